This is an optimization exercise on Yosys and OpenROAD, whose aim is small area, not a production implementation. In this exercise RTL edits were held to simulation tests only and were not proved equivalent to the original. Order is by start time. A run may have started before the one above it ended, and the first run may already hold edits. Not every run is shown, and edits may drop behaviour that the tests do not exercise. The flow treats the clock pin as an ideal source, which a real chip does not have.

==> flow/design.v <==
`timescale 1ns / 1ps
module UART(
    input clk,
    input rst,
    input start,
    output reg tx,
    input rx,
    output reg [7:0] rxdata,
    output reg Rxflag
    );
    parameter clk_value=100_000_000;
    parameter baud=9600;
    parameter wait_count=clk_value/baud;
    reg bitdone;
    integer count;
    parameter idle=0,send=1,check=2;
    reg[1:0] state;
    always@(posedge clk)
    begin
    if(rst)
    begin
        count <=0;
        bitdone <=1'b0;
    end
    else if(state == idle)
    begin
        count <=0;
    end
    else begin
        if(count == wait_count)
        begin
            bitdone <=1'b1;
            count <=0;
        end
        else
        begin
            count<=count+1;
            bitdone <=1'b0;
        end
    end
    end
    reg[9:0] txData;
    integer Bitidx;
    always@(posedge clk)
    begin
    if(rst)
    begin
        tx     <=1'b1;
        txData <=10'h000;
        Bitidx <=0;
        state  <=idle;
    end
    else
    case(state)
        idle: begin
            tx     <=1'b1;
            txData <=8'h00;
            Bitidx=0;
            if(start==1'b1)
            begin
                txData <={1'b1,8'h41,1'b0};
                state <=send;
            end
            else
            begin
                state <=idle;
            end
            end
         send: begin
            tx     <= txData[Bitidx];
            Bitidx <=Bitidx+1;
            state  <=check;
         end
         check: begin
         if(bitdone == 1'b1)
            begin
            if(Bitidx==10)
                begin
                state <=idle;
                end
             else
                begin
                state <=send;
                end   
            end
         end
    default : state <=idle;   
    endcase
    end
    integer rcount;
    integer rindex;
    parameter ridle=0,rwait=1,recv=2,rcheck=3;
    reg [1:0] rstate;
    always@(posedge clk)
    begin
    if(rst)
    begin
        Rxflag <=1'b0;
        rxdata <=8'h00;
        rindex <=0;
        rcount <=0;
        rstate <=ridle;
    end
    else
    case(rstate)
    ridle:
        begin
            Rxflag <=0;
            rxdata <=8'h00;
            rindex <=0;
            if(rx == 1'b0)
            begin
                rstate <= recv;
            end
            else
            begin
                rstate <=ridle;
            end
        end
    rwait:
        begin
            if(rcount < wait_count/2 )
            begin
                rcount <= rcount+1;
                rstate <= rwait;
            end
            else
            begin
                rcount <=0;
                rstate <=recv;
                rxdata <={rx,rxdata[7:1]};
            end
        end    
    recv:
        begin
            if(bitdone == 1'b1)
            begin
                rstate <= rcheck;
            end
            else
            begin
                rstate <=recv;
           end
        end
     rcheck:
        begin
        if(rindex <8)
            begin
                rindex <= rindex+1;
                rstate <= rwait;
            end
        else
            begin
                rstate <=ridle;
                rindex <=0;
                Rxflag <= 1'b1;
            end    
        end 
    default : rstate <=ridle;      
    endcase
    end
endmodule
==> flow/run.sh <==
#!/bin/bash
# synth_recipe.tcl (not shown) runs the flow's synth.tcl, then flattens the netlist and writes it again
# the make line also repeats each setting of config.mk as NAME=value (left out here)
make -C /OpenROAD-flow-scripts/flow DESIGN_CONFIG=/design/flow/config.mk WORK_HOME=/design/flow/orfs CLKGATE_MAP_FILE= SYNTH_SCRIPT=/design/flow/synth_recipe.tcl finish
==> flow/config.mk <==
export PLATFORM = sky130hd
export DESIGN_NAME = UART
export DESIGN_NICKNAME = UART
export VERILOG_FILES = /design/flow/design.v
export SDC_FILE = /design/flow/constraint.sdc
export NUM_CORES = 4
export LEC_CHECK = 0
export CAP_MARGIN = 20
export CORE_MARGIN = 2
export CORE_UTILIZATION = 40
export PLACE_DENSITY = 0.6
export SLEW_MARGIN = 20
==> flow/constraint.sdc <==
create_clock -name core_clock -period 10.0 [get_ports {clk}]
set_input_delay 2.0000 -clock core_clock [delete_from_list [all_inputs] [get_ports {clk}]]
set_output_delay 2.0000 -clock core_clock [all_outputs]
set_load 0.01 [all_outputs]
==> PnR_summary.wiki, run 1 <==
{| class="wikitable"
! Metric !! Value
|-
| Total routed wirelength || 13.2 mm
|-
| Antenna violations before repair || 1
|-
| IO Count || 14
|-
| Final worst path period need || 4290 ps
|-
| Slowest CP cell || clkdlybuf4s50_1
|-
| Final period util || 42.9%
|-
| Number of buffers inserted by hold repair at cts || 0
|-
| Syn_nets || 788
|-
| Post-synthesis share of cell area spent on xor and xnor gates || 14.1%
|-
| Filler cells || 1584
|-
| Rel. slew slack || 28.6%
|-
| Overall die width || 133 um
|-
| Largest net degree at the start of global routing || 34
|-
| Total Neg Setup Slack || 0 ps
|-
| Vias in the first global route || 4798
|-
| Multiplexer fraction of the synthesized cell area || 0.338%
|-
| Setup crit start kind || input pin
|-
| Most frequent standard cell in the layout excluding fill and tap cells || dfxtp_1
|-
| Remaining antenna violation count after routing || 0
|-
| Number of setup buffers added after CTS || 0
|-
| Netlist Area Pre-Place || 0.00666 mm^2
|-
| Number of input and output port buffers inserted || 13
|-
| Number of synthesized flops with an enable pin || 0
|-
| Count of synthesis-stage warnings from yosys || 1
|-
| Worst hold margin || 477 ps
|-
| Syn Area/Cell || 8.60 um^2
|-
| Length of the first detailed-routing pass in iterations || 4
|-
| Die Y-Extent || 133 um
|-
| FF+latch count, synth || 144
|-
| Routed wl met2 || 5.89 mm
|-
| Total vias in the final route || 5225
|-
| Final #Nets || 797
|-
| Area share of fa/ha/maj cells after synthesis || 1.88%
|-
| Initial core utilization || 40.6%
|-
| Dominant combinational cell family by area after synthesis || simple AND/OR/NAND/NOR gates
|-
| Synthesized-area fraction occupied by ao, oa, aoi and oai cells || 5.68%
|-
| Area of the core || 0.0164 mm^2
|-
| Post-detailed-route via-to-cell ratio || 5.14
|-
| Clock latency of the later-clocked register in the worst-skew pair || 420 ps
|-
| Number of rows in the core area || 47
|-
| Number of failing hold endpoints at the final stage || 0
|-
| Wire length of the first global-routing pass || 22.7 mm
|-
| Layout overhead on the synthesized area || 14.2%
|-
| Final setup skew || 9.15 ps
|-
| Most common cell type on the critical path || buf_4
|-
| Maximum fanout along the worst path || 33
|-
| Tot GR Track Use || 15.7%
|-
| Share of synthesized cell area in and, or, nand and nor gates || 31.7%
|-
| DRC viols || 0
|-
| Number of standard cells in the final layout excluding fillers || 1016
|-
| Proportion of layout cells with a drive suffix above 1 || 6.29%
|-
| Metal1 wirelength || 6.87 mm
|-
| Unrepaired setup endpoints after global routing || false
|-
| Most used flip-flop cell after synthesis || dfxtp_1
|-
| Setup violation total in the final timing report || 0
|-
| Instance count after placement with tap cells included || 984
|-
| Reg clk slew, reported paths || 60 ps
|-
| Max-slew violations || 0
|-
| Critical-path cell list || clkdlybuf4s50_1, inv_1, o21ai_2, buf_4, o21bai_2, buf_4, nor2_1, mux2_2
|-
| Data required time at the worst endpoint || 10310 ps
|-
| Number of CTS-inserted buffers || 17
|-
| Share of synthesized registers carrying an async set or reset || 0%
|-
| Weighted congestion reported at the end of routability-driven placement || 0.745
|-
| H-tree Lvls || 4
|-
| Wire length per cell after detailed routing || 13.0 um
|-
| Initial drt markers || 311
|-
| Number of gates resized after cts || 0
|-
| Distinct cell type count after synthesis || 49
|-
| Result of the run || complete, no violations
|-
| Stage delay of the slowest cell on the critical path || 830 ps
|-
| Area enclosed by the die boundary || 0.0177 mm^2
|-
| TritonCTS clock tree || built
|-
| Start-to-end type of the worst setup path || input pin to register
|-
| Number of violations of the max-capacitance limit || 0
|-
| Number of instances in the synthesized netlist || 774
|-
| Min-Delay Path Class || register to register
|-
| Highest signal layer in the routed design || met4
|-
| Critical Path End Type || register
|-
| Highest Clock Rate || 0.233 GHz
|-
| Transition time of the tightest slew-check pin || 1060 ps
|-
| Wire length on met3 || 346 um
|-
| Clk sink count || 144
|-
| Most frequent cells in the layout || dfxtp_1, nor2_1, xor2_1
|-
| Arrival @ worst endpoint || 4600 ps
|-
| Max clock buf depth || 2
|-
| Overflow after GRT || 0
|-
| Root Buffer Master || clkbuf_16
|-
| DP HPWL || 8.68 mm
|-
| Share of synthesized area occupied by flip-flops and latches || 43.3%
|}
==> registers in the layout, summed over array words and instances (netlist names) <==
| register | cells |
|---|---|
| Bitidx | 32 |
| Rxflag | 1 |
| bitdone | 1 |
| count | 32 |
| rcount | 32 |
| rindex | 32 |
| rstate | 2 |
| rxdata | 8 |
| state | 2 |
| tx | 1 |
| txData | 1 |
==> worst paths after layout <==
check | cells after the start | from | slack (ps) | endpoint
max | 8 | rst | 5710 | count[31]
max reg2reg | 7 | rstate[0] | 7280 | rindex[14]
min reg2reg | 2 | txData[7] | 480 | txData[7]
min | 2 | txData[7] | 480 | txData[7]
==> cell usage after synthesis, types with 7 or more instances <==
cell type  count  area, um^2
a41o_1         7        70.1
xnor2_1       34         298
nor4_1        29         181
inv_1         25        93.8
nand2_1       47         176
nor2b_1        8        50.1
nand3_1       43         215
dfxtp_1      144        2880
and4_1        21         184
nor3_1        11        55.1
nor2_1       133         499
and3_1        20         125
or3_1         13        81.3
ha_1          10         125
clkbuf_1      21        78.8
xor2_1        73         639
o21ai_0       18        90.1
nand4_1       44         275
a21oi_1       23         115
==> metrics by stage <==
stage,cell area [um^2],util [%],setup slack (ps)
detailed placement,7000,42.7,5250
global route,7600,46.3,5490
global placement,7000,42.6,5290
finish,7600,46.3,5710
floorplan,6660,-,7060
CTS,7600,46.3,5700
==> worst max-delay path: cells and delay by family <==
family          cells  cell delay [ps]
simple gates        1               70
compound gates      2              320
mux                 1              260
buf+inv             4             1920
==> kinds of logic after synthesis <==
| family | after synthesis |
|---|---|
| fa+ha+maj | 10 |
| flops | 144 |
| buf+inv | 52 |
| mux | 2 |
| xor+xnor | 107 |
| simple gates | 398 |
| compound gates | 61 |
==> layout make-up <==
class | count | area, um^2 | share of cell area, %
diodes | 1 | 2.50 | 0.0329
clock buffers | 21 | 460 | 6.06
clock inverters | 10 | 136 | 1.79
inverters | 25 | 93.8 | 1.23
multi-input cells | 578 | 3590 | 47.2
flip-flops and latches | 144 | 2880 | 37.9
well taps | 220 | 275 | 3.62
repair buffers | 17 | 160 | 2.11
==> metal layers <==
layer | track usage (%) | vias to the layer above
met3 | 4.52 | 4
met1 | 21.3 | 2435
met2 | 23.8 | 43
li1 | - | 2743
met4 | 5.20 | 0
met5 | 0 | -
Power of run 1 is not shown: the default activity estimate is doubtful for this run.
==> run 2: changes to the inputs <==
==> flow/design.v (replaced) <==
`timescale 1ns / 1ps
module UART(
    input clk,
    input rst,
    input start,
    output reg tx,
    input rx,
    output reg [7:0] rxdata,
    output reg Rxflag
    );
    parameter clk_value=100_000_000;
    parameter baud=9600;
    parameter wait_count=clk_value/baud;
    reg bitdone;
    reg [13:0] count;
    parameter idle=0,send=1,check=2;
    reg [1:0] state;
    always@(posedge clk)
    begin
    if(rst) begin
        count <=0;
        bitdone <=1'b0;
    end
    else if(state == idle)
        count <=0;
    else if(count == wait_count) begin
        bitdone <=1'b1;
        count <=0;
    end
    else begin
        count<=count+1'b1;
        bitdone <=1'b0;
    end
    end
    localparam [9:0] txData = {1'b1,8'h41,1'b0};
    reg [3:0] Bitidx;
    always@(posedge clk)
    begin
    if(rst) begin
        tx     <=1'b1;
        Bitidx <=0;
        state  <=idle;
    end
    else
    case(state)
        idle: begin
            tx     <=1'b1;
            Bitidx <=0;
            if(start) state <=send;
        end
        send: begin
            tx     <= txData[Bitidx];
            Bitidx <=Bitidx+1'b1;
            state  <=check;
        end
        default: begin
            if(bitdone)
                state <= (Bitidx==10) ? idle : send;
        end
    endcase
    end
    reg [12:0] rcount;
    reg [3:0] rindex;
    parameter ridle=0,rwait=1,recv=2,rcheck=3;
    reg [1:0] rstate;
    always@(posedge clk)
    begin
    if(rst) begin
        Rxflag <=1'b0;
        rxdata <=8'h00;
        rindex <=0;
        rcount <=0;
        rstate <=ridle;
    end
    else
    case(rstate)
    ridle: begin
        Rxflag <=0;
        rxdata <=8'h00;
        rindex <=0;
        if(rx == 1'b0) rstate <= recv;
    end
    rwait: begin
        if(rcount < wait_count/2) rcount <= rcount+1'b1;
        else begin
            rcount <=0;
            rstate <=recv;
            rxdata <={rx,rxdata[7:1]};
        end
    end
    recv: if(bitdone) rstate <= rcheck;
    rcheck: begin
        if(rindex[3]==1'b0) begin
            rindex <= rindex+1'b1;
            rstate <= rwait;
        end else begin
            rstate <=ridle;
            rindex <=0;
            Rxflag <= 1'b1;
        end
    end
    endcase
    end
endmodule
==> PnR_summary.wiki, run 2 <==
{| class="wikitable"
! Metric !! Value
|-
| Multi-input logic area || 0.00148 mm^2 (-59%)
|-
| Critical-path cell list || clkdlybuf4s50_1, buf_4, inv_1, o21ai_0, or2_1, nor2_1
|-
| Fin util || 45.3% (-1.1 points)
|-
| Wire length per cell after detailed routing || 12.6 um (-2.7%)
|-
| FF+latch count, synth || 50 (-65%)
|-
| Setup crit start kind || input pin
|-
| Overall die width || 85.9 um (-35%)
|-
| Unrepaired setup endpoints after global routing || false
|-
| Crit path setup slack, layout || 6420 ps (+707 ps)
|-
| Number of rows in the core area || 29 (-38%)
|-
| Stage delay of the slowest cell on the critical path || 470 ps (-360 ps)
|-
| Final setup skew || 13.7 ps (+4.57 ps)
|-
| Number of input and output port buffers inserted || 13 (unchanged)
|-
| Clock latency of the later-clocked register in the worst-skew pair || 300 ps (-120 ps)
|-
| Most frequent standard cell in the layout excluding fill and tap cells || dfxtp_1
|-
| Root Buffer Master || clkbuf_8
|-
| Max-slew violations || 0 (unchanged)
|-
| Die Y-Extent || 85.9 um (-35%)
|-
| Final period util || 35.8% (-7.1 points)
|-
| Placement-stage worst setup slack || 6080 ps (+829 ps)
|-
| Final worst path period need || 3580 ps (-707 ps)
|-
| Number of gates resized after cts || 0 (unchanged)
|-
| Result of the run || complete, no violations
|-
| Total routed wirelength || 5.11 mm (-61%)
|-
| Most frequent cells in the layout || dfxtp_1, nand2_1, nor2_1
|-
| Number of instances in the synthesized netlist || 325 (-58%)
|-
| Registers with the most flip-flops || count x14, rcount x13, rxdata x8
|-
| Setup violation total in the final timing report || 0 (unchanged)
|-
| Total vias in the final route || 2214 (-58%)
|-
| Start point of the critical path || rst
|-
| DP HPWL || 3.32 mm (-62%)
|-
| Antenna Cells || 0 (-1)
|-
| Transition time of the tightest slew-check pin || 886 ps (-175 ps)
|-
| Reg clk slew, reported paths || 90 ps (+30 ps)
|-
| Count of synthesis-stage warnings from yosys || 1 (unchanged)
|-
| Netlist Area Pre-Place || 0.00268 mm^2 (-60%)
|-
| Number of buffers inserted by hold repair at cts || 0 (unchanged)
|-
| Number of cells on the worst reg-to-reg path || 6 (-1)
|-
| Clk sink count || 50 (-65%)
|-
| Top post-synthesis cells by count || dfxtp_1, nand2_1, nor2_1
|-
| Share of synthesized area occupied by flip-flops and latches || 37.3% (-6.0 points)
|-
| Number of failing hold endpoints at the final stage || 0 (unchanged)
|-
| Min-Delay Path Class || register to register
|-
| Maximum fanout along the worst path || 36 (+9.1%)
|-
| Critical Path End Type || register
|-
| Share of synthesized registers carrying an async set or reset || 0% (unchanged)
|-
| Startpoint of the worst register-to-register path || rstate[1]
|-
| Most area-hungry cell type in the Yosys netlist || dfxtp_1
|-
| Remaining antenna violation count after routing || 0 (unchanged)
|-
| Start-to-end type of the worst setup path || input pin to register
|-
| Number of setup buffers added after CTS || 0 (unchanged)
|-
| Length of the first detailed-routing pass in iterations || 6 (+2)
|-
| Weighted congestion reported at the end of routability-driven placement || 0.729 (-2.2%)
|-
| Destination of the critical timing path || count[11]
|-
| Post-detailed-route via-to-cell ratio || 5.47 (+6.3%)
|-
| Number of CTS-inserted buffers || 5 (-12)
|-
| DRC viols || 0 (unchanged)
|-
| Most used flip-flop cell after synthesis || dfxtp_1
|-
| Tot GR Track Use || 14.5% (-1.2 points)
|-
| Worst hold margin || 470 ps (-7.14 ps)
|-
| Max FFs per register || 14
|-
| Syn_nets || 341 (-57%)
|-
| Total Neg Setup Slack || 0 ps (unchanged)
|-
| TritonCTS clock tree || built
|-
| Register-to-Register Setup Slack || 7310 ps (+30 ps)
|-
| Synth top area share || 37.3% (-6.0 points)
|-
| Syn Area/Cell || 8.25 um^2 (-4.1%)
|-
| Count leader, synth || dfxtp_1
|-
| Data required time at the worst endpoint || 10170 ps (-140 ps)
|-
| Layout overhead on the synthesized area || 8.40%
|-
| Filler cells || 612 (-61%)
|-
| Highest Clock Rate || 0.279 GHz (+20%)
|-
| Register with the most flip-flops || count
|-
| Area enclosed by the die boundary || 0.00737 mm^2 (-58%)
|-
| Arrival @ worst endpoint || 3750 ps (-850 ps)
|-
| Antenna violations before repair || 0 (-1)
|-
| Number of synthesized flops with an enable pin || 0 (unchanged)
|-
| Number of violations of the max-capacitance limit || 0 (unchanged)
|-
| Storage cell area || 0.00100 mm^2 (-65%)
|-
| Distinct cell type count after synthesis || 48 (-2.0%)
|-
| Proportion of layout cells with a drive suffix above 1 || 5.18% (-1.1 points)
|-
| Vias in the first global route || 1881 (-61%)
|-
| Largest net degree at the start of global routing || 37 (+8.8%)
|-
| Area of the core || 0.00642 mm^2 (-61%)
|-
| Initial core utilization || 41.7% (+1.2 points)
|-
| H-tree Lvls || 2 (-2)
|-
| IO Count || 14 (unchanged)
|-
| Final #Nets || 344 (-57%)
|-
| Wire length of the first global-routing pass || 8.85 mm (-61%)
|-
| Initial drt markers || 178 (-43%)
|-
| Capture point of the worst reg-to-reg path || rstate[0]
|-
| Overflow after GRT || 0 (unchanged)
|-
| Max clock buf depth || 2 (unchanged)
|-
| Slowest CP cell || or2_1
|-
| Top post-synthesis cells by area || dfxtp_1, ha_1, nand2_1, nor2_1, xnor2_1
|-
| Rel. slew slack || 40.8% (+12 points)
|}
run 2: metal layers:
| metal | share of wire (%) | GRT usage, % |
|---|---|---|
| met1 | 53 | 21.6 |
| met3 | 3.3 | 2.31 |
| met5 | 0 | 0 |
| met4 | 1.4 | 4.76 |
| met2 | 42 | 21.2 |
run 2: critical path, delay by kind of cell:
kind / cells / cell delay (ps)
buffers and inverters: 3 / 980
AND/OR/NAND/NOR: 2 / 560
AO/OA/AOI/OAI: 1 / 200
run 2: layout make-up:
cell class                      count  area share [%]
Timing Repair Buffer               15            4.99
Clock inverter                      1            1.03
Inverter                           19            2.45
Sequential cell                    50            34.4
Tap cell                           77            3.31
Clock buffer                        6            2.84
Multi-Input combinational cell    237            50.9
run 2: logic make-up (layout without fill, tap and decap cells):
| logic type | Yosys count | in the layout | share of synthesized area, % |
|---|---|---|---|
| adders and majority gates | 12 | 12 | 5.60 |
| and+or+nand+nor | 139 | 139 | 26.2 |
| AOI/OAI and AO/OA | 69 | 69 | 17.6 |
| buffers and inverters | 38 | 41 | 7.47 |
| muxes | 3 | 3 | 1.21 |
| xor gates and xnor gates | 14 | 14 | 4.57 |
| DFF | 50 | 50 | 37.3 |
run 2: worst min-delay path by stage:
stage | start | endpoint | slack (ps) | cells past startpoint
2_1_floorplan | count[0] | count[0] | 440 | 1
6_report | rindex[3] | Rxflag | 470 | 2
5_1_grt | rindex[3] | Rxflag | 500 | 2
3_5_place_dp | rindex[3] | Rxflag | 460 | 2
3_3_place_gp | rindex[3] | Rxflag | 460 | 2
4_1_cts | rindex[3] | Rxflag | 480 | 2
run 2: metrics by stage:
| stage | instances | cell area (um^2) |
|---|---|---|
| floorplan | 325 | 2680 |
| global placement | 398 | 2790 |
| detailed placement | 398 | 2790 |
| CTS | 405 | 2910 |
| global route | 405 | 2910 |
| finish | 405 | 2910 |
Power of run 2 is not shown: the default activity estimate is doubtful for this run.
==> run 3: changes to the inputs <==
==> flow/design.v (replaced) <==
`timescale 1ns / 1ps
module UART(
    input clk,
    input rst,
    input start,
    output tx,
    input rx,
    output reg [7:0] rxdata,
    output Rxflag
    );
    localparam [13:0] C_START = 14'd5147, C_TERM = 14'd4416, C_MASK = 14'd10943, C_POL = 14'd10922;
    localparam [12:0] R_START = 13'd7005, R_TERM = 13'd392, R_MASK = 13'd1663, R_POL = 13'd2730;
    reg p0;
    reg [3:0] m;
    wire idle = ~p0 & (m == 4'd0);
    wire m10 = m[3] & m[1];                  
    assign tx = ~(m[0] | m[2]);             
    reg [13:0] cq;
    wire [13:0] c = cq ^ C_POL;
    wire cterm = (c & C_MASK) == (C_TERM & C_MASK);
    wire cclr = rst | idle | cterm;
    wire [13:0] c_nx = cclr ? C_START : {c[12:0], c[12] ^ c[13]};
    reg bitdone;
    always @(posedge clk) begin
        cq <= c_nx ^ C_POL;
        bitdone <= ~rst & ~idle & cterm;
    end
    always @(posedge clk) begin
        p0 <= ~rst & ((idle & start) | (bitdone & ~m10));
        if (rst | (bitdone & m10)) m <= 4'd0;
        else if (p0) m <= m + 4'd1;
    end
    localparam RI = 2'd0, RW = 2'd1, RR = 2'd2, RC = 2'd3;
    reg [1:0] rstate;
    reg [3:0] rindex;
    reg [12:0] rq;
    wire [12:0] r = rq ^ R_POL;
    wire rterm = (r & R_MASK) == (R_TERM & R_MASK);
    wire rw = rstate == RW;
    wire [12:0] r_nx = (rst | ~rw | rterm) ? R_START : {r[11:0], r[3] ^ r[12]};
    always @(posedge clk) rq <= r_nx ^ R_POL;
    assign Rxflag = (rstate == RI) & rindex[3];
    always @(posedge clk)
    if (rst) begin
        rxdata <= 8'h00;
        rindex <= 4'd0;
        rstate <= RI;
    end else case (rstate)
        RI: begin
            rxdata <= 8'h00;
            rindex <= 4'd0;
            if (!rx) rstate <= RR;
        end
        RW: if (rterm) begin
            rstate <= RR;
            rxdata <= {rx, rxdata[7:1]};
        end
        RR: if (bitdone) rstate <= RC;
        default: if (!rindex[3]) begin
            rindex <= rindex + 4'd1;
            rstate <= RW;
        end else
            rstate <= RI;
    endcase
endmodule
==> PnR_summary.wiki, run 3 <==
{| class="wikitable"
! Metric !! Value
|-
| Count of synthesis-stage warnings from yosys || 1 (unchanged)
|-
| Result of the run || complete, no violations
|-
| Stages on the worst setup path || 4 (-2)
|-
| Register with the most flip-flops || cq
|-
| Weighted congestion reported at the end of routability-driven placement || 0.764 (+4.9%)
|-
| Hold wc startpoint || rq[11]
|-
| Initial core utilization || 42.0% (+0.30 points)
|-
| Top post-synthesis cells by area || dfxtp_1, nand2_1, ha_1, nor2_1, a21oi_1
|-
| Wire length per cell after detailed routing || 11.6 um (-8.2%)
|-
| Most frequent cells in the layout || dfxtp_1, nand2_1, nor2_1
|-
| Antenna violations before repair || 0 (unchanged)
|-
| Sum of buffers and inverters on the critical path || 2 (-1)
|-
| Total routed wirelength || 2.78 mm (-46%)
|-
| Post-detailed-route via-to-cell ratio || 4.89 (-11%)
|-
| Final setup skew || 10.8 ps (-2.97 ps)
|-
| Most used flip-flop cell after synthesis || dfxtp_1
|-
| Largest net degree at the start of global routing || 22 (-41%)
|-
| FF+latch count, synth || 47 (-6.0%)
|-
| Final #Nets || 200 (-42%)
|-
| Startpoint of the worst register-to-register path || m[0]
|-
| Filler cells || 410 (-33%)
|-
| Vias in the first global route || 1156 (-39%)
|-
| Initial drt markers || 49 (-72%)
|-
| Synth top area share || 55.5% (+18 points)
|-
| Top post-synthesis cells by count || dfxtp_1, nand2_1, nor2_1
|-
| Setup crit start kind || register
|-
| Critical-path cell list || inv_1, ha_1, and2_1, clkdlybuf4s50_1
|-
| Number of setup buffers added after CTS || 0 (unchanged)
|-
| Stage delay of the slowest cell on the critical path || 530 ps (+60 ps)
|-
| Reg clk slew, reported paths || 90 ps (about the same)
|-
| Family with the most delay on the worst path || buffers and inverters
|-
| Clk sink count || 47 (-6.0%)
|-
| Most area-hungry cell type in the Yosys netlist || dfxtp_1
|-
| Remaining antenna violation count after routing || 0 (unchanged)
|-
| Number of buffers inserted by hold repair at cts || 0 (unchanged)
|-
| Layout overhead on the synthesized area || 15.4%
|-
| Critical Path End Type || output port
|-
| Area of the core || 0.00403 mm^2 (-37%)
|-
| DRC viols || 0 (unchanged)
|-
| Number of rows in the core area || 23 (-21%)
|-
| Rel. slew slack || 54.4% (+14 points)
|-
| Overall die width || 69.1 um (-20%)
|-
| DP HPWL || 2.06 mm (-38%)
|-
| Number of violations of the max-capacitance limit || 0 (unchanged)
|-
| Proportion of layout cells with a drive suffix above 1 || 7.37% (+2.2 points)
|-
| Max-slew violations || 0 (unchanged)
|-
| Number of failing hold endpoints at the final stage || 0 (unchanged)
|-
| Slowest CP cell || clkdlybuf4s50_1
|-
| Data required time at the worst endpoint || 8000 ps (-2170 ps)
|-
| Count leader, synth || dfxtp_1
|-
| Root Buffer Master || clkbuf_8
|-
| Arrival @ worst endpoint || 1750 ps (-2000 ps)
|-
| Area enclosed by the die boundary || 0.00477 mm^2 (-35%)
|-
| Number of synthesized flops with an enable pin || 0 (unchanged)
|-
| Overflow after GRT || 0 (unchanged)
|-
| Storage cell area || 941 um^2 (-6.0%)
|-
| Start-to-end type of the worst setup path || register to output port
|-
| Clock latency of the later-clocked register in the worst-skew pair || 300 ps (about the same)
|-
| Most frequent standard cell in the layout excluding fill and tap cells || dfxtp_1
|-
| Transition time of the tightest slew-check pin || 681 ps (-204 ps)
|-
| Met1 track demand over resource in global routing || 14.6% (-7.0 points)
|-
| Length of the first detailed-routing pass in iterations || 4 (-2)
|-
| Min-Delay Path Class || register to register
|-
| Multi-input logic area || 703 um^2 (-52%)
|-
| Number of CTS-inserted buffers || 5 (unchanged)
|-
| GR peak layer || met2
|-
| Setup violation total in the final timing report || 0 (unchanged)
|-
| Die Y-Extent || 69.1 um (-20%)
|-
| TritonCTS clock tree || built
|-
| Final period util || 37.5% (+1.7 points)
|-
| H-tree Lvls || 2 (unchanged)
|-
| Wire length of the first global-routing pass || 4.99 mm (-44%)
|-
| Syn Area/Cell || 9.79 um^2 (+19%)
|-
| Number of gates resized after cts || 0 (unchanged)
|-
| Share of synthesized area occupied by flip-flops and latches || 55.5% (+18 points)
|-
| Met3 Track Usage GR || 5.41% (+3.1 points)
|-
| Register-to-Register Setup Slack || 8310 ps (+1000 ps)
|-
| Max FFs per register || 14 (unchanged)
|-
| Number of instances in the synthesized netlist || 173 (-47%)
|-
| Final worst path period need || 3750 ps (+165 ps)
|-
| Netlist Area Pre-Place || 0.00169 mm^2 (-37%)
|-
| Hold Crit Depth || 1 (-1)
|-
| Number of cells on the worst reg-to-reg path || 6 (unchanged)
|-
| Syn_nets || 184 (-46%)
|-
| Total vias in the final route || 1174 (-47%)
|-
| Share of synthesized registers carrying an async set or reset || 0% (unchanged)
|-
| Highest Clock Rate || 0.267 GHz (-4.4%)
|-
| Total Neg Setup Slack || 0 ps (unchanged)
|-
| Worst Hold Endpoint || rq[12]
|-
| Grt met2 use || 21.3% (+0.049 points)
|-
| Tot GR Track Use || 12.9% (-1.5 points)
|-
| Capture point of the worst reg-to-reg path || cq[3]
|-
| IO Count || 14 (unchanged)
|-
| Maximum fanout along the worst path || 8 (-78%)
|-
| Antenna Cells || 0 (unchanged)
|-
| Max clock buf depth || 2 (unchanged)
|-
| Instance count after placement with tap cells included || 232 (-42%)
|-
| Number of input and output port buffers inserted || 13 (unchanged)
|-
| Number of standard cells in the final layout excluding fillers || 240 (-41%)
|-
| Unrepaired setup endpoints after global routing || false
|-
| Distinct cell type count after synthesis || 35 (-27%)
|-
| Registers with the most flip-flops || cq x14, rq x13, rxdata x8
|}
[run 3: cell count changes after synthesis, sizes merged, moves of 8 or more]
cell / previous run / this run
a31oi: 14 / 0
nor2: 32 / 18
inv: 19 / 8
xnor2: 12 / 1
or3: 10 / 0
clkbuf: 11 / 2
nand2: 37 / 28
o21ai: 12 / 3
nor4: 8 / 0
[run 3: metrics by stage]
| step | util, % | hold slack (ps) | cell area (um^2) | worst slack (ps) |
|---|---|---|---|---|
| global route | 48.5 | 380 | 1960 | 6140 |
| CTS | 48.5 | 371 | 1960 | 6230 |
| floorplan | - | 343 | 1690 | 7140 |
| finish | 48.5 | 369 | 1960 | 6250 |
| global placement | 46.3 | 348 | 1870 | 6220 |
| detailed placement | 46.3 | 349 | 1870 | 6140 |
[run 3: how the worst max path moves through the flow]
stage	from	end	slack [ps]
floorplan	rstate[0]	Rxflag	7140
global placement	rst	cq[8]	6220
detailed placement	rst	cq[9]	6140
CTS	rstate[1]	Rxflag	6230
global route	rstate[0]	Rxflag	6140
finish	rstate[1]	Rxflag	6250
[run 3: per-layer routing]
| metal | part of all wire, % | vias to the layer above |
|---|---|---|
| li1 | - | 609 |
| met1 | 46 | 546 |
| met2 | 49 | 15 |
| met3 | 3.9 | 4 |
| met4 | 1.2 | 0 |
| met5 | 0 | - |
[run 3: final cells by class]
| cell class | count | area share [%] |
|---|---|---|
| flip-flops and latches | 47 | 48.1 |
| multi-input cells | 114 | 36.0 |
| repair buffers | 13 | 6.65 |
| clock buffers | 5 | 3.52 |
| well taps | 50 | 3.20 |
| inverters | 8 | 1.54 |
| clock inverters | 3 | 1.02 |
[run 3: kinds of logic (layout without fill, tap and decap cells)]
logic type | Yosys count | in the layout | share of synthesized area [%]
XOR/XNOR | 5 | 5 | 2.58
multiplexers | 5 | 5 | 3.10
buffers and inverters | 12 | 29 | 2.95
adder cells (fa/ha/maj) | 7 | 7 | 5.17
AO/OA/AOI/OAI | 19 | 19 | 6.80
AND/OR/NAND/NOR | 78 | 78 | 23.9
flip-flops | 47 | 47 | 55.5
Power of run 3 is not shown: the default activity estimate is doubtful for this run.
==> run 4: changes to the inputs <==
==> flow/flow/run.sh (new file) <==
#!/bin/bash
# Own layout flow: the standard ORFS flow (standard.sh) with
#  - synthesis: the standard synthesis script, but abc maps with an
#    area-oriented script (flow/area.abc) and no adder extraction;
#    registers, names and flattening are unchanged;
#  - port buffers: buf_1 instead of the default choice;
#  - CTS: clkbuf_8 buffers only, no dummy loads.
set -euo pipefail
HERE=$(pwd)
# synthesis wrapper: synth_recipe.tcl with abc's script swapped
{
  head -n 1 synth_recipe.tcl
  cat <<EOF
proc abc {args} {
  set i [lsearch -exact \$args -script]
  if {\$i >= 0} { lset args [expr {\$i+1}] $HERE/flow/area.abc }
  yosys abc {*}\$args
}
EOF
  tail -n +2 synth_recipe.tcl
} > area_synth.tcl
export ADDER_MAP_FILE=
bash standard.sh SYNTH_SCRIPT=$HERE/area_synth.tcl \
  "BUFFER_PORTS_ARGS=-buffer_cell sky130_fd_sc_hd__buf_1" \
  "CTS_ARGS=-sink_clustering_enable -repair_clock_nets -dont_use_dummy_load -buf_list sky130_fd_sc_hd__clkbuf_8" \
  finish > flow.log 2>&1
==> flow/flow/area.abc (new file) <==
strash
ifraig
dch -f
map -a
mfs2 -a
strash
dch -f
map -a
mfs2 -a
strash
dch -f
map -a
topo
dnsize
==> flow/standard.sh (new file) <==
#!/bin/bash
# synth_recipe.tcl (not shown) runs the flow's synth.tcl, then flattens the netlist and writes it again
# the make line also repeats each setting of config.mk as NAME=value (left out here)
make -C /OpenROAD-flow-scripts/flow DESIGN_CONFIG=/design/flow/config.mk WORK_HOME=/design/flow/orfs CLKGATE_MAP_FILE= SYNTH_SCRIPT=/design/flow/synth_recipe.tcl "${@:-finish}"
removed: flow/run.sh
==> PnR_summary.wiki, run 4 <==
{| class="wikitable"
! Metric !! Value
|-
| Antenna violations before repair || 0 (unchanged)
|-
| Most frequent standard cell in the layout excluding fill and tap cells || dfxtp_1
|-
| Register with the most flip-flops || cq
|-
| Final period util || 32.8% (-4.7 points)
|-
| Overall die width || 64.5 um (-6.6%)
|-
| Total Neg Setup Slack || 0 ps (unchanged)
|-
| Synth top area share || 64.2% (+8.7 points)
|-
| Filler cells || 338 (-18%)
|-
| Vias in the first global route || 1011 (-13%)
|-
| Distinct cell type count after synthesis || 16 (-54%)
|-
| Remaining antenna violation count after routing || 0 (unchanged)
|-
| Top post-synthesis cells by area || dfxtp_1, nor2_1, nand2_1, a22oi_1, clkinv_1
|-
| TritonCTS clock tree || built
|-
| Top post-synthesis cells by count || dfxtp_1, nor2_1, nand2_1
|-
| Number of rows in the core area || 21 (-8.7%)
|-
| Start-to-end type of the worst setup path || register to output port
|-
| Most common cell type on the critical path || nor2_1
|-
| H-tree Lvls || 2 (unchanged)
|-
| Max FFs per register || 14 (unchanged)
|-
| Root Buffer Master || clkbuf_8
|-
| Wire length of the first global-routing pass || 4.10 mm (-18%)
|-
| Number of input and output port buffers inserted || 13 (unchanged)
|-
| Weighted congestion reported at the end of routability-driven placement || 0.822 (+7.5%)
|-
| Initial core utilization || 42.9% (+0.84 points)
|-
| Number of gates resized after cts || 0 (unchanged)
|-
| Antenna Cells || 0 (unchanged)
|-
| Family with the most delay on the worst path || flip-flops
|-
| Initial drt markers || 75 (+53%)
|-
| Rel. slew slack || 40.1% (-14 points)
|-
| FF+latch count, synth || 47 (unchanged)
|-
| Area enclosed by the die boundary || 0.00416 mm^2 (-13%)
|-
| DP HPWL || 1.74 mm (-16%)
|-
| Syn_nets || 165 (-10%)
|-
| Result of the run || complete, no violations
|-
| Total vias in the final route || 1084 (-7.7%)
|-
| Number of buffers inserted by hold repair at cts || 0 (unchanged)
|-
| Syn Area/Cell || 9.10 um^2 (-7.1%)
|-
| Registers with the most flip-flops || cq x14, rq x13, rxdata x8
|-
| Max clock buf depth || 2 (unchanged)
|-
| Clk sink count || 47 (unchanged)
|-
| Proportion of layout cells with a drive suffix above 1 || 2.79% (-4.6 points)
|-
| IO Count || 14 (unchanged)
|-
| Critical Path End Type || output port
|-
| Number of instances in the synthesized netlist || 161 (-6.9%)
|-
| Critical-path cell list || nor2_1, clkinv_1, nor2_1, buf_1
|-
| Most area-hungry cell type in the Yosys netlist || dfxtp_1
|-
| Final worst path period need || 3280 ps (-469 ps)
|-
| Number of setup buffers added after CTS || 0 (unchanged)
|-
| Slowest CP cell || dfxtp_1
|-
| Final #Nets || 185 (-7.5%)
|-
| Unrepaired setup endpoints after global routing || false
|-
| Stage delay of the slowest cell on the critical path || 340 ps (-190 ps)
|-
| Most used flip-flop cell after synthesis || dfxtp_1
|-
| Share of synthesized registers carrying an async set or reset || 0% (unchanged)
|-
| Number of failing hold endpoints at the final stage || 0 (unchanged)
|-
| Length of the first detailed-routing pass in iterations || 4 (unchanged)
|-
| Total routed wirelength || 2.38 mm (-14%)
|-
| Post-detailed-route via-to-cell ratio || 4.82 (-1.5%)
|-
| Count leader, synth || dfxtp_1
|-
| Die Y-Extent || 64.5 um (-6.6%)
|-
| Arrival @ worst endpoint || 1280 ps (-470 ps)
|-
| Area of the core || 0.00342 mm^2 (-15%)
|-
| Number of violations of the max-capacitance limit || 0 (unchanged)
|-
| Sum of buffers and inverters on the critical path || 2 (unchanged)
|-
| Number of CTS-inserted buffers || 5 (unchanged)
|-
| Wire length per cell after detailed routing || 10.6 um (-8.7%)
|-
| Min-Delay Path Class || register to register
|-
| Maximum fanout along the worst path || 4 (-4)
|-
| Largest net degree at the start of global routing || 19 (-14%)
|-
| Overflow after GRT || 0 (unchanged)
|-
| Most frequent cells in the layout || dfxtp_1, nor2_1, nand2_1
|-
| Setup crit start kind || register
|-
| Register-to-Register Setup Slack || 7800 ps (-510 ps)
|-
| Data required time at the worst endpoint || 8000 ps (about the same)
|-
| Tot GR Track Use || 12.8% (-0.17 points)
|-
| Layout overhead on the synthesized area || 12.0%
|-
| Final setup skew || 25.0 ps (+14.2 ps)
|-
| Netlist Area Pre-Place || 0.00147 mm^2 (-14%)
|-
| Transition time of the tightest slew-check pin || 891 ps (+210 ps)
|-
| Setup violation total in the final timing report || 0 (unchanged)
|-
| Reg clk slew, reported paths || 90 ps (about the same)
|-
| Count of synthesis-stage warnings from yosys || 1 (unchanged)
|-
| Max-slew violations || 0 (unchanged)
|-
| DRC viols || 0 (unchanged)
|-
| Highest Clock Rate || 0.305 GHz (+14%)
|-
| Share of synthesized area occupied by flip-flops and latches || 64.2% (+8.7 points)
|-
| Number of synthesized flops with an enable pin || 0 (unchanged)
|-
| Clock latency of the later-clocked register in the worst-skew pair || 300 ps (about the same)
|}
## run 4: worst paths after layout
path,from,end,cells after the start
min,rq[11],rq[12],1
min reg2reg,rq[11],rq[12],1
max reg2reg,rq[10],rxdata[6],6
max,rstate[0],Rxflag,4
## run 4: worst reg2reg max path, cell delays in order (launching register included)
cell	delay (ps)
dfxtp_1	310
nor4_1	280
nand4_1	170
nor3_1	710
nor2_1	310
a22oi_1	230
nor2_1	60
## run 4: logic make-up after synthesis
| kind of cell | after synthesis | synth area share [%] |
|---|---|---|
| buffers and inverters | 14 | 3.59 |
| AND/OR/NAND/NOR | 75 | 21.0 |
| AO/OA/AOI/OAI | 22 | 9.39 |
| flip-flops | 47 | 64.2 |
| XOR/XNOR | 3 | 1.79 |
## run 4: per-layer routing
layer / up-vias / track usage, % / part of all wire, %
met2: 26 / 21.9 / 45
met4: 0 / 4.79 / 1.9
met5: - / 0 / 0
li1: 564 / - / -
met3: 5 / 5.21 / 5.5
met1: 489 / 14.2 / 47
## run 4: stage by stage
| step | utilization, % | cell area [um^2] | hold slack [ps] | cells | setup WS [ps] |
|---|---|---|---|---|---|
| CTS | 48.0 | 1640 | 379 | 225 | 6700 |
| finish | 48.0 | 1640 | 375 | 225 | 6720 |
| global placement | 46.0 | 1570 | 354 | 220 | 6660 |
| detailed placement | 46.0 | 1570 | 357 | 220 | 6620 |
| floorplan | - | 1470 | 352 | 161 | 7190 |
| global route | 48.0 | 1640 | 386 | 225 | 6570 |
## run 4: cell type report
class | instances | area (um^2) | share of cell area, %
Clock buffer | 5 | 68.8 | 4.20
Sequential cell | 47 | 941 | 57.4
Inverter | 14 | 52.6 | 3.20
Multi-Input combinational cell | 100 | 472 | 28.8
Timing Repair Buffer | 13 | 48.8 | 2.97
Tap cell | 46 | 57.6 | 3.51
Power of run 4 is not shown: the default activity estimate is doubtful for this run.
==> run 5: changes to the inputs <==
==> flow/design.v (replaced) <==
`timescale 1ns / 1ps
module UART(
    input clk,
    input rst,
    input start,
    output tx,
    input rx,
    output reg [7:0] rxdata,
    output Rxflag
    );
    localparam [13:0] C_START = 14'd5147, C_TERM = 14'd4416, C_MASK = 14'd10943, C_POL = 14'd5461;
    localparam [12:0] R_START = 13'd3667, R_TERM = 13'd2304, R_MASK = 13'd3703, R_POL = 13'd2730;
    reg p0;
    reg [3:0] m;
    wire idle = ~p0 & (m == 4'd0);
    wire m10 = m[3] & m[1];                  
    assign tx = ~(m[0] | m[2]);             
    reg [13:0] cq;
    wire [13:0] c = cq ^ C_POL;
    wire cterm = (c & C_MASK) == (C_TERM & C_MASK);
    wire cclr = rst | idle | cterm;
    wire [13:0] c_nx = cclr ? C_START : {c[12:0], c[12] ^ c[13]};
    reg bitdone;
    always @(posedge clk) begin
        cq <= c_nx ^ C_POL;
        bitdone <= ~rst & ~idle & cterm;
    end
    always @(posedge clk) begin
        p0 <= ~rst & ((idle & start) | (bitdone & ~m10));
        if (rst | (bitdone & m10)) m <= 4'd0;
        else if (p0) m <= m + 4'd1;
    end
    localparam [3:0] RFLAG = 4'd9, RIDLE = 4'd11;
    reg rcnt;
    reg [3:0] rindex;
    wire ridle = rindex[3] & rindex[0];      
    wire r8 = rindex[3] & ~rindex[0];
    assign Rxflag = ridle & ~rindex[1];
    wire counting = ~ridle & rcnt;
    reg [12:0] rq;
    wire [12:0] r = rq ^ R_POL;
    wire rterm = (r & R_MASK) == (R_TERM & R_MASK);
    wire [12:0] r_nx = (rst | ~counting | rterm) ? R_START : {r[11:0], r[0] ^ r[12]};
    always @(posedge clk) rq <= r_nx ^ R_POL;
    wire rsh = ~rst & counting & ~r8 & rterm;
    wire rhd = ~rst & ~ridle & ~rsh;
    always @(posedge clk)
        rxdata <= ({8{rsh}} & {rx, rxdata[7:1]}) | ({8{rhd}} & rxdata);
    always @(posedge clk)
    if (rst) begin
        rindex <= RIDLE;
        rcnt <= 1'b0;
    end else if (ridle) begin
        rcnt <= 1'b0;
        rindex <= rx ? RIDLE : 4'd0;
    end else if (!rcnt) begin
        if (bitdone) rcnt <= 1'b1;
    end else if (r8) begin
        rindex <= RFLAG;
    end else if (rterm) begin
        rindex <= rindex + 4'd1;
        rcnt <= 1'b0;
    end
endmodule
==> PnR_summary.wiki, run 5 <==
{| class="wikitable"
! Metric !! Value
|-
| Number of rows in the core area || 21 (unchanged)
|-
| Capture point of the worst reg-to-reg path || rxdata[5]
|-
| Root Buffer Master || clkbuf_8
|-
| Most area-hungry cell type in the Yosys netlist || dfxtp_1
|-
| Netlist Area Pre-Place || 0.00144 mm^2 (-2.0%)
|-
| Critical Path End Type || output port
|-
| Count of synthesis-stage warnings from yosys || 1 (unchanged)
|-
| Clock latency of the later-clocked register in the worst-skew pair || 290 ps (about the same)
|-
| Startpoint of the worst register-to-register path || rq[2]
|-
| Cell area reported after detailed placement || 0.00154 mm^2 (-1.8%)
|-
| Met1 track demand over resource in global routing || 16.2% (+2.0 points)
|-
| Transition time of the tightest slew-check pin || 609 ps (-282 ps)
|-
| Number of buffers inserted by hold repair at cts || 0 (unchanged)
|-
| Most frequent standard cell in the layout excluding fill and tap cells || dfxtp_1
|-
| Area of the core || 0.00339 mm^2 (-0.77%)
|-
| Final #Nets || 187 (+1.1%)
|-
| Overflow after GRT || 0 (unchanged)
|-
| Total vias in the final route || 1067 (-1.6%)
|-
| Top post-synthesis cells by area || dfxtp_1, nor2_1, clkinv_1, nand2_1, o22ai_1
|-
| Most frequent cells in the layout || dfxtp_1, nor2_1, clkinv_1
|-
| Start-to-end type of the worst setup path || register to output port
|-
| Setup crit start kind || register
|-
| Data required time at the worst endpoint || 8000 ps (about the same)
|-
| Hold Crit Depth || 1 (unchanged)
|-
| Antenna violations before repair || 0 (unchanged)
|-
| Die Y-Extent || 63.9 um (-0.92%)
|-
| Number of synthesized flops with an enable pin || 0 (unchanged)
|-
| Number of standard cells in the final layout excluding fillers || 227 (+0.89%)
|-
| Clk sink count || 46 (-2.1%)
|-
| DP HPWL || 1.78 mm (+2.6%)
|-
| Layout overhead on the synthesized area || 12.5%
|-
| Total Neg Setup Slack || 0 ps (unchanged)
|-
| Final setup skew || 14.0 ps (-11.0 ps)
|-
| FF+latch count, synth || 46 (-2.1%)
|-
| Registers with the most flip-flops || cq x14, rq x13, rxdata x8
|-
| Remaining antenna violation count after routing || 0 (unchanged)
|-
| Number of CTS-inserted buffers || 5 (unchanged)
|-
| Worst Hold Endpoint || cq[9]
|-
| Hold wc startpoint || cq[8]
|-
| TritonCTS clock tree || built
|-
| Placement-stage worst setup slack || 6750 ps (+128 ps)
|-
| Maximum fanout along the worst path || 4 (unchanged)
|-
| Min-Delay Path Class || register to register
|-
| Antenna Cells || 0 (unchanged)
|-
| Number of instances in the synthesized netlist || 162 (+0.62%)
|-
| Number of setup buffers added after CTS || 0 (unchanged)
|-
| Unrepaired setup endpoints after global routing || false
|-
| IO Count || 14 (unchanged)
|-
| Number of input and output port buffers inserted || 13 (unchanged)
|-
| Number of cells on the worst reg-to-reg path || 8 (+2)
|-
| Filler cells || 333 (-1.5%)
|-
| Grt met2 use || 21.2% (-0.65 points)
|-
| Area enclosed by the die boundary || 0.00409 mm^2 (-1.8%)
|-
| Initial core utilization || 42.4% (-0.52 points)
|-
| Reg clk slew, reported paths || 80 ps (about the same)
|-
| Register with the most flip-flops || cq
|-
| Max-slew violations || 0 (unchanged)
|-
| Distinct cell type count after synthesis || 15 (-1)
|-
| Tot GR Track Use || 13.7% (+0.90 points)
|-
| Share of synthesized registers carrying an async set or reset || 0% (unchanged)
|-
| Multi-input logic area || 429 um^2 (-9.0%)
|-
| Post-layout instance area || 0.00162 mm^2 (-1.4%)
|-
| Final period util || 34.4% (+1.6 points)
|-
| Initial drt markers || 40 (-47%)
|-
| Post-detailed-route via-to-cell ratio || 4.70 (-2.4%)
|-
| Number of failing hold endpoints at the final stage || 0 (unchanged)
|-
| Weighted congestion reported at the end of routability-driven placement || 0.789 (-4.0%)
|-
| Setup violation total in the final timing report || 0 (unchanged)
|-
| Proportion of layout cells with a drive suffix above 1 || 3.87% (+1.1 points)
|-
| Syn Area/Cell || 8.87 um^2 (-2.6%)
|-
| Synth top area share || 64.1% (-0.11 points)
|-
| Top post-synthesis cells by count || dfxtp_1, nor2_1, clkinv_1
|-
| Vias in the first global route || 1039 (+2.8%)
|-
| Overall die width || 63.9 um (-0.92%)
|-
| Storage cell area || 921 um^2 (-2.1%)
|-
| Result of the run || complete, no violations
|-
| Max FFs per register || 14 (unchanged)
|-
| Syn_nets || 166 (+0.61%)
|-
| Final worst path period need || 3440 ps (+160 ps)
|-
| H-tree Lvls || 2 (unchanged)
|-
| Highest Clock Rate || 0.291 GHz (-4.7%)
|-
| Max clock buf depth || 2 (unchanged)
|-
| GR peak layer || met2
|-
| Number of violations of the max-capacitance limit || 0 (unchanged)
|-
| DRC viols || 0 (unchanged)
|-
| Arrival @ worst endpoint || 1440 ps (+160 ps)
|-
| Register-to-Register Setup Slack || 8230 ps (+430 ps)
|-
| Total routed wirelength || 2.40 mm (+1.0%)
|-
| Instance count after placement with tap cells included || 221 (+0.45%)
|-
| Rel. slew slack || 59.0% (+19 points)
|-
| Count leader, synth || dfxtp_1
|-
| Wire length of the first global-routing pass || 4.28 mm (+4.5%)
|-
| Largest net degree at the start of global routing || 14 (-5)
|-
| Number of gates resized after cts || 0 (unchanged)
|-
| Most used flip-flop cell after synthesis || dfxtp_1
|-
| Wire length per cell after detailed routing || 10.6 um (+0.12%)
|-
| Length of the first detailed-routing pass in iterations || 4 (unchanged)
|-
| Crit path setup slack, layout || 6560 ps (-160 ps)
|-
| Share of synthesized area occupied by flip-flops and latches || 64.1% (-0.11 points)
|-
| Met3 Track Usage GR || 5.28% (+0.073 points)
|}
[run 5: critical path, stage by stage (launching register included)]
cell      delay [ps]
dfxtp_1          370
clkinv_1         140
nor2_1           230
clkinv_1         140
nor2_1           110
buf_1            150
[run 5: kinds of logic (layout without fill, tap and decap cells)]
logic type,count (synthesis),count (layout),synth area share [%]
AND/OR/NAND/NOR,70,70,19.9
flip-flops,46,46,64.1
buffers and inverters,23,42,6.01
AO/OA/AOI/OAI,21,21,8.71
XOR/XNOR,2,2,1.22
[run 5: final cells by class]
type | count | area share [%]
multi-input combinational | 93 | 26.5
timing repair buffer | 14 | 3.33
sequential | 46 | 57.0
tap | 46 | 3.56
clock buffer | 5 | 4.26
inverter | 23 | 5.34
[run 5: metrics by stage]
stage,util (%),hold slack [ps]
global route,47.7,385
detailed placement,45.5,364
global placement,45.5,355
floorplan,-,352
finish,47.7,371
CTS,47.5,370
[run 5: how the worst max path moves through the flow]
stage / endpoint / slack [ps] / cells after the start / from
5_1_grt: Rxflag / 6410 / 5 / rindex[3]
3_3_place_gp: rxdata[3] / 6800 / 5 / rst
4_1_cts: Rxflag / 6560 / 5 / rindex[3]
2_1_floorplan: Rxflag / 7110 / 4 / rindex[3]
6_report: Rxflag / 6560 / 5 / rindex[3]
3_5_place_dp: rxdata[5] / 6750 / 5 / rst
[run 5: metal layers]
metal,wire [um],up-vias
li1,-,562
met1,1160,480
met2,1050,19
met3,131,6
met4,55,0
met5,0,-
Power of run 5 is not shown: the default activity estimate is doubtful for this run.
==> run 6: changes to the inputs <==
==> flow/flow/run.sh (replaced) <==
#!/bin/bash
# Own layout flow: the standard ORFS flow (standard.sh) with
#  - synthesis: the standard synthesis script, but abc maps with an
#    area-oriented script (flow/area.abc) and no adder extraction;
#    registers, their names and the flattening are unchanged;
#  - port buffers: buf_1 instead of the default choice;
#  - CTS: clkbuf_4 buffers, no dummy loads; then flow/post_cts.tcl gives
#    each clock buffer the smallest size that keeps the flip-flop clock
#    slews under target.
# Tool output goes to flow.log here and to ORFS's own logs under orfs/logs.
set -euo pipefail
HERE=$(pwd)
{
  head -n 1 synth_recipe.tcl
  cat <<EOF
proc abc {args} {
  set i [lsearch -exact \$args -script]
  if {\$i >= 0} { lset args [expr {\$i+1}] $HERE/flow/area.abc }
  yosys abc {*}\$args
}
EOF
  tail -n +2 synth_recipe.tcl
} > area_synth.tcl
export ADDER_MAP_FILE=
bash standard.sh SYNTH_SCRIPT=$HERE/area_synth.tcl \
  "BUFFER_PORTS_ARGS=-buffer_cell sky130_fd_sc_hd__buf_1" \
  "CTS_ARGS=-sink_clustering_enable -repair_clock_nets -dont_use_dummy_load -buf_list sky130_fd_sc_hd__clkbuf_4" \
  POST_CTS_TCL=$HERE/flow/post_cts.tcl \
  finish > flow.log 2>&1
==> flow/flow/area.abc (replaced) <==
strash
&get -n
&dch -f
&nf -R 1000
&put
mfs2 -a -W 20 -F 4 -D 20
strash
&get -n
&dch -f
&nf -R 1000
&put
mfs2 -a -W 20 -F 4 -D 20
strash
&get -n
&dch -f
&nf -R 1000
&put
==> flow/flow/post_cts.tcl (new file) <==
# Resize the clock buffers CTS built: each takes the smallest clkbuf size
# that keeps every flip-flop clock pin's slew under the target (estimated
# from placement parasitics): starting from all clkbuf_16, each buffer in
# turn, root first, takes the smallest size that still meets the target. Then re-legalize placement.
set clk_slew_target 0.112
proc max_clk_slew {} {
  estimate_parasitics -placement
  set mx 0
  foreach p [get_pins -hierarchical */CLK] {
    set s [get_property $p slew_max]
    if {$s > $mx} {set mx $s}
  }
  return $mx
}
set bufs {}
foreach c [get_cells clkbuf_*] { lappend bufs [get_full_name $c] }
set bufs [lsort $bufs]
puts "clock buffers: $bufs, max clock slew [max_clk_slew]"
foreach b $bufs { replace_cell $b sky130_fd_sc_hd__clkbuf_16 }
puts "all clkbuf_16: max clock slew [max_clk_slew]"
foreach pass {1 2} {
  foreach b $bufs {
    set orig [get_property [get_cells $b] ref_name]
    set done 0
    foreach sz {1 2 4 8 16} {
      replace_cell $b sky130_fd_sc_hd__clkbuf_$sz
      if {[max_clk_slew] < $clk_slew_target} { set done 1; break }
    }
    if {!$done} { replace_cell $b $orig }
    puts "pass $pass: $b $orig -> [get_property [get_cells $b] ref_name], max clock slew [max_clk_slew]"
  }
}
detailed_placement
puts "after legalization: max clock slew [max_clk_slew]"
==> PnR_summary.wiki, run 6 <==
{| class="wikitable"
! Metric !! Value
|-
| Result of the run || complete, no violations
|-
| Filler cells || 358 (+7.5%)
|-
| Total vias in the final route || 984 (-7.8%)
|-
| Number of instances in the synthesized netlist || 136 (-16%)
|-
| IO Count || 14 (unchanged)
|-
| Netlist Area Pre-Place || 0.00140 mm^2 (-2.3%)
|-
| Overall die width || 63.2 um (-1.1%)
|-
| Antenna Cells || 0 (unchanged)
|-
| Rel. slew slack || 38.2% (-21 points)
|-
| Length of the first detailed-routing pass in iterations || 4 (unchanged)
|-
| Critical Path End Type || output port
|-
| Area of the core || 0.00336 mm^2 (-0.78%)
|-
| Transition time of the tightest slew-check pin || 920 ps (+311 ps)
|-
| DP HPWL || 1.67 mm (-6.0%)
|-
| Wire length of the first global-routing pass || 4.08 mm (-4.7%)
|-
| Synth top area share || 65.6% (+1.5 points)
|-
| Syn_nets || 140 (-16%)
|-
| DRC viols || 0 (unchanged)
|-
| Clk sink count || 46 (unchanged)
|-
| Most frequent cells in the layout || dfxtp_1, nor2_1, nand2_1
|-
| Maximum fanout along the worst path || 7 (+3)
|-
| Number of synthesized flops with an enable pin || 0 (unchanged)
|-
| Distinct cell type count after synthesis || 22 (+7)
|-
| Initial core utilization || 41.7% (-0.64 points)
|-
| Top post-synthesis cells by area || dfxtp_1, nor2_1, a22o_1, nand2_1, nor3_1
|-
| Final setup skew || 33.0 ps (+19.0 ps)
|-
| Final #Nets || 160 (-14%)
|-
| Post-detailed-route via-to-cell ratio || 4.92 (+4.7%)
|-
| Min-Delay Path Class || register to register
|-
| Wire length per cell after detailed routing || 11.4 um (+7.5%)
|-
| Register with the most flip-flops || cq
|-
| Stage delay of the slowest cell on the critical path || 460 ps (+90 ps)
|-
| Most frequent standard cell in the layout excluding fill and tap cells || dfxtp_1
|-
| Number of violations of the max-capacitance limit || 0 (unchanged)
|-
| Weighted congestion reported at the end of routability-driven placement || 0.685 (-13%)
|-
| Reg clk slew, reported paths || 100 ps (+20 ps)
|-
| Final period util || 32.9% (-1.5 points)
|-
| TritonCTS clock tree || built
|-
| Clock latency of the later-clocked register in the worst-skew pair || 490 ps (+200 ps)
|-
| Initial drt markers || 26 (-35%)
|-
| Count of synthesis-stage warnings from yosys || 1 (unchanged)
|-
| Remaining antenna violation count after routing || 0 (unchanged)
|-
| Setup violation total in the final timing report || 0 (unchanged)
|-
| Largest net degree at the start of global routing || 14 (unchanged)
|-
| Setup crit start kind || register
|-
| Number of failing hold endpoints at the final stage || 0 (unchanged)
|-
| Number of rows in the core area || 21 (unchanged)
|-
| Die Y-Extent || 63.2 um (-1.1%)
|-
| Antenna violations before repair || 0 (unchanged)
|-
| Registers with the most flip-flops || cq x14, rq x13, rxdata x8
|-
| Layout overhead on the synthesized area || 11.8%
|-
| Overflow after GRT || 0 (unchanged)
|-
| Total routed wirelength || 2.28 mm (-5.3%)
|-
| Total Neg Setup Slack || 0 ps (unchanged)
|-
| Unrepaired setup endpoints after global routing || false
|-
| Share of synthesized registers carrying an async set or reset || 0% (unchanged)
|-
| Highest Clock Rate || 0.304 GHz (+4.5%)
|-
| Top post-synthesis cells by count || dfxtp_1, nor2_1, nand2_1
|-
| Syn Area/Cell || 10.3 um^2 (+16%)
|-
| Data required time at the worst endpoint || 8000 ps (about the same)
|-
| Tot GR Track Use || 12.7% (-0.91 points)
|-
| Arrival @ worst endpoint || 1290 ps (-150 ps)
|-
| Most area-hungry cell type in the Yosys netlist || dfxtp_1
|-
| Slowest CP cell || dfxtp_1
|-
| Vias in the first global route || 965 (-7.1%)
|-
| Share of synthesized area occupied by flip-flops and latches || 65.6% (+1.5 points)
|-
| Max-slew violations || 0 (unchanged)
|-
| Most used flip-flop cell after synthesis || dfxtp_1
|-
| Start-to-end type of the worst setup path || register to output port
|-
| Area enclosed by the die boundary || 0.00400 mm^2 (-2.1%)
|-
| Count leader, synth || dfxtp_1
|-
| Sum of buffers and inverters on the critical path || 1 (-2)
|-
| Family with the most delay on the worst path || flip-flops
|-
| Number of input and output port buffers inserted || 13 (unchanged)
|-
| FF+latch count, synth || 46 (unchanged)
|-
| Proportion of layout cells with a drive suffix above 1 || 3.25% (-0.62 points)
|-
| Critical-path cell list || nand2_1, nor2_1, buf_1
|-
| Final worst path period need || 3290 ps (-149 ps)
|-
| Max FFs per register || 14 (unchanged)
|}
[run 6: changes by cell type after synthesis, moves of 3 or more]
cell	delta
a22o_1	+8
and3_1	+3
o22ai_1	-7
o21ai_0	-4
clkinv_1	-20
o211ai_1	-3
a21oi_1	+3
nor2_1	-13
[run 6: per-stage QoR]
step / utilization (%) / cells / hold slack, ps / cell area, um^2 / worst slack, ps
6_report: 46.7 / 200 / 355 / 1570 / 6710
5_1_grt: 46.7 / 200 / 365 / 1570 / 6570
3_3_place_gp: 44.9 / 195 / 350 / 1510 / 6060
3_5_place_dp: 45.1 / 195 / 350 / 1520 / 6360
2_1_floorplan: - / 136 / 343 / 1400 / 6510
[run 6: final timing paths]
path,startpoint,to,slack [ps],depth (start not counted)
setup / recovery,rindex[3],Rxflag,6710,3
hold / removal,rq[5],rq[6],350,1
setup reg to reg,rq[2],rxdata[7],7790,5
hold reg to reg,rq[5],rq[6],350,1
[run 6: area by class of cell]
class	count	area (um^2)	area share, %
Clock buffer	5	52.6	3.35
Inverter	3	11.3	0.718
Multi-Input combinational cell	87	478	30.5
Sequential cell	46	921	58.7
Tap cell	46	57.6	3.67
Timing Repair Buffer	13	48.8	3.11
[run 6: cells by family after synthesis]
logic type | count (synthesis) | synth area share [%]
AND/OR/NAND/NOR | 60 | 19.4
buffers and inverters | 3 | 0.802
AO/OA/AOI/OAI | 23 | 11.7
XOR/XNOR | 4 | 2.50
flip-flops | 46 | 65.6
[run 6: per-layer routing]
metal  vias to the layer above  track usage, %  routed length, um
li1                        507               -                  -
met1                       464            15.3               1110
met2                        11            21.1               1080
met3                         2            4.29                 71
met4                         0            4.89                  8
met5                         -               0                  0
Power of run 6 is not shown: the default activity estimate is doubtful for this run.
==> run 7: changes to the inputs <==
--- a/flow/design.v
+++ b/flow/design.v
@@ -9,7 +9,7 @@
     output Rxflag
     );
     localparam [13:0] C_START = 14'd5147, C_TERM = 14'd4416, C_MASK = 14'd10943, C_POL = 14'd5461;
-    localparam [12:0] R_START = 13'd3667, R_TERM = 13'd2304, R_MASK = 13'd3703, R_POL = 13'd2730;
+    localparam [12:0] R_START = 13'd1089, R_TERM = 13'd281, R_MASK = 13'd3815, R_POL = 13'd2730;
     reg p0;
     reg [3:0] m;
     wire idle = ~p0 & (m == 4'd0);
@@ -40,7 +40,7 @@
     reg [12:0] rq;
     wire [12:0] r = rq ^ R_POL;
     wire rterm = (r & R_MASK) == (R_TERM & R_MASK);
-    wire [12:0] r_nx = (rst | ~counting | rterm) ? R_START : {r[11:0], r[0] ^ r[12]};
+    wire [12:0] r_nx = (rst | ~counting | rterm) ? R_START : {r[11:0], r[11] ^ r[12]};
     always @(posedge clk) rq <= r_nx ^ R_POL;
     wire rsh = ~rst & counting & ~r8 & rterm;
     wire rhd = ~rst & ~ridle & ~rsh;
--- a/flow/flow/run.sh
+++ b/flow/flow/run.sh
@@ -4,10 +4,6 @@
 #    area-oriented script (flow/area.abc) and no adder extraction;
 #    registers, their names and the flattening are unchanged;
 #  - port buffers: buf_1 instead of the default choice;
-#  - CTS: clkbuf_4 buffers, no dummy loads; then flow/post_cts.tcl gives
-#    each clock buffer the smallest size that keeps the flip-flop clock
-#    slews under target.
-# Tool output goes to flow.log here and to ORFS's own logs under orfs/logs.
 set -euo pipefail
 HERE=$(pwd)
 {
==> flow/flow/post_cts.tcl (replaced) <==
set clk_slew_target 0.112
proc max_clk_slew {} {
  estimate_parasitics -placement
  set mx 0
  foreach p [get_pins -hierarchical */CLK] {
    set s [get_property $p slew_max]
    if {$s > $mx} {set mx $s}
  }
  return $mx
}
proc buf_area {b} { return [get_property [get_lib_cells [get_property [get_cells $b] ref_name]] area] }
set root ""
set leaves {}
foreach c [get_cells clkbuf_*] {
  set n [get_full_name $c]
  if {[string match clkbuf_0_* $n]} { set root $n } else { lappend leaves $n }
}
set leaves [lsort $leaves]
set orig {}
foreach b [concat [list $root] $leaves] { lappend orig $b [get_property [get_cells $b] ref_name] }
puts "clock tree: root $root, leaves $leaves, max clock slew [max_clk_slew]"
set best_area 1e9
set best {}
foreach rs {1 2 4 8 16} {
  replace_cell $root sky130_fd_sc_hd__clkbuf_$rs
  foreach b $leaves { replace_cell $b sky130_fd_sc_hd__clkbuf_16 }
  if {[max_clk_slew] >= $clk_slew_target} { continue }
  foreach b $leaves {
    foreach sz {1 2 4 8 16} {
      replace_cell $b sky130_fd_sc_hd__clkbuf_$sz
      if {[max_clk_slew] < $clk_slew_target} { break }
    }
  }
  set a 0
  set cfg {}
  foreach b [concat [list $root] $leaves] { set a [expr {$a + [buf_area $b]}]; lappend cfg $b [get_property [get_cells $b] ref_name] }
  puts "root clkbuf_$rs: area $a, max clock slew [max_clk_slew], $cfg"
  if {$a < $best_area} { set best_area $a; set best $cfg }
}
if {$best == {}} { set best $orig }
foreach {b m} $best { replace_cell $b $m }
detailed_placement
puts "chosen: $best, area $best_area, max clock slew after legalization [max_clk_slew]"
--- a/flow/config.mk
+++ b/flow/config.mk
@@ -7,6 +7,6 @@
 export LEC_CHECK = 0
 export CAP_MARGIN = 20
 export CORE_MARGIN = 2
-export CORE_UTILIZATION = 40
-export PLACE_DENSITY = 0.6
+export CORE_UTILIZATION = 60
+export PLACE_DENSITY = 0.8
 export SLEW_MARGIN = 20
==> PnR_summary.wiki, run 7 <==
{| class="wikitable"
! Metric !! Value
|-
| Critical Path End Type || output port
|-
| Setup crit start kind || register
|-
| Wire length per cell after detailed routing || 13.6 um (+19%)
|-
| Clock latency of the later-clocked register in the worst-skew pair || 510 ps (+20 ps)
|-
| FF+latch count, synth || 46 (unchanged)
|-
| Number of instances in the synthesized netlist || 134 (-1.5%)
|-
| Most area-hungry cell type in the Yosys netlist || dfxtp_1
|-
| Tot GR Track Use || 21.7% (+8.9 points)
|-
| Setup violation total in the final timing report || 0 (unchanged)
|-
| DP HPWL || 1.79 mm (+7.2%)
|-
| TritonCTS clock tree || built
|-
| Number of violations of the max-capacitance limit || 0 (unchanged)
|-
| Share of synthesized area occupied by flip-flops and latches || 65.9% (+0.29 points)
|-
| Layout overhead on the synthesized area || 8.86%
|-
| Initial core utilization || 63.2% (+21 points)
|-
| Count of synthesis-stage warnings from yosys || 1 (unchanged)
|-
| Maximum fanout along the worst path || 7 (unchanged)
|-
| Syn Area/Cell || 10.4 um^2 (+1.0%)
|-
| Top post-synthesis cells by count || dfxtp_1, nand2_1, nor2_1
|-
| Most used flip-flop cell after synthesis || dfxtp_1
|-
| Total routed wirelength || 2.44 mm (+7.4%)
|-
| Start point of the critical path || rindex[0]
|-
| Most frequent standard cell in the layout excluding fill and tap cells || dfxtp_1
|-
| Syn_nets || 138 (-1.4%)
|-
| Post-detailed-route via-to-cell ratio || 5.52 (+12%)
|-
| Registers with the most flip-flops || cq x14, rq x13, rxdata x8
|-
| Top post-synthesis cells by area || dfxtp_1, nand2_1, nor2_1, a22o_1, nor3_1
|-
| Final worst path period need || 3350 ps (+65.3 ps)
|-
| Die Y-Extent || 52.3 um (-17%)
|-
| Share of synthesized registers carrying an async set or reset || 0% (unchanged)
|-
| Area enclosed by the die boundary || 0.00273 mm^2 (-32%)
|-
| Data required time at the worst endpoint || 8000 ps (about the same)
|-
| Length of the first detailed-routing pass in iterations || 4 (unchanged)
|-
| Register-to-Register Setup Slack || 7330 ps (-460 ps)
|-
| Clk sink count || 46 (unchanged)
|-
| Register with the most flip-flops || cq
|-
| Netlist Area Pre-Place || 0.00140 mm^2 (-0.45%)
|-
| Transition time of the tightest slew-check pin || 909 ps (-11.1 ps)
|-
| DRC viols || 0 (unchanged)
|-
| Filler cells || 176 (-51%)
|-
| Crit path setup slack, layout || 6650 ps (-65.3 ps)
|-
| Reg clk slew, reported paths || 110 ps (about the same)
|-
| Number of cells on the worst reg-to-reg path || 6 (+1)
|-
| Antenna Cells || 0 (unchanged)
|-
| Initial drt markers || 14 (-46%)
|-
| Unrepaired setup endpoints after global routing || false
|-
| Area of the core || 0.00221 mm^2 (-34%)
|-
| Result of the run || complete, no violations
|-
| Synth top area share || 65.9% (+0.29 points)
|-
| Destination of the critical timing path || Rxflag
|-
| Most frequent cells in the layout || dfxtp_1, nand2_1, nor2_1
|-
| Number of input and output port buffers inserted || 13 (unchanged)
|-
| Max FFs per register || 14 (unchanged)
|-
| Arrival @ worst endpoint || 1350 ps (+60 ps)
|-
| Rel. slew slack || 38.9% (+0.75 points)
|-
| Number of rows in the core area || 17 (-19%)
|-
| Antenna violations before repair || 0 (unchanged)
|-
| Count leader, synth || dfxtp_1
|-
| IO Count || 14 (unchanged)
|-
| Max-slew violations || 0 (unchanged)
|-
| Start-to-end type of the worst setup path || register to output port
|-
| Largest net degree at the start of global routing || 16 (+2)
|-
| Placement-stage worst setup slack || 6300 ps (-61.3 ps)
|-
| Proportion of layout cells with a drive suffix above 1 || 2.63% (-0.62 points)
|-
| Overall die width || 52.3 um (-17%)
|-
| Highest Clock Rate || 0.298 GHz (-1.9%)
|-
| Wire length of the first global-routing pass || 4.08 mm (-0.17%)
|-
| Multi-input logic area || 469 um^2 (-1.8%)
|-
| Vias in the first global route || 980 (+1.6%)
|-
| Total Neg Setup Slack || 0 ps (unchanged)
|-
| Capture point of the worst reg-to-reg path || rxdata[3]
|-
| Startpoint of the worst register-to-register path || rq[11]
|-
| Total vias in the final route || 994 (+1.0%)
|-
| Number of synthesized flops with an enable pin || 0 (unchanged)
|-
| Final setup skew || 22.7 ps (-10.3 ps)
|-
| Min-Delay Path Class || register to register
|-
| Remaining antenna violation count after routing || 0 (unchanged)
|-
| Storage cell area || 921 um^2 (unchanged)
|-
| Number of failing hold endpoints at the final stage || 0 (unchanged)
|-
| Final #Nets || 158 (-1.3%)
|-
| Distinct cell type count after synthesis || 24 (+9.1%)
|-
| Final period util || 33.5% (+0.65 points)
|-
| Weighted congestion reported at the end of routability-driven placement || 0.764 (+11%)
|-
| Overflow after GRT || 0 (unchanged)
|}
-- run 7: layout make-up --
type,count,area share (%)
clock buffer,5,2.63
timing repair buffer,13,3.21
inverter,2,0.493
multi-input combinational,86,30.8
tap,28,2.30
sequential,46,60.5
-- run 7: worst max-delay path: stages, from the launching register on --
cell and delay, ps:
dfxtp_1 460, nand2_1 140, nor2_1 100, buf_1 150
-- run 7: per-stage QoR --
stage / cell area (um^2) / std cells / util, % / hold WS (ps)
5_1_grt: 1520 / 180 / 68.8 / 361
6_report: 1520 / 180 / 68.8 / 353
2_1_floorplan: 1400 / 134 / - / 343
3_3_place_gp: 1480 / 175 / 67.0 / 351
3_5_place_dp: 1480 / 175 / 67.0 / 355
-- run 7: cells by family after synthesis --
kind of cell,count (synthesis),synth area share [%]
simple gates,59,19.3
xor+xnor,4,2.51
compound gates,23,11.7
buf+inv,2,0.537
flops,46,65.9
-- run 7: routing by layer --
layer	vias up	track usage [%]	share of wire [%]
li1	502	-	-
met1	469	22.6	43
met2	17	37.1	51
met3	6	7.71	3.8
met4	0	12.8	2.5
met5	-	0	0
-- run 7: worst min-delay path by stage --
stage                     depth (start not counted)   from  slack, ps     to
after floorplan                                   1  rq[4]        340  rq[5]
after global placement                            1  rq[8]        350  rq[9]
after detailed placement                          1  rq[4]        350  rq[5]
after global routing                              1  rq[8]        360  rq[9]
final                                             1  rq[8]        350  rq[9]
Power of run 7 is not shown: the default activity estimate is doubtful for this run.
==> run 8: changes to the inputs <==
--- a/flow/design.v
+++ b/flow/design.v
@@ -9,7 +9,7 @@
     output Rxflag
     );
     localparam [13:0] C_START = 14'd5147, C_TERM = 14'd4416, C_MASK = 14'd10943, C_POL = 14'd5461;
-    localparam [12:0] R_START = 13'd1089, R_TERM = 13'd281, R_MASK = 13'd3815, R_POL = 13'd2730;
+    localparam [12:0] R_START = 13'd3667, R_TERM = 13'd2304, R_MASK = 13'd3703, R_POL = 13'd2730;
     reg p0;
     reg [3:0] m;
     wire idle = ~p0 & (m == 4'd0);
@@ -40,7 +40,7 @@
     reg [12:0] rq;
     wire [12:0] r = rq ^ R_POL;
     wire rterm = (r & R_MASK) == (R_TERM & R_MASK);
-    wire [12:0] r_nx = (rst | ~counting | rterm) ? R_START : {r[11:0], r[11] ^ r[12]};
+    wire [12:0] r_nx = (rst | ~counting | rterm) ? R_START : {r[11:0], r[0] ^ r[12]};
     always @(posedge clk) rq <= r_nx ^ R_POL;
     wire rsh = ~rst & counting & ~r8 & rterm;
     wire rhd = ~rst & ~ridle & ~rsh;
--- a/flow/config.mk
+++ b/flow/config.mk
@@ -5,8 +5,9 @@
 export SDC_FILE = /design/flow/constraint.sdc
 export NUM_CORES = 4
 export LEC_CHECK = 0
-export CAP_MARGIN = 20
+export CAP_MARGIN = 0
 export CORE_MARGIN = 2
 export CORE_UTILIZATION = 60
+export GPL_TIMING_DRIVEN = 0
 export PLACE_DENSITY = 0.8
-export SLEW_MARGIN = 20
+export SLEW_MARGIN = 0
==> PnR_summary.wiki, run 8 <==
{| class="wikitable"
! Metric !! Value
|-
| Result of the run || complete, no violations
|-
| Number of instances in the synthesized netlist || 136 (+1.5%)
|-
| IO Count || 14 (unchanged)
|-
| Number of input and output port buffers inserted || 13 (unchanged)
|-
| Multiplexer fraction of the synthesized cell area || 0% (unchanged)
|-
| Share of synthesized cell area in and, or, nand and nor gates || 19.4% (+0.092 points)
|-
| Tot GR Track Use || 18.6% (-3.1 points)
|-
| Layout overhead on the synthesized area || 9.36%
|-
| Post-layout instance area || 0.00154 mm^2 (+0.90%)
|-
| Total vias in the final route || 993 (-0.10%)
|-
| Share of synthesized area occupied by flip-flops and latches || 65.6% (-0.29 points)
|-
| Number of synthesized flops with an enable pin || 0 (unchanged)
|-
| Data required time at the worst endpoint || 10280 ps (+2280 ps)
|-
| Arrival @ worst endpoint || 3620 ps (+2270 ps)
|-
| Highest Clock Rate || 0.300 GHz (+0.51%)
|-
| Clk sink count || 46 (unchanged)
|-
| Final period util || 33.4% (-0.17 points)
|-
| Maximum fanout along the worst path || 11 (+4)
|-
| Final worst path period need || 3340 ps (-17.1 ps)
|-
| Count leader, synth || dfxtp_1
|-
| Reg clk slew, reported paths || 100 ps (about the same)
|-
| Critical-path cell list || buf_1, nor4b_2, nor3_1, a22o_1
|-
| Slowest CP cell || nor3_1
|-
| Wire length of the first global-routing pass || 3.55 mm (-13%)
|-
| Start-to-end type of the worst setup path || input pin to register
|-
| Unrepaired setup endpoints after global routing || false
|-
| Share of synthesized registers carrying an async set or reset || 0% (unchanged)
|-
| Final #Nets || 160 (+1.3%)
|-
| DRC viols || 0 (unchanged)
|-
| Registers with the most flip-flops || cq x14, rq x13, rxdata x8
|-
| Overall die width || 52.4 um (+0.20%)
|-
| Number of violations of the max-capacitance limit || 0 (unchanged)
|-
| Most area-hungry cell type in the Yosys netlist || dfxtp_1
|-
| Critical Path End Type || register
|-
| Top post-synthesis cells by area || dfxtp_1, nor2_1, a22o_1, nand2_1, nor3_1
|-
| Proportion of layout cells with a drive suffix above 1 || 3.90% (+1.3 points)
|-
| Initial core utilization || 63.5% (+0.28 points)
|-
| Weighted congestion reported at the end of routability-driven placement || 0.691 (-9.5%)
|-
| Overflow after GRT || 0 (unchanged)
|-
| Min-Delay Path Class || register to register
|-
| Syn Area/Cell || 10.3 um^2 (-1.0%)
|-
| Setup violation total in the final timing report || 0 (unchanged)
|-
| Most frequent cells in the layout || dfxtp_1, nor2_1, nand2_1
|-
| Max FFs per register || 14 (unchanged)
|-
| Largest net degree at the start of global routing || 15 (-1)
|-
| Post-detailed-route via-to-cell ratio || 5.46 (-1.2%)
|-
| Most used flip-flop cell after synthesis || dfxtp_1
|-
| Area of the core || 0.00221 mm^2 (unchanged)
|-
| Wire length per cell after detailed routing || 12.0 um (-11%)
|-
| Post-synthesis share of cell area spent on xor and xnor gates || 2.50% (-0.011 points)
|-
| Total routed wirelength || 2.19 mm (-10%)
|-
| Stage delay of the slowest cell on the critical path || 820 ps (+360 ps)
|-
| Register with the most flip-flops || cq
|-
| Remaining antenna violation count after routing || 0 (unchanged)
|-
| Number of failing hold endpoints at the final stage || 0 (unchanged)
|-
| Vias in the first global route || 846 (-14%)
|-
| Rel. slew slack || 34.4% (-4.5 points)
|-
| Syn_nets || 140 (+1.4%)
|-
| Most frequent standard cell in the layout excluding fill and tap cells || dfxtp_1
|-
| Initial drt markers || 14 (unchanged)
|-
| DP HPWL || 1.55 mm (-14%)
|-
| Setup crit start kind || input pin
|-
| Count of synthesis-stage warnings from yosys || 1 (unchanged)
|-
| Antenna Cells || 0 (unchanged)
|-
| TritonCTS clock tree || built
|-
| Total Neg Setup Slack || 0 ps (unchanged)
|-
| Dominant combinational cell family by area after synthesis || simple AND/OR/NAND/NOR gates
|-
| Transition time of the tightest slew-check pin || 976 ps (+67.1 ps)
|-
| Final setup skew || 25.1 ps (+2.41 ps)
|-
| Synthesized-area fraction occupied by ao, oa, aoi and oai cells || 11.7% (-0.052 points)
|-
| Synth top area share || 65.6% (-0.29 points)
|-
| Length of the first detailed-routing pass in iterations || 4 (unchanged)
|-
| FF+latch count, synth || 46 (unchanged)
|-
| Clock latency of the later-clocked register in the worst-skew pair || 360 ps (-150 ps)
|-
| Number of rows in the core area || 17 (unchanged)
|-
| Die Y-Extent || 52.4 um (+0.20%)
|-
| Area share of fa/ha/maj cells after synthesis || 0% (unchanged)
|-
| Max-slew violations || 0 (unchanged)
|-
| Distinct cell type count after synthesis || 22 (-8.3%)
|-
| Area enclosed by the die boundary || 0.00274 mm^2 (+0.40%)
|-
| Filler cells || 180 (+2.3%)
|-
| Cell area reported after detailed placement || 0.00149 mm^2 (+0.42%)
|-
| Netlist Area Pre-Place || 0.00140 mm^2 (+0.45%)
|-
| Top post-synthesis cells by count || dfxtp_1, nor2_1, nand2_1
|-
| Antenna violations before repair || 0 (unchanged)
|}
==> run 8: metrics by stage <==
stage,util [%],setup slack (ps),hold WS [ps],instances
after floorplan,-,6510,343,136
final,69.4,6660,372,182
after global placement,67.3,5910,349,177
after detailed placement,67.3,5820,365,177
after global routing,69.4,6510,397,182
==> run 8: kinds of logic (layout without fill, tap and decap cells) <==
kind of cell | count (synthesis) | count (layout)
AND/OR/NAND/NOR | 60 | 60
flip-flops | 46 | 46
AO/OA/AOI/OAI | 23 | 23
buffers and inverters | 3 | 21
XOR/XNOR | 4 | 4
==> run 8: routing by layer <==
metal / global-route usage, % / up-vias / part of all wire [%]
met1: 23.7 / 465 / 48
met4: 12.8 / 0 / 1.6
met5: 0 / - / 0
met3: 6.00 / 5 / 4.3
met2: 26.5 / 17 / 46
li1: - / 506 / -
==> run 8: worst paths after layout <==
| path | endpoint | startpoint | depth (start not counted) | slack [ps] |
|---|---|---|---|---|
| setup / recovery | rxdata[1] | rst | 4 | 6660 |
| hold reg to reg | rq[8] | rq[7] | 1 | 370 |
| setup reg to reg | rxdata[1] | rq[2] | 5 | 7800 |
| hold / removal | rq[8] | rq[7] | 1 | 370 |
==> run 8: layout make-up <==
cell class              instances  area [um^2]  area share [%]
well taps                      28         35.0            2.28
repair buffers                 13         48.8            3.18
multi-input cells              87          478            31.1
flip-flops and latches         46          921            60.0
inverters                       3         11.3           0.733
clock buffers                   5         41.3            2.69
==> run 8: critical path, delay by kind of cell <==
kind / cells / cell delay, ps
AO/OA/AOI/OAI: 1 / 240
buffers and inverters: 1 / 360
AND/OR/NAND/NOR: 2 / 1010
Power of run 8 is not shown: the default activity estimate is doubtful for this run.
==> run 9: changes to the inputs <==
--- a/flow/design.v
+++ b/flow/design.v
@@ -9,7 +9,7 @@
     output Rxflag
     );
     localparam [13:0] C_START = 14'd5147, C_TERM = 14'd4416, C_MASK = 14'd10943, C_POL = 14'd5461;
-    localparam [12:0] R_START = 13'd3667, R_TERM = 13'd2304, R_MASK = 13'd3703, R_POL = 13'd2730;
+    localparam [12:0] R_START = 13'd1089, R_TERM = 13'd281, R_MASK = 13'd3815, R_POL = 13'd2730;
     reg p0;
     reg [3:0] m;
     wire idle = ~p0 & (m == 4'd0);
@@ -40,7 +40,7 @@
     reg [12:0] rq;
     wire [12:0] r = rq ^ R_POL;
     wire rterm = (r & R_MASK) == (R_TERM & R_MASK);
-    wire [12:0] r_nx = (rst | ~counting | rterm) ? R_START : {r[11:0], r[0] ^ r[12]};
+    wire [12:0] r_nx = (rst | ~counting | rterm) ? R_START : {r[11:0], r[11] ^ r[12]};
     always @(posedge clk) rq <= r_nx ^ R_POL;
     wire rsh = ~rst & counting & ~r8 & rterm;
     wire rhd = ~rst & ~ridle & ~rsh;
==> flow/config.mk (replaced) <==
export PLATFORM = sky130hd
export DESIGN_NAME = UART
export DESIGN_NICKNAME = UART
export VERILOG_FILES = /design/flow/design.v
export SDC_FILE = /design/flow/constraint.sdc
export NUM_CORES = 4
export LEC_CHECK = 0
export CAP_MARGIN = 20
export CORE_MARGIN = 2
export CORE_UTILIZATION = 40
export PLACE_DENSITY = 0.6
export SLEW_MARGIN = 20
==> PnR_summary.wiki, run 9 <==
{| class="wikitable"
! Metric !! Value
|-
| Register with the most flip-flops || cq
|-
| Unrepaired setup endpoints after global routing || false
|-
| Synth top area share || 65.9% (+0.29 points)
|-
| Clk sink count || 46 (unchanged)
|-
| Most used flip-flop cell after synthesis || dfxtp_1
|-
| Filler cells || 339 (+88%)
|-
| Registers with the most flip-flops || cq x14, rq x13, rxdata x8
|-
| Area enclosed by the die boundary || 0.00398 mm^2 (+45%)
|-
| Start point of the critical path || rindex[3]
|-
| Transition time of the tightest slew-check pin || 881 ps (-94.8 ps)
|-
| Total routed wirelength || 2.28 mm (+4.0%)
|-
| Startpoint of the worst register-to-register path || rq[10]
|-
| Distinct cell type count after synthesis || 24 (+9.1%)
|-
| Final setup skew || 29.5 ps (+4.36 ps)
|-
| Share of synthesized area occupied by flip-flops and latches || 65.9% (+0.29 points)
|-
| DRC viols || 0 (unchanged)
|-
| Result of the run || complete, no violations
|-
| TritonCTS clock tree || built
|-
| Hold wc startpoint || cq[8]
|-
| Total vias in the final route || 968 (-2.5%)
|-
| Count of synthesis-stage warnings from yosys || 1 (unchanged)
|-
| Remaining antenna violation count after routing || 0 (unchanged)
|-
| Overflow after GRT || 0 (unchanged)
|-
| Reg clk slew, reported paths || 110 ps (about the same)
|-
| Rel. slew slack || 40.8% (+6.4 points)
|-
| Number of instances in the synthesized netlist || 134 (-1.5%)
|-
| Number of rows in the core area || 21 (+4)
|-
| Data required time at the worst endpoint || 8000 ps (-2280 ps)
|-
| FF+latch count, synth || 46 (unchanged)
|-
| Number of failing hold endpoints at the final stage || 0 (unchanged)
|-
| Most area-hungry cell type in the Yosys netlist || dfxtp_1
|-
| Number of input and output port buffers inserted || 13 (unchanged)
|-
| Final #Nets || 158 (-1.3%)
|-
| Family with the most delay on the worst path || flip-flops
|-
| Proportion of layout cells with a drive suffix above 1 || 2.63% (-1.3 points)
|-
| Max FFs per register || 14 (unchanged)
|-
| Overall die width || 63.1 um (+21%)
|-
| Count leader, synth || dfxtp_1
|-
| Top post-synthesis cells by area || dfxtp_1, nand2_1, nor2_1, a22o_1, nor3_1
|-
| Netlist Area Pre-Place || 0.00140 mm^2 (-0.45%)
|-
| DP HPWL || 1.59 mm (+2.4%)
|-
| Wire length of the first global-routing pass || 4.03 mm (+14%)
|-
| Share of synthesized registers carrying an async set or reset || 0% (unchanged)
|-
| Layout overhead on the synthesized area || 10.9%
|-
| Initial core utilization || 41.9% (-22 points)
|-
| Syn_nets || 138 (-1.4%)
|-
| Length of the first detailed-routing pass in iterations || 4 (unchanged)
|-
| Most frequent cells in the layout || dfxtp_1, nand2_1, nor2_1
|-
| Arrival @ worst endpoint || 1410 ps (-2210 ps)
|-
| Die Y-Extent || 63.1 um (+21%)
|-
| Initial drt markers || 31 (+17)
|-
| Top post-synthesis cells by count || dfxtp_1, nand2_1, nor2_1
|-
| Critical-path cell list || nand2_1, nor2_1, buf_1
|-
| Highest Clock Rate || 0.294 GHz (-2.1%)
|-
| Final worst path period need || 3410 ps (+71.1 ps)
|-
| Weighted congestion reported at the end of routability-driven placement || 0.709 (+2.6%)
|-
| Number of violations of the max-capacitance limit || 0 (unchanged)
|-
| Sum of buffers and inverters on the critical path || 1 (unchanged)
|-
| Largest net degree at the start of global routing || 15 (unchanged)
|-
| Area of the core || 0.00334 mm^2 (+51%)
|-
| Setup crit start kind || register
|-
| Final period util || 34.1% (+0.71 points)
|-
| IO Count || 14 (unchanged)
|-
| Min-Delay Path Class || register to register
|-
| Antenna violations before repair || 0 (unchanged)
|-
| Start-to-end type of the worst setup path || register to output port
|-
| Setup violation total in the final timing report || 0 (unchanged)
|-
| Total Neg Setup Slack || 0 ps (unchanged)
|-
| Stage delay of the slowest cell on the critical path || 470 ps (-350 ps)
|-
| Max-slew violations || 0 (unchanged)
|-
| Number of synthesized flops with an enable pin || 0 (unchanged)
|-
| Antenna Cells || 0 (unchanged)
|-
| Tot GR Track Use || 13.2% (-5.4 points)
|-
| Clock latency of the later-clocked register in the worst-skew pair || 500 ps (+140 ps)
|-
| Slowest CP cell || dfxtp_1
|-
| Vias in the first global route || 901 (+6.5%)
|-
| Most frequent standard cell in the layout excluding fill and tap cells || dfxtp_1
|-
| Wire length per cell after detailed routing || 11.5 um (-4.4%)
|-
| Maximum fanout along the worst path || 7 (-4)
|-
| Post-detailed-route via-to-cell ratio || 4.89 (-10%)
|-
| Syn Area/Cell || 10.4 um^2 (+1.0%)
|-
| Critical Path End Type || output port
|}
## run 9: final cells by class
class,count,area (um^2),share of cell area (%)
clock buffers,5,46.3,2.99
repair buffers,13,48.8,3.15
multi-input cells,86,469,30.3
well taps,46,57.6,3.71
inverters,2,7.51,0.484
flip-flops and latches,46,921,59.4
## run 9: per-layer routing
metal	track usage, %	wire, um
met4	5.83	19
met2	19.8	1100
met5	0	0
met3	5.89	84
met1	16.3	1080
## run 9: worst register-to-register path, stage by stage (launching register included)
cell and delay (ps):
dfxtp_1 320, nand3b_1 150, nor4_1 550, nand2_1 110
nor3_1 690, nor3_1 330, a22o_1 270
## run 9: worst paths after layout
kind                            depth (start not counted)  slack, ps   endpoint
worst max-delay path                                    3       6590     Rxflag
worst min-delay path                                    1        360      cq[9]
worst max register to register                          6       7520  rxdata[7]
worst min register to register                          1        360      cq[9]
## run 9: cells by family after synthesis
family                 count (synthesis)  share of synthesized area, %
buffers and inverters                  2                         0.537
AND/OR/NAND/NOR                       59                          19.3
flip-flops                            46                          65.9
AO/OA/AOI/OAI                         23                          11.7
XOR/XNOR                               4                          2.51
## run 9: metrics by stage
stage	util, %	cell area, um^2	hold WS [ps]	cells	worst slack [ps]
floorplan	-	1400	343	134	6850
global placement	45.1	1500	352	193	6380
detailed placement	45.1	1500	357	193	6300
global route	46.5	1550	387	198	6420
finish	46.5	1550	359	198	6590
Power of run 9 is not shown: the default activity estimate is doubtful for this run.
==> run 10: changes to the inputs <==
--- a/flow/config.mk
+++ b/flow/config.mk
@@ -8,5 +8,5 @@
 export CAP_MARGIN = 20
 export CORE_MARGIN = 2
 export CORE_UTILIZATION = 40
-export PLACE_DENSITY = 0.6
+export PLACE_DENSITY = 0.8
 export SLEW_MARGIN = 20
==> PnR_summary.wiki, run 10 <==
{| class="wikitable"
! Metric !! Value
|-
| Post-detailed-route via-to-cell ratio || 4.99 (+2.1%)
|-
| DRC viols || 0 (unchanged)
|-
| Total vias in the final route || 988 (+2.1%)
|-
| Tot GR Track Use || 13.2% (+0.045 points)
|-
| Destination of the critical timing path || Rxflag
|-
| Overall die width || 63.1 um (unchanged)
|-
| Number of instances in the synthesized netlist || 134 (unchanged)
|-
| DP HPWL || 1.78 mm (+12%)
|-
| Number of rows in the core area || 21 (unchanged)
|-
| Startpoint of the worst register-to-register path || rq[11]
|-
| Min-Delay Path Class || register to register
|-
| Most area-hungry cell type in the Yosys netlist || dfxtp_1
|-
| Syn Area/Cell || 10.4 um^2 (unchanged)
|-
| Share of synthesized registers carrying an async set or reset || 0% (unchanged)
|-
| TritonCTS clock tree || built
|-
| Total routed wirelength || 2.35 mm (+3.0%)
|-
| Number of failing hold endpoints at the final stage || 0 (unchanged)
|-
| Register with the most flip-flops || cq
|-
| Clock latency of the later-clocked register in the worst-skew pair || 470 ps (-30 ps)
|-
| Multi-input logic area || 469 um^2 (unchanged)
|-
| Arrival @ worst endpoint || 1310 ps (-100 ps)
|-
| Final setup skew || 28.3 ps (-1.18 ps)
|-
| Weighted congestion reported at the end of routability-driven placement || 0.725 (+2.1%)
|-
| Setup violation total in the final timing report || 0 (unchanged)
|-
| Area of the core || 0.00334 mm^2 (unchanged)
|-
| Area enclosed by the die boundary || 0.00398 mm^2 (unchanged)
|-
| Largest net degree at the start of global routing || 15 (unchanged)
|-
| Netlist Area Pre-Place || 0.00140 mm^2 (unchanged)
|-
| Storage cell area || 921 um^2 (unchanged)
|-
| Number of synthesized flops with an enable pin || 0 (unchanged)
|-
| Length of the first detailed-routing pass in iterations || 4 (unchanged)
|-
| Stage delay of the slowest cell on the critical path || 450 ps (-20 ps)
|-
| Final #Nets || 158 (unchanged)
|-
| Registers with the most flip-flops || cq x14, rq x13, rxdata x8
|-
| Highest Clock Rate || 0.302 GHz (+2.9%)
|-
| Unrepaired setup endpoints after global routing || false
|-
| Distinct cell type count after synthesis || 24 (unchanged)
|-
| FF+latch count, synth || 46 (unchanged)
|-
| Vias in the first global route || 982 (+9.0%)
|-
| Start point of the critical path || rindex[3]
|-
| Data required time at the worst endpoint || 8000 ps (about the same)
|-
| Share of synthesized area occupied by flip-flops and latches || 65.9% (unchanged)
|-
| Register-to-Register Setup Slack || 7450 ps (-70 ps)
|-
| Count of synthesis-stage warnings from yosys || 1 (unchanged)
|-
| Syn_nets || 138 (unchanged)
|-
| Clk sink count || 46 (unchanged)
|-
| Layout overhead on the synthesized area || 10.5%
|-
| Transition time of the tightest slew-check pin || 865 ps (-16.4 ps)
|-
| Final period util || 33.1% (-0.97 points)
|-
| Most frequent cells in the layout || dfxtp_1, nand2_1, nor2_1
|-
| Setup crit start kind || register
|-
| Sum of buffers and inverters on the critical path || 1 (unchanged)
|-
| Wire length of the first global-routing pass || 4.13 mm (+2.4%)
|-
| Critical-path cell list || nand2_1, nor2_1, buf_1
|-
| Max FFs per register || 14 (unchanged)
|-
| Number of violations of the max-capacitance limit || 0 (unchanged)
|-
| Start-to-end type of the worst setup path || register to output port
|-
| Filler cells || 342 (+0.88%)
|-
| Critical Path End Type || output port
|-
| Capture point of the worst reg-to-reg path || rxdata[5]
|-
| IO Count || 14 (unchanged)
|-
| Slowest CP cell || dfxtp_1
|-
| Die Y-Extent || 63.1 um (unchanged)
|-
| Initial core utilization || 41.9% (unchanged)
|-
| Total Neg Setup Slack || 0 ps (unchanged)
|-
| Wire length per cell after detailed routing || 11.9 um (+3.0%)
|-
| Final worst path period need || 3310 ps (-97.3 ps)
|-
| Proportion of layout cells with a drive suffix above 1 || 2.63% (unchanged)
|-
| Rel. slew slack || 41.9% (+1.1 points)
|-
| Maximum fanout along the worst path || 7 (unchanged)
|-
| Synth top area share || 65.9% (unchanged)
|-
| Number of input and output port buffers inserted || 13 (unchanged)
|-
| Antenna violations before repair || 0 (unchanged)
|-
| Reg clk slew, reported paths || 100 ps (about the same)
|-
| Most used flip-flop cell after synthesis || dfxtp_1
|-
| Family with the most delay on the worst path || flip-flops
|-
| Remaining antenna violation count after routing || 0 (unchanged)
|-
| Number of cells on the worst reg-to-reg path || 6 (unchanged)
|-
| Initial drt markers || 74 (+140%)
|-
| Top post-synthesis cells by count || dfxtp_1, nand2_1, nor2_1
|-
| Count leader, synth || dfxtp_1
|-
| Stages on the worst setup path || 3 (unchanged)
|-
| Max-slew violations || 0 (unchanged)
|-
| Overflow after GRT || 0 (unchanged)
|-
| Top post-synthesis cells by area || dfxtp_1, nand2_1, nor2_1, a22o_1, nor3_1
|-
| Antenna Cells || 0 (unchanged)
|-
| Result of the run || complete, no violations
|-
| Most frequent standard cell in the layout excluding fill and tap cells || dfxtp_1
|}
## run 10: routing by layer
layer  up-vias  global-route usage [%]  wire [um]
met5         -                       0          0
met2        13                    24.6       1260
met3         4                    4.29         86
li1        504                       -          -
met1       467                    13.7        974
met4         0                    5.00         24
## run 10: cells by family after synthesis
family,after synthesis,share of synthesized area [%]
buf+inv,2,0.537
compound gates,23,11.7
simple gates,59,19.3
flops,46,65.9
xor+xnor,4,2.51
## run 10: worst reg2reg max path, cell delays in order (launching register included)
cell and delay, ps:
dfxtp_1 380, nand3b_1 100, nor4_1 590, nand2_1 110, nor3_1 660, nor3_1 320, a22o_1 260
## run 10: how the worst min path moves through the flow
stage / depth (start not counted) / from / slack [ps] / endpoint
after global routing: 1 / cq[2] / 390 / cq[3]
after detailed placement: 1 / rq[8] / 360 / rq[9]
after global placement: 1 / rq[8] / 350 / rq[9]
after floorplan: 1 / rq[4] / 340 / rq[5]
final: 1 / cq[2] / 370 / cq[3]
## run 10: area by class of cell
type,count,area share (%)
clock buffer,5,2.59
inverter,2,0.486
multi-input combinational,86,30.4
sequential,46,59.6
tap,46,3.73
timing repair buffer,13,3.16
## run 10: stage by stage
| stage | setup slack, ps | cell area [um^2] | instances | hold slack, ps | util (%) |
|---|---|---|---|---|---|
| floorplan | 6850 | 1400 | 134 | 343 | - |
| global placement | 6470 | 1500 | 193 | 352 | 45.1 |
| detailed placement | 6340 | 1500 | 193 | 360 | 45.1 |
| global route | 6570 | 1540 | 198 | 391 | 46.3 |
| finish | 6690 | 1540 | 198 | 368 | 46.3 |
Power of run 10 is not shown: the default activity estimate is doubtful for this run.
==> run 11: changes to the inputs <==
==> flow/flow/area.abc (replaced) <==
strash
ifraig
&get -n
&dch -f
&nf -R 1000 -E 10
&put
mfs3 -a
strash
&get -n
&dch -f
&nf -R 1000 -E 10
&put
mfs2 -a -W 20 -F 4 -D 20
strash
dch -f
map -a
mfs2 -a -W 30 -F 6 -D 30 -M 10000
strash
&get -n
&dch -f
&nf -R 1000
&put
==> PnR_summary.wiki, run 11 <==
{| class="wikitable"
! Metric !! Value
|-
| Result of the run || complete, no violations
|-
| Clk sink count || 46 (unchanged)
|-
| Arrival @ worst endpoint || 1400 ps (+90 ps)
|-
| Met1 track demand over resource in global routing || 16.2% (+2.5 points)
|-
| TritonCTS clock tree || built
|-
| Count leader, synth || dfxtp_1
|-
| Unrepaired setup endpoints after global routing || false
|-
| Die Y-Extent || 63.0 um (-0.21%)
|-
| Number of rows in the core area || 21 (unchanged)
|-
| Final #Nets || 160 (+1.3%)
|-
| Min-Delay Path Class || register to register
|-
| Length of the first detailed-routing pass in iterations || 4 (unchanged)
|-
| Syn_nets || 140 (+1.4%)
|-
| Slowest CP cell || dfxtp_1
|-
| FF+latch count, synth || 46 (unchanged)
|-
| Transition time of the tightest slew-check pin || 926 ps (+60.8 ps)
|-
| Grt met2 use || 19.7% (-4.9 points)
|-
| Layout overhead on the synthesized area || 11.0%
|-
| Count of synthesis-stage warnings from yosys || 1 (unchanged)
|-
| Most frequent standard cell in the layout excluding fill and tap cells || dfxtp_1
|-
| Maximum fanout along the worst path || 8 (+1)
|-
| Remaining antenna violation count after routing || 0 (unchanged)
|-
| Top post-synthesis cells by area || dfxtp_1, nor2_1, nand2_1, a22o_1, a21oi_1
|-
| Number of synthesized flops with an enable pin || 0 (unchanged)
|-
| Critical Path End Type || output port
|-
| Final worst path period need || 3400 ps (+90.9 ps)
|-
| Largest net degree at the start of global routing || 14 (-1)
|-
| Tot GR Track Use || 13.5% (+0.26 points)
|-
| IO Count || 14 (unchanged)
|-
| Top post-synthesis cells by count || dfxtp_1, nor2_1, nand2_1
|-
| Clock latency of the later-clocked register in the worst-skew pair || 550 ps (+80 ps)
|-
| Post-detailed-route via-to-cell ratio || 5.02 (+0.50%)
|-
| Setup crit start kind || register
|-
| Overflow after GRT || 0 (unchanged)
|-
| DP HPWL || 1.60 mm (-9.9%)
|-
| Initial core utilization || 41.7% (-0.19 points)
|-
| Proportion of layout cells with a drive suffix above 1 || 2.60% (-0.034 points)
|-
| Number of instances in the synthesized netlist || 136 (+1.5%)
|-
| DRC viols || 0 (unchanged)
|-
| Number of failing hold endpoints at the final stage || 0 (unchanged)
|-
| Overall die width || 63.0 um (-0.21%)
|-
| Most used flip-flop cell after synthesis || dfxtp_1
|-
| Wire length of the first global-routing pass || 4.02 mm (-2.7%)
|-
| Critical-path cell list || nand2_1, nor2_1, buf_1
|-
| Wire length per cell after detailed routing || 11.3 um (-4.5%)
|-
| Number of input and output port buffers inserted || 13 (unchanged)
|-
| Number of violations of the max-capacitance limit || 0 (unchanged)
|-
| Total Neg Setup Slack || 0 ps (unchanged)
|-
| Vias in the first global route || 923 (-6.0%)
|-
| Most frequent cells in the layout || dfxtp_1, nor2_1, nand2_1
|-
| Max FFs per register || 14 (unchanged)
|-
| Syn Area/Cell || 10.2 um^2 (-1.9%)
|-
| Max-slew violations || 0 (unchanged)
|-
| Most area-hungry cell type in the Yosys netlist || dfxtp_1
|-
| Antenna Cells || 0 (unchanged)
|-
| Data required time at the worst endpoint || 8000 ps (about the same)
|-
| Total routed wirelength || 2.27 mm (-3.5%)
|-
| Final period util || 34.0% (+0.91 points)
|-
| Share of synthesized area occupied by flip-flops and latches || 66.2% (+0.30 points)
|-
| Registers with the most flip-flops || cq x14, rq x13, rxdata x8
|-
| Total vias in the final route || 1003 (+1.5%)
|-
| Highest Clock Rate || 0.294 GHz (-2.7%)
|-
| Initial drt markers || 22 (-70%)
|-
| Reg clk slew, reported paths || 80 ps (-20 ps)
|-
| Sum of buffers and inverters on the critical path || 1 (unchanged)
|-
| Final setup skew || 30.3 ps (+2.02 ps)
|-
| Area enclosed by the die boundary || 0.00397 mm^2 (-0.43%)
|-
| Register with the most flip-flops || cq
|-
| GR peak layer || met2
|-
| Weighted congestion reported at the end of routability-driven placement || 0.794 (+9.6%)
|-
| Start-to-end type of the worst setup path || register to output port
|-
| Synth top area share || 66.2% (+0.30 points)
|-
| Share of synthesized registers carrying an async set or reset || 0% (unchanged)
|-
| Antenna violations before repair || 0 (unchanged)
|-
| Netlist Area Pre-Place || 0.00139 mm^2 (-0.45%)
|-
| Family with the most delay on the worst path || flip-flops
|-
| Area of the core || 0.00334 mm^2 (unchanged)
|-
| Distinct cell type count after synthesis || 22 (-8.3%)
|-
| Met3 Track Usage GR || 4.32% (+0.039 points)
|-
| Register-to-Register Setup Slack || 8060 ps (+610 ps)
|-
| Setup violation total in the final timing report || 0 (unchanged)
|-
| Stage delay of the slowest cell on the critical path || 450 ps (about the same)
|-
| Rel. slew slack || 37.8% (-4.1 points)
|}
[run 11: changes by cell type after synthesis, sizes merged, moves of 2 or more]
cell,previous run,this run
nand3,0,2
a21oi,6,9
o21ai,2,4
xnor2,3,1
a31oi,1,3
[run 11: layer usage]
layer / wire length, um / share of wire (%)
met1: 1060 / 47
met4: 90 / 4.0
met3: 105 / 4.6
met5: 0 / 0
met2: 1010 / 45
[run 11: stage by stage]
stage / hold slack (ps) / worst slack (ps) / cells / instance area (um^2) / util, %
detailed placement: 352 / 6250 / 195 / 1500 / 44.9
finish: 371 / 6600 / 200 / 1540 / 46.3
floorplan: 343 / 6890 / 136 / 1390 / -
global route: 384 / 6490 / 200 / 1540 / 46.3
global placement: 347 / 6360 / 195 / 1500 / 44.9
[run 11: worst register-to-register path, cell delays in order (launching register included)]
cell and delay (ps):
dfxtp_1 360, nor3_1 60, nand3_1 70, nor2_1 80, and3_1 270, nor3_1 780, a22o_1 260
[run 11: cell families after synthesis]
family	Yosys count	share of synthesized area, %
AOI/OAI and AO/OA	29	13.9
xor gates and xnor gates	2	1.26
and+or+nand+nor	57	18.1
buffers and inverters	2	0.540
DFF	46	66.2
[run 11: final timing paths]
kind | endpoint | depth (start not counted) | start
worst max-delay path | Rxflag | 3 | rindex[0]
worst min-delay path | rq[9] | 1 | rq[8]
worst max register to register | rxdata[7] | 6 | rq[2]
worst min register to register | rq[9] | 1 | rq[8]
[run 11: layout make-up]
type / count / area (um^2)
fillers: 331 / 1790
flip-flops and latches: 46 / 921
multi-input cells: 88 / 463
well taps: 46 / 57.6
repair buffers: 13 / 48.8
clock buffers: 5 / 46.3
inverters: 2 / 7.51
Power of run 11 is not shown: the default activity estimate is doubtful for this run.
==> run 12: changes to the inputs <==
--- a/flow/config.mk
+++ b/flow/config.mk
@@ -8,5 +8,5 @@
 export CAP_MARGIN = 20
 export CORE_MARGIN = 2
 export CORE_UTILIZATION = 40
-export PLACE_DENSITY = 0.8
+export PLACE_DENSITY = 0.9
 export SLEW_MARGIN = 20
==> PnR_summary.wiki, run 12 <==
{| class="wikitable"
! Metric !! Value
|-
| Result of the run || complete, no violations
|-
| Die Y-Extent || 63.0 um (unchanged)
|-
| Crit path setup slack, layout || 6680 ps (+84.6 ps)
|-
| Number of cells on the worst reg-to-reg path || 4 (-2)
|-
| Unrepaired setup endpoints after global routing || false
|-
| Max FFs per register || 14 (unchanged)
|-
| Sum of buffers and inverters on the critical path || 1 (unchanged)
|-
| Hold Crit Depth || 1 (unchanged)
|-
| Start-to-end type of the worst setup path || register to output port
|-
| Wire length of the first global-routing pass || 3.88 mm (-3.4%)
|-
| Top post-synthesis cells by count || dfxtp_1, nor2_1, nand2_1
|-
| Total vias in the final route || 1001 (-0.20%)
|-
| Number of instances in the synthesized netlist || 136 (unchanged)
|-
| Final #Nets || 160 (unchanged)
|-
| Rel. slew slack || 42.0% (+4.1 points)
|-
| Start point of the critical path || rindex[0]
|-
| Stages on the worst setup path || 3 (unchanged)
|-
| Most used flip-flop cell after synthesis || dfxtp_1
|-
| Syn Area/Cell || 10.2 um^2 (unchanged)
|-
| Highest Clock Rate || 0.302 GHz (+2.6%)
|-
| IO Count || 14 (unchanged)
|-
| Multi-input logic area || 463 um^2 (unchanged)
|-
| Final period util || 33.2% (-0.85 points)
|-
| Clk sink count || 46 (unchanged)
|-
| Slowest CP cell || dfxtp_1
|-
| Maximum fanout along the worst path || 8 (unchanged)
|-
| Area enclosed by the die boundary || 0.00397 mm^2 (unchanged)
|-
| Filler cells || 314 (-5.1%)
|-
| Final setup skew || 23.5 ps (-6.84 ps)
|-
| Number of rows in the core area || 21 (unchanged)
|-
| Fin util || 46.1% (-0.19 points)
|-
| DP HPWL || 1.59 mm (-0.61%)
|-
| Weighted congestion reported at the end of routability-driven placement || 0.770 (-3.0%)
|-
| Hold wc startpoint || rq[5]
|-
| Length of the first detailed-routing pass in iterations || 4 (unchanged)
|-
| Syn_nets || 140 (unchanged)
|-
| Netlist Area Pre-Place || 0.00139 mm^2 (unchanged)
|-
| Post-detailed-route via-to-cell ratio || 5.01 (-0.20%)
|-
| Tot GR Track Use || 12.7% (-0.77 points)
|-
| Register with the most flip-flops || cq
|-
| Storage cell area || 921 um^2 (unchanged)
|-
| Share of synthesized area occupied by flip-flops and latches || 66.2% (unchanged)
|-
| Number of failing hold endpoints at the final stage || 0 (unchanged)
|-
| Number of violations of the max-capacitance limit || 0 (unchanged)
|-
| Antenna Cells || 0 (unchanged)
|-
| Synth top area share || 66.2% (unchanged)
|-
| Max-slew violations || 0 (unchanged)
|-
| Placement-stage worst setup slack || 6300 ps (+55.2 ps)
|-
| Area of the core || 0.00334 mm^2 (unchanged)
|-
| Number of input and output port buffers inserted || 13 (unchanged)
|-
| Vias in the first global route || 906 (-1.8%)
|-
| Antenna violations before repair || 0 (unchanged)
|-
| Layout overhead on the synthesized area || 10.5%
|-
| Distinct cell type count after synthesis || 22 (unchanged)
|-
| Count of synthesis-stage warnings from yosys || 1 (unchanged)
|-
| Min-Delay Path Class || register to register
|-
| Final worst path period need || 3320 ps (-84.6 ps)
|-
| Overflow after GRT || 0 (unchanged)
|-
| Arrival @ worst endpoint || 1320 ps (-80 ps)
|-
| Total routed wirelength || 2.23 mm (-1.5%)
|-
| Most frequent cells in the layout || dfxtp_1, nor2_1, nand2_1
|-
| Startpoint of the worst register-to-register path || rindex[3]
|-
| Critical Path End Type || output port
|-
| Total Neg Setup Slack || 0 ps (unchanged)
|-
| Stage delay of the slowest cell on the critical path || 460 ps (about the same)
|-
| FF+latch count, synth || 46 (unchanged)
|-
| Setup violation total in the final timing report || 0 (unchanged)
|-
| Wire length per cell after detailed routing || 11.2 um (-1.5%)
|-
| Count leader, synth || dfxtp_1
|-
| Overall die width || 63.0 um (unchanged)
|-
| Family with the most delay on the worst path || flip-flops
|-
| Share of synthesized registers carrying an async set or reset || 0% (unchanged)
|-
| Setup crit start kind || register
|-
| Number of synthesized flops with an enable pin || 0 (unchanged)
|-
| TritonCTS clock tree || built
|-
| Proportion of layout cells with a drive suffix above 1 || 2.60% (unchanged)
|-
| Most area-hungry cell type in the Yosys netlist || dfxtp_1
|-
| Clock latency of the later-clocked register in the worst-skew pair || 490 ps (-60 ps)
|-
| Top post-synthesis cells by area || dfxtp_1, nor2_1, nand2_1, a22o_1, a21oi_1
|-
| Initial core utilization || 41.7% (unchanged)
|-
| Registers with the most flip-flops || cq x14, rq x13, rxdata x8
|-
| Initial drt markers || 119 (+440%)
|-
| Most frequent standard cell in the layout excluding fill and tap cells || dfxtp_1
|-
| Largest net degree at the start of global routing || 16 (+2)
|-
| DRC viols || 0 (unchanged)
|-
| Data required time at the worst endpoint || 8000 ps (about the same)
|-
| Reg clk slew, reported paths || 110 ps (+30 ps)
|-
| Transition time of the tightest slew-check pin || 864 ps (-61.5 ps)
|-
| Critical-path cell list || nand2_1, nor2_1, buf_1
|-
| Remaining antenna violation count after routing || 0 (unchanged)
|}
## run 12: metal layers
metal	track usage, %	vias to the layer above	share of wire [%]	routed length (um)
met5	0	-	0	0
met4	7.50	0	1.4	31
met3	4.32	6	4.2	94
met2	18.5	21	46	1030
met1	16.3	464	48	1070
li1	-	510	-	-
## run 12: path summary, 6_finish.rpt
kind          endpoint  slack (ps)
max             Rxflag        6680
min              rq[6]         380
max reg2reg  rxdata[4]        8170
min reg2reg      rq[6]         380
## run 12: layout make-up
type	count	share of cell area, %
sequential	46	59.9
tap	46	3.74
inverter	2	0.488
multi-input combinational	88	30.1
timing repair buffer	13	3.17
clock buffer	5	2.60
## run 12: kinds of logic (layout without fill, tap and decap cells)
group	count (synthesis)	in the layout	synth area share, %
AOI/OAI and AO/OA	29	29	13.9
xor gates and xnor gates	2	2	1.26
buffers and inverters	2	20	0.540
DFF	46	46	66.2
and+or+nand+nor	57	57	18.1
## run 12: stage by stage
step / cells / area, um^2 / hold slack, ps
2_1_floorplan: 136 / 1390 / 343
3_3_place_gp: 195 / 1500 / 347
3_5_place_dp: 195 / 1500 / 356
5_1_grt: 200 / 1540 / 398
6_report: 200 / 1540 / 376
Power of run 12 is not shown: the default activity estimate is doubtful for this run.
==> run 13: changes to the inputs <==
--- a/flow/config.mk
+++ b/flow/config.mk
@@ -8,5 +8,5 @@
 export CAP_MARGIN = 20
 export CORE_MARGIN = 2
 export CORE_UTILIZATION = 40
-export PLACE_DENSITY = 0.9
+export PLACE_DENSITY = 0.7
 export SLEW_MARGIN = 20
==> PnR_summary.wiki, run 13 <==
{| class="wikitable"
! Metric !! Value
|-
| Result of the run || complete, no violations
|-
| Setup crit start kind || register
|-
| Number of instances in the synthesized netlist || 136 (unchanged)
|-
| Share of synthesized registers carrying an async set or reset || 0% (unchanged)
|-
| Data required time at the worst endpoint || 8000 ps (about the same)
|-
| Registers with the most flip-flops || cq x14, rq x13, rxdata x8
|-
| Overall die width || 63.0 um (unchanged)
|-
| Top post-synthesis cells by count || dfxtp_1, nor2_1, nand2_1
|-
| Transition time of the tightest slew-check pin || 845 ps (-18.7 ps)
|-
| Length of the first detailed-routing pass in iterations || 4 (unchanged)
|-
| Setup violation total in the final timing report || 0 (unchanged)
|-
| Maximum fanout along the worst path || 7 (-1)
|-
| Post-detailed-route via-to-cell ratio || 5.03 (+0.40%)
|-
| IO Count || 14 (unchanged)
|-
| Share of synthesized area occupied by flip-flops and latches || 66.2% (unchanged)
|-
| Initial core utilization || 41.7% (unchanged)
|-
| Area enclosed by the die boundary || 0.00397 mm^2 (unchanged)
|-
| Clk sink count || 46 (unchanged)
|-
| Hold wc startpoint || rq[0]
|-
| Layout overhead on the synthesized area || 11.0%
|-
| Capture point of the worst reg-to-reg path || rxdata[5]
|-
| Register with the most flip-flops || cq
|-
| Initial drt markers || 55 (-54%)
|-
| Most area-hungry cell type in the Yosys netlist || dfxtp_1
|-
| Syn Area/Cell || 10.2 um^2 (unchanged)
|-
| Highest Clock Rate || 0.298 GHz (-1.2%)
|-
| Number of cells on the worst reg-to-reg path || 6 (+2)
|-
| Wire length of the first global-routing pass || 4.24 mm (+9.4%)
|-
| Most frequent standard cell in the layout excluding fill and tap cells || dfxtp_1
|-
| Tot GR Track Use || 13.7% (+1.0 points)
|-
| Critical Path End Type || output port
|-
| Arrival @ worst endpoint || 1360 ps (+40 ps)
|-
| TritonCTS clock tree || built
|-
| Number of input and output port buffers inserted || 13 (unchanged)
|-
| Start-to-end type of the worst setup path || register to output port
|-
| Clock latency of the later-clocked register in the worst-skew pair || 490 ps (about the same)
|-
| Top post-synthesis cells by area || dfxtp_1, nor2_1, nand2_1, a22o_1, a21oi_1
|-
| Number of failing hold endpoints at the final stage || 0 (unchanged)
|-
| Remaining antenna violation count after routing || 0 (unchanged)
|-
| Largest net degree at the start of global routing || 15 (-1)
|-
| Final period util || 33.6% (+0.42 points)
|-
| Total vias in the final route || 1005 (+0.40%)
|-
| Number of synthesized flops with an enable pin || 0 (unchanged)
|-
| Count leader, synth || dfxtp_1
|-
| Final setup skew || 33.4 ps (+9.91 ps)
|-
| Overflow after GRT || 0 (unchanged)
|-
| Max FFs per register || 14 (unchanged)
|-
| Weighted congestion reported at the end of routability-driven placement || 0.791 (+2.7%)
|-
| Worst Hold Endpoint || rq[1]
|-
| Die Y-Extent || 63.0 um (unchanged)
|-
| Syn_nets || 140 (unchanged)
|-
| Wire length per cell after detailed routing || 11.5 um (+3.1%)
|-
| Reg clk slew, reported paths || 100 ps (about the same)
|-
| Most frequent cells in the layout || dfxtp_1, nor2_1, nand2_1
|-
| Startpoint of the worst register-to-register path || rq[2]
|-
| Min-Delay Path Class || register to register
|-
| Filler cells || 351 (+12%)
|-
| Max-slew violations || 0 (unchanged)
|-
| Total Neg Setup Slack || 0 ps (unchanged)
|-
| Total routed wirelength || 2.30 mm (+3.1%)
|-
| Hold Crit Depth || 1 (unchanged)
|-
| Final #Nets || 160 (unchanged)
|-
| FF+latch count, synth || 46 (unchanged)
|-
| Proportion of layout cells with a drive suffix above 1 || 2.60% (unchanged)
|-
| Final worst path period need || 3360 ps (+41.6 ps)
|-
| Distinct cell type count after synthesis || 22 (unchanged)
|-
| Netlist Area Pre-Place || 0.00139 mm^2 (unchanged)
|-
| Most used flip-flop cell after synthesis || dfxtp_1
|-
| Number of violations of the max-capacitance limit || 0 (unchanged)
|-
| Rel. slew slack || 43.2% (+1.3 points)
|-
| DRC viols || 0 (unchanged)
|-
| Antenna Cells || 0 (unchanged)
|-
| Number of rows in the core area || 21 (unchanged)
|-
| Vias in the first global route || 989 (+9.2%)
|-
| DP HPWL || 1.71 mm (+7.3%)
|-
| Count of synthesis-stage warnings from yosys || 1 (unchanged)
|-
| Placement-stage worst setup slack || 6270 ps (-30.3 ps)
|-
| Antenna violations before repair || 0 (unchanged)
|-
| Unrepaired setup endpoints after global routing || false
|-
| Crit path setup slack, layout || 6640 ps (-41.6 ps)
|-
| Area of the core || 0.00334 mm^2 (unchanged)
|-
| Register-to-Register Setup Slack || 8150 ps (-20 ps)
|-
| Synth top area share || 66.2% (unchanged)
|}
[run 13: cell counts after synthesis]
Identical to the previous run, type by type.
[run 13: worst max-delay path, cell delays in order (launching register included)]
cell,delay (ps)
dfxtp_1,450
nand2_1,120
nor2_1,130
buf_1,160
[run 13: final cells by class]
cell class | count | area (um^2) | share of cell area, %
inverters | 2 | 7.51 | 0.486
repair buffers | 13 | 48.8 | 3.16
well taps | 46 | 57.6 | 3.73
multi-input cells | 88 | 463 | 30.0
clock buffers | 5 | 46.3 | 3.00
flip-flops and latches | 46 | 921 | 59.6
[run 13: cells by family (layout without fill, tap and decap cells)]
logic type,after synthesis,in the layout,synth area share (%)
AOI/OAI and AO/OA,29,29,13.9
xor gates and xnor gates,2,2,1.26
buffers and inverters,2,20,0.540
DFF,46,46,66.2
and+or+nand+nor,57,57,18.1
[run 13: how the worst max path moves through the flow]
stage	from	end	slack, ps
2_1_floorplan	rst	rxdata[0]	6890
3_3_place_gp	rst	rxdata[1]	6410
3_5_place_dp	rst	rxdata[3]	6270
5_1_grt	rindex[3]	Rxflag	6480
6_report	rindex[3]	Rxflag	6640
[run 13: metrics by stage]
step	hold slack, ps	utilization (%)	instance area, um^2	cells
6_report	360	46.3	1540	200
5_1_grt	393	46.3	1540	200
3_5_place_dp	357	44.9	1500	195
3_3_place_gp	349	44.9	1500	195
2_1_floorplan	343	-	1390	136
[run 13: routing by layer]
layer  vias to the layer above  track usage [%]  routed length (um)
li1                        513                -                   -
met1                       470             16.1                1110
met2                        18             22.2                1080
met3                         4             4.86                  85
met4                         0             6.67                  25
met5                         -                0                   0
Power of run 13 is not shown: the default activity estimate is doubtful for this run.
==> run 14: changes to the inputs <==
--- a/flow/config.mk
+++ b/flow/config.mk
@@ -8,5 +8,5 @@
 export CAP_MARGIN = 20
 export CORE_MARGIN = 2
 export CORE_UTILIZATION = 40
-export PLACE_DENSITY = 0.7
+export PLACE_DENSITY = 0.9
 export SLEW_MARGIN = 20
==> PnR_summary.wiki, run 14 <==
{| class="wikitable"
! Metric !! Value
|-
| Result of the run || complete, no violations
|-
| Number of instances in the synthesized netlist || 136 (unchanged)
|-
| Syn_nets || 140 (unchanged)
|-
| Total routed wirelength || 2.23 mm (-3.0%)
|-
| Highest Clock Rate || 0.302 GHz (+1.3%)
|-
| Weighted congestion reported at the end of routability-driven placement || 0.770 (-2.6%)
|-
| Syn Area/Cell || 10.2 um^2 (unchanged)
|-
| Total Neg Setup Slack || 0 ps (unchanged)
|-
| Met3 Track Usage GR || 4.32% (-0.54 points)
|-
| Final worst path period need || 3320 ps (-41.6 ps)
|-
| Reg clk slew, reported paths || 110 ps (about the same)
|-
| Most frequent standard cell in the layout excluding fill and tap cells || dfxtp_1
|-
| Top post-synthesis cells by area || dfxtp_1, nor2_1, nand2_1, a22o_1, a21oi_1
|-
| Number of input and output port buffers inserted || 13 (unchanged)
|-
| Final #Nets || 160 (unchanged)
|-
| Area enclosed by the die boundary || 0.00397 mm^2 (unchanged)
|-
| Met1 track demand over resource in global routing || 16.3% (+0.22 points)
|-
| IO Count || 14 (unchanged)
|-
| Max FFs per register || 14 (unchanged)
|-
| FF+latch count, synth || 46 (unchanged)
|-
| Clock latency of the later-clocked register in the worst-skew pair || 490 ps (about the same)
|-
| Share of synthesized registers carrying an async set or reset || 0% (unchanged)
|-
| Wire length of the first global-routing pass || 3.88 mm (-8.6%)
|-
| Area of the core || 0.00334 mm^2 (unchanged)
|-
| Max-slew violations || 0 (unchanged)
|-
| Initial core utilization || 41.7% (unchanged)
|-
| Sum of buffers and inverters on the critical path || 1 (unchanged)
|-
| Overall die width || 63.0 um (unchanged)
|-
| Most frequent cells in the layout || dfxtp_1, nor2_1, nand2_1
|-
| Registers with the most flip-flops || cq x14, rq x13, rxdata x8
|-
| Most used flip-flop cell after synthesis || dfxtp_1
|-
| Vias in the first global route || 906 (-8.4%)
|-
| Synth top area share || 66.2% (unchanged)
|-
| Layout overhead on the synthesized area || 10.5%
|-
| Multi-input logic area || 463 um^2 (unchanged)
|-
| Top post-synthesis cells by count || dfxtp_1, nor2_1, nand2_1
|-
| Critical Path End Type || output port
|-
| Register with the most flip-flops || cq
|-
| Start-to-end type of the worst setup path || register to output port
|-
| Maximum fanout along the worst path || 8 (+1)
|-
| Data required time at the worst endpoint || 8000 ps (about the same)
|-
| Unrepaired setup endpoints after global routing || false
|-
| TritonCTS clock tree || built
|-
| Stage delay of the slowest cell on the critical path || 460 ps (about the same)
|-
| Count leader, synth || dfxtp_1
|-
| Storage cell area || 921 um^2 (unchanged)
|-
| Number of failing hold endpoints at the final stage || 0 (unchanged)
|-
| Count of synthesis-stage warnings from yosys || 1 (unchanged)
|-
| Slowest CP cell || dfxtp_1
|-
| DRC viols || 0 (unchanged)
|-
| Antenna violations before repair || 0 (unchanged)
|-
| Tot GR Track Use || 12.7% (-1.0 points)
|-
| Share of synthesized area occupied by flip-flops and latches || 66.2% (unchanged)
|-
| Transition time of the tightest slew-check pin || 864 ps (+18.7 ps)
|-
| Clk sink count || 46 (unchanged)
|-
| GR peak layer || met2
|-
| Grt met2 use || 18.5% (-3.7 points)
|-
| Number of synthesized flops with an enable pin || 0 (unchanged)
|-
| Most area-hungry cell type in the Yosys netlist || dfxtp_1
|-
| Rel. slew slack || 42.0% (-1.3 points)
|-
| Filler cells || 314 (-11%)
|-
| Die Y-Extent || 63.0 um (unchanged)
|-
| Setup violation total in the final timing report || 0 (unchanged)
|-
| Critical-path cell list || nand2_1, nor2_1, buf_1
|-
| Proportion of layout cells with a drive suffix above 1 || 2.60% (unchanged)
|-
| Final period util || 33.2% (-0.42 points)
|-
| Initial drt markers || 119 (+120%)
|-
| Arrival @ worst endpoint || 1320 ps (-40 ps)
|-
| Post-detailed-route via-to-cell ratio || 5.01 (-0.40%)
|-
| Largest net degree at the start of global routing || 16 (+1)
|-
| Register-to-Register Setup Slack || 8170 ps (+20 ps)
|-
| Netlist Area Pre-Place || 0.00139 mm^2 (unchanged)
|-
| Length of the first detailed-routing pass in iterations || 4 (unchanged)
|-
| Number of rows in the core area || 21 (unchanged)
|-
| Family with the most delay on the worst path || flip-flops
|-
| Wire length per cell after detailed routing || 11.2 um (-3.0%)
|-
| Distinct cell type count after synthesis || 22 (unchanged)
|-
| Total vias in the final route || 1001 (-0.40%)
|-
| DP HPWL || 1.59 mm (-6.8%)
|-
| Antenna Cells || 0 (unchanged)
|-
| Number of violations of the max-capacitance limit || 0 (unchanged)
|-
| Min-Delay Path Class || register to register
|-
| Final setup skew || 23.5 ps (-9.91 ps)
|-
| Remaining antenna violation count after routing || 0 (unchanged)
|-
| Setup crit start kind || register
|-
| Overflow after GRT || 0 (unchanged)
|}
-- run 14: cell types whose count changed in the layout (fill, tap and decap cells not counted) --
| cell | before | now |
|---|---|---|
| clkbuf_8 | 2 | 1 |
| clkbuf_4 | 2 | 3 |
-- run 14: per-layer routing --
metal / vias to the layer above / wire [um]
li1: 510 / -
met1: 464 / 1070
met2: 21 / 1030
met3: 6 / 94
met4: 0 / 31
met5: - / 0
-- run 14: through the flow --
step	instances	utilization (%)	cell area (um^2)	worst slack (ps)	hold WS [ps]
floorplan	136	-	1390	6890	343
global placement	195	44.9	1500	6360	347
detailed placement	195	44.9	1500	6300	356
global route	200	46.1	1540	6560	398
finish	200	46.1	1540	6680	376
-- run 14: area by class of cell --
class / instances / area share (%)
well taps: 46 / 3.74
repair buffers: 13 / 3.17
flip-flops and latches: 46 / 59.9
clock buffers: 5 / 2.60
inverters: 2 / 0.488
multi-input cells: 88 / 30.1
-- run 14: path summary, 6_finish.rpt --
check	from	end	cells past startpoint
worst max-delay path	rindex[0]	Rxflag	3
worst min register to register	rq[5]	rq[6]	1
worst min-delay path	rq[5]	rq[6]	1
worst max register to register	rindex[3]	rxdata[4]	4
-- run 14: cell families (layout without fill, tap and decap cells) --
logic type | Yosys count | after routing | share of synthesized area, %
AND/OR/NAND/NOR | 57 | 57 | 18.1
flip-flops | 46 | 46 | 66.2
AO/OA/AOI/OAI | 29 | 29 | 13.9
XOR/XNOR | 2 | 2 | 1.26
buffers and inverters | 2 | 20 | 0.540
Power of run 14 is not shown: the default activity estimate is doubtful for this run.
==> run 15: changes to the inputs <==
--- a/flow/design.v
+++ b/flow/design.v
@@ -9,7 +9,7 @@
     output Rxflag
     );
     localparam [13:0] C_START = 14'd5147, C_TERM = 14'd4416, C_MASK = 14'd10943, C_POL = 14'd5461;
-    localparam [12:0] R_START = 13'd1089, R_TERM = 13'd281, R_MASK = 13'd3815, R_POL = 13'd2730;
+    localparam [12:0] R_PRE = 13'd4640, R_PMASK = 13'd4077, R_TERM = 13'd281, R_MASK = 13'd3815, R_POL = 13'd2730;
     reg p0;
     reg [3:0] m;
     wire idle = ~p0 & (m == 4'd0);
@@ -31,34 +31,28 @@
         else if (p0) m <= m + 4'd1;
     end
     localparam [3:0] RFLAG = 4'd9, RIDLE = 4'd11;
-    reg rcnt;
     reg [3:0] rindex;
     wire ridle = rindex[3] & rindex[0];      
     wire r8 = rindex[3] & ~rindex[0];
     assign Rxflag = ridle & ~rindex[1];
-    wire counting = ~ridle & rcnt;
     reg [12:0] rq;
     wire [12:0] r = rq ^ R_POL;
     wire rterm = (r & R_MASK) == (R_TERM & R_MASK);
-    wire [12:0] r_nx = (rst | ~counting | rterm) ? R_START : {r[11:0], r[11] ^ r[12]};
+    wire rpre = (r & R_PMASK) == (R_PRE & R_PMASK);
+    wire counting = ~ridle & ~rpre;
+    wire [12:0] r_nx = (rst | ridle | rterm | (rpre & ~bitdone)) ? R_PRE : {r[11:0], r[11] ^ r[12]};
     always @(posedge clk) rq <= r_nx ^ R_POL;
-    wire rsh = ~rst & counting & ~r8 & rterm;
+    wire rsh = ~rst & rterm;                
     wire rhd = ~rst & ~ridle & ~rsh;
     always @(posedge clk)
         rxdata <= ({8{rsh}} & {rx, rxdata[7:1]}) | ({8{rhd}} & rxdata);
     always @(posedge clk)
-    if (rst) begin
+    if (rst)
         rindex <= RIDLE;
-        rcnt <= 1'b0;
-    end else if (ridle) begin
-        rcnt <= 1'b0;
+    else if (ridle)
         rindex <= rx ? RIDLE : 4'd0;
-    end else if (!rcnt) begin
-        if (bitdone) rcnt <= 1'b1;
-    end else if (r8) begin
+    else if (counting & r8)
         rindex <= RFLAG;
-    end else if (rterm) begin
+    else if (rterm)
         rindex <= rindex + 4'd1;
-        rcnt <= 1'b0;
-    end
 endmodule
==> PnR_summary.wiki, run 15 <==
{| class="wikitable"
! Metric !! Value
|-
| Highest Clock Rate || 0.293 GHz (-2.8%)
|-
| Final setup skew || 15.9 ps (-7.61 ps)
|-
| Number of violations of the max-capacitance limit || 0 (unchanged)
|-
| Overflow after GRT || 0 (unchanged)
|-
| Transition time of the tightest slew-check pin || 796 ps (-68.0 ps)
|-
| Most used flip-flop cell after synthesis || dfxtp_1
|-
| Setup violation total in the final timing report || 0 (unchanged)
|-
| Syn Area/Cell || 10.1 um^2 (-0.90%)
|-
| Weighted congestion reported at the end of routability-driven placement || 0.811 (+5.3%)
|-
| Post-synthesis share of cell area spent on xor and xnor gates || 2.54% (+1.3 points)
|-
| Most frequent standard cell in the layout excluding fill and tap cells || dfxtp_1
|-
| Total Neg Setup Slack || 0 ps (unchanged)
|-
| Final worst path period need || 3410 ps (+97.2 ps)
|-
| Sum of buffers and inverters on the critical path || 1 (unchanged)
|-
| Post-layout instance area || 0.00153 mm^2 (-0.41%)
|-
| Largest net degree at the start of global routing || 15 (-1)
|-
| Wire length per cell after detailed routing || 11.4 um (+1.8%)
|-
| Share of synthesized registers carrying an async set or reset || 0% (unchanged)
|-
| Initial drt markers || 35 (-71%)
|-
| FF+latch count, synth || 45 (-2.2%)
|-
| Share of synthesized cell area in and, or, nand and nor gates || 18.9% (+0.80 points)
|-
| DRC viols || 0 (unchanged)
|-
| TritonCTS clock tree || built
|-
| Synth top area share || 65.3% (-0.85 points)
|-
| Number of input and output port buffers inserted || 13 (unchanged)
|-
| Max FFs per register || 14 (unchanged)
|-
| Number of synthesized flops with an enable pin || 0 (unchanged)
|-
| Maximum fanout along the worst path || 7 (-1)
|-
| Arrival @ worst endpoint || 1410 ps (+90 ps)
|-
| Dominant combinational cell family by area after synthesis || simple AND/OR/NAND/NOR gates
|-
| Critical Path End Type || output port
|-
| Total routed wirelength || 2.27 mm (+1.8%)
|-
| Setup crit start kind || register
|-
| Layout overhead on the synthesized area || 11.1%
|-
| Unrepaired setup endpoints after global routing || false
|-
| Number of rows in the core area || 21 (unchanged)
|-
| IO Count || 14 (unchanged)
|-
| Syn_nets || 140 (unchanged)
|-
| Met1 track demand over resource in global routing || 16.8% (+0.51 points)
|-
| Critical-path cell list || nand2_1, nor2_1, buf_1
|-
| Initial core utilization || 41.6% (-0.047 points)
|-
| Overall die width || 62.7 um (-0.42%)
|-
| Count of synthesis-stage warnings from yosys || 1 (unchanged)
|-
| Final period util || 34.1% (+0.97 points)
|-
| Final #Nets || 160 (unchanged)
|-
| Wire length of the first global-routing pass || 3.98 mm (+2.7%)
|-
| Register-to-Register Setup Slack || 8010 ps (-160 ps)
|-
| Die Y-Extent || 62.7 um (-0.42%)
|-
| Cell area reported after detailed placement || 0.00149 mm^2 (-0.84%)
|-
| Area enclosed by the die boundary || 0.00393 mm^2 (-0.84%)
|-
| Share of synthesized area occupied by flip-flops and latches || 65.3% (-0.85 points)
|-
| Total vias in the final route || 1013 (+1.2%)
|-
| Clk sink count || 45 (-2.2%)
|-
| Family with the most delay on the worst path || flip-flops
|-
| Area share of fa/ha/maj cells after synthesis || 0% (unchanged)
|-
| Synthesized-area fraction occupied by ao, oa, aoi and oai cells || 13.0% (-0.96 points)
|-
| Met3 Track Usage GR || 4.32% (unchanged)
|-
| Most frequent cells in the layout || dfxtp_1, nor2_1, nand2_1
|-
| Distinct cell type count after synthesis || 23 (+4.5%)
|-
| Antenna Cells || 0 (unchanged)
|-
| DP HPWL || 1.71 mm (+7.3%)
|-
| Most area-hungry cell type in the Yosys netlist || dfxtp_1
|-
| Max-slew violations || 0 (unchanged)
|-
| Multiplexer fraction of the synthesized cell area || 0% (unchanged)
|-
| Count leader, synth || dfxtp_1
|-
| Rel. slew slack || 46.4% (+4.4 points)
|-
| Top post-synthesis cells by count || dfxtp_1, nor2_1, nand2_1
|-
| Result of the run || complete, no violations
|-
| Data required time at the worst endpoint || 8000 ps (about the same)
|-
| Grt met2 use || 19.5% (+1.0 points)
|-
| Number of instances in the synthesized netlist || 136 (unchanged)
|-
| Antenna violations before repair || 0 (unchanged)
|-
| Number of failing hold endpoints at the final stage || 0 (unchanged)
|-
| Vias in the first global route || 915 (+0.99%)
|-
| Top post-synthesis cells by area || dfxtp_1, nor2_1, a22o_1, nand2_1, a21oi_1
|-
| Stage delay of the slowest cell on the critical path || 440 ps (-20 ps)
|-
| Area of the core || 0.00331 mm^2 (-0.79%)
|-
| Tot GR Track Use || 12.9% (+0.20 points)
|-
| Clock latency of the later-clocked register in the worst-skew pair || 490 ps (about the same)
|-
| Netlist Area Pre-Place || 0.00138 mm^2 (-0.90%)
|-
| Min-Delay Path Class || register to register
|-
| Slowest CP cell || dfxtp_1
|-
| Post-detailed-route via-to-cell ratio || 5.07 (+1.2%)
|-
| Remaining antenna violation count after routing || 0 (unchanged)
|-
| Proportion of layout cells with a drive suffix above 1 || 2.60% (unchanged)
|-
| Registers with the most flip-flops || cq x14, rq x13, rxdata x8
|-
| Reg clk slew, reported paths || 80 ps (-30 ps)
|-
| Register with the most flip-flops || cq
|-
| Start-to-end type of the worst setup path || register to output port
|-
| GR peak layer || met2
|-
| Length of the first detailed-routing pass in iterations || 4 (unchanged)
|}
run 15: worst paths after layout:
kind	startpoint	cells after the start	end
worst min-delay path	cq[10]	1	cq[11]
worst max-delay path	rindex[3]	3	Rxflag
worst min register to register	cq[10]	1	cq[11]
worst max register to register	rq[5]	6	rq[0]
run 15: worst register-to-register path: stages (launching register included):
cell     delay [ps]
dfxtp_1         330
and3_1          170
nand3_1         130
nand2_1         100
nor2_1          500
o21ai_0         480
nor2_1          210
run 15: metrics by stage:
step / worst slack [ps] / std cells / hold WS, ps / util, %
3_3_place_gp: 6560 / 195 / 364 / 44.9
5_1_grt: 6470 / 200 / 402 / 46.3
3_5_place_dp: 6440 / 195 / 370 / 44.9
2_1_floorplan: 7040 / 136 / 358 / -
6_report: 6590 / 200 / 385 / 46.3
run 15: area by class of cell:
type	count	area, um^2
clock buffers	5	46.3
repair buffers	13	48.8
multi-input cells	90	474
well taps	46	57.6
flip-flops and latches	45	901
fillers	348	1780
inverters	1	3.75
run 15: kinds of logic (layout without fill, tap and decap cells):
logic type	count (synthesis)	in the layout
AO/OA/AOI/OAI	26	26
XOR/XNOR	4	4
flip-flops	45	45
AND/OR/NAND/NOR	60	60
buffers and inverters	1	19
run 15: per-layer routing:
layer | up-vias | wire (um)
li1 | 510 | -
met1 | 463 | 1070
met2 | 32 | 1030
met3 | 8 | 121
met4 | 0 | 45
met5 | - | 0
Power of run 15 is not shown: the default activity estimate is doubtful for this run.
==> run 16: changes to the inputs <==
==> flow/flow/area.abc (replaced) <==
strash
&get -n
&synch2
&put
dch -f
map -a
mfs3 -a
strash
&get -n
&dch
&nf -R 1000
&put
mfs3 -a -E 10000 -I 30
strash
&get -n
&dch -f -r
&nf -R 1000 -E 10
&put
mfs2 -a -W 20 -F 4 -D 20
strash
&get -n
&dch -f
&nf -R 100
&put
==> PnR_summary.wiki, run 16 <==
{| class="wikitable"
! Metric !! Value
|-
| Slowest CP cell || dfxtp_1
|-
| Capture point of the worst reg-to-reg path || rq[8]
|-
| Instance count after placement with tap cells included || 192 (-1.5%)
|-
| Number of standard cells in the final layout excluding fillers || 197 (-1.5%)
|-
| Start-to-end type of the worst setup path || register to output port
|-
| Register with the most flip-flops || cq
|-
| Remaining antenna violation count after routing || 0 (unchanged)
|-
| Total Neg Setup Slack || 0 ps (unchanged)
|-
| Die Y-Extent || 62.6 um (-0.21%)
|-
| Reg clk slew, reported paths || 90 ps (about the same)
|-
| Initial core utilization || 41.5% (-0.19 points)
|-
| Layout overhead on the synthesized area || 11.5%
|-
| Wire length per cell after detailed routing || 10.5 um (-7.1%)
|-
| TritonCTS clock tree || built
|-
| Proportion of layout cells with a drive suffix above 1 || 3.31% (+0.71 points)
|-
| Final setup skew || 26.6 ps (+10.7 ps)
|-
| Data required time at the worst endpoint || 8000 ps (about the same)
|-
| Clock latency of the later-clocked register in the worst-skew pair || 520 ps (+30 ps)
|-
| Most frequent cells in the layout || dfxtp_1, nor2_1, nand2_1
|-
| Most area-hungry cell type in the Yosys netlist || dfxtp_1
|-
| Area of the core || 0.00331 mm^2 (unchanged)
|-
| IO Count || 14 (unchanged)
|-
| Top post-synthesis cells by count || dfxtp_1, nor2_1, nand2_1
|-
| Min-Delay Path Class || register to register
|-
| Initial drt markers || 53 (+51%)
|-
| Antenna Cells || 0 (unchanged)
|-
| Count leader, synth || dfxtp_1
|-
| Rel. slew slack || 43.5% (-2.9 points)
|-
| Number of rows in the core area || 21 (unchanged)
|-
| Stage delay of the slowest cell on the critical path || 450 ps (about the same)
|-
| Startpoint of the worst register-to-register path || rq[0]
|-
| Critical Path End Type || output port
|-
| Transition time of the tightest slew-check pin || 839 ps (+42.7 ps)
|-
| Worst Hold Endpoint || cq[2]
|-
| Antenna violations before repair || 0 (unchanged)
|-
| DP HPWL || 1.53 mm (-10%)
|-
| Arrival @ worst endpoint || 1350 ps (-60 ps)
|-
| Wire length of the first global-routing pass || 3.82 mm (-4.0%)
|-
| Highest Clock Rate || 0.299 GHz (+2.0%)
|-
| Unrepaired setup endpoints after global routing || false
|-
| Setup crit start kind || register
|-
| Share of synthesized registers carrying an async set or reset || 0% (unchanged)
|-
| Post-detailed-route via-to-cell ratio || 4.81 (-5.0%)
|-
| Netlist Area Pre-Place || 0.00137 mm^2 (-0.45%)
|-
| Distinct cell type count after synthesis || 24 (+4.3%)
|-
| Clk sink count || 45 (unchanged)
|-
| Top post-synthesis cells by area || dfxtp_1, nor2_1, a22o_1, nand2_1, nor3_1
|-
| Count of synthesis-stage warnings from yosys || 1 (unchanged)
|-
| Hold Crit Depth || 1 (unchanged)
|-
| Final period util || 33.5% (-0.66 points)
|-
| FF+latch count, synth || 45 (unchanged)
|-
| Syn_nets || 137 (-2.1%)
|-
| Area enclosed by the die boundary || 0.00392 mm^2 (-0.41%)
|-
| Hold wc startpoint || cq[1]
|-
| Number of cells on the worst reg-to-reg path || 5 (-1)
|-
| Length of the first detailed-routing pass in iterations || 4 (unchanged)
|-
| Result of the run || complete, no violations
|-
| Total routed wirelength || 2.08 mm (-8.5%)
|-
| Post-layout instance area || 0.00153 mm^2 (about the same)
|-
| Start point of the critical path || rindex[0]
|-
| Overflow after GRT || 0 (unchanged)
|-
| Weighted congestion reported at the end of routability-driven placement || 0.804 (-0.81%)
|-
| Number of synthesized flops with an enable pin || 0 (unchanged)
|-
| Number of instances in the synthesized netlist || 133 (-2.2%)
|-
| Largest net degree at the start of global routing || 14 (-1)
|-
| Register-to-Register Setup Slack || 7990 ps (-20 ps)
|-
| Most used flip-flop cell after synthesis || dfxtp_1
|-
| Critical-path cell list || nand2_1, nor2_1, buf_1
|-
| Number of input and output port buffers inserted || 13 (unchanged)
|-
| Total vias in the final route || 948 (-6.4%)
|-
| Final #Nets || 157 (-1.9%)
|-
| Setup violation total in the final timing report || 0 (unchanged)
|-
| Syn Area/Cell || 10.3 um^2 (+1.8%)
|-
| Vias in the first global route || 900 (-1.6%)
|-
| Cell area reported after detailed placement || 0.00148 mm^2 (-0.42%)
|-
| Maximum fanout along the worst path || 6 (-1)
|-
| Fin util || 46.2% (about the same)
|-
| Registers with the most flip-flops || cq x14, rq x13, rxdata x8
|-
| Max-slew violations || 0 (unchanged)
|-
| Number of violations of the max-capacitance limit || 0 (unchanged)
|-
| Filler cells || 321 (-7.8%)
|-
| Synth top area share || 65.6% (+0.30 points)
|-
| Number of failing hold endpoints at the final stage || 0 (unchanged)
|-
| Share of synthesized area occupied by flip-flops and latches || 65.6% (+0.30 points)
|-
| Max FFs per register || 14 (unchanged)
|-
| Tot GR Track Use || 12.8% (-0.12 points)
|-
| Most frequent standard cell in the layout excluding fill and tap cells || dfxtp_1
|-
| Overall die width || 62.6 um (-0.21%)
|-
| DRC viols || 0 (unchanged)
|-
| Final worst path period need || 3350 ps (-65.5 ps)
|}
## run 16: cell types whose count changed after synthesis, sizes merged, moves of 3 or more
cell	change
nor2	-3
and2	+3
a21oi	-4
nor3	+4
## run 16: logic make-up (layout without fill, tap and decap cells)
group,after synthesis,in the layout,synth area share [%]
AO/OA/AOI/OAI,21,21,11.8
XOR/XNOR,3,3,1.91
AND/OR/NAND/NOR,63,63,20.4
flip-flops,45,45,65.6
buffers and inverters,1,19,0.273
## run 16: final cells by class
type / count / area [um^2] / share of cell area, %
tap: 46 / 57.6 / 3.76
timing repair buffer: 13 / 48.8 / 3.19
sequential: 45 / 901 / 58.9
multi-input combinational: 87 / 473 / 30.9
inverter: 1 / 3.75 / 0.245
clock buffer: 5 / 46.3 / 3.03
## run 16: worst max-delay path, delay by kind of cell (launching register included)
family        cells  cell delay [ps]
buf+inv           1              160
flops             1              450
simple gates      2              230
## run 16: worst max-delay path by stage
stage,endpoint,slack (ps),cells past startpoint
2_1_floorplan,rq[0],6600,3
3_3_place_gp,rq[0],6090,4
3_5_place_dp,rq[0],5960,4
5_1_grt,Rxflag,6460,3
6_report,Rxflag,6650,3
## run 16: through the flow
stage                     worst slack (ps)  hold WS (ps)
after floorplan                       6600           353
after global placement                6090           359
after detailed placement              5960           369
after global routing                  6460           402
final                                 6650           371
## run 16: per-layer routing
layer | global-route usage [%] | routed length, um | vias to the layer above
met1 | 15.0 | 1010 | 430
met2 | 19.2 | 926 | 15
met5 | 0 | 0 | -
met4 | 8.33 | 50 | 0
li1 | - | - | 497
met3 | 5.41 | 94 | 6
Power of run 16 is not shown: the default activity estimate is doubtful for this run.
==> run 17: changes to the inputs <==
--- a/flow/flow/post_cts.tcl
+++ b/flow/flow/post_cts.tcl
@@ -1,4 +1,4 @@
-set clk_slew_target 0.112
+set clk_slew_target 0.118
 proc max_clk_slew {} {
   estimate_parasitics -placement
   set mx 0
==> PnR_summary.wiki, run 17 <==
{| class="wikitable"
! Metric !! Value
|-
| Result of the run || complete, no violations
|-
| Weighted congestion reported at the end of routability-driven placement || 0.804 (unchanged)
|-
| Number of failing hold endpoints at the final stage || 0 (unchanged)
|-
| Transition time of the tightest slew-check pin || 832 ps (-6.38 ps)
|-
| Number of input and output port buffers inserted || 13 (unchanged)
|-
| Reg clk slew, reported paths || 110 ps (+20 ps)
|-
| Number of synthesized flops with an enable pin || 0 (unchanged)
|-
| Maximum fanout along the worst path || 6 (unchanged)
|-
| Total routed wirelength || 2.08 mm (about the same)
|-
| Vias in the first global route || 884 (-1.8%)
|-
| Register with the most flip-flops || cq
|-
| Register-to-Register Setup Slack || 8010 ps (+20 ps)
|-
| Multi-input logic area || 473 um^2 (unchanged)
|-
| Area of the core || 0.00331 mm^2 (unchanged)
|-
| Count of synthesis-stage warnings from yosys || 1 (unchanged)
|-
| Largest net degree at the start of global routing || 14 (unchanged)
|-
| IO Count || 14 (unchanged)
|-
| Capture point of the worst reg-to-reg path || rq[10]
|-
| Antenna Cells || 0 (unchanged)
|-
| Remaining antenna violation count after routing || 0 (unchanged)
|-
| Highest Clock Rate || 0.312 GHz (+4.5%)
|-
| Registers with the most flip-flops || cq x14, rq x13, rxdata x8
|-
| Top post-synthesis cells by area || dfxtp_1, nor2_1, a22o_1, nand2_1, nor3_1
|-
| Post-detailed-route via-to-cell ratio || 4.83 (+0.42%)
|-
| Antenna violations before repair || 0 (unchanged)
|-
| Storage cell area || 901 um^2 (unchanged)
|-
| Length of the first detailed-routing pass in iterations || 4 (unchanged)
|-
| Final #Nets || 157 (unchanged)
|-
| Most area-hungry cell type in the Yosys netlist || dfxtp_1
|-
| Max-slew violations || 0 (unchanged)
|-
| Hold wc startpoint || cq[7]
|-
| Final period util || 32.0% (-1.4 points)
|-
| DP HPWL || 1.53 mm (unchanged)
|-
| Syn Area/Cell || 10.3 um^2 (unchanged)
|-
| FF+latch count, synth || 45 (unchanged)
|-
| Min-Delay Path Class || register to register
|-
| Number of violations of the max-capacitance limit || 0 (unchanged)
|-
| Netlist Area Pre-Place || 0.00137 mm^2 (unchanged)
|-
| Max FFs per register || 14 (unchanged)
|-
| Critical-path cell list || nand2_1, nor2_1, buf_1
|-
| Number of instances in the synthesized netlist || 133 (unchanged)
|-
| Wire length of the first global-routing pass || 3.82 mm (-0.18%)
|-
| Synth top area share || 65.6% (unchanged)
|-
| Fin util || 46.1% (-0.15 points)
|-
| Most frequent standard cell in the layout excluding fill and tap cells || dfxtp_1
|-
| Number of rows in the core area || 21 (unchanged)
|-
| Setup violation total in the final timing report || 0 (unchanged)
|-
| Filler cells || 322 (+0.31%)
|-
| Initial drt markers || 42 (-21%)
|-
| Layout overhead on the synthesized area || 11.1%
|-
| Clk sink count || 45 (unchanged)
|-
| DRC viols || 0 (unchanged)
|-
| Arrival @ worst endpoint || 1200 ps (-150 ps)
|-
| Overflow after GRT || 0 (unchanged)
|-
| Setup crit start kind || register
|-
| Most used flip-flop cell after synthesis || dfxtp_1
|-
| Initial core utilization || 41.5% (unchanged)
|-
| Worst Hold Endpoint || cq[8]
|-
| Overall die width || 62.6 um (unchanged)
|-
| Proportion of layout cells with a drive suffix above 1 || 3.97% (+0.66 points)
|-
| Final setup skew || 27.3 ps (+0.675 ps)
|-
| Share of synthesized area occupied by flip-flops and latches || 65.6% (unchanged)
|-
| Hold Crit Depth || 1 (unchanged)
|-
| Slowest CP cell || dfxtp_1
|-
| Tot GR Track Use || 12.6% (-0.23 points)
|-
| Die Y-Extent || 62.6 um (unchanged)
|-
| TritonCTS clock tree || built
|-
| Total vias in the final route || 952 (+0.42%)
|-
| Rel. slew slack || 43.9% (+0.43 points)
|-
| Most frequent cells in the layout || dfxtp_1, nor2_1, nand2_1
|-
| Syn_nets || 137 (unchanged)
|-
| Top post-synthesis cells by count || dfxtp_1, nor2_1, nand2_1
|-
| Number of cells on the worst reg-to-reg path || 5 (unchanged)
|-
| Start-to-end type of the worst setup path || register to output port
|-
| Area enclosed by the die boundary || 0.00392 mm^2 (unchanged)
|-
| Startpoint of the worst register-to-register path || rq[0]
|-
| Wire length per cell after detailed routing || 10.5 um (about the same)
|-
| Final worst path period need || 3200 ps (-143 ps)
|-
| Total Neg Setup Slack || 0 ps (unchanged)
|-
| Clock latency of the later-clocked register in the worst-skew pair || 380 ps (-140 ps)
|-
| Stage delay of the slowest cell on the critical path || 450 ps (about the same)
|-
| Share of synthesized registers carrying an async set or reset || 0% (unchanged)
|-
| Unrepaired setup endpoints after global routing || false
|-
| Critical Path End Type || output port
|-
| Count leader, synth || dfxtp_1
|-
| Distinct cell type count after synthesis || 24 (unchanged)
|-
| Data required time at the worst endpoint || 8000 ps (about the same)
|}
==> run 17: cell counts after synthesis <==
No cell type changed its count.
==> run 17: per-stage QoR <==
step	instance area (um^2)	setup WS, ps	hold slack [ps]	instances
2_1_floorplan	1370	6600	353	133
3_3_place_gp	1480	6090	359	192
3_5_place_dp	1480	5960	369	192
5_1_grt	1530	6620	378	197
6_report	1530	6800	366	197
==> run 17: critical path, delay by kind of cell, from the launching register on <==
kind          cells  cell delay [ps]
buf+inv           1              160
flops             1              450
simple gates      2              230
==> run 17: per-layer routing <==
| layer | share of wire, % | track usage (%) | wire, um | vias to the layer above |
|---|---|---|---|---|
| li1 | - | - | - | 497 |
| met3 | 4.5 | 5.41 | 94 | 5 |
| met4 | 2.0 | 5.83 | 41 | 0 |
| met1 | 48 | 15.4 | 1000 | 434 |
| met2 | 45 | 19.1 | 939 | 16 |
| met5 | 0 | 0 | 0 | - |
==> run 17: logic make-up (layout without fill, tap and decap cells) <==
family / after synthesis / in the layout / synth area share, %
simple gates: 63 / 63 / 20.4
buf+inv: 1 / 19 / 0.273
flops: 45 / 45 / 65.6
compound gates: 21 / 21 / 11.8
xor+xnor: 3 / 3 / 1.91
==> run 17: how the worst max path moves through the flow <==
stage / startpoint / to / slack, ps / cells after the start
after floorplan: rst / rq[0] / 6600 / 3
after global placement: rst / rq[0] / 6090 / 4
after detailed placement: rst / rq[0] / 5960 / 4
after global routing: rst / rq[10] / 6620 / 4
final: rindex[0] / Rxflag / 6800 / 3
==> run 17: area by class of cell <==
cell class / instances / share of cell area (%)
Multi-Input combinational cell: 87 / 31.0
Inverter: 1 / 0.246
Timing Repair Buffer: 13 / 3.20
Clock buffer: 5 / 2.71
Tap cell: 46 / 3.77
Sequential cell: 45 / 59.1
Power of run 17 is not shown: the default activity estimate is doubtful for this run.
==> run 18: changes to the inputs <==
--- a/flow/flow/post_cts.tcl
+++ b/flow/flow/post_cts.tcl
@@ -1,4 +1,4 @@
-set clk_slew_target 0.118
+set clk_slew_target 0.124
 proc max_clk_slew {} {
   estimate_parasitics -placement
   set mx 0
==> PnR_summary.wiki, run 18 <==
{| class="wikitable"
! Metric !! Value
|-
| Clock latency of the later-clocked register in the worst-skew pair || 490 ps (+110 ps)
|-
| Maximum fanout along the worst path || 5 (-1)
|-
| Startpoint of the worst register-to-register path || rq[5]
|-
| Critical Path End Type || output port
|-
| Die Y-Extent || 62.6 um (unchanged)
|-
| Layout overhead on the synthesized area || 10.6%
|-
| Vias in the first global route || 864 (-2.3%)
|-
| Most used flip-flop cell after synthesis || dfxtp_1
|-
| Proportion of layout cells with a drive suffix above 1 || 3.31% (-0.66 points)
|-
| Routed wl met2 || 897 um (-4.5%)
|-
| Start point of the critical path || rindex[3]
|-
| Number of cells on the worst reg-to-reg path || 5 (unchanged)
|-
| Wire length of the first global-routing pass || 3.73 mm (-2.3%)
|-
| Transition time of the tightest slew-check pin || 823 ps (-9.66 ps)
|-
| Crit path setup slack, layout || 6690 ps (-103 ps)
|-
| Register-to-Register Setup Slack || 7970 ps (-40 ps)
|-
| Initial core utilization || 41.5% (unchanged)
|-
| Top post-synthesis cells by count || dfxtp_1, nor2_1, nand2_1
|-
| Rel. slew slack || 44.6% (+0.65 points)
|-
| Total Neg Setup Slack || 0 ps (unchanged)
|-
| Count leader, synth || dfxtp_1
|-
| Most frequent standard cell in the layout excluding fill and tap cells || dfxtp_1
|-
| Slowest CP cell || dfxtp_1
|-
| Final period util || 33.1% (+1.0 points)
|-
| Wire length on met3 || 103 um (+9.6%)
|-
| Number of failing hold endpoints at the final stage || 0 (unchanged)
|-
| Wire length per cell after detailed routing || 10.3 um (-2.5%)
|-
| Worst hold margin || 377 ps (+11.1 ps)
|-
| Stage delay of the slowest cell on the critical path || 430 ps (-20 ps)
|-
| Setup violation total in the final timing report || 0 (unchanged)
|-
| Registers with the most flip-flops || cq x14, rq x13, rxdata x8
|-
| Overall die width || 62.6 um (unchanged)
|-
| Stages on the worst setup path || 3 (unchanged)
|-
| Max FFs per register || 14 (unchanged)
|-
| Netlist Area Pre-Place || 0.00137 mm^2 (unchanged)
|-
| Antenna Cells || 0 (unchanged)
|-
| Number of input and output port buffers inserted || 13 (unchanged)
|-
| Area enclosed by the die boundary || 0.00392 mm^2 (unchanged)
|-
| Share of synthesized area occupied by flip-flops and latches || 65.6% (unchanged)
|-
| Area of the core || 0.00331 mm^2 (unchanged)
|-
| Post-detailed-route via-to-cell ratio || 4.83 (-0.11%)
|-
| Total vias in the final route || 951 (-0.11%)
|-
| Syn_nets || 137 (unchanged)
|-
| Placement-stage worst setup slack || 5960 ps (unchanged)
|-
| Tot GR Track Use || 12.3% (-0.27 points)
|-
| FF+latch count, synth || 45 (unchanged)
|-
| Filler cells || 326 (+1.2%)
|-
| Clk sink count || 45 (unchanged)
|-
| Data required time at the worst endpoint || 8000 ps (about the same)
|-
| Weighted congestion reported at the end of routability-driven placement || 0.804 (unchanged)
|-
| Sum of buffers and inverters on the critical path || 1 (unchanged)
|-
| Register with the most flip-flops || cq
|-
| Largest net degree at the start of global routing || 14 (unchanged)
|-
| Reg clk slew, reported paths || 120 ps (about the same)
|-
| Arrival @ worst endpoint || 1310 ps (+110 ps)
|-
| TritonCTS clock tree || built
|-
| Metal1 wirelength || 994 um (-0.80%)
|-
| Highest Clock Rate || 0.302 GHz (-3.1%)
|-
| Number of instances in the synthesized netlist || 133 (unchanged)
|-
| Start-to-end type of the worst setup path || register to output port
|-
| Number of rows in the core area || 21 (unchanged)
|-
| Syn Area/Cell || 10.3 um^2 (unchanged)
|-
| Result of the run || complete, no violations
|-
| Setup crit start kind || register
|-
| Destination of the critical timing path || Rxflag
|-
| Remaining antenna violation count after routing || 0 (unchanged)
|-
| Share of synthesized registers carrying an async set or reset || 0% (unchanged)
|-
| Family with the most delay on the worst path || flip-flops
|-
| Final setup skew || 23.8 ps (-3.44 ps)
|-
| Synth top area share || 65.6% (unchanged)
|-
| Most area-hungry cell type in the Yosys netlist || dfxtp_1
|-
| Final worst path period need || 3310 ps (+103 ps)
|-
| Number of violations of the max-capacitance limit || 0 (unchanged)
|-
| Total routed wirelength || 2.03 mm (-2.5%)
|-
| Distinct cell type count after synthesis || 24 (unchanged)
|-
| Critical-path cell list || nand2_1, nor2_1, buf_1
|-
| Capture point of the worst reg-to-reg path || rq[10]
|-
| Length of the first detailed-routing pass in iterations || 5 (+1)
|-
| Unrepaired setup endpoints after global routing || false
|-
| Number of synthesized flops with an enable pin || 0 (unchanged)
|-
| DP HPWL || 1.53 mm (unchanged)
|-
| Top post-synthesis cells by area || dfxtp_1, nor2_1, a22o_1, nand2_1, nor3_1
|-
| IO Count || 14 (unchanged)
|-
| Most frequent cells in the layout || dfxtp_1, nor2_1, nand2_1
|-
| Initial drt markers || 55 (+31%)
|-
| Antenna violations before repair || 0 (unchanged)
|-
| Overflow after GRT || 0 (unchanged)
|-
| Min-Delay Path Class || register to register
|-
| Highest signal layer in the routed design || met4
|-
| DRC viols || 0 (unchanged)
|-
| Max-slew violations || 0 (unchanged)
|-
| Count of synthesis-stage warnings from yosys || 1 (unchanged)
|-
| Final #Nets || 157 (unchanged)
|}
run 18: cells by family (layout without fill, tap and decap cells):
group | count (synthesis) | after routing | share of synthesized area (%)
buffers and inverters | 1 | 19 | 0.273
AO/OA/AOI/OAI | 21 | 21 | 11.8
AND/OR/NAND/NOR | 63 | 63 | 20.4
XOR/XNOR | 3 | 3 | 1.91
flip-flops | 45 | 45 | 65.6
run 18: cell type report:
class,instances,area (um^2),area share [%]
clock buffers,5,33.8,2.23
well taps,46,57.6,3.79
multi-input cells,87,473,31.2
repair buffers,13,48.8,3.22
inverters,1,3.75,0.247
flip-flops and latches,45,901,59.4
run 18: routing by layer:
metal	track usage [%]	vias up
li1	-	499
met1	15.3	429
met2	18.0	18
met3	5.41	5
met4	6.39	0
met5	0	-
run 18: worst min-delay path by stage:
stage | slack (ps) | to | start | cells after the start
floorplan | 350 | cq[2] | cq[1] | 1
global placement | 360 | cq[2] | cq[1] | 1
detailed placement | 370 | rq[7] | rq[6] | 1
global route | 410 | cq[6] | cq[5] | 1
finish | 380 | cq[2] | cq[1] | 1
run 18: stage by stage:
step | instance area (um^2) | instances | utilization, %
3_3_place_gp | 1480 | 192 | 44.7
5_1_grt | 1520 | 197 | 45.8
2_1_floorplan | 1370 | 133 | -
3_5_place_dp | 1480 | 192 | 44.7
6_report | 1520 | 197 | 45.8
run 18: worst register-to-register path, stage by stage, from the launching register on:
cell and delay (ps):
dfxtp_1 340, and3_1 170, and3_1 220, a211oi_2 510
o21ai_0 490, nor2_1 200
Power of run 18 is not shown: the default activity estimate is doubtful for this run.

-- separate check: timing with driven ports --
In the flow no input, the clock included, has a driving cell. The finished layouts below were timed again as built, in two steps. Step 1 sets driving cells, clkbuf_16 on the clock port and buf_2 on the other inputs (assumed; they add their load-dependent delay and slew). Step 2, shift: input delay + t, output delay - t, t = (earliest + latest rising clock arrival at the registers) / 2. This alone moves slack from input paths to output paths. a / b / c = ideal ports / drivers / drivers and shift; a / b = the first two.
run | t, ns | slack for setup (ns) | worst setup path at the end | worst register clock-pin slew, ns | pins driven straight from the clock port
run 1 | 0.457 | 5.713 / 5.727 / 5.270 | input to register | 0.06 / 0.06 | 1
run 2 | 0.325 | 6.420 / 6.427 / 6.102 | input to register | 0.10 / 0.10 | 1
run 3 | 0.321 | 6.255 / 6.230 / 6.178 | input to register | 0.09 / 0.09 | 1
run 4 | 0.310 | 6.724 / 6.700 / 6.647 | input to register | 0.09 / 0.09 | 1
run 5 | 0.308 | 6.564 / 6.540 / 6.697 | input to register | 0.08 / 0.08 | 1
run 6 | 0.494 | 6.713 / 6.691 / 6.328 | input to register | 0.10 / 0.10 | 1
run 7 | 0.520 | 6.648 / 6.623 / 6.277 | input to register | 0.11 / 0.11 | 1
run 8 | 0.373 | 6.665 / 6.663 / 6.290 | input to register | 0.10 / 0.10 | 1
run 9 | 0.508 | 6.594 / 6.571 / 6.315 | input to register | 0.11 / 0.11 | 1
run 10 | 0.477 | 6.691 / 6.670 / 6.346 | input to register | 0.11 / 0.11 | 1
run 11 | 0.558 | 6.600 / 6.578 / 6.189 | input to register | 0.10 / 0.10 | 1
run 12 | 0.502 | 6.685 / 6.662 / 6.260 | input to register | 0.11 / 0.11 | 1
run 13 | 0.491 | 6.643 / 6.623 / 6.302 | input to register | 0.10 / 0.10 | 1
run 14 | 0.502 | 6.685 / 6.662 / 6.260 | input to register | 0.11 / 0.11 | 1
run 15 | 0.499 | 6.588 / 6.568 / 6.419 | input to register | 0.09 / 0.09 | 1
run 16 | 0.522 | 6.653 / 6.633 / 6.437 | input to register | 0.10 / 0.10 | 1
run 17 | 0.391 | 6.796 / 6.776 / 6.442 | input to register | 0.11 / 0.11 | 1
run 18 | 0.498 | 6.693 / 6.673 / 6.445 | input to register | 0.12 / 0.12 | 1
After both steps setup and hold are still met in every run listed. The setup slack of run 1, which loses most, moves by +0.014 ns with the drivers and by -0.443 ns with both steps.
